What follows belongs to an exercise in optimizing a design on an open flow for small area; a production flow would make more cautious choices. Only simulation tests tie the RTL to the original design; equivalence was not proved. The runs stand in the order in which they began. Some may have run side by side, so a run need not build on the results above it, and the first need not be the original design. The series may have gaps, and a smaller design here may also do less where the tests do not look. In runs 8 to 12 the design's own scripts or RTL, not TritonCTS, make the clock network. The clock port is modelled as an ideal driver, which makes a skipped or thinned clock tree look cheaper than it is; a real chip needs a root buffer or a tree.

==> design.v <==
module battleship (
  input            clk  ,
  input            rst  ,
  input            start,
  input      [1:0] X    ,
  input      [1:0] Y    ,
  input            pAb  ,
  input            pBb  ,
  output reg [7:0] disp0,
  output reg [7:0] disp1,
  output reg [7:0] disp2,
  output reg [7:0] disp3,
  output reg [7:0] led
);
parameter IDLE = 0, DISPLAY_A = 1, INPUT_A = 2, ERROR_A = 3, DISPLAY_B = 4, INPUT_B = 5, ERROR_B = 6, SHOW_SCORE = 7;
parameter SHOOT_A = 8, SINK_A = 9, WIN_A = 10, SHOOT_B = 11, SINK_B = 12, WIN_B = 13, OVRWIN_A = 14, OVRWIN_B = 15;
reg [3:0] cState; 
reg [2:0] input_counter;  
reg [15:0] matrixA, matrixB;
reg [3:0] scoreA, scoreB, overallA, overallB;
reg [1:0] XQ, YQ;
reg buttonA, buttonB, Z, lastWinner;
reg [5:0] clk_counter;
always @(posedge clk) begin
  if (rst) begin
    input_counter <= 0;
    matrixA <= 0;
    matrixB <= 0;
    scoreA <= 0;
    scoreB <= 0;
    overallA <= 0;
    overallB <= 0;
    clk_counter <= 0;
    Z <= 0;
    cState <= IDLE;
    lastWinner <= 0;
  end 
  else begin
    XQ <= X;
    YQ <= Y;
    buttonA <= pAb;
    buttonB <= pBb;
    case (cState)
      IDLE: begin
        if (start) begin
          clk_counter <= 0;
          if(lastWinner)
            cState <= DISPLAY_B;
          else
            cState <= DISPLAY_A;
        end
        else begin
          cState <= IDLE;
        end
      end
      DISPLAY_A: begin
        if (clk_counter == 49) begin
          clk_counter <= 0;
          cState <= INPUT_A;
        end
        else begin
          clk_counter <= clk_counter + 1;
          cState <= DISPLAY_A;
        end
      end
      INPUT_A: begin
        if (buttonA) begin
          if (matrixA[{YQ,XQ}] == 1) begin
            clk_counter <= 0;
            cState <= ERROR_A;
          end
          else begin
            matrixA[{YQ,XQ}] <= 1;
            if (input_counter == 3) begin 
              clk_counter <= 0;
              input_counter <= 0;
              if(lastWinner)
                cState <= SHOW_SCORE;
              else
                cState <= DISPLAY_B;
            end
            else begin
              input_counter <= input_counter + 1;
              clk_counter <= clk_counter + 1;
              cState <= INPUT_A;
            end
          end
        end
        else begin
          matrixA <= matrixA;
          cState <= INPUT_A;
        end
      end
      ERROR_A: begin
        if (clk_counter == 49) begin
          clk_counter <= 0;
          cState <= INPUT_A;
        end
        else begin
          clk_counter <= clk_counter + 1;
          cState <= ERROR_A;
        end
      end
      DISPLAY_B: begin
        if (clk_counter == 49) begin
          clk_counter <= 0;
          cState <= INPUT_B;
        end
        else begin
          clk_counter <= clk_counter + 1;
          cState <= DISPLAY_B;
        end
      end
      INPUT_B: begin
        if (buttonB) begin
          if (matrixB[{YQ,XQ}] == 1) begin
            clk_counter <= 0;
            cState <= ERROR_B;
          end
          else begin
            matrixB[{YQ,XQ}] <= 1;
            if (input_counter == 3) begin 
              input_counter <= 0;
              clk_counter <= 0;
              if(lastWinner)
                cState <= DISPLAY_A;
              else
                cState <= SHOW_SCORE;
            end
            else begin
              input_counter <= input_counter + 1;
              clk_counter <= clk_counter + 1;
              cState <= INPUT_B;
            end
          end
        end
        else begin
          matrixB <= matrixB;
          cState <= INPUT_B;
        end
      end
      ERROR_B: begin
        if (clk_counter == 49) begin
          clk_counter <= 0;
          cState <= INPUT_B;
        end
        else begin
          clk_counter <= clk_counter + 1;
          cState <= ERROR_B;
        end
      end
      SHOW_SCORE: begin
        if (clk_counter == 49) begin
          clk_counter <= 0;
          if(lastWinner)
            cState <= SHOOT_B;
          else
            cState <= SHOOT_A;
        end
        else begin
          clk_counter <= clk_counter + 1;
          cState <= SHOW_SCORE;
        end 
      end
      SHOOT_A: begin
        if (buttonA) begin
          if (matrixB[{YQ,XQ}] == 1) begin
            scoreA <= scoreA + 1;
            Z <= matrixB[{YQ,XQ}];
            matrixB[{YQ,XQ}] <= 0;
          end
          else begin
            scoreA <= scoreA;
            Z <= matrixB[{YQ,XQ}];
          end
          clk_counter <= 0;
          cState <= SINK_A;
        end
        else begin
          matrixA <= matrixA;
          clk_counter <= clk_counter + 1;
          cState <= SHOOT_A;
        end
      end
      SINK_A: begin
        if (clk_counter == 49) begin
          clk_counter <= 0;
          if (scoreA == 4) begin
            clk_counter <= 0;
            overallA <= overallA + 1;
            cState <= WIN_A;
          end
          else begin
            cState <= SHOOT_B;
          end
        end
        else begin
          clk_counter <= clk_counter + 1;
          cState <= SINK_A;
        end
      end
      SHOOT_B: begin
        if (buttonB) begin
          if (matrixA[{YQ,XQ}] == 1) begin
            scoreB <= scoreB + 1;
            Z <= matrixA[{YQ,XQ}];
            matrixA[{YQ,XQ}] <= 0;
          end
          else begin
            scoreB <= scoreB;
            Z <= matrixA[{YQ,XQ}];
          end
          clk_counter <= 0;
          cState <= SINK_B;
        end
        else begin
          matrixB <= matrixB;
          clk_counter <= clk_counter + 1;
          cState <= SHOOT_B;
        end
      end
      SINK_B: begin
        if (clk_counter == 49) begin
          clk_counter <= 0;
          if (scoreB == 4) begin
            clk_counter <= 0;
            overallB <= overallB + 1; 
            cState <= WIN_B;
          end
          else
            cState <= SHOOT_A;
        end
        else begin
          clk_counter <= clk_counter + 1;
          cState <= SINK_B;
        end
      end
      WIN_A: begin
        if (clk_counter == 49) begin
          clk_counter <= 0;
          if(overallA == 2) begin
            cState <= OVRWIN_A;
          end
          else begin
            matrixA <= 0;
            matrixB <= 0;
            scoreA <= 0;
            scoreB <= 0;
            input_counter <= 0;
            Z <= 0;
            lastWinner <= 0;
            cState <= DISPLAY_A;
          end
        end
        else begin
          clk_counter <= clk_counter + 1;
          cState <= WIN_A;
        end
      end
      WIN_B: begin
        if (clk_counter == 49) begin
          clk_counter <= 0;
          if(overallB == 2) begin
            cState <= OVRWIN_B;
          end
          else begin
            matrixA <= 0;
            matrixB <= 0;
            scoreA <= 0;
            scoreB <= 0;
            input_counter <= 0;
            Z <= 0;
            lastWinner <= 1;
            cState <= DISPLAY_B;
          end
        end
        else begin
          clk_counter <= clk_counter + 1;
          cState <= WIN_B;
        end
      end
      OVRWIN_A: begin
        cState <= OVRWIN_A;
      end
      OVRWIN_B: begin
        cState <= OVRWIN_B;
      end
      default: begin
        cState <= IDLE;
      end
    endcase
  end
end
always @(*) begin
  disp3 = 8'b00000000;
  disp2 = 8'b00000000;
  disp1 = 8'b00000000;
  disp0 = 8'b00000000;
  led = 8'b00000000;
  case (cState)
    IDLE: begin
      disp3 = 8'b00000110;  
      disp2 = 8'b01011110;  
      disp1 = 8'b00111000;  
      disp0 = 8'b01111001;  
      led = 8'b10011001;
    end
    DISPLAY_A: begin
      disp3 = 8'b01110111;
      disp2 = 8'b00000000;
      disp1 = 8'b00000000;
      disp0 = 8'b00000000;
    end
    INPUT_A: begin
      disp3 = 8'b00000000;
      disp2 = 8'b00000000;
      if (XQ == 2'b00)
        disp1 = 8'b00111111;
      else if (XQ == 2'b01)
        disp1 = 8'b00000110;
      else if (XQ == 2'b10)
        disp1 = 8'b01011011;
      else if (XQ == 2'b11)
        disp1 = 8'b01001111;
      else 
        disp1 = 8'b00000000;
      if (YQ == 2'b00)
        disp0 = 8'b00111111;
      else if (YQ == 2'b01)
        disp0 = 8'b00000110;
      else if (YQ == 2'b10)
        disp0 = 8'b01011011;
      else if (YQ == 2'b11)
        disp0 = 8'b01001111;
      else 
        disp0 = 8'b00000000;
      led = 8'b10000000;
      led[5:4] = input_counter;
    end
    ERROR_A: begin
      disp3 = 8'b01111001;  
      disp2 = 8'b01010000;  
      disp1 = 8'b01010000;  
      disp0 = 8'b01011100;  
      led = 8'b10011001;
    end
    DISPLAY_B: begin
      disp3 = 8'b01111100;
      disp2 = 8'b00000000;
      disp1 = 8'b00000000;
      disp0 = 8'b00000000;
      led = 8'b10011001;
    end
    INPUT_B: begin
      disp3 = 8'b00000000;
      disp2 = 8'b00000000;
      if (XQ == 2'b00)
        disp1 = 8'b00111111;
      else if (XQ == 2'b01)
        disp1 = 8'b00000110;
      else if (XQ == 2'b10)
        disp1 = 8'b01011011;
      else if (XQ == 2'b11)
        disp1 = 8'b01001111;
      else 
        disp1 = 8'b00000000;
      if (YQ == 2'b00)
        disp0 = 8'b00111111;
      else if (YQ == 2'b01)
        disp0 = 8'b00000110;
      else if (YQ == 2'b10)
        disp0 = 8'b01011011;
      else if (YQ == 2'b11)
        disp0 = 8'b01001111;
      else 
        disp0 = 8'b00000000;
      led = 8'b00000001;
      led[3:2] = input_counter;
    end
    ERROR_B: begin
      disp3 = 8'b01111001;  
      disp2 = 8'b01010000;  
      disp1 = 8'b01010000;  
      disp0 = 8'b01011100;  
      led = 8'b10011001;
    end
    SHOW_SCORE: begin
      disp3 = 8'b00000000;
      disp2 = 8'b00111111;
      disp1 = 8'b01000000;
      disp0 = 8'b00111111;
      led = 8'b10011001;
    end
    SHOOT_A: begin
      disp3 = 8'b00000000;
      disp2 = 8'b00000000;
      if (XQ == 2'b00)
        disp1 = 8'b00111111;
      else if (XQ == 2'b01)
        disp1 = 8'b00000110;
      else if (XQ == 2'b10)
        disp1 = 8'b01011011;
      else if (XQ == 2'b11)
        disp1 = 8'b01001111;
      else 
        disp1 = 8'b00000000;
      if (YQ == 2'b00)
        disp0 = 8'b00111111;
      else if (YQ == 2'b01)
        disp0 = 8'b00000110;
      else if (YQ == 2'b10)
        disp0 = 8'b01011011;
      else if (YQ == 2'b11)
        disp0 = 8'b01001111;
      else 
        disp0 = 8'b00000000;
      led = 8'b00000000;
      led[5:4] = scoreA[1:0];
      led[3:2] = scoreB[1:0];
      led[7] = 1;
    end
    SINK_A: begin
      disp3 = 8'b00000000;
      if (scoreA == 2'b00)
        disp2 = 8'b00111111;
      else if (scoreA == 2'b01)
        disp2 = 8'b00000110;
      else if (scoreA == 2'b10)
        disp2 = 8'b01011011;
      else if (scoreA == 2'b11)
        disp2 = 8'b01001111;
      else if (scoreA == 3'b100)
        disp2 = 8'b01100110;
      else 
        disp2 = 8'b00000000;
      disp1 = 8'b01000000;
      if (scoreB == 2'b00)
        disp0 = 8'b00111111;
      else if (scoreB == 2'b01)
        disp0 = 8'b00000110;
      else if (scoreB == 2'b10)
        disp0 = 8'b01011011;
      else if (scoreB == 2'b11)
        disp0 = 8'b01001111;
      else if (scoreB == 3'b100)
        disp0 = 8'b01100110;
      else 
        disp0 = 8'b00000000;
      if (Z)
        led = 8'b11111111;
      else 
        led = 8'b00000000;
    end
    SHOOT_B: begin
      disp3 = 8'b00000000;
      disp2 = 8'b00000000;
      if (XQ == 2'b00)
        disp1 = 8'b00111111;
      else if (XQ == 2'b01)
        disp1 = 8'b00000110;
      else if (XQ == 2'b10)
        disp1 = 8'b01011011;
      else if (XQ == 2'b11)
        disp1 = 8'b01001111;
      else 
        disp1 = 8'b00000000;
      if (YQ == 2'b00)
        disp0 = 8'b00111111;
      else if (YQ == 2'b01)
        disp0 = 8'b00000110;
      else if (YQ == 2'b10)
        disp0 = 8'b01011011;
      else if (YQ == 2'b11)
        disp0 = 8'b01001111;
      else 
        disp0 = 8'b00000000;
      led = 8'b00000000;
      led[5:4] = scoreA[1:0];
      led[3:2] = scoreB[1:0];
      led[0] = 1;
    end
    SINK_B: begin
      disp3 = 8'b00000000;
      if (scoreA == 2'b00)
        disp2 = 8'b00111111;
      else if (scoreA == 2'b01)
        disp2 = 8'b00000110;
      else if (scoreA == 2'b10)
        disp2 = 8'b01011011;
      else if (scoreA == 2'b11)
        disp2 = 8'b01001111;
      else if (scoreA == 3'b100)
        disp2 = 8'b01100110;
      else 
        disp2 = 8'b00000000;
      disp1 = 8'b01000000;
      if (scoreB == 2'b00)
        disp0 = 8'b00111111;
      else if (scoreB == 2'b01)
        disp0 = 8'b00000110;
      else if (scoreB == 2'b10)
        disp0 = 8'b01011011;
      else if (scoreB == 2'b11)
        disp0 = 8'b01001111;
      else if (scoreB == 3'b100)
        disp0 = 8'b01100110;
      else 
        disp0 = 8'b00000000;
      if (Z)
          led = 8'b11111111;
      else 
          led = 8'b00000000;
    end
    WIN_A: begin
      disp3 = 8'b00000000;
      if (overallA == 2'b00)
        disp2 = 8'b00111111;
      else if (overallA == 2'b01)
        disp2 = 8'b00000110;
      else if (overallA == 2'b10)
        disp2 = 8'b01011011;
      disp1 =  8'b01000000;
      if (overallB == 2'b00)
        disp0 = 8'b00111111;
      else if (overallB == 2'b01)
        disp0 = 8'b00000110;
      else if (overallB == 2'b10)
        disp0 = 8'b01011011;
      led <= 8'b10101010;
    end
    WIN_B: begin
      disp3 = 8'b00000000;
      if (overallA == 2'b00)
        disp2 = 8'b00111111;
      else if (overallA == 2'b01)
        disp2 = 8'b00000110;
      else if (overallA == 2'b10)
        disp2 = 8'b01011011;
      disp1 =  8'b01000000;
      if (overallB == 2'b00)
        disp0 = 8'b00111111;
      else if (overallB == 2'b01)
        disp0 = 8'b00000110;
      else if (overallB == 2'b10)
        disp0 = 8'b01011011;
      led <= 8'b10101010;
    end
    OVRWIN_A: begin
      disp3 = 8'b01110111;
      disp2 = 8'b01011011;
      disp1 =  8'b01000000;
      if (overallB == 2'b00)
        disp0 = 8'b00111111;
      else if (overallB == 2'b01)
        disp0 = 8'b00000110;
      else if (overallB == 2'b10)
        disp0 = 8'b01011011;
      led <= 8'b10101010;
    end
    OVRWIN_B: begin
      disp3 = 8'b01111100;
      if (overallA == 2'b00)
        disp2 = 8'b00111111;
      else if (overallA == 2'b01)
        disp2 = 8'b00000110;
      else if (overallA == 2'b10)
        disp2 = 8'b01011011;
      disp1 = 8'b01000000;
      disp0 = 8'b01011011; 
      led <= 8'b10101010;
    end
    default: begin
      disp3 = 8'b00000000;
      disp2 = 8'b00000000;
      disp1 = 8'b00000000;
      disp0 = 8'b00000000;
      led = 8'b00000000;
    end
  endcase
end
endmodule
==> run.sh <==
#!/bin/bash
# synth_recipe.tcl (not shown) runs the flow's synth.tcl, then flattens the netlist and writes it again
# the make line also repeats each setting of config.mk as NAME=value (left out here)
make -C /OpenROAD-flow-scripts/flow DESIGN_CONFIG=/design/flow/config.mk WORK_HOME=/design/flow/orfs CLKGATE_MAP_FILE= SYNTH_SCRIPT=/design/flow/synth_recipe.tcl finish
==> config.mk <==
export PLATFORM = sky130hd
export DESIGN_NAME = battleship
export DESIGN_NICKNAME = battleship
export VERILOG_FILES = /design/flow/design.v
export SDC_FILE = /design/flow/constraint.sdc
export NUM_CORES = 4
export LEC_CHECK = 0
export CAP_MARGIN = 20
export CORE_MARGIN = 2
export CORE_UTILIZATION = 40
export SLEW_MARGIN = 20
==> constraint.sdc <==
create_clock -name core_clock -period 5.0 [get_ports {clk}]
set_input_delay 1.0000 -clock core_clock [delete_from_list [all_inputs] [get_ports {clk}]]
set_output_delay 1.0000 -clock core_clock [all_outputs]
set_load 0.01 [all_outputs]
==> results of run 1 <==
-- placed cells by master (no fill, tap or decap), types with 7 or more instances in the layout --
cell	count
sky130_fd_sc_hd__a311oi_1	11
sky130_fd_sc_hd__a21o_1	18
sky130_fd_sc_hd__mux2i_1	8
sky130_fd_sc_hd__dfxtp_1	62
sky130_fd_sc_hd__or3_1	7
sky130_fd_sc_hd__ha_1	26
sky130_fd_sc_hd__a21oi_1	66
sky130_fd_sc_hd__o21ai_0	58
sky130_fd_sc_hd__o2111ai_1	7
sky130_fd_sc_hd__inv_1	44
sky130_fd_sc_hd__nor4_1	7
sky130_fd_sc_hd__o211ai_1	8
sky130_fd_sc_hd__a221oi_1	8
sky130_fd_sc_hd__buf_4	14
sky130_fd_sc_hd__a31oi_1	9
sky130_fd_sc_hd__nor2b_1	11
sky130_fd_sc_hd__nor2_1	69
sky130_fd_sc_hd__nor3_1	18
sky130_fd_sc_hd__clkdlybuf4s50_1	43
sky130_fd_sc_hd__nand3_1	20
sky130_fd_sc_hd__clkbuf_16	10
sky130_fd_sc_hd__nand2_1	63
sky130_fd_sc_hd__o22ai_1	13
sky130_fd_sc_hd__nand2b_1	12
-- worst max-delay path: stages, from the launching register on --
cell and delay (ns):
sky130_fd_sc_hd__dfxtp_1 0.75, sky130_fd_sc_hd__nor2b_1 0.49, sky130_fd_sc_hd__nor2_1 0.20, sky130_fd_sc_hd__nor3b_1 0.39
sky130_fd_sc_hd__nand2_1 0.14, sky130_fd_sc_hd__o311ai_0 0.47, sky130_fd_sc_hd__nand2b_1 0.17, sky130_fd_sc_hd__clkdlybuf4s50_1 0.54
-- worst paths after layout --
| kind | slack (ns) | end | start | cells past startpoint |
|---|---|---|---|---|
| hold / removal | 0.45 | matrixA[2] | matrixA[2] | 2 |
| setup / recovery | 0.51 | disp2[3] | cState[2] | 7 |
| setup reg to reg | 1.52 | matrixA[7] | cState[0] | 7 |
| hold reg to reg | 0.45 | matrixA[2] | matrixA[2] | 2 |
-- per-layer routing --
metal | share of wire, % | track usage [%] | wire [um]
met1 | 44 | 36.7 | 8980
met2 | 44 | 38.5 | 9150
met3 | 9.4 | 4.85 | 1930
met4 | 2.7 | 10.2 | 553
met5 | 0 | 0 | 0
-- layout make-up --
| cell class | count | area (um^2) | area share (%) |
|---|---|---|---|
| Antenna cell | 2 | 5.00 | 0.0760 |
| Timing Repair Buffer | 58 | 541 | 8.21 |
| Multi-Input combinational cell | 591 | 3900 | 59.3 |
| Tap cell | 184 | 230 | 3.50 |
| Inverter | 46 | 173 | 2.62 |
| Clock buffer | 12 | 258 | 3.92 |
| Clock inverter | 4 | 30.0 | 0.456 |
| Sequential cell | 69 | 1440 | 21.9 |
-- flip-flops by register name (all words and copies together), names as in the netlist --
name,cells
cState,4
input_counter,3
buttonB,1
matrixB,16
buttonA,1
Z,1
clk_counter,6
XQ,2
YQ,2
scoreB,4
lastWinner,1
overallA,4
overallB,4
scoreA,4
matrixA,16
-- per-stage QoR --
step | util (%) | worst slack (ns) | instance area [um^2]
final | 45.8 | 0.511 | 6580
after global routing | 45.8 | 0.283 | 6580
after CTS | 45.8 | 0.630 | 6580
after detailed placement | 43.8 | 1.02 | 6290
after global placement | 43.7 | 1.16 | 6280
after floorplan | - | 1.92 | 5820
-- logic make-up (layout without fill, tap and decap cells) --
group,Yosys count,count (layout),share of synthesized area (%)
multiplexers,18,18,3.77
XOR/XNOR,6,6,0.904
adder cells (fa/ha/maj),26,26,5.60
AND/OR/NAND/NOR,242,242,20.1
flip-flops,69,69,24.8
AO/OA/AOI/OAI,295,295,36.6
other,1,6,0.0645
buffers and inverters,110,120,8.20
==> metrics.log, run 1 <==
INFO  metric outcome = timing/DRC/antenna clean
INFO  metric timing_max_transition_violations_final = 0
INFO  metric synth-seq-area-share = 24.8%
INFO  metric total_standard_cell_area_after_synthesis = between 5000 and 6000 um^2
INFO  metric synthCells = 767
INFO  metric grt_pass1_vias = 5,697
INFO  metric num-fill-cells = 1,444
INFO  metric post-place-cells = 948
INFO  metric drtPass1Iterations = 6
INFO  metric detail-route-antenna-nets = 0
INFO  metric totalWireLength = 20.6 mm
INFO  metric cts_buffer_depth = 2
INFO  metric yosys_most_used_dff = sky130_fd_sc_hd__dfxtp_1
INFO  metric global_route.usage.total = about a quarter
INFO  metric postCtsSetupBuffers = 0
INFO  metric antenna_found_initial = 2
INFO  metric hold_buffers = 0
INFO  metric cts_made_buffers = 9
INFO  metric timing.hold.ws = 0.452 ns
INFO  metric post-dp-hpwl = 15.4 mm
INFO  metric ys_warn_count = 1
INFO  metric grt_max_degree = 39
INFO  metric die-height = 125 um
INFO  metric clock-skew-final = 0.00841 ns
INFO  metric tritoncts_clock_tree = done
INFO  metric place_congestion = between 0.9 and 1
INFO  metric drt_iter0_markers = approximately 810
INFO  metric hold_viol = 0
INFO  metric io_buffer_count = 44
INFO  metric worst_pin_slew = 0.906 ns
INFO  metric synth-seq-cells = 69
INFO  metric report.final.setup_viol = 0
INFO  metric drv.max_cap_violation_count = 0
INFO  metric drive_above_1_share = 9.62%
INFO  metric timing.slew.headroom = between 30% and 40%
INFO  metric vias = 6,258
INFO  metric setup_total_negative_slack = 0 ns
INFO  metric crit_fanout = 21
INFO  metric routedWlPerCell = ~21 um
INFO  metric cts_sinks = 69
INFO  metric core_area = around 14,000 um^2
INFO  metric die-area = between 15,000 and 20,000 um^2
INFO  metric max_clock_freq = 0.223 GHz
INFO  metric floorplan.io_pins = 49
INFO  metric yosys.cell_types.count = just under 90
INFO  metric horizontal_die_dimension = 125 um
INFO  metric final_period_util = 89.8%
INFO  metric arrival = 3.49 ns
INFO  metric h-tree-depth = 3
INFO  metric synth_enable_flop_cells = 6
INFO  metric synthesis.area_per_instance = 7.58 um^2
INFO  metric global_route_wire_length_before_repair = 31.9 mm
INFO  metric async_flop_share = 0%
INFO  metric cts.root.buffer_cell = sky130_fd_sc_hd__clkbuf_16
INFO  metric setup_repair_after_global_routing_missed_its_margin = no
INFO  metric critical_path_class = reg -> out
INFO  metric flow.area_growth_from_synthesis = 13.3%
INFO  metric initial_core_util = 40.4%
INFO  metric floorplan.rows = 44
INFO  metric cp_data_required_time = 4.00 ns
INFO  metric synth.area.top_cells = sky130_fd_sc_hd__dfxtp_1 (22%), sky130_fd_sc_hd__a21oi_1 (5.7%), sky130_fd_sc_hd__ha_1 (5.6%), sky130_fd_sc_hd__o21ai_0 (5.0%), sky130_fd_sc_hd__nor2_1 (4.5%)
INFO  metric post-synth-top-area-cell = sky130_fd_sc_hd__dfxtp_1
INFO  metric nets = 810
INFO  metric cts.repair.resized = 0
INFO  metric yosys-top-cells-count = sky130_fd_sc_hd__nor2_1 (69), sky130_fd_sc_hd__a21oi_1 (66), sky130_fd_sc_hd__dfxtp_1 (63), sky130_fd_sc_hd__nand2_1 (63), sky130_fd_sc_hd__o21ai_0 (58)
INFO  metric count_leader_synth = sky130_fd_sc_hd__nor2_1
INFO  metric grt-ovfl-total = 0
INFO  metric clkSlewWorstSetupHoldPaths = 0.06 ns
INFO  metric timing.final.crit_period = 4.49 ns
INFO  metric holdCritPathClass = reg -> reg
INFO  metric netlist.area_leader.share = 21.7%
INFO  metric post_detailed_route_via_to_cell_ratio = 6.48
INFO  metric layout.cells.non_filler = 966
INFO  metric endpoint_kind = output pin
INFO  metric clk-insertion-delay-late = 0.34 ns
INFO  metric route.detailed.drc = 0
INFO  metric setup.worst_path.start_class = flop
Power of run 1 is not shown: the default activity estimate is doubtful for this run.
==> run 2, diff against run 1 <==
==> design.v (replaced) <==
module battleship (
  input            clk  ,
  input            rst  ,
  input            start,
  input      [1:0] X    ,
  input      [1:0] Y    ,
  input            pAb  ,
  input            pBb  ,
  output reg [7:0] disp0,
  output reg [7:0] disp1,
  output reg [7:0] disp2,
  output reg [7:0] disp3,
  output reg [7:0] led
);
localparam [3:0] IDLE      = 4'd0,  DISPLAY_A = 4'd1,  INPUT_A  = 4'd2,  ERROR_A  = 4'd3;
localparam [3:0] DISPLAY_B = 4'd4,  INPUT_B   = 4'd5,  ERROR_B  = 4'd6,  SHOW_SCORE = 4'd7;
localparam [3:0] SHOOT_A   = 4'd8,  SINK_A    = 4'd9,  WIN_A    = 4'd10, SHOOT_B  = 4'd11;
localparam [3:0] SINK_B    = 4'd12, WIN_B     = 4'd13, OVRWIN_A = 4'd14, OVRWIN_B = 4'd15;
localparam [7:0] D0 = 8'b00111111, D1 = 8'b00000110, D2 = 8'b01011011, D4 = 8'b01100110;
function [7:0] dig;
  input [1:0] v;
  dig = {1'b0, v[1], ~v[1] & ~v[0], ~v[0], v[1] | ~v[0], ~v[1] | v[0], 1'b1, v[1] | ~v[0]};
endfunction
reg  [3:0]  st;
reg  [5:0]  cnt;       
reg  [15:0] mA, mB;    
reg  [1:0]  sA, sB;    
reg  [1:0]  XQ, YQ;
reg         bA, bB;
reg         Z;         
reg         oa, ob;    
reg         lw;        
wire s_idle  = st == IDLE;
wire s_dispa = st == DISPLAY_A;
wire s_inpa  = st == INPUT_A;
wire s_erra  = st == ERROR_A;
wire s_dispb = st == DISPLAY_B;
wire s_inpb  = st == INPUT_B;
wire s_errb  = st == ERROR_B;
wire s_show  = st == SHOW_SCORE;
wire s_shta  = st == SHOOT_A;
wire s_sinka = st == SINK_A;
wire s_wina  = st == WIN_A;
wire s_shtb  = st == SHOOT_B;
wire s_sinkb = st == SINK_B;
wire s_winb  = st == WIN_B;
wire s_ovra  = st == OVRWIN_A;
wire s_ovrb  = st == OVRWIN_B;
wire timed = s_dispa | s_dispb | s_erra | s_errb | s_show | s_sinka | s_sinkb | s_wina | s_winb;
wire t49   = cnt[5] & cnt[4] & cnt[0];
wire [3:0] yx = {YQ, XQ};
wire rdsel = s_inpb | s_shta;
wire [3:0] waddr = (s_dispa | s_dispb) ? cnt[3:0] : yx;
wire [15:0] dec = 16'd1 << waddr;
wire rdA = mA[yx];
wire rdB = mB[yx];
wire rd = rdsel ? rdB : rdA;
wire winA = Z & (sA == 2'd0);
wire winB = Z & (sB == 2'd0);
reg [3:0] nst;
integer i;
always @(*) begin
  nst = st;
  case (st)
    IDLE:       if (start) nst = DISPLAY_A;
    DISPLAY_A:  if (t49) nst = INPUT_A;
    INPUT_A:    if (bA) begin
                  if (rd) nst = ERROR_A;
                  else if (sA == 2'd3) nst = lw ? SHOW_SCORE : DISPLAY_B;
                end
    ERROR_A:    if (t49) nst = INPUT_A;
    DISPLAY_B:  if (t49) nst = INPUT_B;
    INPUT_B:    if (bB) begin
                  if (rd) nst = ERROR_B;
                  else if (sB == 2'd3) nst = lw ? DISPLAY_A : SHOW_SCORE;
                end
    ERROR_B:    if (t49) nst = INPUT_B;
    SHOW_SCORE: if (t49) nst = lw ? SHOOT_B : SHOOT_A;
    SHOOT_A:    if (bA) nst = SINK_A;
    SINK_A:     if (t49) nst = winA ? WIN_A : SHOOT_B;
    WIN_A:      if (t49) nst = oa ? OVRWIN_A : DISPLAY_A;
    SHOOT_B:    if (bB) nst = SINK_B;
    SINK_B:     if (t49) nst = winB ? WIN_B : SHOOT_A;
    WIN_B:      if (t49) nst = ob ? OVRWIN_B : DISPLAY_B;
    default:    nst = st;
  endcase
end
wire incA = bA & ((s_inpa & ~rd) | (s_shta & rd));
wire incB = bB & ((s_inpb & ~rd) | (s_shtb & rd));
wire clrS = s_dispa | s_dispb;
wire weA = s_dispa | (bA & s_inpa) | (bB & s_shtb);
wire weB = s_dispb | (bB & s_inpb) | (bA & s_shta);
always @(posedge clk) begin
  XQ  <= X;
  YQ  <= Y;
  bA <= pAb;
  bB <= pBb;
  cnt <= (timed & ~t49) ? cnt + 6'd1 : 6'd0;
  for (i = 0; i < 16; i = i + 1) begin
    if (weA & dec[i]) mA[i] <= s_inpa;
    if (weB & dec[i]) mB[i] <= s_inpb;
  end
  if (clrS) sA <= 2'd0; else if (incA) sA <= sA + 2'd1;
  if (clrS) sB <= 2'd0; else if (incB) sB <= sB + 2'd1;
  if (s_shta | s_shtb) Z <= rd;
  if (rst) begin
    st <= IDLE;
    oa <= 1'b0;
    ob <= 1'b0;
    lw <= 1'b0;
  end else begin
    st <= nst;
    if (s_wina & t49 & ~oa) begin oa <= 1'b1; lw <= 1'b0; end
    if (s_winb & t49 & ~ob) begin ob <= 1'b1; lw <= 1'b1; end
  end
end
always @(*) begin
  disp3 = 8'h00;
  disp2 = 8'h00;
  disp1 = 8'h00;
  disp0 = 8'h00;
  led   = 8'h00;
  case (st)
    IDLE: begin
      disp3 = 8'b00000110; disp2 = 8'b01011110; disp1 = 8'b00111000; disp0 = 8'b01111001;
      led = 8'b10011001;
    end
    DISPLAY_A: disp3 = 8'b01110111;
    DISPLAY_B: begin disp3 = 8'b01111100; led = 8'b10011001; end
    ERROR_A, ERROR_B: begin
      disp3 = 8'b01111001; disp2 = 8'b01010000; disp1 = 8'b01010000; disp0 = 8'b01011100;
      led = 8'b10011001;
    end
    SHOW_SCORE: begin
      disp2 = D0; disp1 = 8'b01000000; disp0 = D0;
      led = 8'b10011001;
    end
    INPUT_A, SHOOT_A: begin
      disp1 = dig(XQ); disp0 = dig(YQ);
      led = {2'b10, sA, sB, 2'b00};
    end
    INPUT_B, SHOOT_B: begin
      disp1 = dig(XQ); disp0 = dig(YQ);
      led = {2'b00, sA, sB, 2'b01};
    end
    SINK_A: begin
      disp2 = winA ? D4 : dig(sA); disp1 = 8'b01000000; disp0 = dig(sB);
      led = {8{Z}};
    end
    SINK_B: begin
      disp2 = dig(sA); disp1 = 8'b01000000; disp0 = winB ? D4 : dig(sB);
      led = {8{Z}};
    end
    WIN_A, OVRWIN_A: begin
      disp3 = s_ovra ? 8'b01110111 : 8'h00;
      disp2 = oa ? D2 : D1; disp1 = 8'b01000000; disp0 = ob ? D1 : D0;
      led = 8'b10101010;
    end
    WIN_B, OVRWIN_B: begin
      disp3 = s_ovrb ? 8'b01111100 : 8'h00;
      disp2 = oa ? D1 : D0; disp1 = 8'b01000000; disp0 = ob ? D2 : D1;
      led = 8'b10101010;
    end
    default: ;
  endcase
end
endmodule
--- a/config.mk
+++ b/config.mk
@@ -5,6 +5,7 @@
 export SDC_FILE = /design/flow/constraint.sdc
 export NUM_CORES = 4
 export LEC_CHECK = 0
+export ABC_AREA = 1
 export CAP_MARGIN = 20
 export CORE_MARGIN = 2
 export CORE_UTILIZATION = 40
==> run 2 against run 1 <==
Effect of this change: synthesized area fell by 39%; die area is 38% lower; clock skew increased by 0.0016 ns; sequential cell count fell by 13; cell area down 37%; global-route usage fell by 5.0 points; critical path depth up 3; first-iteration DRC count is 64% lower; worst setup slack improved by 0.42 ns; clock-buffer cell count is 6 lower; final cell count fell by 34%; highest routed layer unchanged.
==> metrics.log, run 2 <==
INFO  metric cts_sinks = 56 (was 69)
INFO  metric clock-skew-final = 0.0100 ns (was 0.00841 ns)
INFO  metric routedWlPerCell = 15.4 um (was 21.3 um)
INFO  metric cts_made_buffers = 5 (was 9)
INFO  metric tritoncts_clock_tree = done (unchanged)
INFO  metric cts_buffer_depth = 2 (unchanged)
INFO  metric timing.final.crit_period = 4.07 ns (was 4.49 ns)
INFO  metric drive_above_1_share = 5.81% (was 9.62%)
INFO  metric vias = 3,315 (was 6,258)
INFO  metric grt_util_met3 = 4.44% (was 4.85%)
INFO  metric synth-seq-cells = 56 (was 69)
INFO  metric reg_top3 = mA (16), mB (16), cnt (6) (was matrixA (16), matrixB (16), clk_counter (6))
INFO  metric postCtsSetupBuffers = 0 (unchanged)
INFO  metric num-fill-cells = 896 (was 1,444)
INFO  metric setup_repair_after_global_routing_missed_its_margin = no (unchanged)
INFO  metric synthCells = 488 (was 767)
INFO  metric synth_enable_flop_cells = 33 (was 6)
INFO  metric grtUsageMet2 = 31.4% (was 38.5%)
INFO  metric detailed_place.area = 4050 um^2 (was 6290 um^2)
INFO  metric arrival = 3.07 ns (was 3.49 ns)
INFO  metric io_buffer_count = 44 (unchanged)
INFO  metric critical_path_class = reg -> out (unchanged)
INFO  metric async_flop_share = 0% (unchanged)
INFO  metric hold_viol = 0 (unchanged)
INFO  metric global_route.usage.total = 20.8% (was 25.8%)
INFO  metric global_route_wire_length_before_repair = 15.9 mm (was 31.9 mm)
INFO  metric floorplan.io_pins = 49 (unchanged)
INFO  metric grt_max_degree = 23 (was 39)
INFO  metric cts.repair.resized = 0 (unchanged)
INFO  metric h-tree-depth = 2 (was 3)
INFO  metric synth-seq-area-share = 41.3% (was 24.8%)
INFO  metric final_period_util = 81.3% (was 89.8%)
INFO  metric multi_input_comb_area = 1710 um^2 (was 3900 um^2)
INFO  metric endpoint_kind = output pin (unchanged)
INFO  metric flow.area_growth_from_synthesis = 17.6% (was 13.3%)
INFO  metric slowest_delay = 0.58 ns (was 0.75 ns)
INFO  metric cts.root.buffer_cell = sky130_fd_sc_hd__clkbuf_8 (was sky130_fd_sc_hd__clkbuf_16)
INFO  metric post_detailed_route_via_to_cell_ratio = 5.16 (was 6.48)
INFO  metric antenna_found_initial = 0 (was 2)
INFO  metric cp_data_required_time = 4.00 ns (about the same)
INFO  metric nets = 551 (was 810)
INFO  metric layout_common_cells = sky130_fd_sc_hd__nand2_1 (109), sky130_fd_sc_hd__nor2_1 (89), sky130_fd_sc_hd__inv_1 (72), sky130_fd_sc_hd__clkdlybuf4s50_1 (44), sky130_fd_sc_hd__edfxtp_1 (33) (was sky130_fd_sc_hd__nor2_1 (69), sky130_fd_sc_hd__a21oi_1 (66), sky130_fd_sc_hd__nand2_1 (63), sky130_fd_sc_hd__dfxtp_1 (62), sky130_fd_sc_hd__o21ai_0 (58))
INFO  metric outcome = timing/DRC/antenna clean (unchanged)
INFO  metric most_common_cell_after_layout_fill_and_taps_aside = sky130_fd_sc_hd__nand2_1 (was sky130_fd_sc_hd__nor2_1)
INFO  metric regArea = 1450 um^2 (was 1440 um^2)
INFO  metric grt_pass1_vias = 3,110 (was 5,697)
INFO  metric synthesis.area_per_instance = 7.21 um^2 (was 7.58 um^2)
INFO  metric grt.met1_usage = 30.1% (was 36.7%)
INFO  metric critical-path-top-cell-by-count = sky130_fd_sc_hd__nor2_1
INFO  metric post-dp-hpwl = 7.61 mm (was 15.4 mm)
INFO  metric ys_warn_count = 1 (unchanged)
INFO  metric setup.worst_path.start_class = flop (unchanged)
INFO  metric timing_max_transition_violations_final = 0 (unchanged)
INFO  metric setup_total_negative_slack = 0 ns (unchanged)
INFO  metric grt-busiest-layer = met2 (unchanged)
INFO  metric postLayoutCellArea = 4140 um^2 (was 6580 um^2)
INFO  metric die-height = 97.8 um (was 125 um)
INFO  metric initial_core_util = 40.7% (was 40.4%)
INFO  metric floorplan.rows = 34 (was 44)
INFO  metric hold_buffers = 0 (unchanged)
INFO  metric holdCritPathClass = reg -> reg (unchanged)
INFO  metric report.final.setup_viol = 0 (unchanged)
INFO  metric grt-ovfl-total = 0 (unchanged)
INFO  metric yosys-top-cells-count = sky130_fd_sc_hd__nand2_1 (109), sky130_fd_sc_hd__nor2_1 (90), sky130_fd_sc_hd__inv_1 (72) (was sky130_fd_sc_hd__nor2_1 (69), sky130_fd_sc_hd__a21oi_1 (66), sky130_fd_sc_hd__dfxtp_1 (63), sky130_fd_sc_hd__nand2_1 (63), sky130_fd_sc_hd__o21ai_0 (58))
INFO  metric total_standard_cell_area_after_synthesis = 3520 um^2 (was 5810 um^2)
INFO  metric die-area = 9560 um^2 (was 15,500 um^2)
INFO  metric max_clock_freq = 0.246 GHz (was 0.223 GHz)
INFO  metric route.detailed.drc = 0 (unchanged)
INFO  metric netlist.area_leader.share = 28.2% (was 21.7%)
INFO  metric timing.critical_path.cells = inv_2, nor2_1, nand2_2, inv_1, buf_4, nor2_1, nand2_1, clkinv_1, o31ai_1, clkdlybuf4s50_1 (was nor2b_1, nor2_1, nor3b_1, nand2_1, o311ai_0, nand2b_1, clkdlybuf4s50_1)
INFO  metric place_congestion = 0.974 (was 0.979)
INFO  metric detail-route-antenna-nets = 0 (unchanged)
INFO  metric clkSlewWorstSetupHoldPaths = 0.11 ns (was 0.06 ns)
INFO  metric timing.slew.headroom = 51.0% (was 39.1%)
INFO  metric yosys_most_used_dff = sky130_fd_sc_hd__edfxtp_1 (was sky130_fd_sc_hd__dfxtp_1)
INFO  metric crit_fanout = 22 (was 21)
INFO  metric drv.max_cap_violation_count = 0 (unchanged)
INFO  metric yosys.cell_types.count = 40 (was 88)
INFO  metric core_area = 8640 um^2 (was 14,400 um^2)
INFO  metric antenna-diode-count = 0 (was 2)
INFO  metric horizontal_die_dimension = 97.8 um (was 125 um)
INFO  metric critPathSlowestCell = sky130_fd_sc_hd__clkdlybuf4s50_1 (was sky130_fd_sc_hd__dfxtp_1)
INFO  metric count_leader_synth = sky130_fd_sc_hd__nand2_1 (was sky130_fd_sc_hd__nor2_1)
INFO  metric worst_pin_slew = 0.730 ns (was 0.906 ns)
INFO  metric drtPass1Iterations = 5 (was 6)
INFO  metric post-synth-top-area-cell = sky130_fd_sc_hd__edfxtp_1 (was sky130_fd_sc_hd__dfxtp_1)
INFO  metric drt_iter0_markers = 291 (was 807)
INFO  metric synth.area.top_cells = sky130_fd_sc_hd__edfxtp_1 (28%), sky130_fd_sc_hd__dfxtp_1 (13%), sky130_fd_sc_hd__nand2_1 (12%), sky130_fd_sc_hd__nor2_1 (9.6%), sky130_fd_sc_hd__inv_1 (7.7%) (was sky130_fd_sc_hd__dfxtp_1 (22%), sky130_fd_sc_hd__a21oi_1 (5.7%), sky130_fd_sc_hd__ha_1 (5.6%), sky130_fd_sc_hd__o21ai_0 (5.0%), sky130_fd_sc_hd__nor2_1 (4.5%))
INFO  metric totalWireLength = 9.91 mm (was 20.6 mm)
INFO  metric clk-insertion-delay-late = 0.32 ns (was 0.34 ns)
## run 2: cell count changes in the layout (fill, tap and decap cells not counted), moves of 17 or more
cell / delta
sky130_fd_sc_hd__a21oi_1: -48
sky130_fd_sc_hd__a21o_1: -18
sky130_fd_sc_hd__o21ai_0: -44
sky130_fd_sc_hd__nor2_1: +20
sky130_fd_sc_hd__inv_1: +28
sky130_fd_sc_hd__nand2_1: +46
sky130_fd_sc_hd__edfxtp_1: +27
sky130_fd_sc_hd__ha_1: -17
sky130_fd_sc_hd__dfxtp_1: -39
## run 2: critical path: cells and delay by family (launching register included)
| family | cells | cell delay, ns |
|---|---|---|
| AO/OA/AOI/OAI | 1 | 0.27 |
| buffers and inverters | 5 | 1.29 |
| flip-flops | 1 | 0.48 |
| AND/OR/NAND/NOR | 4 | 0.72 |
## run 2: final cells by class
cell class                      instances  area share, %
Clock inverter                          2          0.333
Multi-Input combinational cell        345           41.3
Inverter                               78           7.08
Clock buffer                            6           1.75
Sequential cell                        56           35.1
Tap cell                              108           3.27
Timing Repair Buffer                   47           11.2
## run 2: final timing paths
kind | startpoint | to | slack (ns) | depth (start not counted)
worst min-delay path | cnt[3] | cnt[3] | 0.50 | 2
worst max register to register | st[0] | mB[13] | 2.21 | 12
worst min register to register | cnt[3] | cnt[3] | 0.50 | 2
worst max-delay path | st[0] | led[2] | 0.93 | 10
## run 2: routing by layer
metal / vias up / wire, um
li1: 1649 / -
met1: 1528 / 4810
met2: 123 / 4270
met3: 15 / 655
met4: 0 / 175
met5: - / 0
## run 2: metrics by stage
step	cells	util [%]	setup WS (ns)	hold slack, ns
after floorplan	491	-	1.79	0.459
after global placement	634	46.9	1.43	0.487
after detailed placement	634	46.9	1.30	0.490
after CTS	642	47.9	0.939	0.505
after global routing	642	47.9	0.583	0.570
final	642	47.9	0.934	0.503
## run 2: kinds of logic (layout without fill, tap and decap cells)
kind of cell    after synthesis  count (layout)  share of synthesized area (%)
flops                        56              56                           41.3
buf+inv                      90             133                           10.6
other cells                   1               4                          0.107
simple gates                273             273                           34.6
fa+ha+maj                     9               9                           3.20
xor+xnor                      3               3                          0.747
compound gates               56              56                           9.50
Power of run 2 is not shown: the default activity estimate is doubtful for this run.
==> run 3, diff against run 2 <==
==> design.v (replaced) <==
module battleship (
  input            clk  ,
  input            rst  ,
  input            start,
  input      [1:0] X    ,
  input      [1:0] Y    ,
  input            pAb  ,
  input            pBb  ,
  output reg [7:0] disp0,
  output reg [7:0] disp1,
  output reg [7:0] disp2,
  output reg [7:0] disp3,
  output reg [7:0] led
);
localparam [3:0] IDLE = 4'd0;
localparam [3:0] DISPLAY_A = 4'd1;
localparam [3:0] INPUT_A = 4'd2;
localparam [3:0] ERROR_A = 4'd3;
localparam [3:0] DISPLAY_B = 4'd4;
localparam [3:0] INPUT_B = 4'd5;
localparam [3:0] ERROR_B = 4'd6;
localparam [3:0] SHOW_SCORE = 4'd7;
localparam [3:0] SHOOT_A = 4'd8;
localparam [3:0] SINK_A = 4'd9;
localparam [3:0] WIN_A = 4'd10;
localparam [3:0] SHOOT_B = 4'd11;
localparam [3:0] SINK_B = 4'd12;
localparam [3:0] WIN_B = 4'd13;
localparam [3:0] OVRWIN_A = 4'd14;
localparam [3:0] OVRWIN_B = 4'd15;
localparam [7:0] D0 = 8'b00111111, D1 = 8'b00000110, D2 = 8'b01011011, D4 = 8'b01100110;
function [7:0] dig;
  input [1:0] v;
  dig = {1'b0, v[1], ~v[1] & ~v[0], ~v[0], v[1] | ~v[0], ~v[1] | v[0], 1'b1, v[1] | ~v[0]};
endfunction
reg  [3:0]  st;
reg  [5:0]  cnt;
reg  [15:0] mA, mB;
reg  [1:0]  sA, sB;
reg  [1:0]  XQ, YQ;
reg         Z;
reg         oa, ob;
reg         lw;
reg         bA, bB;
wire s_IDLE = st == IDLE;
wire s_DISPLAY_A = st == DISPLAY_A;
wire s_INPUT_A = st == INPUT_A;
wire s_ERROR_A = st == ERROR_A;
wire s_DISPLAY_B = st == DISPLAY_B;
wire s_INPUT_B = st == INPUT_B;
wire s_ERROR_B = st == ERROR_B;
wire s_SHOW_SCORE = st == SHOW_SCORE;
wire s_SHOOT_A = st == SHOOT_A;
wire s_SINK_A = st == SINK_A;
wire s_WIN_A = st == WIN_A;
wire s_SHOOT_B = st == SHOOT_B;
wire s_SINK_B = st == SINK_B;
wire s_WIN_B = st == WIN_B;
wire s_OVRWIN_A = st == OVRWIN_A;
wire s_OVRWIN_B = st == OVRWIN_B;
wire timed = s_DISPLAY_A | s_DISPLAY_B | s_ERROR_A | s_ERROR_B | s_SHOW_SCORE | s_SINK_A | s_SINK_B | s_WIN_A | s_WIN_B;
wire [3:0] yx = {YQ, XQ};
wire rdsel = s_INPUT_B | s_SHOOT_A;
wire t49 = cnt[0] & ~cnt[1] & ~cnt[2] & cnt[3] & ~cnt[5];
wire [5:0] cnt_n = (timed & ~t49) ? {cnt[4:0], ~(cnt[5] ^ cnt[4])} : 6'd0;
wire rd = rdsel ? mB[yx] : mA[yx];
wire winA = Z & (sA == 2'd0);
wire winB = Z & (sB == 2'd0);
reg [3:0] nst;
always @(*) begin
  nst = st;
  case (st)
    IDLE:       if (start) nst = DISPLAY_A;
    DISPLAY_A:  if (t49) nst = INPUT_A;
    INPUT_A:    if (bA) begin
                  if (rd) nst = ERROR_A;
                  else if (sA == 2'd3) nst = lw ? SHOW_SCORE : DISPLAY_B;
                end
    ERROR_A:    if (t49) nst = INPUT_A;
    DISPLAY_B:  if (t49) nst = INPUT_B;
    INPUT_B:    if (bB) begin
                  if (rd) nst = ERROR_B;
                  else if (sB == 2'd3) nst = lw ? DISPLAY_A : SHOW_SCORE;
                end
    ERROR_B:    if (t49) nst = INPUT_B;
    SHOW_SCORE: if (t49) nst = lw ? SHOOT_B : SHOOT_A;
    SHOOT_A:    if (bA) nst = SINK_A;
    SINK_A:     if (t49) nst = winA ? WIN_A : SHOOT_B;
    WIN_A:      if (t49) nst = oa ? OVRWIN_A : DISPLAY_A;
    SHOOT_B:    if (bB) nst = SINK_B;
    SINK_B:     if (t49) nst = winB ? WIN_B : SHOOT_A;
    WIN_B:      if (t49) nst = ob ? OVRWIN_B : DISPLAY_B;
    default:    nst = st;
  endcase
end
wire incA = bA & ((s_INPUT_A & ~rd) | (s_SHOOT_A & rd));
wire incB = bB & ((s_INPUT_B & ~rd) | (s_SHOOT_B & rd));
wire clrS = s_DISPLAY_A | s_DISPLAY_B;
wire weA = s_DISPLAY_A | (bA & s_INPUT_A) | (bB & s_SHOOT_B);
wire weB = s_DISPLAY_B | (bB & s_INPUT_B) | (bA & s_SHOOT_A);
wire [3:0] col = (4'd1 << XQ) | {4{s_DISPLAY_A | s_DISPLAY_B}};
wire [3:0] rowA = ((4'd1 << YQ) & {4{(bA & s_INPUT_A) | (bB & s_SHOOT_B)}}) | {4{s_DISPLAY_A}};
wire [3:0] rowB = ((4'd1 << YQ) & {4{(bB & s_INPUT_B) | (bA & s_SHOOT_A)}}) | {4{s_DISPLAY_B}};
wire [15:0] wdA, wdB;
genvar gi;
generate for (gi = 0; gi < 16; gi = gi + 1) begin : g_we
  assign wdA[gi] = rowA[gi/4] & col[gi%4];
  assign wdB[gi] = rowB[gi/4] & col[gi%4];
end endgenerate
integer i;
always @(posedge clk) begin
  XQ  <= X;
  YQ  <= Y;
  bA  <= pAb;
  bB  <= pBb;
  cnt <= cnt_n;
  for (i = 0; i < 16; i = i + 1) begin
    if (wdA[i]) mA[i] <= s_INPUT_A;
    if (wdB[i]) mB[i] <= s_INPUT_B;
  end
  if (clrS) sA <= 2'd0; else if (incA) sA <= sA + 2'd1;
  if (clrS) sB <= 2'd0; else if (incB) sB <= sB + 2'd1;
  if (s_SHOOT_A | s_SHOOT_B) Z <= rd;
  if (rst) begin
    st <= IDLE;
    oa <= 1'b0;
    ob <= 1'b0;
    lw <= 1'b0;
  end else begin
    st <= nst;
    if (s_WIN_A & t49 & ~oa) begin oa <= 1'b1; lw <= 1'b0; end
    if (s_WIN_B & t49 & ~ob) begin ob <= 1'b1; lw <= 1'b1; end
  end
end
wire d_xy   = s_INPUT_A | s_SHOOT_A | s_INPUT_B | s_SHOOT_B;
wire d_sink = s_SINK_A | s_SINK_B;
wire d_wa   = s_WIN_A | s_OVRWIN_A;
wire d_wb   = s_WIN_B | s_OVRWIN_B;
wire d_num  = d_xy | d_sink | d_wa | d_wb | s_SHOW_SCORE;
wire [1:0] v0 = d_xy ? YQ : d_sink ? sB : d_wa ? {1'b0, ob} : d_wb ? {ob, ~ob} : 2'd0;
wire [1:0] v2 = d_sink ? sA : d_wa ? {oa, ~oa} : d_wb ? {1'b0, oa} : 2'd0;
wire four0 = s_SINK_B & winB;
wire four2 = s_SINK_A & winA;
always @(*) begin
  disp3 = 8'h00;
  disp2 = 8'h00;
  disp1 = 8'h00;
  disp0 = 8'h00;
  led   = 8'h00;
  if (d_num) begin
    disp0 = four0 ? D4 : dig(v0);
    if (!d_xy) disp2 = four2 ? D4 : dig(v2);
    disp1 = d_xy ? dig(XQ) : 8'b01000000;
  end
  case (st)
    IDLE: begin
      disp3 = 8'b00000110; disp2 = 8'b01011110; disp1 = 8'b00111000; disp0 = 8'b01111001;
      led = 8'b10011001;
    end
    DISPLAY_A: disp3 = 8'b01110111;
    DISPLAY_B: begin disp3 = 8'b01111100; led = 8'b10011001; end
    ERROR_A, ERROR_B: begin
      disp3 = 8'b01111001; disp2 = 8'b01010000; disp1 = 8'b01010000; disp0 = 8'b01011100;
      led = 8'b10011001;
    end
    SHOW_SCORE: led = 8'b10011001;
    INPUT_A, SHOOT_A: led = {2'b10, sA, sB, 2'b00};
    INPUT_B, SHOOT_B: led = {2'b00, sA, sB, 2'b01};
    SINK_A, SINK_B: led = {8{Z}};
    OVRWIN_A: begin disp3 = 8'b01110111; led = 8'b10101010; end
    OVRWIN_B: begin disp3 = 8'b01111100; led = 8'b10101010; end
    WIN_A, WIN_B: led = 8'b10101010;
    default: ;
  endcase
end
endmodule
==> flow/run.sh (new file) <==
#!/bin/bash
# Layout flow: the standard synthesis, then an area-oriented re-mapping of the
# combinational logic (registers untouched), then the standard layout with
# minimum-size port buffers.
set -u
RES=$PWD/orfs/results/$FLOW_PLATFORM/battleship/base
bash standard.sh synth > 1_standard_synth.log 2>&1 || { echo "standard synth failed"; exit 1; }
cp "$RES/1_2_yosys.v" 1_2_yosys_standard.v
if yosys -c flow/remap.tcl > 2_remap_yosys.log 2>&1 && [ -s 1_2_yosys_remap.v ]; then
  cp 1_2_yosys_remap.v "$RES/1_2_yosys.v"
  rm -f "$RES/1_synth.odb" "$RES/1_synth.sdc"
else
  echo "remap failed, keeping the standard netlist"
fi
bash standard.sh "BUFFER_PORTS_ARGS=-buffer_cell sky130_fd_sc_hd__buf_1" finish > 3_standard_layout.log 2>&1 || { echo "layout failed"; tail -20 3_standard_layout.log; exit 1; }
==> flow/remap.tcl (new file) <==
yosys -import
set lib $::env(FLOW_HOME)/platforms/$::env(FLOW_PLATFORM)/lib/sky130_fd_sc_hd__tt_025C_1v80.lib
set res $::env(PWD)/orfs/results/$::env(FLOW_PLATFORM)/battleship/base
# cells ORFS keeps out of synthesis
set dont_use {}
foreach c [list probe_p_8 probec_p_8 lpflow_bleeder_1 lpflow_clkbufkapwr_1 lpflow_clkbufkapwr_16 lpflow_clkbufkapwr_2 lpflow_clkbufkapwr_4 lpflow_clkbufkapwr_8 lpflow_clkinvkapwr_1 lpflow_clkinvkapwr_16 lpflow_clkinvkapwr_2 lpflow_clkinvkapwr_4 lpflow_clkinvkapwr_8 lpflow_decapkapwr_12 lpflow_decapkapwr_3 lpflow_decapkapwr_4 lpflow_decapkapwr_6 lpflow_decapkapwr_8 lpflow_inputiso0n_1 lpflow_inputiso0p_1 lpflow_inputiso1n_1 lpflow_inputiso1p_1 lpflow_inputisolatch_1 lpflow_isobufsrc_1 lpflow_isobufsrc_16 lpflow_isobufsrc_2 lpflow_isobufsrc_4 lpflow_isobufsrc_8 lpflow_isobufsrckapwr_16 lpflow_lsbuf_lh_hl_isowell_tap_1 lpflow_lsbuf_lh_hl_isowell_tap_2 lpflow_lsbuf_lh_hl_isowell_tap_4 lpflow_lsbuf_lh_isowell_4 lpflow_lsbuf_lh_isowell_tap_1 lpflow_lsbuf_lh_isowell_tap_2 lpflow_lsbuf_lh_isowell_tap_4] {
  lappend dont_use -dont_use sky130_fd_sc_hd__$c
}
read_liberty -ignore_miss_func $lib
# registers and tie cells stay as they are
set keep [list]
foreach c [split [exec grep -o {sky130_fd_sc_hd__[a-z0-9_]*} $res/1_2_yosys.v | sort -u] "\n"] {
  if {[regexp {df|dl|conb|sdf|edf} $c]} { lappend keep $c }
}
blackbox {*}$keep
read_verilog $res/1_2_yosys.v
hierarchy -top $::env(FLOW_TOP)
flatten
opt_clean
hierarchy -top $::env(FLOW_TOP)
write_verilog -noattr $::env(PWD)/2_remap_generic.v
design -reset
read_liberty -lib $lib
read_verilog $::env(PWD)/2_remap_generic.v
hierarchy -top $::env(FLOW_TOP)
techmap
opt -fast
abc -liberty $lib {*}$dont_use -script "+strash; &get -n; &deepsyn -T 20; &put; dch -f; map -a"
opt_clean -purge
splitnets
opt_clean -purge
hilomap -singleton -hicell sky130_fd_sc_hd__conb_1 HI -locell sky130_fd_sc_hd__conb_1 LO
opt_clean -purge
yosys rename -hide {w:*.*}
opt_clean -purge
tee -o $::env(PWD)/2_remap_stat.txt stat -liberty $lib
check -assert -mapped
write_verilog -noattr -nohex -nodec $::env(PWD)/1_2_yosys_remap.v
==> standard.sh (new file) <==
#!/bin/bash
# synth_recipe.tcl (not shown) runs the flow's synth.tcl, then flattens the netlist and writes it again
# the make line also repeats each setting of config.mk as NAME=value (left out here)
make -C /OpenROAD-flow-scripts/flow DESIGN_CONFIG=/design/flow/config.mk WORK_HOME=/design/flow/orfs CLKGATE_MAP_FILE= SYNTH_SCRIPT=/design/flow/synth_recipe.tcl "${@:-finish}"
removed: run.sh
==> run 3 against run 2 <==
Effect of this change: still clean on timing, DRC and antenna; synthesized area shrank 20%; first-iteration DRC count shrank 12%; synthesized cell count shrank 29%; global-route usage grew 0.66 points; sequential share of layout area grew 9.6 points; maximum frequency shrank 12%; wire length shrank 19%; critical path depth grew 3; non-clock buffer count grew 3; critical endpoint is now disp0[0]; highest routed layer unchanged.
==> metrics.log, run 3 <==
INFO  metric outcome = timing/DRC/antenna clean (unchanged)
INFO  metric ys_warn_count = 1 (unchanged)
INFO  metric post-dp-hpwl = 6.24 mm (was 7.61 mm)
INFO  metric timing.slew.headroom = 52.4% (was 51.0%)
INFO  metric floorplan.rows = 30 (was 34)
INFO  metric endpoint_kind = output pin (unchanged)
INFO  metric totalWireLength = 8.07 mm (was 9.91 mm)
INFO  metric drv.max_cap_violation_count = 0 (unchanged)
INFO  metric setup_repair_after_global_routing_missed_its_margin = no (unchanged)
INFO  metric post_detailed_route_via_to_cell_ratio = 5.45 (was 5.16)
INFO  metric core_area = 6790 um^2 (was 8640 um^2)
INFO  metric crit_fanout = 20 (was 22)
INFO  metric critical_path_class = reg -> out (unchanged)
INFO  metric final_period_util = 92.7% (was 81.3%)
INFO  metric total_standard_cell_area_after_synthesis = 2800 um^2 (was 3520 um^2)
INFO  metric synthCells = 348 (was 488)
INFO  metric layout.cells.non_filler = 505 (was 642)
INFO  metric flow.area_growth_from_synthesis = 16.1% (was 17.6%)
INFO  metric io_buffer_count = 44 (unchanged)
INFO  metric postCtsSetupBuffers = 0 (unchanged)
INFO  metric most_common_cell_after_layout_fill_and_taps_aside = sky130_fd_sc_hd__nor2_1 (was sky130_fd_sc_hd__nand2_1)
INFO  metric nets = 417 (was 551)
INFO  metric clock-skew-final = 0.0110 ns (was 0.0100 ns)
INFO  metric route.detailed.drc = 0 (unchanged)
INFO  metric arrival = 3.63 ns (was 3.07 ns)
INFO  metric initial_core_util = 41.2% (was 40.7%)
INFO  metric antenna-diode-count = 0 (unchanged)
INFO  metric antenna_found_initial = 0 (unchanged)
INFO  metric worst_pin_slew = 0.713 ns (was 0.730 ns)
INFO  metric cts_made_buffers = 5 (unchanged)
INFO  metric vias = 2,750 (was 3,315)
INFO  metric routedWlPerCell = 16.0 um (was 15.4 um)
INFO  metric horizontal_die_dimension = 87.7 um (was 97.8 um)
INFO  metric cts.root.buffer_cell = sky130_fd_sc_hd__clkbuf_8 (unchanged)
INFO  metric drive_above_1_share = 3.91% (was 5.81%)
INFO  metric report.final.setup_viol = 0 (unchanged)
INFO  metric clkSlewWorstSetupHoldPaths = 0.10 ns (was 0.11 ns)
INFO  metric post-place-cells = 497 (was 634)
INFO  metric max_clock_freq = 0.216 GHz (was 0.246 GHz)
INFO  metric cts.repair.resized = 0 (unchanged)
INFO  metric holdCritPathClass = reg -> reg (unchanged)
INFO  metric grt_max_degree = 21 (was 23)
INFO  metric global_route_wire_length_before_repair = 12.7 mm (was 15.9 mm)
INFO  metric layout_common_cells = sky130_fd_sc_hd__nor2_1 (101), sky130_fd_sc_hd__clkinv_1 (56), sky130_fd_sc_hd__buf_1 (44), sky130_fd_sc_hd__edfxtp_1 (33), sky130_fd_sc_hd__nand2_1 (33) (was sky130_fd_sc_hd__nand2_1 (109), sky130_fd_sc_hd__nor2_1 (89), sky130_fd_sc_hd__inv_1 (72), sky130_fd_sc_hd__clkdlybuf4s50_1 (44), sky130_fd_sc_hd__edfxtp_1 (33))
INFO  metric h-tree-depth = 2 (unchanged)
INFO  metric place_congestion = 1.06 (was 0.974)
INFO  metric cts_sinks = 56 (unchanged)
INFO  metric setup_total_negative_slack = 0 ns (unchanged)
INFO  metric die-area = 7680 um^2 (was 9560 um^2)
INFO  metric grt_pass1_vias = 2,556 (was 3,110)
INFO  metric drtPass1Iterations = 5 (unchanged)
INFO  metric cp_data_required_time = 4.00 ns (about the same)
INFO  metric synthesis.area_per_instance = 8.04 um^2 (was 7.21 um^2)
INFO  metric grt-ovfl-total = 0 (unchanged)
INFO  metric tritoncts_clock_tree = done (unchanged)
INFO  metric setup.worst_path.start_class = flop (unchanged)
INFO  metric timing_max_transition_violations_final = 0 (unchanged)
INFO  metric clk-insertion-delay-late = 0.31 ns (was 0.32 ns)
INFO  metric num-fill-cells = 671 (was 896)
INFO  metric hold_viol = 0 (unchanged)
INFO  metric reg_top3 = mA (16), mB (16), cnt (6) (unchanged)
INFO  metric hold_buffers = 0 (unchanged)
INFO  metric die-height = 87.7 um (was 97.8 um)
INFO  metric cts_buffer_depth = 2 (unchanged)
INFO  metric detail-route-antenna-nets = 0 (unchanged)
INFO  metric drt_iter0_markers = 256 (was 291)
INFO  metric timing.final.crit_period = 4.63 ns (was 4.07 ns)
INFO  metric global_route.usage.total = 21.5% (was 20.8%)
INFO  metric floorplan.io_pins = 49 (unchanged)
-- run 3: layout make-up --
| type | count | area, um^2 | area share (%) |
|---|---|---|---|
| inverters | 56 | 210 | 6.47 |
| multi-input cells | 239 | 1150 | 35.4 |
| repair buffers | 50 | 210 | 6.47 |
| clock inverters | 2 | 35.0 | 1.08 |
| flip-flops and latches | 56 | 1450 | 44.6 |
| clock buffers | 6 | 72.6 | 2.23 |
| well taps | 96 | 120 | 3.70 |
-- run 3: final timing paths --
path	startpoint	endpoint	slack (ns)	depth (start not counted)
worst max-delay path	st[3]	disp0[0]	0.37	13
worst min-delay path	cnt[0]	cnt[1]	0.43	2
worst max register to register	st[3]	sB[1]	1.00	20
worst min register to register	cnt[0]	cnt[1]	0.43	2
-- run 3: worst max-delay path, cell delays in order (launching register included) --
cell,delay [ns]
sky130_fd_sc_hd__dfxtp_1,0.43
sky130_fd_sc_hd__nor2_1,0.19
sky130_fd_sc_hd__clkinv_1,0.20
sky130_fd_sc_hd__nor2_1,0.09
sky130_fd_sc_hd__buf_4,0.21
sky130_fd_sc_hd__nor2_1,0.30
sky130_fd_sc_hd__clkinv_1,0.14
sky130_fd_sc_hd__nor2_1,0.44
sky130_fd_sc_hd__clkinv_1,0.33
sky130_fd_sc_hd__a221oi_1,0.43
sky130_fd_sc_hd__clkinv_1,0.17
sky130_fd_sc_hd__a31oi_1,0.21
sky130_fd_sc_hd__nand2_1,0.07
sky130_fd_sc_hd__buf_1,0.13
-- run 3: per-stage QoR --
| stage | utilization (%) | worst slack (ns) | hold slack [ns] | instance area [um^2] |
|---|---|---|---|---|
| after CTS | 47.8 | 0.506 | 0.432 | 3250 |
| final | 47.8 | 0.365 | 0.428 | 3250 |
| after global placement | 46.2 | 1.04 | 0.414 | 3140 |
| after detailed placement | 46.2 | 0.862 | 0.416 | 3140 |
| after global routing | 47.8 | 0.0122 | 0.452 | 3250 |
| after floorplan | - | 1.39 | 0.403 | 2810 |
-- run 3: metal layers --
metal | wire length [um] | share of wire [%] | GRT usage, % | vias to the layer above
met5 | 0 | 0 | 0 | -
met4 | 211 | 2.6 | 7.69 | 0
met3 | 470 | 5.8 | 3.77 | 23
met2 | 3960 | 49 | 36.8 | 118
met1 | 3430 | 42 | 27.2 | 1290
li1 | - | - | - | 1319
Power of run 3 is not shown: the default activity estimate is doubtful for this run.
==> run 4, diff against run 3 <==
==> design.v (replaced) <==
module battleship (
  input            clk  ,
  input            rst  ,
  input            start,
  input      [1:0] X    ,
  input      [1:0] Y    ,
  input            pAb  ,
  input            pBb  ,
  output reg [7:0] disp0,
  output reg [7:0] disp1,
  output reg [7:0] disp2,
  output reg [7:0] disp3,
  output reg [7:0] led
);
localparam [3:0] IDLE = 4'd0;
localparam [3:0] DISPLAY_A = 4'd8;
localparam [3:0] INPUT_A = 4'd2;
localparam [3:0] ERROR = 4'd10;
localparam [3:0] DISPLAY_B = 4'd9;
localparam [3:0] INPUT_B = 4'd3;
localparam [3:0] SHOW_SCORE = 4'd11;
localparam [3:0] SHOOT_A = 4'd4;
localparam [3:0] SINK_A = 4'd12;
localparam [3:0] WIN_A = 4'd14;
localparam [3:0] SHOOT_B = 4'd5;
localparam [3:0] SINK_B = 4'd13;
localparam [3:0] WIN_B = 4'd15;
localparam [3:0] OVRWIN_A = 4'd6;
localparam [3:0] OVRWIN_B = 4'd7;
localparam [7:0] D0 = 8'b00111111, D1 = 8'b00000110, D2 = 8'b01011011, D4 = 8'b01100110;
function [7:0] dig;
  input [1:0] v;
  dig = {1'b0, v[1], ~v[1] & ~v[0], ~v[0], v[1] | ~v[0], ~v[1] | v[0], 1'b1, v[1] | ~v[0]};
endfunction
reg  [3:0]  st;
reg  [15:0] mA, mB;    
reg  [1:0]  sA, sB;    
reg  [1:0]  XQ, YQ;    
reg         Z;         
reg         oa, ob;    
reg         lw;        
reg  [1:0]  ch;        
wire [5:0] cnt = {ch, YQ, XQ};
reg         btn;       
wire bA = btn, bB = btn;
wire s_IDLE = st == IDLE;
wire s_DISPLAY_A = st == DISPLAY_A;
wire s_INPUT_A = st == INPUT_A;
wire s_ERROR = st == ERROR;
wire s_DISPLAY_B = st == DISPLAY_B;
wire s_INPUT_B = st == INPUT_B;
wire s_SHOW_SCORE = st == SHOW_SCORE;
wire s_SHOOT_A = st == SHOOT_A;
wire s_SINK_A = st == SINK_A;
wire s_WIN_A = st == WIN_A;
wire s_SHOOT_B = st == SHOOT_B;
wire s_SINK_B = st == SINK_B;
wire s_WIN_B = st == WIN_B;
wire s_OVRWIN_A = st == OVRWIN_A;
wire s_OVRWIN_B = st == OVRWIN_B;
wire timed = s_DISPLAY_A | s_DISPLAY_B | s_ERROR | s_SHOW_SCORE | s_SINK_A | s_SINK_B | s_WIN_A | s_WIN_B;
wire t49 = cnt[0] & ~cnt[1] & ~cnt[2] & cnt[3] & ~cnt[5];
wire [5:0] cnt_inc = {cnt[4:0], ~(cnt[5] ^ cnt[4])};
wire run = timed & ~t49;
wire errB = sA == 2'd0;    
wire winA = Z & (sA == 2'd0);
wire winB = Z & (sB == 2'd0);
wire rd;
reg [3:0] nst;
always @(*) begin
  nst = st;
  case (st)
    IDLE:       if (start) nst = DISPLAY_A;
    DISPLAY_A:  if (t49) nst = INPUT_A;
    INPUT_A:    if (bA) begin
                  if (rd) nst = ERROR;
                  else if (sA == 2'd3) nst = lw ? SHOW_SCORE : DISPLAY_B;
                end
    ERROR:      if (t49) nst = errB ? INPUT_B : INPUT_A;
    DISPLAY_B:  if (t49) nst = INPUT_B;
    INPUT_B:    if (bB) begin
                  if (rd) nst = ERROR;
                  else if (sB == 2'd3) nst = lw ? DISPLAY_A : SHOW_SCORE;
                end
    SHOW_SCORE: if (t49) nst = lw ? SHOOT_B : SHOOT_A;
    SHOOT_A:    if (bA) nst = SINK_A;
    SINK_A:     if (t49) nst = winA ? WIN_A : SHOOT_B;
    WIN_A:      if (t49) nst = oa ? OVRWIN_A : DISPLAY_A;
    SHOOT_B:    if (bB) nst = SINK_B;
    SINK_B:     if (t49) nst = winB ? WIN_B : SHOOT_A;
    WIN_B:      if (t49) nst = ob ? OVRWIN_B : DISPLAY_B;
    OVRWIN_A, OVRWIN_B: nst = st;
    default:    nst = 4'bxxxx;
  endcase
end
wire ntimed = (nst == DISPLAY_A) | (nst == DISPLAY_B) | (nst == ERROR) | (nst == SHOW_SCORE) | (nst == SINK_A) | (nst == SINK_B) | (nst == WIN_A) | (nst == WIN_B);
wire nsideb = (nst == INPUT_B) | (nst == SHOOT_B);
wire wrA = (bA & s_INPUT_A) | (bB & s_SHOOT_B);
wire wrB = (bB & s_INPUT_B) | (bA & s_SHOOT_A);
wire [3:0] col  = (4'd1 << XQ) | {4{s_DISPLAY_A | s_DISPLAY_B}};
wire [3:0] rowA = ((4'd1 << YQ) & {4{wrA}}) | {4{s_DISPLAY_A}};
wire [3:0] rowB = ((4'd1 << YQ) & {4{wrB}}) | {4{s_DISPLAY_B}};
wire [15:0] wdA, wdB;
genvar gi;
generate for (gi = 0; gi < 16; gi = gi + 1) begin : g_we
  assign wdA[gi] = rowA[gi/4] & col[gi%4];
  assign wdB[gi] = rowB[gi/4] & col[gi%4];
end endgenerate
assign rd = |(mA & wdA) | |(mB & wdB);
wire incA = bA & ((s_INPUT_A & ~rd) | (s_SHOOT_A & rd));
wire incB = bB & ((s_INPUT_B & ~rd) | (s_SHOOT_B & rd));
wire clrS = s_DISPLAY_A | s_DISPLAY_B;
integer i;
always @(posedge clk) begin
  if (run)         {ch, YQ, XQ} <= cnt_inc;
  else if (ntimed) {ch, YQ, XQ} <= 6'd0;
  else begin       ch <= 2'd0; YQ <= Y; XQ <= X; end
  btn <= nsideb ? pBb : pAb;
  for (i = 0; i < 16; i = i + 1) begin
    if (wdA[i]) mA[i] <= s_INPUT_A;
    if (wdB[i]) mB[i] <= s_INPUT_B;
  end
  if (clrS) sA <= 2'd0; else if (incA) sA <= sA + 2'd1;
  if (clrS) sB <= 2'd0; else if (incB) sB <= sB + 2'd1;
  if ((s_SHOOT_A & bA) | (s_SHOOT_B & bB)) Z <= rd;
  if (rst) begin
    st <= IDLE;
    oa <= 1'b0;
    ob <= 1'b0;
    lw <= 1'b0;
  end else begin
    st <= nst;
    if (s_WIN_A & t49 & ~oa) begin oa <= 1'b1; lw <= 1'b0; end
    if (s_WIN_B & t49 & ~ob) begin ob <= 1'b1; lw <= 1'b1; end
  end
end
wire d_xy   = s_INPUT_A | s_SHOOT_A | s_INPUT_B | s_SHOOT_B;
wire d_sink = s_SINK_A | s_SINK_B;
wire d_wa   = s_WIN_A | s_OVRWIN_A;
wire d_wb   = s_WIN_B | s_OVRWIN_B;
wire d_num  = d_xy | d_sink | d_wa | d_wb | s_SHOW_SCORE;
wire [1:0] v0 = d_xy ? YQ : d_sink ? sB : d_wa ? {1'b0, ob} : d_wb ? {ob, ~ob} : 2'd0;
wire [1:0] v2 = d_sink ? sA : d_wa ? {oa, ~oa} : d_wb ? {1'b0, oa} : 2'd0;
wire four0 = s_SINK_B & winB;
wire four2 = s_SINK_A & winA;
always @(*) begin
  disp3 = 8'h00;
  disp2 = 8'h00;
  disp1 = 8'h00;
  disp0 = 8'h00;
  led   = 8'h00;
  if (d_num) begin
    disp0 = four0 ? D4 : dig(v0);
    if (!d_xy) disp2 = four2 ? D4 : dig(v2);
    disp1 = d_xy ? dig(XQ) : 8'b01000000;
  end
  case (st)
    IDLE: begin
      disp3 = 8'b00000110; disp2 = 8'b01011110; disp1 = 8'b00111000; disp0 = 8'b01111001;
      led = 8'b10011001;
    end
    DISPLAY_A: disp3 = 8'b01110111;
    DISPLAY_B: begin disp3 = 8'b01111100; led = 8'b10011001; end
    ERROR: begin
      disp3 = 8'b01111001; disp2 = 8'b01010000; disp1 = 8'b01010000; disp0 = 8'b01011100;
      led = 8'b10011001;
    end
    SHOW_SCORE: led = 8'b10011001;
    INPUT_A, SHOOT_A: led = {2'b10, sA, sB, 2'b00};
    INPUT_B, SHOOT_B: led = {2'b00, sA, sB, 2'b01};
    SINK_A, SINK_B: led = {8{Z}};
    OVRWIN_A: begin disp3 = 8'b01110111; led = 8'b10101010; end
    OVRWIN_B: begin disp3 = 8'b01111100; led = 8'b10101010; end
    WIN_A, WIN_B: led = 8'b10101010;
    default: begin disp3 = 8'bxxxxxxxx; disp2 = 8'bxxxxxxxx; disp1 = 8'bxxxxxxxx; disp0 = 8'bxxxxxxxx; led = 8'bxxxxxxxx; end
  endcase
end
endmodule
--- a/flow/run.sh
+++ b/flow/run.sh
@@ -12,4 +12,4 @@
 else
   echo "remap failed, keeping the standard netlist"
 fi
-bash standard.sh "BUFFER_PORTS_ARGS=-buffer_cell sky130_fd_sc_hd__buf_1" finish > 3_standard_layout.log 2>&1 || { echo "layout failed"; tail -20 3_standard_layout.log; exit 1; }
+bash standard.sh "BUFFER_PORTS_ARGS=-buffer_cell sky130_fd_sc_hd__buf_1" "CTS_ARGS=-sink_clustering_enable -repair_clock_nets -dont_use_dummy_load" finish > 3_standard_layout.log 2>&1 || { echo "layout failed"; tail -20 3_standard_layout.log; exit 1; }
==> run 4 against run 3 <==
Effect of this change: critical endpoint is now btn; highest routed layer unchanged; clock skew grew 0.0097 ns; non-clock buffer count shrank 1; critical path depth grew 5; utilization shrank 0.54 points; sequential share of layout area grew 0.60 points; worst hold slack gained 0.011 ns; register-to-register slack lost 0.50 ns; cell area shrank 8.1%.
==> metrics.log, run 4 <==
INFO  metric totalWireLength = 7.33 mm (was 8.07 mm)
INFO  metric timing.critical_path.from = st[0] (was st[3])
INFO  metric arrival = 4.68 ns (was 3.63 ns)
INFO  metric die-area = 7170 um^2 (was 7680 um^2)
INFO  metric floorplan.rows = 29 (was 30)
INFO  metric floorplan.io_pins = 49 (unchanged)
INFO  metric endpoint_kind = flop (was output pin)
INFO  metric synthesis.area_per_instance = 8.31 um^2 (was 8.04 um^2)
INFO  metric postCtsSetupBuffers = 0 (unchanged)
INFO  metric setup_total_negative_slack = 0 ns (unchanged)
INFO  metric timing.hold.ws = 0.438 ns (was 0.428 ns)
INFO  metric post-dp-hpwl = 5.68 mm (was 6.24 mm)
INFO  metric cts_made_buffers = 5 (unchanged)
INFO  metric route.detailed.drc = 0 (unchanged)
INFO  metric critical_path.endpoint = btn (was disp0[0])
INFO  metric crit_fanout = 9 (was 20)
INFO  metric drt_iter0_markers = 174 (was 256)
INFO  metric regToRegStartpoint = st[0] (was st[3])
INFO  metric h-tree-depth = 2 (unchanged)
INFO  metric r2r_slack = 0.50 ns (was 1.00 ns)
INFO  metric r2r_cells = 18 (was 20)
INFO  metric nets = 381 (was 417)
INFO  metric cts.repair.resized = 0 (unchanged)
INFO  metric critical_path_class = reg -> reg (was reg -> out)
INFO  metric layout_common_cells = sky130_fd_sc_hd__nor2_1 (82), sky130_fd_sc_hd__clkinv_1 (45), sky130_fd_sc_hd__buf_1 (44), sky130_fd_sc_hd__edfxtp_1 (33), sky130_fd_sc_hd__nand2_1 (26) (was sky130_fd_sc_hd__nor2_1 (101), sky130_fd_sc_hd__clkinv_1 (56), sky130_fd_sc_hd__buf_1 (44), sky130_fd_sc_hd__edfxtp_1 (33), sky130_fd_sc_hd__nand2_1 (33))
INFO  metric synthCells = 313 (was 348)
INFO  metric setup_repair_after_global_routing_missed_its_margin = no (unchanged)
INFO  metric post_detailed_route_via_to_cell_ratio = 5.54 (was 5.45)
INFO  metric timing.slew.headroom = 33.1% (was 52.4%)
INFO  metric antenna_found_initial = 0 (unchanged)
INFO  metric core_area = 6310 um^2 (was 6790 um^2)
INFO  metric timing_max_transition_violations_final = 0 (unchanged)
INFO  metric cts_sinks = 51 (was 56)
INFO  metric timing.final.crit_period = 4.50 ns (was 4.63 ns)
INFO  metric crit-reg2reg-capture = btn (was sB[1])
INFO  metric finish.utilization = 47.3% (was 47.8%)
INFO  metric initial_core_util = 41.2% (about the same)
INFO  metric io_buffer_count = 44 (unchanged)
INFO  metric holdCritPathClass = reg -> reg (unchanged)
INFO  metric cts.root.buffer_cell = sky130_fd_sc_hd__clkbuf_8 (unchanged)
INFO  metric ys_warn_count = 1 (unchanged)
INFO  metric die-height = 84.7 um (was 87.7 um)
INFO  metric horizontal_die_dimension = 84.7 um (was 87.7 um)
INFO  metric flow.area_growth_from_synthesis = 14.8% (was 16.1%)
INFO  metric grt-ovfl-total = 0 (unchanged)
INFO  metric detailed_place.area = 2920 um^2 (was 3140 um^2)
INFO  metric place_congestion = 0.972 (was 1.06)
INFO  metric drive_above_1_share = 6.22% (was 3.91%)
INFO  metric final_period_util = 89.9% (was 92.7%)
INFO  metric grt_max_degree = 18 (was 21)
INFO  metric antenna-diode-count = 0 (unchanged)
INFO  metric worst_pin_slew = 0.998 ns (was 0.713 ns)
INFO  metric vias = 2,477 (was 2,750)
INFO  metric routedWlPerCell = 16.4 um (was 16.0 um)
INFO  metric clock-skew-final = 0.0208 ns (was 0.0110 ns)
INFO  metric drtPass1Iterations = 5 (unchanged)
INFO  metric hold_buffers = 0 (unchanged)
INFO  metric tritoncts_clock_tree = done (unchanged)
INFO  metric hold_viol = 0 (unchanged)
INFO  metric outcome = timing/DRC/antenna clean (unchanged)
INFO  metric max_clock_freq = 0.222 GHz (was 0.216 GHz)
INFO  metric postLayoutCellArea = 2990 um^2 (was 3250 um^2)
INFO  metric reg_top3 = mA (16), mB (16), st (4) (was mA (16), mB (16), cnt (6))
INFO  metric report.final.setup_viol = 0 (unchanged)
INFO  metric drv.max_cap_violation_count = 0 (unchanged)
INFO  metric detail-route-antenna-nets = 0 (unchanged)
INFO  metric most_common_cell_after_layout_fill_and_taps_aside = sky130_fd_sc_hd__nor2_1 (unchanged)
INFO  metric setup.worst_path.start_class = flop (unchanged)
INFO  metric global_route_wire_length_before_repair = 11.8 mm (was 12.7 mm)
INFO  metric cts_buffer_depth = 2 (unchanged)
INFO  metric clk-insertion-delay-late = 0.31 ns (about the same)
INFO  metric grt_pass1_vias = 2,263 (was 2,556)
INFO  metric clkSlewWorstSetupHoldPaths = 0.10 ns (about the same)
INFO  metric global_route.usage.total = 21.1% (was 21.5%)
INFO  metric cp_data_required_time = 5.19 ns (was 4.00 ns)
INFO  metric total_standard_cell_area_after_synthesis = 2600 um^2 (was 2800 um^2)
==> run 4: layout make-up <==
cell class,count,area [um^2]
clock buffers,5,68.8
fillers,649,3330
flip-flops and latches,51,1350
multi-input cells,220,1100
repair buffers,49,203
well taps,77,96.3
inverters,45,169
==> run 4: worst min path at each step <==
stage | startpoint | end | cells after the start | slack (ns)
after global routing | ch[0] | ch[1] | 2 | 0.46
after floorplan | ch[0] | ch[1] | 2 | 0.41
after global placement | ch[0] | ch[1] | 2 | 0.43
after detailed placement | ch[0] | ch[1] | 2 | 0.43
final | ch[0] | ch[1] | 2 | 0.44
after CTS | ch[0] | ch[1] | 2 | 0.44
==> run 4: metrics by stage <==
| stage | std cells | setup WS [ns] |
|---|---|---|
| after floorplan | 316 | 1.29 |
| after global placement | 442 | 0.588 |
| after detailed placement | 442 | 0.596 |
| after CTS | 447 | 0.574 |
| after global routing | 447 | 0.260 |
| final | 447 | 0.504 |
==> run 4: critical path, stage by stage (launching register included) <==
cell	delay (ns)
sky130_fd_sc_hd__dfxtp_1	0.33
sky130_fd_sc_hd__clkinv_1	0.24
sky130_fd_sc_hd__nor2_1	0.23
sky130_fd_sc_hd__clkinv_1	0.16
sky130_fd_sc_hd__nand2_1	0.20
sky130_fd_sc_hd__nor2_1	0.08
sky130_fd_sc_hd__a21oi_1	0.40
sky130_fd_sc_hd__nor2_1	0.13
sky130_fd_sc_hd__a22o_2	0.27
sky130_fd_sc_hd__nor4_1	0.38
sky130_fd_sc_hd__nand3_1	0.24
sky130_fd_sc_hd__xor2_1	0.30
sky130_fd_sc_hd__nand2_1	0.15
sky130_fd_sc_hd__nor3_1	0.24
sky130_fd_sc_hd__nor3_1	0.10
sky130_fd_sc_hd__o21ai_0	0.37
sky130_fd_sc_hd__a211oi_1	0.10
sky130_fd_sc_hd__o21ai_0	0.12
sky130_fd_sc_hd__mux2_2	0.35
==> run 4: routing by layer <==
metal  vias up  wire length, um  GRT usage [%]
met5         -                0              0
met4         0               75           5.63
met3         8              519           3.83
met2       112             3150           29.8
met1      1149             3590           33.2
li1       1208                -              -
Power of run 4 is not shown: the default activity estimate is doubtful for this run.
==> run 5, diff against run 4 <==
--- a/flow/run.sh
+++ b/flow/run.sh
@@ -12,4 +12,4 @@
 else
   echo "remap failed, keeping the standard netlist"
 fi
-bash standard.sh "BUFFER_PORTS_ARGS=-buffer_cell sky130_fd_sc_hd__buf_1" "CTS_ARGS=-sink_clustering_enable -repair_clock_nets -dont_use_dummy_load" finish > 3_standard_layout.log 2>&1 || { echo "layout failed"; tail -20 3_standard_layout.log; exit 1; }
+bash standard.sh "BUFFER_PORTS_ARGS=-buffer_cell sky130_fd_sc_hd__buf_1" "CTS_ARGS=-sink_clustering_enable -repair_clock_nets -dont_use_dummy_load -sink_clustering_size 60 -sink_clustering_max_diameter 500 -buf_list sky130_fd_sc_hd__clkbuf_16" finish > 3_standard_layout.log 2>&1 || { echo "layout failed"; tail -20 3_standard_layout.log; exit 1; }
==> run 5 against run 4 <==
Effect of this change: via count hardly changed; highest routed layer unchanged; synthesized cell count unchanged; final cell count unchanged; maximum frequency about the same; first-iteration DRC count increased by 22%; sequential share of layout area is 0.84 points lower.
==> metrics.log, run 5 <==
INFO  metric outcome = timing/DRC/antenna clean (unchanged)
INFO  metric max_clock_freq = 0.222 GHz (about the same)
INFO  metric cts.root.buffer_cell = sky130_fd_sc_hd__clkbuf_16 (was sky130_fd_sc_hd__clkbuf_8)
INFO  metric setup.worst_path.start_class = flop (unchanged)
INFO  metric report.final.setup_viol = 0 (unchanged)
INFO  metric critical-path-top-cell-by-count = sky130_fd_sc_hd__nor2_1 (unchanged)
INFO  metric crit_fanout = 9 (unchanged)
INFO  metric reg_top3 = mA (16), mB (16), st (4) (unchanged)
INFO  metric critPathSlowestCell = sky130_fd_sc_hd__a21oi_1 (unchanged)
INFO  metric drive_above_1_share = 6.22% (unchanged)
INFO  metric detailed_place.area = 2920 um^2 (unchanged)
INFO  metric holdCritPathClass = reg -> reg (unchanged)
INFO  metric die-area = 7170 um^2 (unchanged)
INFO  metric grt_pass1_vias = 2,246 (was 2,263)
INFO  metric most_common_cell_after_layout_fill_and_taps_aside = sky130_fd_sc_hd__nor2_1 (unchanged)
INFO  metric worst-path-buf-inv = 2 (unchanged)
INFO  metric tritoncts_clock_tree = done (unchanged)
INFO  metric cts.repair.resized = 0 (unchanged)
INFO  metric initial_core_util = 41.2% (unchanged)
INFO  metric timing.final.crit_period = 4.50 ns (about the same)
INFO  metric die-height = 84.7 um (unchanged)
INFO  metric nets = 381 (unchanged)
INFO  metric multi_input_comb_area = 1100 um^2 (unchanged)
INFO  metric cp_data_required_time = 5.18 ns (was 5.19 ns)
INFO  metric horizontal_die_dimension = 84.7 um (unchanged)
INFO  metric setup_repair_after_global_routing_missed_its_margin = no (unchanged)
INFO  metric io_buffer_count = 44 (unchanged)
INFO  metric layout_common_cells = sky130_fd_sc_hd__nor2_1 (82), sky130_fd_sc_hd__clkinv_1 (45), sky130_fd_sc_hd__buf_1 (44), sky130_fd_sc_hd__edfxtp_1 (33), sky130_fd_sc_hd__nand2_1 (26) (unchanged)
INFO  metric num-fill-cells = 641 (was 649)
INFO  metric routedWlPerCell = 16.5 um (was 16.4 um)
INFO  metric total_standard_cell_area_after_synthesis = 2600 um^2 (unchanged)
INFO  metric synthesis.area_per_instance = 8.31 um^2 (unchanged)
INFO  metric regArea = 1350 um^2 (unchanged)
INFO  metric floorplan.rows = 29 (unchanged)
INFO  metric drtPass1Iterations = 5 (unchanged)
INFO  metric floorplan.io_pins = 49 (unchanged)
INFO  metric clk-insertion-delay-late = 0.29 ns (was 0.31 ns)
INFO  metric vias = 2,475 (was 2,477)
INFO  metric totalWireLength = 7.38 mm (was 7.33 mm)
INFO  metric grt_max_degree = 18 (unchanged)
INFO  metric drt_iter0_markers = 213 (was 174)
INFO  metric flow.area_growth_from_synthesis = 16.9% (was 14.8%)
INFO  metric core_area = 6310 um^2 (unchanged)
INFO  metric hold_buffers = 0 (unchanged)
INFO  metric global_route_wire_length_before_repair = 11.8 mm (about the same)
INFO  metric critPathTopFamily = simple AND/OR/NAND/NOR gates (unchanged)
INFO  metric post-dp-hpwl = 5.68 mm (unchanged)
INFO  metric slowest_delay = 0.39 ns (was 0.40 ns)
INFO  metric finish.utilization = 48.2% (was 47.3%)
INFO  metric antenna_found_initial = 0 (unchanged)
INFO  metric critical_path_class = reg -> reg (unchanged)
INFO  metric grt-ovfl-total = 0 (unchanged)
INFO  metric layout.cells.non_filler = 447 (unchanged)
INFO  metric cts_sinks = 51 (unchanged)
INFO  metric timing_max_transition_violations_final = 0 (unchanged)
INFO  metric antenna-diode-count = 0 (unchanged)
INFO  metric post_detailed_route_via_to_cell_ratio = 5.54 (about the same)
INFO  metric hold_viol = 0 (unchanged)
INFO  metric postLayoutCellArea = 3040 um^2 (was 2990 um^2)
INFO  metric final_period_util = 89.9% (about the same)
INFO  metric post-place-cells = 442 (unchanged)
INFO  metric place_congestion = 0.972 (unchanged)
INFO  metric postCtsSetupBuffers = 0 (unchanged)
INFO  metric global_route.usage.total = 21.1% (about the same)
INFO  metric clkSlewWorstSetupHoldPaths = 0.07 ns (was 0.10 ns)
INFO  metric h-tree-depth = 2 (unchanged)
INFO  metric ys_warn_count = 1 (unchanged)
INFO  metric arrival = 4.67 ns (was 4.68 ns)
INFO  metric drv.max_cap_violation_count = 0 (unchanged)
INFO  metric endpoint_kind = flop (unchanged)
INFO  metric route.detailed.drc = 0 (unchanged)
INFO  metric detail-route-antenna-nets = 0 (unchanged)
INFO  metric clock-skew-final = 0.0132 ns (was 0.0208 ns)
INFO  metric synthCells = 313 (unchanged)
INFO  metric cts_buffer_depth = 2 (unchanged)
INFO  metric cts_made_buffers = 5 (unchanged)
INFO  metric worst_pin_slew = 1.01 ns (was 0.998 ns)
INFO  metric timing.slew.headroom = 32.4% (was 33.1%)
INFO  metric timing.critical_path.cells = clkinv_1, nor2_1, clkinv_1, nand2_1, nor2_1, a21oi_1, nor2_1, a22o_2, nor4_1, nand3_1, xor2_1, nand2_1, nor3_1, nor3_1, o21ai_0, a211oi_1, o21ai_0, mux2_2 (unchanged)
INFO  metric setup_total_negative_slack = 0 ns (unchanged)
[run 5: worst register-to-register path, stage by stage, from the launching register on]
cell	delay [ns]
sky130_fd_sc_hd__dfxtp_1	0.33
sky130_fd_sc_hd__clkinv_1	0.24
sky130_fd_sc_hd__nor2_1	0.23
sky130_fd_sc_hd__clkinv_1	0.16
sky130_fd_sc_hd__nand2_1	0.20
sky130_fd_sc_hd__nor2_1	0.08
sky130_fd_sc_hd__a21oi_1	0.39
sky130_fd_sc_hd__nor2_1	0.13
sky130_fd_sc_hd__a22o_2	0.27
sky130_fd_sc_hd__nor4_1	0.38
sky130_fd_sc_hd__nand3_1	0.24
sky130_fd_sc_hd__xor2_1	0.30
sky130_fd_sc_hd__nand2_1	0.15
sky130_fd_sc_hd__nor3_1	0.24
sky130_fd_sc_hd__nor3_1	0.10
sky130_fd_sc_hd__o21ai_0	0.37
sky130_fd_sc_hd__a211oi_1	0.10
sky130_fd_sc_hd__o21ai_0	0.12
sky130_fd_sc_hd__mux2_2	0.35
[run 5: metal layers]
metal,wire length [um],share of wire [%],up-vias,global-route usage [%]
li1,-,-,1213,-
met1,3660,50,1137,33.2
met2,3130,42,117,29.6
met3,496,6.7,8,3.83
met4,93,1.3,0,5.63
met5,0,0,-,0
[run 5: final timing paths]
check	end	slack, ns	depth (start not counted)	startpoint
setup / recovery	btn	0.50	18	st[0]
hold / removal	ch[1]	0.43	2	ch[0]
setup reg to reg	btn	0.50	18	st[0]
hold reg to reg	ch[1]	0.43	2	ch[0]
[run 5: area by class of cell]
class	count	share of cell area [%]
Sequential cell	51	44.4
Inverter	45	5.55
Multi-Input combinational cell	220	36.1
Clock buffer	5	4.11
Timing Repair Buffer	49	6.66
Tap cell	77	3.17
[run 5: through the flow]
stage | hold slack, ns | setup WS (ns)
4_1_cts | 0.436 | 0.577
3_3_place_gp | 0.425 | 0.588
6_report | 0.434 | 0.503
2_1_floorplan | 0.411 | 1.29
5_1_grt | 0.457 | 0.263
3_5_place_dp | 0.426 | 0.596
Power of run 5 is not shown: the default activity estimate is doubtful for this run.
==> run 6, diff against run 5 <==
--- a/flow/run.sh
+++ b/flow/run.sh
@@ -12,4 +12,4 @@
 else
   echo "remap failed, keeping the standard netlist"
 fi
-bash standard.sh "BUFFER_PORTS_ARGS=-buffer_cell sky130_fd_sc_hd__buf_1" "CTS_ARGS=-sink_clustering_enable -repair_clock_nets -dont_use_dummy_load -sink_clustering_size 60 -sink_clustering_max_diameter 500 -buf_list sky130_fd_sc_hd__clkbuf_16" finish > 3_standard_layout.log 2>&1 || { echo "layout failed"; tail -20 3_standard_layout.log; exit 1; }
+bash standard.sh "BUFFER_PORTS_ARGS=-buffer_cell sky130_fd_sc_hd__buf_1" "CTS_ARGS=-sink_clustering_enable -repair_clock_nets -dont_use_dummy_load -sink_clustering_size 30 -sink_clustering_max_diameter 500 -buf_list sky130_fd_sc_hd__clkbuf_8" finish > 3_standard_layout.log 2>&1 || { echo "layout failed"; tail -20 3_standard_layout.log; exit 1; }
==> run 6 against run 5 <==
Effect of this change: synthesized area unchanged; synthesized cell count unchanged; worst setup slack about the same; first-iteration DRC count decreased by 18%; critical path type unchanged; highest routed layer unchanged.
==> metrics.log, run 6 <==
INFO  metric arrival = 4.68 ns (was 4.67 ns)
INFO  metric initial_core_util = 41.2% (unchanged)
INFO  metric vias = 2,477 (was 2,475)
INFO  metric global_route.usage.total = 21.1% (about the same)
INFO  metric drive_above_1_share = 6.22% (unchanged)
INFO  metric layout.cells.non_filler = 447 (unchanged)
INFO  metric floorplan.rows = 29 (unchanged)
INFO  metric global_route_wire_length_before_repair = 11.8 mm (about the same)
INFO  metric holdCritPathClass = reg -> reg (unchanged)
INFO  metric max_clock_freq = 0.222 GHz (about the same)
INFO  metric setup_repair_after_global_routing_missed_its_margin = no (unchanged)
INFO  metric core_area = 6310 um^2 (unchanged)
INFO  metric dr_wl_met2 = 3.15 mm (was 3.13 mm)
INFO  metric hp_start = ch[0] (unchanged)
INFO  metric clk-insertion-delay-late = 0.31 ns (was 0.29 ns)
INFO  metric clock-skew-final = 0.0208 ns (was 0.0132 ns)
INFO  metric timing_max_transition_violations_final = 0 (unchanged)
INFO  metric endpoint_kind = flop (unchanged)
INFO  metric die-height = 84.7 um (unchanged)
INFO  metric cts_buffer_depth = 2 (unchanged)
INFO  metric tritoncts_clock_tree = done (unchanged)
INFO  metric met3RoutedLength = 519 um (was 496 um)
INFO  metric horizontal_die_dimension = 84.7 um (unchanged)
INFO  metric cp_data_required_time = 5.19 ns (was 5.18 ns)
INFO  metric ys_warn_count = 1 (unchanged)
INFO  metric cts.root.buffer_cell = sky130_fd_sc_hd__clkbuf_8 (was sky130_fd_sc_hd__clkbuf_16)
INFO  metric crit_fanout = 9 (unchanged)
INFO  metric multi_input_comb_area = 1100 um^2 (unchanged)
INFO  metric totalWireLength = 7.33 mm (was 7.38 mm)
INFO  metric reg_top3 = mA (16), mB (16), st (4) (unchanged)
INFO  metric place_congestion = 0.972 (unchanged)
INFO  metric layout_common_cells = sky130_fd_sc_hd__nor2_1 (82), sky130_fd_sc_hd__clkinv_1 (45), sky130_fd_sc_hd__buf_1 (44), sky130_fd_sc_hd__edfxtp_1 (33), sky130_fd_sc_hd__nand2_1 (26) (unchanged)
INFO  metric r2r_slack = 0.50 ns (about the same)
INFO  metric regArea = 1350 um^2 (unchanged)
INFO  metric report.final.setup_viol = 0 (unchanged)
INFO  metric drv.max_cap_violation_count = 0 (unchanged)
INFO  metric outcome = timing/DRC/antenna clean (unchanged)
INFO  metric synthCells = 313 (unchanged)
INFO  metric floorplan.io_pins = 49 (unchanged)
INFO  metric post-place-cells = 442 (unchanged)
INFO  metric grt_pass1_vias = 2,263 (was 2,246)
INFO  metric cts_sinks = 51 (unchanged)
INFO  metric num-fill-cells = 649 (was 641)
INFO  metric hold_viol = 0 (unchanged)
INFO  metric synthesis.area_per_instance = 8.31 um^2 (unchanged)
INFO  metric detail-route-antenna-nets = 0 (unchanged)
INFO  metric drtPass1Iterations = 5 (unchanged)
INFO  metric die-area = 7170 um^2 (unchanged)
INFO  metric nets = 381 (unchanged)
INFO  metric crit-reg2reg-capture = btn (unchanged)
INFO  metric r2r_cells = 18 (unchanged)
INFO  metric clkSlewWorstSetupHoldPaths = 0.10 ns (was 0.07 ns)
INFO  metric timing.hold.ws = 0.438 ns (was 0.434 ns)
INFO  metric timing.critical_path.from = st[0] (unchanged)
INFO  metric critical_path.endpoint = btn (unchanged)
INFO  metric total_standard_cell_area_after_synthesis = 2600 um^2 (unchanged)
INFO  metric regToRegStartpoint = st[0] (unchanged)
INFO  metric cts_made_buffers = 5 (unchanged)
INFO  metric hold_buffers = 0 (unchanged)
INFO  metric drt_iter0_markers = 174 (was 213)
INFO  metric drt-met1-wl = 3.59 mm (was 3.66 mm)
INFO  metric final_period_util = 89.9% (about the same)
INFO  metric antenna_found_initial = 0 (unchanged)
INFO  metric post_detailed_route_via_to_cell_ratio = 5.54 (about the same)
INFO  metric cts.repair.resized = 0 (unchanged)
INFO  metric antenna-diode-count = 0 (unchanged)
INFO  metric grt_max_degree = 18 (unchanged)
INFO  metric top_layer_used = met4 (unchanged)
INFO  metric setup_total_negative_slack = 0 ns (unchanged)
INFO  metric timing.slew.headroom = 33.1% (was 32.4%)
INFO  metric post-dp-hpwl = 5.68 mm (unchanged)
INFO  metric routedWlPerCell = 16.4 um (was 16.5 um)
INFO  metric flow.area_growth_from_synthesis = 14.8% (was 16.9%)
INFO  metric grt-ovfl-total = 0 (unchanged)
INFO  metric h-tree-depth = 2 (unchanged)
INFO  metric postCtsSetupBuffers = 0 (unchanged)
INFO  metric timing.final.crit_period = 4.50 ns (about the same)
INFO  metric most_common_cell_after_layout_fill_and_taps_aside = sky130_fd_sc_hd__nor2_1 (unchanged)
INFO  metric worst_pin_slew = 0.998 ns (was 1.01 ns)
INFO  metric io_buffer_count = 44 (unchanged)
INFO  metric critical_path_class = reg -> reg (unchanged)
INFO  metric route.detailed.drc = 0 (unchanged)
INFO  metric finish.utilization = 47.3% (was 48.2%)
INFO  metric setup.worst_path.start_class = flop (unchanged)
## run 6: critical path, cell delays in order, from the launching register on
cell	delay, ns
sky130_fd_sc_hd__dfxtp_1	0.33
sky130_fd_sc_hd__clkinv_1	0.24
sky130_fd_sc_hd__nor2_1	0.23
sky130_fd_sc_hd__clkinv_1	0.16
sky130_fd_sc_hd__nand2_1	0.20
sky130_fd_sc_hd__nor2_1	0.08
sky130_fd_sc_hd__a21oi_1	0.40
sky130_fd_sc_hd__nor2_1	0.13
sky130_fd_sc_hd__a22o_2	0.27
sky130_fd_sc_hd__nor4_1	0.38
sky130_fd_sc_hd__nand3_1	0.24
sky130_fd_sc_hd__xor2_1	0.30
sky130_fd_sc_hd__nand2_1	0.15
sky130_fd_sc_hd__nor3_1	0.24
sky130_fd_sc_hd__nor3_1	0.10
sky130_fd_sc_hd__o21ai_0	0.37
sky130_fd_sc_hd__a211oi_1	0.10
sky130_fd_sc_hd__o21ai_0	0.12
sky130_fd_sc_hd__mux2_2	0.35
## run 6: worst min path at each step
stage / end / slack, ns / depth (start not counted)
global route: ch[1] / 0.46 / 2
finish: ch[1] / 0.44 / 2
floorplan: ch[1] / 0.41 / 2
CTS: ch[1] / 0.44 / 2
global placement: ch[1] / 0.43 / 2
detailed placement: ch[1] / 0.43 / 2
## run 6: final cells by class
class	count	share of cell area, %
flip-flops and latches	51	45.2
multi-input cells	220	36.8
repair buffers	49	6.79
inverters	45	5.66
well taps	77	3.23
clock buffers	5	2.30
## run 6: through the flow
| stage | instance area, um^2 | setup WS [ns] |
|---|---|---|
| after floorplan | 2610 | 1.29 |
| after global placement | 2920 | 0.588 |
| after detailed placement | 2920 | 0.596 |
| after CTS | 2990 | 0.574 |
| after global routing | 2990 | 0.260 |
| final | 2990 | 0.504 |
## run 6: per-layer routing
| layer | global-route usage (%) | vias to the layer above |
|---|---|---|
| li1 | - | 1208 |
| met1 | 33.2 | 1149 |
| met2 | 29.8 | 112 |
| met3 | 3.83 | 8 |
| met4 | 5.63 | 0 |
| met5 | 0 | - |
Power of run 6 is not shown: the default activity estimate is doubtful for this run.
==> run 7, diff against run 6 <==
--- a/flow/run.sh
+++ b/flow/run.sh
@@ -12,4 +12,4 @@
 else
   echo "remap failed, keeping the standard netlist"
 fi
-bash standard.sh "BUFFER_PORTS_ARGS=-buffer_cell sky130_fd_sc_hd__buf_1" "CTS_ARGS=-sink_clustering_enable -repair_clock_nets -dont_use_dummy_load -sink_clustering_size 30 -sink_clustering_max_diameter 500 -buf_list sky130_fd_sc_hd__clkbuf_8" finish > 3_standard_layout.log 2>&1 || { echo "layout failed"; tail -20 3_standard_layout.log; exit 1; }
+bash standard.sh "BUFFER_PORTS_ARGS=-buffer_cell sky130_fd_sc_hd__buf_1" "CTS_ARGS=-sink_clustering_enable -repair_clock_nets -dont_use_dummy_load" finish > 3_standard_layout.log 2>&1 || { echo "layout failed"; tail -20 3_standard_layout.log; exit 1; }
--- a/config.mk
+++ b/config.mk
@@ -6,7 +6,8 @@
 export NUM_CORES = 4
 export LEC_CHECK = 0
 export ABC_AREA = 1
-export CAP_MARGIN = 20
+export CAP_MARGIN = 0
 export CORE_MARGIN = 2
 export CORE_UTILIZATION = 40
-export SLEW_MARGIN = 20
+export GPL_TIMING_DRIVEN = 0
+export SLEW_MARGIN = 0
==> run 7 against run 6 <==
Effect of this change: wire length is 5.2% lower; synthesized area stayed put; die area stayed put; clock-buffer cell count stayed put; via count is 3.8% lower; non-clock buffer count is 5 lower; worst hold slack better by 0.0018 ns; utilization is 0.44 points lower; synthesized cell count stayed put; final cell count is 1.1% lower; sequential cell count stayed put.
==> metrics.log, run 7 <==
INFO  metric tritoncts_clock_tree = done (unchanged)
INFO  metric cts_sinks = 51 (unchanged)
INFO  metric die-height = 84.7 um (unchanged)
INFO  metric place_congestion = 0.930 (was 0.972)
INFO  metric routedWlPerCell = 15.7 um (was 16.4 um)
INFO  metric max_clock_freq = 0.221 GHz (was 0.222 GHz)
INFO  metric timing_max_transition_violations_final = 0 (unchanged)
INFO  metric most_common_cell_after_layout_fill_and_taps_aside = sky130_fd_sc_hd__nor2_1 (unchanged)
INFO  metric total_standard_cell_area_after_synthesis = 2600 um^2 (unchanged)
INFO  metric outcome = timing/DRC/antenna clean (unchanged)
INFO  metric regToRegStartpoint = st[3] (was st[0])
INFO  metric h-tree-depth = 2 (unchanged)
INFO  metric post-dp-hpwl = 5.27 mm (was 5.68 mm)
INFO  metric setup_total_negative_slack = 0 ns (unchanged)
INFO  metric antenna_found_initial = 0 (unchanged)
INFO  metric timing.critical_path.cells = clkinv_1, nor2_1, clkinv_1, nor2_1, a21oi_1, nor2_1, a22oi_1, nand4_1, nor2_1, nand3_1, xor2_1, nand2_1, nor3_1, nor3_1, o21ai_0, a211oi_1, o21ai_0, mux2_2 (was clkinv_1, nor2_1, clkinv_1, nand2_1, nor2_1, a21oi_1, nor2_1, a22o_2, nor4_1, nand3_1, xor2_1, nand2_1, nor3_1, nor3_1, o21ai_0, a211oi_1, o21ai_0, mux2_2)
INFO  metric critical_path_class = reg -> reg (unchanged)
INFO  metric route.detailed.drc = 0 (unchanged)
INFO  metric floorplan.io_pins = 49 (unchanged)
INFO  metric antenna-diode-count = 0 (unchanged)
INFO  metric endpoint_kind = flop (unchanged)
INFO  metric setup.worst_path.start_class = flop (unchanged)
INFO  metric grt_pass1_vias = 2,230 (was 2,263)
INFO  metric crit-reg2reg-capture = btn (unchanged)
INFO  metric cts_buffer_depth = 2 (unchanged)
INFO  metric clkSlewWorstSetupHoldPaths = 0.08 ns (was 0.10 ns)
INFO  metric totalWireLength = 6.95 mm (was 7.33 mm)
INFO  metric critPathSlowestCell = sky130_fd_sc_hd__dfxtp_1 (was sky130_fd_sc_hd__a21oi_1)
INFO  metric arrival = 4.71 ns (was 4.68 ns)
INFO  metric post_detailed_route_via_to_cell_ratio = 5.39 (was 5.54)
INFO  metric worst_pin_slew = 1.09 ns (was 0.998 ns)
INFO  metric initial_core_util = 41.2% (unchanged)
INFO  metric crit_fanout = 13 (was 9)
INFO  metric global_route.usage.total = 20.4% (was 21.1%)
INFO  metric vias = 2,384 (was 2,477)
INFO  metric drt_iter0_markers = 174 (unchanged)
INFO  metric nets = 376 (was 381)
INFO  metric r2r_cells = 18 (unchanged)
INFO  metric final_period_util = 90.6% (was 89.9%)
INFO  metric cts_made_buffers = 5 (unchanged)
INFO  metric ys_warn_count = 1 (unchanged)
INFO  metric layout_common_cells = sky130_fd_sc_hd__nor2_1 (80), sky130_fd_sc_hd__clkinv_1 (44), sky130_fd_sc_hd__buf_1 (44), sky130_fd_sc_hd__edfxtp_1 (33), sky130_fd_sc_hd__nand2_1 (26) (was sky130_fd_sc_hd__nor2_1 (82), sky130_fd_sc_hd__clkinv_1 (45), sky130_fd_sc_hd__buf_1 (44), sky130_fd_sc_hd__edfxtp_1 (33), sky130_fd_sc_hd__nand2_1 (26))
INFO  metric detail-route-antenna-nets = 0 (unchanged)
INFO  metric die-area = 7170 um^2 (unchanged)
INFO  metric synthCells = 313 (unchanged)
INFO  metric cp_data_required_time = 5.19 ns (about the same)
INFO  metric floorplan.rows = 29 (unchanged)
INFO  metric timing.slew.headroom = 27.3% (was 33.1%)
INFO  metric clock-skew-final = 0.0216 ns (was 0.0208 ns)
INFO  metric hp_start = ch[0] (unchanged)
INFO  metric drv.max_cap_violation_count = 0 (unchanged)
INFO  metric io_buffer_count = 44 (unchanged)
INFO  metric drtPass1Iterations = 4 (was 5)
INFO  metric timing.final.crit_period = 4.53 ns (was 4.50 ns)
INFO  metric hold_buffers = 0 (unchanged)
INFO  metric synthesis.area_per_instance = 8.31 um^2 (unchanged)
INFO  metric drive_above_1_share = 6.03% (was 6.22%)
INFO  metric horizontal_die_dimension = 84.7 um (unchanged)
INFO  metric reg_top3 = mA (16), mB (16), st (4) (unchanged)
INFO  metric grt-ovfl-total = 0 (unchanged)
INFO  metric clk-insertion-delay-late = 0.31 ns (about the same)
INFO  metric grt_max_degree = 18 (unchanged)
INFO  metric global_route_wire_length_before_repair = 11.5 mm (was 11.8 mm)
INFO  metric hold-path-endpoint = ch[1] (unchanged)
INFO  metric report.final.setup_viol = 0 (unchanged)
INFO  metric setup_repair_after_global_routing_missed_its_margin = no (unchanged)
INFO  metric holdCritPathClass = reg -> reg (unchanged)
INFO  metric slowest_delay = 0.62 ns (was 0.40 ns)
INFO  metric hold_viol = 0 (unchanged)
INFO  metric min_path_cells = 2 (unchanged)
INFO  metric r2r_slack = 0.47 ns (was 0.50 ns)
INFO  metric flow.area_growth_from_synthesis = 13.7% (was 14.8%)
INFO  metric cts.root.buffer_cell = sky130_fd_sc_hd__clkbuf_8 (unchanged)
INFO  metric core_area = 6310 um^2 (unchanged)
INFO  metric critical-path-top-cell-by-count = sky130_fd_sc_hd__nor2_1 (unchanged)
==> run 7: changes by cell type in the layout (fill, tap and decap cells not counted), sizes merged <==
cell | before | now
buf | 49 | 44
clkinvlp | 0 | 1
clkinv | 45 | 44
==> run 7: repair_timing <==
item / 4_1_cts / 5_1_grt
buffers inserted: 0 / 0
resized for setup: 0 / 4
endpoints found under the setup margin: 0 / 6
==> run 7: worst max path at each step <==
stage,start,endpoint,slack [ns]
2_1_floorplan,st[0],btn,1.29
3_3_place_gp,st[0],btn,0.15
3_5_place_dp,st[0],btn,0.19
4_1_cts,st[0],btn,0.18
5_1_grt,st[1],btn,0.02
6_report,st[3],btn,0.47
==> run 7: metal layers <==
layer | track usage, % | vias to the layer above | share of wire [%]
met1 | 30.6 | 1083 | 48
met4 | 6.35 | 0 | 1.8
met3 | 3.05 | 11 | 6.9
met2 | 30.4 | 90 | 43
li1 | - | 1200 | -
met5 | 0 | - | 0
==> run 7: area by class of cell <==
class	instances	area, um^2
fill	655	3350
sequential	51	1350
multi-input combinational	220	1100
inverter	45	173
timing repair buffer	44	165
tap	77	96.3
clock buffer	5	68.8
==> run 7: worst max-delay path, delay by kind of cell, from the launching register on <==
family | cells | cell delay (ns)
flip-flops | 1 | 0.62
AND/OR/NAND/NOR | 9 | 1.88
multiplexers | 1 | 0.35
XOR/XNOR | 1 | 0.30
AO/OA/AOI/OAI | 5 | 0.74
buffers and inverters | 2 | 0.52
==> run 7: stage by stage <==
step	setup slack [ns]	hold WS (ns)	cells	instance area [um^2]	util, %
6_report	0.472	0.440	442	2960	46.9
5_1_grt	0.0231	0.458	442	2960	46.9
4_1_cts	0.184	0.446	442	2950	46.7
3_5_place_dp	0.190	0.435	437	2880	45.6
3_3_place_gp	0.154	0.422	437	2880	45.5
2_1_floorplan	1.29	0.411	316	2610	-
Power of run 7 is not shown: the default activity estimate is doubtful for this run.
==> run 8, diff against run 7 <==
==> flow/run.sh (replaced) <==
#!/bin/bash
# Layout flow: the standard synthesis; an area-oriented re-mapping of the
# combinational logic (registers untouched, best of several ABC seeds); the standard flow's
# standard layout with minimum-size port buffers; after CTS, the clock tree is
# replaced by a few clock buffers that each drive a compact group of flip-flops.
set -u
RES=$PWD/orfs/results/$FLOW_PLATFORM/battleship/base
bash standard.sh synth > 1_standard_synth.log 2>&1 || { echo "standard synth failed"; exit 1; }
cp "$RES/1_2_yosys.v" 1_2_yosys_standard.v
export REMAP_T=20
REMAP_SEED=0 yosys -c flow/remap.tcl > 2_remap_yosys_0.log 2>&1
pids=""
for s in 1 2 3 4 5 6 7 8 9 10 11; do
  REMAP_SEED=$s yosys -c flow/remap.tcl > 2_remap_yosys_$s.log 2>&1 &
  pids="$pids $!"
  if [ $((s % 4)) -eq 3 ]; then wait $pids; pids=""; fi
done
wait $pids
best=""; besta=""
for s in 0 1 2 3 4 5 6 7 8 9 10 11; do
  f=1_2_yosys_remap_$s.v; st=2_remap_stat_$s.txt
  [ -s "$f" ] && [ -s "$st" ] || continue
  a=$(grep "Chip area for module" "$st" | awk '{print $NF}')
  echo "remap seed $s: $a" >> 2_remap_summary.txt
  if [ -z "$besta" ] || awk "BEGIN{exit !($a < $besta)}"; then best=$f; besta=$a; fi
done
if [ -n "$best" ]; then
  echo "using $best ($besta)" >> 2_remap_summary.txt
  cp "$best" "$RES/1_2_yosys.v"
  rm -f "$RES/1_synth.odb" "$RES/1_synth.sdc"
else
  echo "remap failed, keeping the standard netlist" | tee -a 2_remap_summary.txt
fi
export MC_CLOCK_PORT=clk MC_BUF=sky130_fd_sc_hd__clkbuf_8 MC_GROUPS=3
bash standard.sh "BUFFER_PORTS_ARGS=-buffer_cell sky130_fd_sc_hd__buf_1" \
  "CTS_ARGS=-sink_clustering_enable -repair_clock_nets -dont_use_dummy_load" \
  "POST_CTS_TCL=$PWD/flow/manual_clock.tcl" finish > 3_standard_layout.log 2>&1 || { echo "layout failed"; tail -20 3_standard_layout.log; exit 1; }
==> flow/manual_clock.tcl (new file) <==
# Replace the clock tree that CTS built with a few clock buffers, each driving a
# compact group of flip-flops (all groups hang off the clock port the same way).
set mc_buf    [expr {[info exists ::env(MC_BUF)] ? $::env(MC_BUF) : "sky130_fd_sc_hd__clkbuf_4"}]
set mc_groups [expr {[info exists ::env(MC_GROUPS)] ? $::env(MC_GROUPS) : 3}]
set block [ord::get_db_block]
set db [ord::get_db]
set clk_port_net [[$block findBTerm $::env(MC_CLOCK_PORT)] getNet]
set sinks {}
foreach inst [$block getInsts] {
  if {[[$inst getMaster] isSequential]} {
    foreach it [$inst getITerms] {
      if {[[$it getMTerm] getSigType] == "CLOCK" || [[$it getMTerm] getName] == "CLK"} { lappend sinks $it }
    }
  }
}
# remove the buffers, inverters and loads CTS inserted between the port and the sinks
set old_nets {}
foreach inst [$block getInsts] {
  set n [$inst getName]
  if {[string match clkbuf_* $n] || [string match clkload* $n]} {
    foreach it [$inst getITerms] {
      set net [$it getNet]
      if {$net != "NULL" && [$net getName] != [$clk_port_net getName]} { lappend old_nets $net }
    }
    odb::dbInst_destroy $inst
  }
}
foreach it $sinks { if {[$it getNet] != "NULL"} { $it disconnect } }
foreach net [lsort -unique $old_nets] {
  if {[llength [$net getITerms]] == 0 && [llength [$net getBTerms]] == 0} { odb::dbNet_destroy $net }
}
# group the sinks by k-means on their positions, starting from strips in x
set pts {}
foreach it $sinks { set xy [$it getAvgXY]; lappend pts [list [lindex $xy 1] [lindex $xy 2] $it] }
set pts [lsort -integer -index 0 $pts]
set n [llength $pts]
set cent {}
for {set k 0} {$k < $mc_groups} {incr k} {
  set p [lindex $pts [expr {int(($k + 0.5) * $n / $mc_groups)}]]
  lappend cent [list [lindex $p 0] [lindex $p 1]]
}
set cap [expr {($n + $mc_groups - 1) / $mc_groups + 2}]
for {set iter 0} {$iter < 20} {incr iter} {
  for {set k 0} {$k < $mc_groups} {incr k} { set grp($k) {} }
  # assign farthest-first to the nearest centre that still has room
  set order {}
  foreach p $pts {
    set best 1e18
    foreach c $cent { set d [expr {abs([lindex $p 0] - [lindex $c 0]) + abs([lindex $p 1] - [lindex $c 1])}]; if {$d < $best} { set best $d } }
    lappend order [list $best $p]
  }
  foreach e [lsort -real -decreasing -index 0 $order] {
    set p [lindex $e 1]
    set bk -1; set bd 1e18
    for {set k 0} {$k < $mc_groups} {incr k} {
      if {[llength $grp($k)] >= $cap} continue
      set c [lindex $cent $k]
      set d [expr {abs([lindex $p 0] - [lindex $c 0]) + abs([lindex $p 1] - [lindex $c 1])}]
      if {$d < $bd} { set bd $d; set bk $k }
    }
    lappend grp($bk) $p
  }
  set cent {}
  for {set k 0} {$k < $mc_groups} {incr k} {
    set sx 0; set sy 0
    foreach p $grp($k) { set sx [expr {$sx + [lindex $p 0]}]; set sy [expr {$sy + [lindex $p 1]}] }
    set c [llength $grp($k)]
    lappend cent [list [expr {$sx / max($c,1)}] [expr {$sy / max($c,1)}]]
  }
}
set master [$db findMaster $mc_buf]
for {set k 0} {$k < $mc_groups} {incr k} {
  set inst [odb::dbInst_create $block $master clkbuf_m_$k]
  set net [odb::dbNet_create $block clknet_m_$k]
  $net setSigType CLOCK
  [$inst findITerm A] connect $clk_port_net
  [$inst findITerm X] connect $net
  foreach p $grp($k) { [lindex $p 2] connect $net }
  set c [lindex $cent $k]
  $inst setLocation [expr {int([lindex $c 0])}] [expr {int([lindex $c 1])}]
  $inst setPlacementStatus PLACED
  puts "manual clock: group $k [llength $grp($k)] sinks at $c"
}
$clk_port_net setSigType CLOCK
detailed_placement
check_placement -verbose
estimate_parasitics -placement
--- a/flow/remap.tcl
+++ b/flow/remap.tcl
@@ -18,14 +18,14 @@
 flatten
 opt_clean
 hierarchy -top $::env(FLOW_TOP)
-write_verilog -noattr $::env(PWD)/2_remap_generic.v
+if {$::env(REMAP_SEED) == 0} { write_verilog -noattr $::env(PWD)/2_remap_generic.v }
 design -reset
 read_liberty -lib $lib
 read_verilog $::env(PWD)/2_remap_generic.v
 hierarchy -top $::env(FLOW_TOP)
 techmap
 opt -fast
-abc -liberty $lib {*}$dont_use -script "+strash; &get -n; &deepsyn -T 20; &put; dch -f; map -a"
+abc -liberty $lib {*}$dont_use -script "+strash; &get -n; &deepsyn -T $::env(REMAP_T) -S $::env(REMAP_SEED); &put; dch -f; map -a"
 opt_clean -purge
 splitnets
 opt_clean -purge
@@ -33,6 +33,6 @@
 opt_clean -purge
 yosys rename -hide {w:*.*}
 opt_clean -purge
-tee -o $::env(PWD)/2_remap_stat.txt stat -liberty $lib
+tee -o $::env(PWD)/2_remap_stat_$::env(REMAP_SEED).txt stat -liberty $lib
 check -assert -mapped
-write_verilog -noattr -nohex -nodec $::env(PWD)/1_2_yosys_remap.v
+write_verilog -noattr -nohex -nodec $::env(PWD)/1_2_yosys_remap_$::env(REMAP_SEED).v
==> run 8 against run 7 <==
Effect of this change: still clean on timing, DRC and antenna; cell area shrank 1.9%; sequential share of layout area up 0.84 points; die area is 1.3% lower; via count decreased by 3.4%; synthesized area decreased by 1.3%; worst hold slack worse by 0.0050 ns; critical path depth grew 3; sequential cell count unchanged; worst setup slack improved by 0.093 ns; final cell count shrank 1.4%.
==> metrics.log, run 8 <==
INFO  metric outcome = timing/DRC/antenna clean (unchanged)
INFO  metric drtPass1Iterations = 4 (unchanged)
INFO  metric critical_path.endpoint = btn (unchanged)
INFO  metric flow.area_growth_from_synthesis = 13.1% (was 13.7%)
INFO  metric clkSlewWorstSetupHoldPaths = 0.10 ns (was 0.08 ns)
INFO  metric grt_max_degree = 20 (was 18)
INFO  metric regToRegStartpoint = st[1] (was st[3])
INFO  metric synthesis.area_per_instance = 8.31 um^2 (about the same)
INFO  metric critical_path_class = reg -> reg (unchanged)
INFO  metric arrival = 4.49 ns (was 4.71 ns)
INFO  metric timing.slew.headroom = 38.6% (was 27.3%)
INFO  metric final_period_util = 88.7% (was 90.6%)
INFO  metric cp_data_required_time = 5.05 ns (was 5.19 ns)
INFO  metric horizontal_die_dimension = 84.1 um (was 84.7 um)
INFO  metric vias = 2,304 (was 2,384)
INFO  metric global_route.usage.total = 19.1% (was 20.4%)
INFO  metric max_clock_freq = 0.225 GHz (was 0.221 GHz)
INFO  metric r2r_cells = 21 (was 18)
INFO  metric detail-route-antenna-nets = 0 (unchanged)
INFO  metric core_area = 6280 um^2 (was 6310 um^2)
INFO  metric nets = 370 (was 376)
INFO  metric crit_fanout = 5 (was 13)
INFO  metric route.detailed.drc = 0 (unchanged)
INFO  metric report.final.setup_viol = 0 (unchanged)
INFO  metric clk-insertion-delay-late = 0.16 ns (was 0.31 ns)
INFO  metric synthCells = 309 (was 313)
INFO  metric timing.critical_path.from = st[1] (was st[3])
INFO  metric crit-reg2reg-capture = btn (unchanged)
INFO  metric die-area = 7080 um^2 (was 7170 um^2)
INFO  metric die-height = 84.1 um (was 84.7 um)
INFO  metric clock-skew-final = 0.0130 ns (was 0.0216 ns)
INFO  metric timing_max_transition_violations_final = 0 (unchanged)
INFO  metric grt-ovfl-total = 0 (unchanged)
INFO  metric totalWireLength = 6.60 mm (was 6.95 mm)
INFO  metric cts_sinks = 51 (unchanged)
INFO  metric grt_pass1_vias = 2,286 (was 2,230)
INFO  metric endpoint_kind = flop (unchanged)
INFO  metric place_congestion = 0.901 (was 0.930)
INFO  metric total_standard_cell_area_after_synthesis = 2570 um^2 (was 2600 um^2)
INFO  metric reg_top3 = mA (16), mB (16), st (4) (unchanged)
INFO  metric drv.max_cap_violation_count = 0 (unchanged)
INFO  metric post-dp-hpwl = 5.11 mm (was 5.27 mm)
INFO  metric most_common_cell_after_layout_fill_and_taps_aside = sky130_fd_sc_hd__nor2_1 (unchanged)
INFO  metric r2r_slack = 0.57 ns (was 0.47 ns)
INFO  metric timing.final.crit_period = 4.43 ns (was 4.53 ns)
INFO  metric post_detailed_route_via_to_cell_ratio = 5.28 (was 5.39)
INFO  metric floorplan.rows = 29 (unchanged)
INFO  metric io_buffer_count = 44 (unchanged)
INFO  metric antenna_found_initial = 0 (unchanged)
INFO  metric worst_pin_slew = 0.917 ns (was 1.09 ns)
INFO  metric initial_core_util = 40.9% (was 41.2%)
INFO  metric layout_common_cells = sky130_fd_sc_hd__nor2_1 (90), sky130_fd_sc_hd__clkinv_1 (44), sky130_fd_sc_hd__buf_1 (44), sky130_fd_sc_hd__edfxtp_1 (33), sky130_fd_sc_hd__nand2_1 (25) (was sky130_fd_sc_hd__nor2_1 (80), sky130_fd_sc_hd__clkinv_1 (44), sky130_fd_sc_hd__buf_1 (44), sky130_fd_sc_hd__edfxtp_1 (33), sky130_fd_sc_hd__nand2_1 (26))
INFO  metric antenna-diode-count = 0 (unchanged)
INFO  metric setup_total_negative_slack = 0 ns (unchanged)
INFO  metric holdCritPathClass = reg -> reg (unchanged)
INFO  metric drive_above_1_share = 4.46% (was 6.03%)
INFO  metric setup_repair_after_global_routing_missed_its_margin = no (unchanged)
INFO  metric ys_warn_count = 1 (unchanged)
INFO  metric routedWlPerCell = 15.1 um (was 15.7 um)
INFO  metric setup.worst_path.start_class = flop (unchanged)
INFO  metric global_route_wire_length_before_repair = 10.9 mm (was 11.5 mm)
INFO  metric floorplan.io_pins = 49 (unchanged)
INFO  metric hold_viol = 0 (unchanged)
INFO  metric drt_iter0_markers = 126 (was 174)
[run 8: worst max-delay path, stage by stage (launching register included)]
cell and delay (ns):
sky130_fd_sc_hd__dfxtp_1 0.42, sky130_fd_sc_hd__clkinv_1 0.13, sky130_fd_sc_hd__nor2_1 0.15, sky130_fd_sc_hd__clkinv_1 0.13
sky130_fd_sc_hd__nor2_1 0.12, sky130_fd_sc_hd__clkinv_1 0.10, sky130_fd_sc_hd__nor2_1 0.17, sky130_fd_sc_hd__nor2_1 0.08
sky130_fd_sc_hd__nor2_1 0.28, sky130_fd_sc_hd__nor3_2 0.13, sky130_fd_sc_hd__a31oi_1 0.32, sky130_fd_sc_hd__nor2_1 0.12
sky130_fd_sc_hd__a22o_2 0.25, sky130_fd_sc_hd__nor4_1 0.28, sky130_fd_sc_hd__nand3_1 0.28, sky130_fd_sc_hd__xnor2_1 0.26
sky130_fd_sc_hd__nor2_1 0.19, sky130_fd_sc_hd__clkinv_1 0.11, sky130_fd_sc_hd__a21oi_1 0.19, sky130_fd_sc_hd__o22ai_1 0.13
sky130_fd_sc_hd__nor2_1 0.14, sky130_fd_sc_hd__mux2_2 0.35
[run 8: through the flow]
step / util, % / hold slack [ns] / instances / setup slack [ns] / cell area (um^2)
2_1_floorplan: - / 0.414 / 312 / 1.48 / 2580
3_5_place_dp: 45.2 / 0.423 / 433 / 0.619 / 2840
3_3_place_gp: 45.2 / 0.423 / 433 / 0.583 / 2840
6_report: 46.2 / 0.435 / 436 / 0.565 / 2900
5_1_grt: 46.2 / 0.457 / 436 / 0.0600 / 2900
[run 8: metal layers]
metal / vias up / track usage (%) / part of all wire, %
met5: - / 0 / 0
met3: 10 / 2.77 / 3.9
met4: 0 / 5.43 / 1.7
li1: 1177 / - / -
met1: 1056 / 24.8 / 46
met2: 61 / 33.3 / 49
[run 8: how the worst min path moves through the flow]
stage	startpoint	end	slack [ns]	depth (start not counted)
2_1_floorplan	ch[0]	ch[1]	0.41	2
3_3_place_gp	ch[0]	ch[1]	0.42	2
3_5_place_dp	ch[0]	ch[1]	0.42	2
5_1_grt	ch[0]	ch[1]	0.46	2
6_report	ch[0]	ch[1]	0.44	2
[run 8: cell type report]
type,count,area [um^2]
Inverter,44,165
Tap cell,77,96.3
Multi-Input combinational cell,217,1080
Sequential cell,51,1350
Fill cell,638,3370
Buffer,3,41.3
Timing Repair Buffer,44,165
Power of run 8 is not shown: the default activity estimate is doubtful for this run.
==> run 9, diff against run 8 <==
--- a/flow/run.sh
+++ b/flow/run.sh
@@ -8,16 +8,18 @@
 bash standard.sh synth > 1_standard_synth.log 2>&1 || { echo "standard synth failed"; exit 1; }
 cp "$RES/1_2_yosys.v" 1_2_yosys_standard.v
 export REMAP_T=20
-REMAP_SEED=0 yosys -c flow/remap.tcl > 2_remap_yosys_0.log 2>&1
+REMAP_SEED=0 REMAP_TAG=0 REMAP_EXTRA="" yosys -c flow/remap.tcl > 2_remap_yosys_0.log 2>&1
 pids=""
-for s in 1 2 3 4 5 6 7 8 9 10 11; do
-  REMAP_SEED=$s yosys -c flow/remap.tcl > 2_remap_yosys_$s.log 2>&1 &
+for s in $(seq 1 15); do
+  extra=""
+  if [ $s -ge 8 ]; then extra="; strash; dch -f; map -a"; fi
+  REMAP_SEED=$((s % 8)) REMAP_TAG=$s REMAP_EXTRA="$extra" yosys -c flow/remap.tcl > 2_remap_yosys_$s.log 2>&1 &
   pids="$pids $!"
   if [ $((s % 4)) -eq 3 ]; then wait $pids; pids=""; fi
 done
 wait $pids
 best=""; besta=""
-for s in 0 1 2 3 4 5 6 7 8 9 10 11; do
+for s in $(seq 0 15); do
   f=1_2_yosys_remap_$s.v; st=2_remap_stat_$s.txt
   [ -s "$f" ] && [ -s "$st" ] || continue
   a=$(grep "Chip area for module" "$st" | awk '{print $NF}')
--- a/flow/remap.tcl
+++ b/flow/remap.tcl
@@ -18,14 +18,14 @@
 flatten
 opt_clean
 hierarchy -top $::env(FLOW_TOP)
-if {$::env(REMAP_SEED) == 0} { write_verilog -noattr $::env(PWD)/2_remap_generic.v }
+if {$::env(REMAP_TAG) == 0} { write_verilog -noattr $::env(PWD)/2_remap_generic.v }
 design -reset
 read_liberty -lib $lib
 read_verilog $::env(PWD)/2_remap_generic.v
 hierarchy -top $::env(FLOW_TOP)
 techmap
 opt -fast
-abc -liberty $lib {*}$dont_use -script "+strash; &get -n; &deepsyn -T $::env(REMAP_T) -S $::env(REMAP_SEED); &put; dch -f; map -a"
+abc -liberty $lib {*}$dont_use -script "+strash; &get -n; &deepsyn -T $::env(REMAP_T) -S $::env(REMAP_SEED); &put; dch -f; map -a$::env(REMAP_EXTRA)"
 opt_clean -purge
 splitnets
 opt_clean -purge
@@ -33,6 +33,6 @@
 opt_clean -purge
 yosys rename -hide {w:*.*}
 opt_clean -purge
-tee -o $::env(PWD)/2_remap_stat_$::env(REMAP_SEED).txt stat -liberty $lib
+tee -o $::env(PWD)/2_remap_stat_$::env(REMAP_TAG).txt stat -liberty $lib
 check -assert -mapped
-write_verilog -noattr -nohex -nodec $::env(PWD)/1_2_yosys_remap_$::env(REMAP_SEED).v
+write_verilog -noattr -nohex -nodec $::env(PWD)/1_2_yosys_remap_$::env(REMAP_TAG).v
==> run 9 against run 8 <==
Effect of this change: critical endpoint unchanged; synthesized area down 0.39%; maximum frequency up 1.7%; sequential share of layout area up 0.51 points; final cell count up 0.23%; worst setup slack better by 0.073 ns; utilization down 0.50 points; worst hold slack better by 0.0077 ns; sequential cell count unchanged.
==> metrics.log, run 9 <==
INFO  metric outcome = timing/DRC/antenna clean (unchanged)
INFO  metric timing.critical_path.from = st[1] (unchanged)
INFO  metric critical_path.endpoint = btn (unchanged)
INFO  metric dr_wl_met2 = 3.14 mm (was 3.22 mm)
INFO  metric regToRegStartpoint = st[1] (unchanged)
INFO  metric place_congestion = 0.940 (was 0.901)
INFO  metric detail-route-antenna-nets = 0 (unchanged)
INFO  metric reg_top3 = mA (16), mB (16), st (4) (unchanged)
INFO  metric core_area = 6280 um^2 (unchanged)
INFO  metric finish.utilization = 45.7% (was 46.2%)
INFO  metric holdCritPathClass = reg -> reg (unchanged)
INFO  metric clock-skew-final = 0.0126 ns (was 0.0130 ns)
INFO  metric crit_fanout = 5 (unchanged)
INFO  metric grt_pass1_vias = 2,244 (was 2,286)
INFO  metric top_layer_used = met4 (unchanged)
INFO  metric report.final.setup_viol = 0 (unchanged)
INFO  metric post-dp-hpwl = 5.06 mm (was 5.11 mm)
INFO  metric drtPass1Iterations = 4 (unchanged)
INFO  metric most_common_cell_after_layout_fill_and_taps_aside = sky130_fd_sc_hd__nor2_1 (unchanged)
INFO  metric nets = 371 (was 370)
INFO  metric die-area = 7050 um^2 (was 7080 um^2)
INFO  metric routedWlPerCell = 14.8 um (was 15.1 um)
INFO  metric r2r_slack = 0.64 ns (was 0.57 ns)
INFO  metric hold_viol = 0 (unchanged)
INFO  metric global_route_wire_length_before_repair = 10.9 mm (about the same)
INFO  metric cts_sinks = 51 (unchanged)
INFO  metric endpoint_kind = flop (unchanged)
INFO  metric worst_pin_slew = 0.980 ns (was 0.917 ns)
INFO  metric max_clock_freq = 0.229 GHz (was 0.225 GHz)
INFO  metric ys_warn_count = 1 (unchanged)
INFO  metric final_period_util = 87.2% (was 88.7%)
INFO  metric clk-insertion-delay-late = 0.17 ns (was 0.16 ns)
INFO  metric timing.final.crit_period = 4.36 ns (was 4.43 ns)
INFO  metric global_route.usage.total = 19.1% (about the same)
INFO  metric cp_data_required_time = 5.06 ns (was 5.05 ns)
INFO  metric critical_path_class = reg -> reg (unchanged)
INFO  metric timing.slew.headroom = 34.4% (was 38.6%)
INFO  metric io_buffer_count = 44 (unchanged)
INFO  metric layout_common_cells = sky130_fd_sc_hd__nor2_1 (87), sky130_fd_sc_hd__buf_1 (44), sky130_fd_sc_hd__clkinv_1 (42), sky130_fd_sc_hd__edfxtp_1 (33), sky130_fd_sc_hd__nand2_1 (28) (was sky130_fd_sc_hd__nor2_1 (90), sky130_fd_sc_hd__clkinv_1 (44), sky130_fd_sc_hd__buf_1 (44), sky130_fd_sc_hd__edfxtp_1 (33), sky130_fd_sc_hd__nand2_1 (25))
INFO  metric antenna_found_initial = 0 (unchanged)
INFO  metric arrival = 4.42 ns (was 4.49 ns)
INFO  metric total_standard_cell_area_after_synthesis = 2560 um^2 (was 2570 um^2)
INFO  metric regArea = 1350 um^2 (unchanged)
INFO  metric multi_input_comb_area = 1060 um^2 (was 1080 um^2)
INFO  metric drv.max_cap_violation_count = 0 (unchanged)
INFO  metric timing_max_transition_violations_final = 0 (unchanged)
INFO  metric setup_ws = 0.638 ns (was 0.565 ns)
INFO  metric totalWireLength = 6.46 mm (was 6.60 mm)
INFO  metric met3RoutedLength = 227 um (was 260 um)
INFO  metric detailedPlace.worstSlack = 0.704 ns (was 0.619 ns)
INFO  metric drt-met1-wl = 3.02 mm (was 3.00 mm)
INFO  metric r2r_cells = 22 (was 21)
INFO  metric post-place-cells = 434 (was 433)
INFO  metric antenna-diode-count = 0 (unchanged)
INFO  metric vias = 2,320 (was 2,304)
INFO  metric floorplan.rows = 29 (unchanged)
INFO  metric drt_iter0_markers = 187 (was 126)
INFO  metric synthCells = 310 (was 309)
INFO  metric die-height = 84.0 um (was 84.1 um)
INFO  metric clkSlewWorstSetupHoldPaths = 0.11 ns (was 0.10 ns)
INFO  metric floorplan.io_pins = 49 (unchanged)
INFO  metric layout.cells.non_filler = 437 (was 436)
INFO  metric crit-reg2reg-capture = btn (unchanged)
INFO  metric synthesis.area_per_instance = 8.25 um^2 (was 8.31 um^2)
INFO  metric setup_total_negative_slack = 0 ns (unchanged)
INFO  metric num-fill-cells = 633 (was 638)
INFO  metric setup.worst_path.start_class = flop (unchanged)
INFO  metric horizontal_die_dimension = 84.0 um (was 84.1 um)
INFO  metric post_detailed_route_via_to_cell_ratio = 5.31 (was 5.28)
INFO  metric grt_max_degree = 20 (unchanged)
INFO  metric setup_repair_after_global_routing_missed_its_margin = no (unchanged)
INFO  metric grt-ovfl-total = 0 (unchanged)
INFO  metric drive_above_1_share = 2.50% (was 4.46%)
INFO  metric route.detailed.drc = 0 (unchanged)
INFO  metric initial_core_util = 40.7% (was 40.9%)
INFO  metric flow.area_growth_from_synthesis = 12.3% (was 13.1%)
## run 9: routing by layer
layer	global-route usage [%]	vias up
li1	-	1181
met1	25.5	1094
met2	32.7	37
met3	2.67	8
met4	4.69	0
met5	0	-
## run 9: area by class of cell
| cell class | instances | share of cell area, % |
|---|---|---|
| sequential | 51 | 47.1 |
| multi-input combinational | 220 | 36.9 |
| timing repair buffer | 44 | 5.75 |
| inverter | 42 | 5.49 |
| tap | 77 | 3.36 |
| buffer | 3 | 1.44 |
## run 9: worst min-delay path by stage
stage | from | end | slack, ns | cells past startpoint
after global placement | ch[0] | ch[1] | 0.42 | 2
after detailed placement | ch[0] | ch[1] | 0.43 | 2
after floorplan | ch[0] | ch[1] | 0.41 | 2
after global routing | ch[0] | ch[1] | 0.46 | 2
final | ch[0] | ch[1] | 0.44 | 2
## run 9: worst max-delay path: stages, from the launching register on
cell and delay (ns):
sky130_fd_sc_hd__dfxtp_1 0.43, sky130_fd_sc_hd__clkinv_1 0.13, sky130_fd_sc_hd__nor2_1 0.16, sky130_fd_sc_hd__clkinv_1 0.13
sky130_fd_sc_hd__nor2_1 0.11, sky130_fd_sc_hd__clkinv_1 0.11, sky130_fd_sc_hd__nor2_1 0.13, sky130_fd_sc_hd__nor2_1 0.08
sky130_fd_sc_hd__nor2_1 0.28, sky130_fd_sc_hd__nor3_1 0.15, sky130_fd_sc_hd__a21oi_1 0.35, sky130_fd_sc_hd__nor2_1 0.13
sky130_fd_sc_hd__a22o_2 0.27, sky130_fd_sc_hd__nor4_1 0.33, sky130_fd_sc_hd__nand2_1 0.19, sky130_fd_sc_hd__nand2_1 0.14
sky130_fd_sc_hd__nand2_1 0.10, sky130_fd_sc_hd__nor2_1 0.16, sky130_fd_sc_hd__clkinv_1 0.11, sky130_fd_sc_hd__a21oi_1 0.12
sky130_fd_sc_hd__o21ai_0 0.12, sky130_fd_sc_hd__nor3_1 0.18, sky130_fd_sc_hd__mux2_2 0.35
## run 9: through the flow
step,hold slack (ns),instance area (um^2)
finish,0.443,2870
global placement,0.418,2830
floorplan,0.414,2570
global route,0.458,2870
detailed placement,0.427,2830
Power of run 9 is not shown: the default activity estimate is doubtful for this run.
==> run 10, diff against run 9 <==
--- a/flow/run.sh
+++ b/flow/run.sh
@@ -36,4 +36,4 @@
 export MC_CLOCK_PORT=clk MC_BUF=sky130_fd_sc_hd__clkbuf_8 MC_GROUPS=3
 bash standard.sh "BUFFER_PORTS_ARGS=-buffer_cell sky130_fd_sc_hd__buf_1" \
   "CTS_ARGS=-sink_clustering_enable -repair_clock_nets -dont_use_dummy_load" \
-  "POST_CTS_TCL=$PWD/flow/manual_clock.tcl" finish > 3_standard_layout.log 2>&1 || { echo "layout failed"; tail -20 3_standard_layout.log; exit 1; }
+  "POST_CTS_TCL=$PWD/flow/manual_clock.tcl" SKIP_REPAIR_TIE_FANOUT=1 finish > 3_standard_layout.log 2>&1 || { echo "layout failed"; tail -20 3_standard_layout.log; exit 1; }
==> run 10 against run 9 <==
Effect of this change: still clean; worst hold slack got worse by 0.00097 ns; maximum frequency barely moved; utilization fell by 0.080 points; synthesized cell count did not move; clock skew rose by 0.0076 ns; final cell count fell by 0.69%; sequential cell count did not move; synthesized area did not move.
==> metrics.log, run 10 <==
INFO  metric outcome = timing/DRC/antenna clean (unchanged)
INFO  metric crit-reg2reg-capture = btn (unchanged)
INFO  metric total_standard_cell_area_after_synthesis = 2560 um^2 (unchanged)
INFO  metric hold-path-endpoint = ch[1] (unchanged)
INFO  metric ys_warn_count = 1 (unchanged)
INFO  metric global_route.usage.total = 18.9% (was 19.1%)
INFO  metric report.final.setup_viol = 0 (unchanged)
INFO  metric critPathSlowestCell = sky130_fd_sc_hd__dfxtp_1 (unchanged)
INFO  metric critical-path-top-cell-by-count = sky130_fd_sc_hd__nor2_1 (unchanged)
INFO  metric antenna_found_initial = 0 (unchanged)
INFO  metric horizontal_die_dimension = 84.0 um (unchanged)
INFO  metric hold_viol = 0 (unchanged)
INFO  metric grt_pass1_vias = 2,208 (was 2,244)
INFO  metric totalWireLength = 6.38 mm (was 6.46 mm)
INFO  metric io_buffer_count = 44 (unchanged)
INFO  metric min_path_cells = 2 (unchanged)
INFO  metric global_route_wire_length_before_repair = 10.7 mm (was 10.9 mm)
INFO  metric clkSlewWorstSetupHoldPaths = 0.11 ns (about the same)
INFO  metric endpoint_kind = flop (unchanged)
INFO  metric synthesis.area_per_instance = 8.25 um^2 (unchanged)
INFO  metric floorplan.io_pins = 49 (unchanged)
INFO  metric layout_common_cells = sky130_fd_sc_hd__nor2_1 (87), sky130_fd_sc_hd__buf_1 (44), sky130_fd_sc_hd__clkinv_1 (42), sky130_fd_sc_hd__edfxtp_1 (33), sky130_fd_sc_hd__nand2_1 (28) (unchanged)
INFO  metric vias = 2,346 (was 2,320)
INFO  metric hp_start = ch[0] (unchanged)
INFO  metric max_clock_freq = 0.229 GHz (about the same)
INFO  metric routedWlPerCell = 14.7 um (was 14.8 um)
INFO  metric grt_max_degree = 20 (unchanged)
INFO  metric setup_total_negative_slack = 0 ns (unchanged)
INFO  metric route.detailed.drc = 0 (unchanged)
INFO  metric most_common_cell_after_layout_fill_and_taps_aside = sky130_fd_sc_hd__nor2_1 (unchanged)
INFO  metric place_congestion = 0.955 (was 0.940)
INFO  metric regArea = 1350 um^2 (unchanged)
INFO  metric drt_iter0_markers = 138 (was 187)
INFO  metric initial_core_util = 40.7% (unchanged)
INFO  metric final_period_util = 87.3% (was 87.2%)
INFO  metric drv.max_cap_violation_count = 0 (unchanged)
INFO  metric post_detailed_route_via_to_cell_ratio = 5.41 (was 5.31)
INFO  metric cp_data_required_time = 5.04 ns (was 5.06 ns)
INFO  metric clk-insertion-delay-late = 0.17 ns (about the same)
INFO  metric timing_max_transition_violations_final = 0 (unchanged)
INFO  metric regToRegStartpoint = st[1] (unchanged)
INFO  metric nets = 368 (was 371)
INFO  metric synthCells = 310 (unchanged)
INFO  metric cts_sinks = 51 (unchanged)
INFO  metric grt-ovfl-total = 0 (unchanged)
INFO  metric r2r_slack = 0.64 ns (about the same)
INFO  metric num-fill-cells = 635 (was 633)
INFO  metric slowest_delay = 0.40 ns (was 0.43 ns)
INFO  metric holdCritPathClass = reg -> reg (unchanged)
INFO  metric arrival = 4.41 ns (was 4.42 ns)
INFO  metric timing.critical_path.cells = clkinv_1, nor2_1, clkinv_1, nor2_1, clkinv_1, nor2_1, nor2_1, nor2_1, nor3_1, a31oi_1, nor2_1, a22o_2, nor4_1, nand2_1, nand2_1, nand2_1, nor2_1, clkinv_1, a21oi_1, o21ai_0, nor3_1, mux2_2 (was clkinv_1, nor2_1, clkinv_1, nor2_1, clkinv_1, nor2_1, nor2_1, nor2_1, nor3_1, a21oi_1, nor2_1, a22o_2, nor4_1, nand2_1, nand2_1, nand2_1, nor2_1, clkinv_1, a21oi_1, o21ai_0, nor3_1, mux2_2)
INFO  metric crit_fanout = 5 (unchanged)
INFO  metric drive_above_1_share = 2.80% (was 2.50%)
INFO  metric floorplan.rows = 29 (unchanged)
INFO  metric die-height = 84.0 um (unchanged)
INFO  metric setup_repair_after_global_routing_missed_its_margin = no (unchanged)
INFO  metric antenna-diode-count = 0 (unchanged)
INFO  metric clock-skew-final = 0.0202 ns (was 0.0126 ns)
INFO  metric drtPass1Iterations = 4 (unchanged)
INFO  metric critPathTopFamily = simple AND/OR/NAND/NOR gates (unchanged)
INFO  metric worst-path-buf-inv = 4 (unchanged)
INFO  metric detail-route-antenna-nets = 0 (unchanged)
INFO  metric multi_input_comb_area = 1050 um^2 (was 1060 um^2)
INFO  metric r2r_cells = 22 (unchanged)
INFO  metric timing.slew.headroom = 33.9% (was 34.4%)
INFO  metric reg_top3 = mA (16), mB (16), st (4) (unchanged)
INFO  metric die-area = 7050 um^2 (unchanged)
INFO  metric setup.worst_path.start_class = flop (unchanged)
INFO  metric flow.area_growth_from_synthesis = 12.1% (was 12.3%)
INFO  metric critical_path_class = reg -> reg (unchanged)
INFO  metric core_area = 6280 um^2 (unchanged)
INFO  metric timing.final.crit_period = 4.36 ns (about the same)
INFO  metric post-dp-hpwl = 5.02 mm (was 5.06 mm)
INFO  metric worst_pin_slew = 0.988 ns (was 0.980 ns)
==> run 10: final cells by class <==
type / instances / area share [%]
plain buffers: 3 / 1.44
multi-input cells: 217 / 36.8
inverters: 42 / 5.50
well taps: 77 / 3.36
repair buffers: 44 / 5.76
flip-flops and latches: 51 / 47.1
==> run 10: worst reg2reg max path, delay by kind of cell, from the launching register on <==
kind	cells	cell delay [ns]
buffers and inverters	4	0.48
flip-flops	1	0.40
multiplexers	1	0.36
AND/OR/NAND/NOR	13	2.14
AO/OA/AOI/OAI	4	0.89
==> run 10: how the worst max path moves through the flow <==
stage	from	to	slack, ns	cells after the start
final	st[1]	btn	0.64	22
after global routing	st[1]	btn	0.05	22
after detailed placement	st[1]	btn	0.71	23
after global placement	st[1]	btn	0.80	22
after floorplan	st[1]	btn	1.55	22
==> run 10: metal layers <==
| metal | global-route usage [%] | vias to the layer above | part of all wire [%] |
|---|---|---|---|
| met5 | 0 | - | 0 |
| met4 | 5.57 | 0 | 1.6 |
| met1 | 24.6 | 1111 | 46 |
| li1 | - | 1175 | - |
| met3 | 2.77 | 11 | 3.5 |
| met2 | 32.5 | 49 | 49 |
==> run 10: stage by stage <==
step | utilization [%] | cell area [um^2] | setup slack, ns | hold WS (ns) | instances
final | 45.7 | 2870 | 0.636 | 0.442 | 434
after global routing | 45.7 | 2870 | 0.0484 | 0.457 | 434
after detailed placement | 44.9 | 2820 | 0.711 | 0.430 | 431
after global placement | 44.9 | 2820 | 0.803 | 0.418 | 431
after floorplan | - | 2560 | 1.55 | 0.414 | 310
Power of run 10 is not shown: the default activity estimate is doubtful for this run.
==> run 11, diff against run 10 <==
--- a/design.v
+++ b/design.v
@@ -38,7 +38,7 @@
 reg  [1:0]  XQ, YQ;    
 reg         Z;         
 reg         oa, ob;    
-reg         lw;        
+wire        lw = Z;    
 reg  [1:0]  ch;        
 wire [5:0] cnt = {ch, YQ, XQ};
 reg         btn;       
@@ -122,16 +122,18 @@
   end
   if (clrS) sA <= 2'd0; else if (incA) sA <= sA + 2'd1;
   if (clrS) sB <= 2'd0; else if (incB) sB <= sB + 2'd1;
-  if ((s_SHOOT_A & bA) | (s_SHOOT_B & bB)) Z <= rd;
   if (rst) begin
     st <= IDLE;
     oa <= 1'b0;
     ob <= 1'b0;
-    lw <= 1'b0;
+    Z  <= 1'b0;
   end else begin
     st <= nst;
-    if (s_WIN_A & t49 & ~oa) begin oa <= 1'b1; lw <= 1'b0; end
-    if (s_WIN_B & t49 & ~ob) begin ob <= 1'b1; lw <= 1'b1; end
+    if (s_WIN_A & t49) oa <= 1'b1;
+    if (s_WIN_B & t49) ob <= 1'b1;
+    if ((s_SHOOT_A | s_SHOOT_B) & btn) Z <= rd;
+    else if (s_WIN_A) Z <= 1'b0;
+    else if (s_WIN_B) Z <= 1'b1;
   end
 end
 wire d_xy   = s_INPUT_A | s_SHOOT_A | s_INPUT_B | s_SHOOT_B;
==> run 11 against run 10 <==
Effect of this change: sequential share of layout area shrank 0.95 points; synthesized area shrank 0.20%; register-to-register slack gained 0.29 ns; first-iteration DRC count grew 46%; via count grew 2.8%; cell area shrank 0.22%; utilization shrank 0.10 points; maximum frequency shrank 4.6%; global-route usage grew 0.61 points; worst setup slack lost 0.21 ns; die area shrank 0.19%; final cell count shrank 1.2%; critical path type is now reg -> out; largest cell class unchanged; highest routed layer unchanged.
==> metrics.log, run 11 <==
INFO  metric outcome = timing/DRC/antenna clean (unchanged)
INFO  metric vias = 2,412 (was 2,346)
INFO  metric final_period_util = 91.5% (was 87.3%)
INFO  metric post_detailed_route_via_to_cell_ratio = 5.62 (was 5.41)
INFO  metric finish.utilization = 45.6% (was 45.7%)
INFO  metric holdCritPathClass = reg -> reg (unchanged)
INFO  metric most_common_cell_after_layout_fill_and_taps_aside = sky130_fd_sc_hd__nor2_1 (unchanged)
INFO  metric clock-skew-final = 0.0268 ns (was 0.0202 ns)
INFO  metric setup_total_negative_slack = 0 ns (unchanged)
INFO  metric ys_warn_count = 1 (unchanged)
INFO  metric antenna_found_initial = 0 (unchanged)
INFO  metric nets = 363 (was 368)
INFO  metric clk-insertion-delay-late = 0.17 ns (about the same)
INFO  metric drt_iter0_markers = 202 (was 138)
INFO  metric global_route.usage.total = 19.5% (was 18.9%)
INFO  metric route.detailed.drc = 0 (unchanged)
INFO  metric floorplan.io_pins = 49 (unchanged)
INFO  metric regToRegStartpoint = st[1] (unchanged)
INFO  metric detail-route-antenna-nets = 0 (unchanged)
INFO  metric cts_sinks = 50 (was 51)
INFO  metric drtPass1Iterations = 5 (was 4)
INFO  metric horizontal_die_dimension = 83.9 um (was 84.0 um)
INFO  metric reg_top3 = mA (16), mB (16), st (4) (unchanged)
INFO  metric timing.final.crit_period = 4.57 ns (was 4.36 ns)
INFO  metric timing_max_transition_violations_final = 0 (unchanged)
INFO  metric antenna-diode-count = 0 (unchanged)
INFO  metric routedWlPerCell = 16.1 um (was 14.7 um)
INFO  metric setup.worst_path.start_class = flop (unchanged)
INFO  metric report.final.setup_viol = 0 (unchanged)
INFO  metric global_route_wire_length_before_repair = 11.0 mm (was 10.7 mm)
INFO  metric r2r_cells = 17 (was 22)
INFO  metric grt-ovfl-total = 0 (unchanged)
INFO  metric r2r_slack = 0.93 ns (was 0.64 ns)
INFO  metric clkSlewWorstSetupHoldPaths = 0.08 ns (was 0.11 ns)
INFO  metric crit_fanout = 9 (was 5)
INFO  metric io_buffer_count = 44 (unchanged)
INFO  metric cp_data_required_time = 4.00 ns (was 5.04 ns)
INFO  metric total_standard_cell_area_after_synthesis = 2550 um^2 (was 2560 um^2)
INFO  metric grt_pass1_vias = 2,225 (was 2,208)
INFO  metric drive_above_1_share = 4.26% (was 2.80%)
INFO  metric layout_common_cells = sky130_fd_sc_hd__nor2_1 (79), sky130_fd_sc_hd__buf_1 (44), sky130_fd_sc_hd__clkinv_1 (41), sky130_fd_sc_hd__edfxtp_1 (32), sky130_fd_sc_hd__a21oi_1 (27) (was sky130_fd_sc_hd__nor2_1 (87), sky130_fd_sc_hd__buf_1 (44), sky130_fd_sc_hd__clkinv_1 (42), sky130_fd_sc_hd__edfxtp_1 (33), sky130_fd_sc_hd__nand2_1 (28))
INFO  metric crit-reg2reg-capture = sB[1] (was btn)
INFO  metric flow.area_growth_from_synthesis = 12.1% (about the same)
INFO  metric endpoint_kind = output pin (was flop)
INFO  metric hp_start = ch[0] (unchanged)
INFO  metric grt_max_degree = 20 (unchanged)
INFO  metric min_path_cells = 2 (unchanged)
INFO  metric timing.slew.headroom = 30.2% (was 33.9%)
INFO  metric die-height = 83.9 um (was 84.0 um)
INFO  metric drv.max_cap_violation_count = 0 (unchanged)
INFO  metric hold_viol = 0 (unchanged)
INFO  metric critical_path_class = reg -> out (was reg -> reg)
INFO  metric core_area = 6280 um^2 (unchanged)
INFO  metric post-dp-hpwl = 5.34 mm (was 5.02 mm)
INFO  metric arrival = 3.57 ns (was 4.41 ns)
INFO  metric worst_pin_slew = 1.04 ns (was 0.988 ns)
INFO  metric hold-path-endpoint = ch[1] (unchanged)
INFO  metric place_congestion = 0.923 (was 0.955)
INFO  metric synthesis.area_per_instance = 8.37 um^2 (was 8.25 um^2)
INFO  metric die-area = 7040 um^2 (was 7050 um^2)
INFO  metric totalWireLength = 6.92 mm (was 6.38 mm)
INFO  metric floorplan.rows = 29 (unchanged)
INFO  metric initial_core_util = 40.7% (about the same)
INFO  metric synthCells = 305 (was 310)
INFO  metric max_clock_freq = 0.219 GHz (was 0.229 GHz)
INFO  metric setup_repair_after_global_routing_missed_its_margin = no (unchanged)
run 11: routing by layer:
layer / up-vias / part of all wire, % / GRT usage [%]
met4: 0 / 2.2 / 7.04
met2: 102 / 44 / 29.5
li1: 1179 / - / -
met1: 1115 / 47 / 28.2
met3: 16 / 6.4 / 3.07
met5: - / 0 / 0
run 11: worst max-delay path, stage by stage, from the launching register on:
cell,delay [ns]
sky130_fd_sc_hd__dfxtp_1,0.38
sky130_fd_sc_hd__nor2_2,0.38
sky130_fd_sc_hd__clkinv_1,0.26
sky130_fd_sc_hd__nor2_1,0.31
sky130_fd_sc_hd__nor2_1,0.14
sky130_fd_sc_hd__nand2_1,0.14
sky130_fd_sc_hd__a21oi_1,0.13
sky130_fd_sc_hd__clkinv_1,0.10
sky130_fd_sc_hd__a21oi_1,0.06
sky130_fd_sc_hd__o21ai_0,0.09
sky130_fd_sc_hd__o21ai_0,0.15
sky130_fd_sc_hd__or2_2,0.32
sky130_fd_sc_hd__a31oi_1,0.26
sky130_fd_sc_hd__o211ai_1,0.17
sky130_fd_sc_hd__nand2_1,0.11
sky130_fd_sc_hd__nand3_1,0.11
sky130_fd_sc_hd__a21oi_1,0.15
sky130_fd_sc_hd__a21oi_1,0.06
sky130_fd_sc_hd__buf_1,0.14
run 11: area by class of cell:
class	count	area, um^2
well taps	77	96.3
multi-input cells	214	1080
flip-flops and latches	50	1320
fillers	654	3420
repair buffers	44	165
plain buffers	3	41.3
inverters	41	154
run 11: per-stage QoR:
stage	hold WS (ns)	setup slack, ns	cells	cell area (um^2)
after floorplan	0.417	0.842	305	2550
after global placement	0.425	0.475	426	2810
after detailed placement	0.437	0.479	426	2810
after global routing	0.482	0.103	429	2860
final	0.451	0.426	429	2860
run 11: worst max-delay path by stage:
stage	start	slack [ns]	endpoint	cells after the start
2_1_floorplan	st[1]	0.84	disp2[4]	17
3_3_place_gp	st[1]	0.48	disp2[4]	18
3_5_place_dp	st[1]	0.48	disp2[4]	18
5_1_grt	st[1]	0.10	disp2[4]	19
6_report	st[1]	0.43	disp2[4]	18
Power of run 11 is not shown: the default activity estimate is doubtful for this run.
==> run 12, diff against run 11 <==
--- a/flow/run.sh
+++ b/flow/run.sh
@@ -2,7 +2,8 @@
 # Layout flow: the standard synthesis; an area-oriented re-mapping of the
 # combinational logic (registers untouched, best of several ABC seeds); the standard flow's
 # standard layout with minimum-size port buffers; after CTS, the clock tree is
-# replaced by a few clock buffers that each drive a compact group of flip-flops.
+# replaced by a few clock buffers that each drive a compact group of flip-flops;
+# one tie cell drives all the constant outputs.
 set -u
 RES=$PWD/orfs/results/$FLOW_PLATFORM/battleship/base
 bash standard.sh synth > 1_standard_synth.log 2>&1 || { echo "standard synth failed"; exit 1; }
==> run 12 against run 11 <==
Effect of this change: still clean on timing, DRC and antenna; die area is the same; maximum frequency is essentially flat; sequential cell count is the same; worst hold slack is essentially flat; largest cell class unchanged.
==> metrics.log, run 12 <==
INFO  metric outcome = timing/DRC/antenna clean (unchanged)
INFO  metric num-fill-cells = 654 (unchanged)
INFO  metric setup_repair_after_global_routing_missed_its_margin = no (unchanged)
INFO  metric min_path_cells = 2 (unchanged)
INFO  metric timing.critical_path.from = st[1] (unchanged)
INFO  metric hold_viol = 0 (unchanged)
INFO  metric flow.area_growth_from_synthesis = 12.1% (unchanged)
INFO  metric r2r_cells = 17 (unchanged)
INFO  metric setup_total_negative_slack = 0 ns (unchanged)
INFO  metric drt_iter0_markers = 195 (was 202)
INFO  metric timing.slew.headroom = 29.4% (was 30.2%)
INFO  metric detail-route-antenna-nets = 0 (unchanged)
INFO  metric setup.worst_path.start_class = flop (unchanged)
INFO  metric clk-insertion-delay-late = 0.17 ns (about the same)
INFO  metric most_common_cell_after_layout_fill_and_taps_aside = sky130_fd_sc_hd__nor2_1 (unchanged)
INFO  metric timing.final.crit_period = 4.57 ns (about the same)
INFO  metric die-area = 7040 um^2 (unchanged)
INFO  metric hp_start = ch[0] (unchanged)
INFO  metric crit_fanout = 9 (unchanged)
INFO  metric total_standard_cell_area_after_synthesis = 2550 um^2 (unchanged)
INFO  metric post-dp-hpwl = 5.34 mm (unchanged)
INFO  metric nets = 363 (unchanged)
INFO  metric global_route.usage.total = 19.5% (unchanged)
INFO  metric timing_max_transition_violations_final = 0 (unchanged)
INFO  metric clock-skew-final = 0.0281 ns (was 0.0268 ns)
INFO  metric drv.max_cap_violation_count = 0 (unchanged)
INFO  metric cp_data_required_time = 4.00 ns (about the same)
INFO  metric max_clock_freq = 0.219 GHz (about the same)
INFO  metric antenna_found_initial = 0 (unchanged)
INFO  metric synthCells = 305 (unchanged)
INFO  metric place_congestion = 0.923 (unchanged)
INFO  metric holdCritPathClass = reg -> reg (unchanged)
INFO  metric core_area = 6280 um^2 (unchanged)
INFO  metric final_period_util = 91.4% (was 91.5%)
INFO  metric reg_top3 = mA (16), mB (16), st (4) (unchanged)
INFO  metric initial_core_util = 40.7% (unchanged)
INFO  metric layout_common_cells = sky130_fd_sc_hd__nor2_1 (79), sky130_fd_sc_hd__buf_1 (44), sky130_fd_sc_hd__clkinv_1 (41), sky130_fd_sc_hd__edfxtp_1 (32), sky130_fd_sc_hd__a21oi_1 (27) (unchanged)
INFO  metric drtPass1Iterations = 5 (unchanged)
INFO  metric endpoint_kind = output pin (unchanged)
INFO  metric die-height = 83.9 um (unchanged)
INFO  metric floorplan.io_pins = 49 (unchanged)
INFO  metric totalWireLength = 6.92 mm (about the same)
INFO  metric crit-reg2reg-capture = sB[1] (unchanged)
INFO  metric global_route_wire_length_before_repair = 11.0 mm (unchanged)
INFO  metric drive_above_1_share = 4.26% (unchanged)
INFO  metric route.detailed.drc = 0 (unchanged)
INFO  metric r2r_slack = 0.92 ns (was 0.93 ns)
INFO  metric grt_max_degree = 20 (unchanged)
INFO  metric io_buffer_count = 44 (unchanged)
INFO  metric grt-ovfl-total = 0 (unchanged)
INFO  metric hold-path-endpoint = ch[1] (unchanged)
INFO  metric clkSlewWorstSetupHoldPaths = 0.08 ns (about the same)
INFO  metric arrival = 3.57 ns (about the same)
INFO  metric routedWlPerCell = 16.1 um (about the same)
INFO  metric post_detailed_route_via_to_cell_ratio = 5.63 (was 5.62)
INFO  metric critical_path_class = reg -> out (unchanged)
INFO  metric grt_pass1_vias = 2,225 (unchanged)
INFO  metric vias = 2,417 (was 2,412)
INFO  metric worst_pin_slew = 1.06 ns (was 1.04 ns)
INFO  metric floorplan.rows = 29 (unchanged)
INFO  metric report.final.setup_viol = 0 (unchanged)
INFO  metric ys_warn_count = 1 (unchanged)
INFO  metric horizontal_die_dimension = 83.9 um (unchanged)
INFO  metric regToRegStartpoint = st[1] (unchanged)
INFO  metric synthesis.area_per_instance = 8.37 um^2 (unchanged)
INFO  metric cts_sinks = 50 (unchanged)
INFO  metric antenna-diode-count = 0 (unchanged)
## run 12: area by class of cell
| class | count | area (um^2) | share of cell area [%] |
|---|---|---|---|
| well taps | 77 | 96.3 | 3.37 |
| repair buffers | 44 | 165 | 5.77 |
| flip-flops and latches | 50 | 1320 | 46.2 |
| plain buffers | 3 | 41.3 | 1.44 |
| inverters | 41 | 154 | 5.38 |
| multi-input cells | 214 | 1080 | 37.8 |
## run 12: worst max-delay path by stage
stage                     cells after the start  slack (ns)        to
after global placement                       18        0.48  disp2[4]
final                                        18        0.43  disp2[4]
after detailed placement                     18        0.48  disp2[4]
after floorplan                              17        0.84  disp2[4]
after global routing                         19        0.10  disp2[4]
## run 12: per-layer routing
metal	vias to the layer above	GRT usage, %	wire, um
met3	16	3.07	342
met5	-	0	0
met2	92	29.5	3060
li1	1180	-	-
met1	1129	28.2	3360
met4	0	7.04	153
## run 12: stage by stage
| step | cells | utilization [%] | instance area (um^2) | hold WS [ns] | worst slack, ns |
|---|---|---|---|---|---|
| global route | 429 | 45.6 | 2860 | 0.482 | 0.103 |
| global placement | 426 | 44.8 | 2810 | 0.425 | 0.475 |
| floorplan | 305 | - | 2550 | 0.417 | 0.842 |
| detailed placement | 426 | 44.8 | 2810 | 0.437 | 0.479 |
| finish | 429 | 45.6 | 2860 | 0.450 | 0.429 |
## run 12: worst max-delay path: stages, from the launching register on
cell and delay (ns):
sky130_fd_sc_hd__dfxtp_1 0.38, sky130_fd_sc_hd__nor2_2 0.38, sky130_fd_sc_hd__clkinv_1 0.26, sky130_fd_sc_hd__nor2_1 0.31, sky130_fd_sc_hd__nor2_1 0.14, sky130_fd_sc_hd__nand2_1 0.14
sky130_fd_sc_hd__a21oi_1 0.12, sky130_fd_sc_hd__clkinv_1 0.10, sky130_fd_sc_hd__a21oi_1 0.06, sky130_fd_sc_hd__o21ai_0 0.09, sky130_fd_sc_hd__o21ai_0 0.15, sky130_fd_sc_hd__or2_2 0.32
sky130_fd_sc_hd__a31oi_1 0.25, sky130_fd_sc_hd__o211ai_1 0.17, sky130_fd_sc_hd__nand2_1 0.11, sky130_fd_sc_hd__nand3_1 0.11, sky130_fd_sc_hd__a21oi_1 0.16, sky130_fd_sc_hd__a21oi_1 0.06
sky130_fd_sc_hd__buf_1 0.14
Power of run 12 is not shown: the default activity estimate is doubtful for this run.

static timing again, ports no longer ideal:
In the flow no input, the clock included, has a driving cell. The finished layouts below were timed again as built, in two steps. Step 1 (the two cells are an assumption about what drives the block):
set clk [get_ports {clk}]
set_driving_cell -lib_cell sky130_fd_sc_hd__clkbuf_16 $clk
set_driving_cell -lib_cell sky130_fd_sc_hd__buf_2 [delete_from_list [all_inputs] $clk]
Step 2 moves the port delays by t, midway between the first and last clock arrival at a register: inputs arrive t later, outputs are due t later. That takes back most of the time a late clock gives input paths. Three values: ideal ports, drivers, drivers and shift; two values: the first two.
| run | shift t [ns] | slack for setup (ns) | worst hold slack (ns) | worst setup path after step 2 | pins driven straight from the clock port |
|---|---|---|---|---|---|
| run 1 | 0.383 | 0.511 / 0.468 / 0.851 | 0.452 / 0.452 / 0.452 | register to output | 1 |
| run 2 | 0.346 | 0.934 / 0.901 / 1.247 | 0.503 / 0.503 / 0.503 | register to output | 1 |
| run 3 | 0.338 | 0.365 / 0.337 / 0.674 | 0.428 / 0.428 / 0.428 | register to output | 1 |
| run 4 | 0.329 | 0.503 / 0.504 / 0.504 | 0.438 / 0.438 / 0.438 | register to register | 1 |
| run 5 | 0.320 | 0.503 / 0.503 / 0.503 | 0.434 / 0.434 / 0.434 | register to register | 1 |
| run 6 | 0.329 | 0.503 / 0.504 / 0.504 | 0.438 / 0.438 / 0.438 | register to register | 1 |
| run 7 | 0.332 | 0.472 / 0.472 / 0.472 | 0.440 / 0.440 / 0.440 | register to register | 1 |
| run 8 | 0.206 | 0.565 / 0.565 / 0.565 | 0.435 / 0.435 / 0.435 | register to register | 3 |
| run 9 | 0.213 | 0.638 / 0.638 / 0.638 | 0.443 / 0.443 / 0.443 | register to register | 3 |
| run 10 | 0.209 | 0.636 / 0.636 / 0.636 | 0.442 / 0.442 / 0.442 | register to register | 3 |
| run 11 | 0.205 | 0.426 / 0.376 / 0.581 | 0.451 / 0.451 / 0.451 | register to output | 3 |
| run 12 | 0.203 | 0.429 / 0.380 / 0.583 | 0.450 / 0.450 / 0.450 | register to output | 3 |
After both steps every run listed still meets setup and hold.
